Source: an optimization exercise on an open RTL-to-GDS flow (aim: small area). Production flows keep margins and buffers that such runs may drop.
At most, simulation tests tie the RTL to the original design; equivalence was not proved.
The runs stand in the order in which they began. Some may have run side by side, so a run need not build on the results above it, and the first need not be the original design.
Some runs may be left out. An edit can pass the tests and still lose a function that they never use.
The RTL of run 13 was laid out without a check of its function. The clock port is modelled as an ideal driver; clocking choices that lean on that would not hold on a real chip.

**flow/config.mk**
```make
export PLATFORM = sky130hd
export DESIGN_NAME = audiotrans
export DESIGN_NICKNAME = audiotrans
export VERILOG_FILES = /design/flow/design.v
export SDC_FILE = /design/flow/constraint.sdc
export NUM_CORES = 4
export LEC_CHECK = 0
export CAP_MARGIN = 20
export CORE_MARGIN = 2
export CORE_UTILIZATION = 40
export SLEW_MARGIN = 20
```
**flow/constraint.sdc**
```tcl
create_clock -name core_clock -period 30.0 [get_ports {CLOCK_50}]
set_input_delay 6.0000 -clock core_clock [delete_from_list [all_inputs] [get_ports {CLOCK_50}]]
set_output_delay 6.0000 -clock core_clock [all_outputs]
set_load 0.01 [all_outputs]
```
**flow/run.sh**
```bash
#!/bin/bash
# synth_recipe.tcl (not shown) runs the flow's synth.tcl, then flattens the netlist and writes it again
# the make line also repeats each setting of config.mk as NAME=value (left out here)
make -C /OpenROAD-flow-scripts/flow DESIGN_CONFIG=/design/flow/config.mk WORK_HOME=/design/flow/orfs CLKGATE_MAP_FILE= SYNTH_SCRIPT=/design/flow/synth_recipe.tcl finish
```
**flow/design.v**
```verilog
module displayLogic(input logic [3:0] dispNum, output logic [6:0] dispOut); 
always_comb
	begin
		case (dispNum)
			4'd0: dispOut=7'b1000000; 
			4'd1: dispOut=7'b1111001; 
			4'd2: dispOut=7'b0100100; 
			4'd3: dispOut=7'b0110000; 
			4'd4: dispOut=7'b0011001; 
			4'd5: dispOut=7'b0010010; 
			4'd6: dispOut=7'b0000010; 
			4'd7: dispOut=7'b1111000; 
			4'd8: dispOut=7'b0000000; 
			4'd9: dispOut=7'b0011000; 
			4'd15: dispOut=7'b0111111; 
			default: dispOut=7'b0111111; 
		endcase
	end
endmodule
module dualDisp(input logic [3:0] inputValue, output logic [6:0] disp1, disp2);
logic [3:0] inDisp1, inDisp2;
logic [3:0] inValue;
always_comb
begin
			inValue = inputValue; 
end
always_comb 
begin
		if(inValue>=4'd10) begin 
			inDisp2 = inValue % 4'd10;
			inDisp1 = inValue/(4'd10);
		end else begin 
			inDisp1=0;
			inDisp2=inValue;
		end
end
displayLogic display1(.dispNum(inDisp1),.dispOut(disp1));
displayLogic display2(.dispNum(inDisp2),.dispOut(disp2));
endmodule
module bitcrush(input logic [32:1] inleft, inright,  
                    input logic reset, clock, slow_tick,
                    output logic [32:1] outleft, outright);		  
always_ff @(posedge clock or negedge reset) begin
	if(~reset) begin
		outleft<=32'd0;
		outright<=32'd0;
	end else if(slow_tick) begin
		outleft<=inleft;
		outright<=inright;
	end
end
endmodule
module compressor(input logic [31:0] inleft, inright, 				 
                        input logic clock, reset,     				 
                        output logic [31:0] outleft, outright); 	 
		localparam logic [31:0] threshold = 32'd4294967295/32'd2;  
		logic [31:0] rcomp0, rcomp1, rcomp2, rcomp3, rcomp4, rcomp5, rcomp6, rcomp7, rcomp8, rcomp9,rcomp10, rcomp11, rcomp12, rcomp13, rcomp14, rcomp15, rcomp16, rcomp17, rcomp18, rcomp19, rcomp;
		logic [31:0] lcomp0, lcomp1, lcomp2, lcomp3, lcomp4, lcomp5, lcomp6, lcomp7, lcomp8, lcomp9, lcomp10, lcomp11, lcomp12, lcomp13, lcomp14, lcomp15, lcomp16, lcomp17, lcomp18, lcomp19, lcomp;
		always_comb begin
			if (inleft<threshold) begin 
				outleft = (inleft);
			end else begin
				outleft = threshold+(lcomp-threshold);
			end
			if (inright<threshold) begin  
				outright = (inright);
			end else begin
				outright = threshold+(rcomp-threshold); 
			end
		end
		always_ff @(posedge clock or negedge reset)begin
			if(~reset) begin
				rcomp19<=32'd0;
				rcomp18<=32'd0;
				rcomp17<=32'd0;
				rcomp16<=32'd0;
				rcomp15<=32'd0;
				rcomp14<=32'd0;
				rcomp13<=32'd0;
				rcomp12<=32'd0;
				rcomp11<=32'd0;
				rcomp10<=32'd0;
				rcomp9<=32'd0;
				rcomp8<=32'd0;
				rcomp7<=32'd0;
				rcomp6<=32'd0;
				rcomp5<=32'd0;
				rcomp4<=32'd0;
				rcomp3<=32'd0;
				rcomp2<=32'd0;
				rcomp1<=32'd0;
				rcomp0<=32'd0;
				rcomp<=32'd0;
			end else begin
				rcomp19<=rcomp18;
				rcomp18<=rcomp17;
				rcomp17<=rcomp16;
				rcomp16<=rcomp15;
				rcomp15<=rcomp14;
				rcomp14<=rcomp13;
				rcomp13<=rcomp12;
				rcomp12<=rcomp11;
				rcomp11<=rcomp10;
				rcomp10<=rcomp9;
				rcomp9<=rcomp8;
				rcomp8<=rcomp7;
				rcomp7<=rcomp6;
				rcomp6<=rcomp5;
				rcomp5<=rcomp4;
				rcomp4<=rcomp3;
				rcomp3<=rcomp2;
				rcomp2<=rcomp1;
				rcomp1<=rcomp0;
				rcomp0<=inright;  
				rcomp <= ({5'd0,rcomp0} +rcomp1+rcomp2+rcomp3+rcomp4+rcomp5+rcomp6+rcomp7+rcomp8+rcomp9+rcomp10+rcomp11+rcomp12+rcomp13+rcomp14+rcomp15+rcomp16+rcomp17+rcomp18+rcomp19) / 37'd20;
			end
		end
		always_ff @(posedge clock or negedge reset)begin
			if(~reset) begin
				lcomp19<=32'd0;
				lcomp18<=32'd0;
				lcomp17<=32'd0;
				lcomp16<=32'd0;
				lcomp15<=32'd0;
				lcomp14<=32'd0;
				lcomp13<=32'd0;
				lcomp12<=32'd0;
				lcomp11<=32'd0;
				lcomp10<=32'd0;
				lcomp9<=32'd0;
				lcomp8<=32'd0;
				lcomp7<=32'd0;
				lcomp6<=32'd0;
				lcomp5<=32'd0;
				lcomp4<=32'd0;
				lcomp3<=32'd0;
				lcomp2<=32'd0;
				lcomp1<=32'd0;
				lcomp0<=32'd0;
				lcomp<=32'd0;
			end else begin
				lcomp19<=lcomp18;
				lcomp18<=lcomp17;
				lcomp17<=lcomp16;
				lcomp16<=lcomp15;
				lcomp15<=lcomp14;
				lcomp14<=lcomp13;
				lcomp13<=lcomp12;
				lcomp12<=lcomp11;
				lcomp11<=lcomp10;
				lcomp10<=lcomp9;
				lcomp9<=lcomp8;
				lcomp8<=lcomp7;
				lcomp7<=lcomp6;
				lcomp6<=lcomp5;
				lcomp5<=lcomp4;
				lcomp4<=lcomp3;
				lcomp3<=lcomp2;
				lcomp2<=lcomp1;
				lcomp1<=lcomp0;
				lcomp0<=inleft;  
				lcomp <= ({5'd0,lcomp0} +lcomp1+lcomp2+lcomp3+lcomp4+lcomp5+lcomp6+lcomp7+lcomp8+lcomp9+lcomp10+lcomp11+lcomp12+lcomp13+lcomp14+lcomp15+lcomp16+lcomp17+lcomp18+lcomp19) / 37'd20;
			end
		end
endmodule
module visualizer(input logic clock, com_tick, reset,			 
						input logic [31:0] right, left,
						output logic [25:0] lights);
		int i;
		logic [31:0] rms0, rms1, rms2, rms3, rms4, rms5, rms6, rms7, rms8, rms9, rms;
		logic [25:0] temp;
		always_comb begin
		rms0 = ({1'b0,left} + {1'b0,right}) / 33'd2;
		 for(i = 25; i >= 0; i = i - 1)
			  begin
				temp[i] = ( rms > (600000/2*i) ) ? 1'b1 : 1'b0;  
			  end
		end
		always_ff @(posedge clock or negedge reset)begin
			if(~reset) begin
				rms9<=32'd0;
				rms8<=32'd0;
				rms7<=32'd0;
				rms6<=32'd0;
				rms5<=32'd0;
				rms4<=32'd0;
				rms3<=32'd0;
				rms2<=32'd0;
				rms1<=32'd0;
				rms<=32'd0;
				lights<=26'd0;
			end else if(com_tick) begin
				rms9<=rms8;
				rms8<=rms7;
				rms7<=rms6;
				rms6<=rms5;
				rms5<=rms4;
				rms4<=rms3;
				rms3<=rms2;
				rms2<=rms1;
				rms1<=rms0;
				lights<=temp;  
				rms <= ({4'd0,rms0} +rms1+rms2+rms3+rms4+rms5+rms6+rms7+rms8+rms9) / 36'd10;
			end
		end
endmodule
module fxfsm(input logic clock, slow_tick, reset,  
					input logic [3:0] sel,
					input logic [31:0] leftin,rightin,
					output logic [31:0] leftout,rightout);
	logic [31:0] bcright, bcleft, compright, compleft; 
	typedef enum logic [3:0] {IDLE, BCRUSH, MONO, BIT8, COMP} statetype;  
	statetype presentState, nextState;
	always_ff@(posedge clock or negedge reset)
		begin
		if(~reset) begin
			presentState<=IDLE;
		end else begin
			presentState<=nextState;
		end
		end
	always_comb
		begin
			case(presentState)
			IDLE: if(sel==4'b0001)  
							nextState=BCRUSH;
					else if(sel==4'b0010)  
							nextState=MONO;
							else if(sel==4'b0100)  
								nextState=BIT8;
								else if(sel==4'b1000)  
									nextState=COMP;
									else
										nextState=IDLE;  
			BCRUSH: if(sel==4'b0000)
							nextState=IDLE;
					else
							nextState=BCRUSH;  
			MONO: if(sel==4'b0000)
							nextState=IDLE;
					else
							nextState=MONO;  
			BIT8: if(sel==4'b0000)
							nextState=IDLE;
					else
							nextState=BIT8;  
			COMP: if(sel==4'b0000)
							nextState=IDLE;
					else
							nextState=COMP;  
			default: nextState=IDLE;
			endcase
		end
	always_ff@(posedge clock or negedge reset)
		begin
		if(~reset) begin
		leftout<=32'd0;
		rightout<=32'd0;
		end else begin
			case(presentState)
				IDLE: begin  
				leftout<=leftin;
				rightout<=rightin;
				end
				BCRUSH: begin  
				leftout<=bcleft;
				rightout<=bcright;
				end
				MONO: begin  
				leftout<=leftin;
				rightout<=leftin;
				end
				BIT8: begin  
				leftout<=leftin/(32'd256);
				rightout<=rightin/(32'd256);
				end
				COMP: begin
				leftout<=compleft;
				rightout<=compright;
				end
			endcase
			end
		end
		compressor comp(.inleft(leftin), .inright(rightin),  
								.clock(clock), .reset(reset),
								.outleft(compleft), .outright(compright));
		bitcrush bc(.inright(rightin), .inleft(leftin), .clock(clock), .slow_tick(slow_tick),  
						.reset(reset),
						.outright(bcright),.outleft(bcleft));	
endmodule
module reset(input logic clk, rst,
					output logic rstSync);
	logic intRst;
	always_ff@(posedge clk or negedge rst) begin
		if(~rst) begin
			intRst<=1'b0;
			rstSync<=1'b0;
		end else begin
			intRst<=1'b1;
			rstSync<=intRst;
		end
	end
endmodule
module audiotrans(		input logic CLOCK_50, reset_in,
						input logic slow_tick, com_tick,
						input logic [0:3] volume,
						input logic [3:0] sel,
						input logic [31:0] left_in, right_in,
						output logic [31:0] left_out, right_out,
						output logic [25:0] lights,
						output logic [6:0] vol0, vol1);
	logic reset;
	logic [31:0] right_internal, left_internal;
	always_comb begin
		right_out = right_internal*volume;
		left_out = left_internal*volume;
	end
	reset rst(.clk(CLOCK_50), .rst(reset_in),.rstSync(reset));
	fxfsm fx(.clock(CLOCK_50), .slow_tick(slow_tick), .reset(reset),
						 .sel(sel),
						.leftin(left_in),.rightin(right_in),
						.leftout(left_internal),.rightout(right_internal));
	visualizer viz(.clock(CLOCK_50), .com_tick(com_tick), .reset(reset), .right(right_internal), .left(left_internal), .lights(lights));
	dualDisp dispVolume(.inputValue(volume), .disp1(vol0), .disp2(vol1));
endmodule
```
==> results of run 1 <==
==> worst max-delay path: cells and delay by family, from the launching register on <==
family | cells | cell delay, ns
xor gates and xnor gates | 2 | 0.42
DFF | 1 | 0.43
and+or+nand+nor | 15 | 5.24
AOI/OAI and AO/OA | 56 | 14.55
adders and majority gates | 7 | 3.15
buffers and inverters | 4 | 0.28
muxes | 3 | 1.20
==> cells by family after synthesis <==
kind of cell / count (synthesis) / share of synthesized area, %
AO/OA/AOI/OAI: 2024 / 12.2
XOR/XNOR: 324 / 2.42
adder cells (fa/ha/maj): 1773 / 28.3
buffers and inverters: 1745 / 5.71
flip-flops: 1823 / 38.8
multiplexers: 468 / 4.65
other: 2 / 0.00638
AND/OR/NAND/NOR: 1953 / 7.98
==> cell type report <==
class | count | area, sq um | area share, %
timing repair buffer | 314 | 2900 | 2.20
sequential | 1823 | 45600 | 34.7
antenna | 8 | 20.0 | 0.0152
clock buffer | 282 | 5910 | 4.50
clock inverter | 99 | 1450 | 1.10
multi-input combinational | 6546 | 65500 | 49.8
inverter | 1358 | 5100 | 3.88
tap | 3919 | 4900 | 3.73
==> metrics by stage <==
step	hold WS, ns	instance area, sq um
6_report	0.348	131000
5_1_grt	0.358	131000
4_1_cts	0.352	131000
3_5_place_dp	0.343	124000
3_3_place_gp	0.339	124000
2_1_floorplan	0.331	118000
==> Yosys cell counts (all sizes together), types with 27 or more instances <==
| cell | n |
|---|---|
| mux2 | 361 |
| dfrtp | 1823 |
| nor4 | 72 |
| nor3 | 165 |
| and2 | 90 |
| a31oi | 71 |
| nand2b | 38 |
| nand3 | 229 |
| o221ai | 32 |
| o21ai | 395 |
| fa | 1479 |
| a211oi | 100 |
| nand2 | 653 |
| o211ai | 94 |
| a21oi | 465 |
| xor2 | 96 |
| mux2i | 83 |
| a21o | 87 |
| nor2 | 380 |
| o31ai | 46 |
| buf | 87 |
| a221oi | 28 |
| and3 | 54 |
| or2 | 32 |
| a22oi | 27 |
| o22ai | 34 |
| or3 | 46 |
| inv | 1356 |
| a211o | 27 |
| o311ai | 28 |
| o21bai | 83 |
| a32oi | 27 |
| clkbuf | 300 |
| ha | 280 |
| xnor2 | 228 |
| a221o | 74 |
| a2111oi | 46 |
| o21a | 60 |
| nand4 | 94 |
==> how the worst min path moves through the flow <==
| stage | end | slack [ns] | cells after the start |
|---|---|---|---|
| after floorplan | rst.rstSync$_DFF_PN0_ | 0.33 | 0 |
| after global placement | rst.rstSync$_DFF_PN0_ | 0.34 | 0 |
| after detailed placement | rst.rstSync$_DFF_PN0_ | 0.34 | 0 |
| after CTS | fx.comp.lcomp15[21]$_DFF_PN0_ | 0.35 | 0 |
| after global routing | fx.comp.lcomp6[11]$_DFF_PN0_ | 0.36 | 0 |
| final | fx.comp.lcomp6[11]$_DFF_PN0_ | 0.35 | 0 |
==> per-layer routing <==
layer	global-route usage [%]	up-vias
li1	-	34600
met1	27.1	40200
met2	32.5	2162
met3	2.99	491
met4	7.89	8
met5	0	-
==> run_results.csv, run 1 <==
group,metric,value,unit
finish,final_layout_size_suffix_gt1_share,10.2,%
run,timing.max_cap.violations,0,
synthesis,async_flop_share,100,%
timing,max_freq,0.0394,GHz
route,met2WireLength,140000,um
die,placeableCoreArea,0.293,sq mm
synthesis,avgSynthCellArea,11.6,sq um
setup_path,crit_fanout,21,
grt,grt-ovfl-total,0,
route,first_pass_iters,8,
finish,nNetsFinal,12100,
grt,grt_max_degree,202,
clock_network,h-tree-depth,4,
setup_path,reg2reg_depth,87,
setup_path,criticalPathCategory,"reg -> reg",
route,vias,77400,
timing,worst_pin_slew,1.15,ns
setup_path,worst_r2r_endpoint,"viz.rms[0]$_DFFE_PN0P_",
placement,dp_worst_setup_slack,4.37,ns
clock_network,cts-resized-gates,0,
timing,setup_viol,0,
synthesis,synth-edff-count,0,
setup_path,worstPathRequired,30.77,ns
synthesis,synthTopCellsByArea,"dfrtp_1 39%, fa_1 25%, inv_1 4.3%",
synthesis,synthCells,10100,
setup_path,cp-start-kind,"flop",
grt,grt_pass1_vias,83200,
grt,antenna_found_initial,22,
clock_network,clock_path_buffers,4,
placement,place_congestion,0.899,
setup_path,crit_path_top_delay_cell,"or4_1",
route,avgRoutedWirePerCell,20.5,um
die,die_y,546,um
finish,syn2layout_area_growth,11.7,%
route,topRoutingLayerUsed,"met5",
finish,layout_commonest_cell,"dfrtp_1",
finish,final_cell_mix,"1820 x dfrtp_1, 1479 x fa_1, 1345 x inv_1, 652 x nand2_1, 455 x a21oi_1",
finish,final_core_util,44.8,%
synthesis,synth.cell_area,0.118,sq mm
timing,setup_slack,4.59,ns
die,design.die.area,0.298,sq mm
die,row_count,199,
timing,rsz0062_at_grt,"false",
setup_path,critical-path-max-stage-delay,0.73,ns
timing,relSlewSlack,23.1,%
die,initial_core_util,40.1,%
placement,place_hpwl,225000,um
setup_path,end_kind,"flop",
route,drt-total-wl,294000,um
setup_path,cp.arrival,26.18,ns
clock_network,cts_root_buf,"clkbuf_16",
outcome,status,"complete, no violations",
clock_network,post_cts_buffers,0,
route,dr_wl_met3,15700,um
timing,slew_viol_final,0,
grt,grt_use_total,20.0,%
setup_path,worstSetupEndpoint,"viz.rms[0]$_DFFE_PN0P_",
setup_path,regToRegSetupSlack,4.59,ns
setup_path,r2r_start,"fx.rightout[1]$_DFFE_PN0P_",
timing,post-route-period-util,84.7,%
placement,portBuffers,176,
synthesis,yosys.area.top_type_share,38.8,%
timing,period_needed,25.41,ns
finish,final_cells,14300,
synthesis,ys_seq_area_share,38.8,%
route,drc,0,
synthesis,synth_area_leader_cell,"dfrtp_1",
die,die_w,546,um
timing,finalHoldViolCount,0,
clock_network,holdBufCountCts,0,
clock_network,cts_sinks,1823,
synthesis,synth_cell_types,142,
hold_path,min_path_type,"reg -> reg",
clock_network,cts_tree,"built",
placement,post-place-cells,14000,
route,met1_length,126000,um
synthesis,synth_top_flop_cell,"dfrtp_1",
timing,skew,0.0726,ns
clock_network,clk_latency,0.92,ns
synthesis,ys_seq_elements,1823,
clock_network,clk_pin_slew,0.07,ns
route,final_antenna_net_count,0,
clock_network,cts_made_buffers,208,
hold_path,min_from,"fx.comp.lcomp5[11]$_DFF_PN0_",
synthesis,yosysWarnings,8,
finish,n_fill_cell,26800,
route,vias_per_cell,5.40,
timing,tns,0,ns
setup_path,cp-startpoint,"fx.rightout[1]$_DFFE_PN0P_",
route,drt_first_iter_violations,6047,
die,ios,180,
grt,grt_pass1_wl,476000,um
Power of run 1 is left out: the tool's default activity adds up to more than one toggle a clock period on the data nets, which glitch-free logic cannot reach.
==> inputs of run 2 (changes only) <==
==> flow/design.v (replaced) <==
module displayLogic(input logic [3:0] dispNum, output logic [6:0] dispOut);	 
always_comb
	begin
		case (dispNum)
			4'd0: dispOut=7'b1000000;
			4'd1: dispOut=7'b1111001;
			4'd2: dispOut=7'b0100100;
			4'd3: dispOut=7'b0110000;
			4'd4: dispOut=7'b0011001;
			4'd5: dispOut=7'b0010010;
			4'd6: dispOut=7'b0000010;
			4'd7: dispOut=7'b1111000;
			4'd8: dispOut=7'b0000000;
			4'd9: dispOut=7'b0011000;
			default: dispOut=7'bxxxxxxx;	 
		endcase
	end
endmodule
module dualDisp(input logic [3:0] inputValue, output logic [6:0] disp1, disp2);
logic ten;
logic [3:0] units;
always_comb begin
	ten = inputValue >= 4'd10;
	units = ten ? inputValue - 4'd10 : inputValue;
end
assign disp1 = ten ? 7'b1111001 : 7'b1000000;
displayLogic display2(.dispNum(units), .dispOut(disp2));
endmodule
module bitcrush(input logic [31:0] inleft, inright,	 
				input logic reset, clock, slow_tick,
				output logic [31:0] outleft, outright,
				output logic valid);	 
always_ff @(posedge clock) begin
	if(slow_tick) begin
		outleft<=inleft;
		outright<=inright;
	end
end
always_ff @(posedge clock or negedge reset) begin
	if(~reset) valid<=1'b0;
	else if(slow_tick) valid<=1'b1;
end
endmodule
module compressor(input logic [31:0] inleft, inright,	 
				  input logic clock, reset,
				  output logic [31:0] avgleft, avgright);
	logic [4:0] cnt;
	logic full;
	assign full = (cnt == 5'd20);
	always_ff @(posedge clock or negedge reset) begin
		if (~reset) cnt <= 5'd0;
		else if (!full) cnt <= cnt + 5'd1;
	end
	avg20 l(.clock(clock), .reset(reset), .full(full), .in(inleft), .avg(avgleft));
	avg20 r(.clock(clock), .reset(reset), .full(full), .in(inright), .avg(avgright));
endmodule
module avg20(input logic clock, reset, full,
			 input logic [31:0] in,
			 output logic [31:0] avg);
	logic [31:0] h [0:19];	 
	logic [36:0] s, sn;		 
	logic [36:0] cs, cc;	 
	logic [31:0] nh;
	logic unused;
	assign nh = ~(h[19] & {32{full}});
	always_comb begin
		for (int i = 0; i < 32; i++) begin
			cs[i] = s[i] ^ in[i] ^ nh[i];
			cc[i+1] = (s[i] & in[i]) | (s[i] & nh[i]) | (in[i] & nh[i]);
		end
		for (int i = 32; i < 37; i++) cs[i] = ~s[i];
		for (int i = 32; i < 36; i++) cc[i+1] = s[i];
		cc[0] = 1'b1;
	end
	rca #(37) add(.a(cs), .b(cc), .ci(1'b0), .s(sn), .co(unused));
	always_ff @(posedge clock) begin
		h[0] <= in;
		for (int k = 1; k < 20; k++) h[k] <= h[k-1];
		avg <= div20(s);
	end
	always_ff @(posedge clock or negedge reset) begin
		if (~reset) s <= 37'd0;
		else s <= sn;
	end
	function automatic logic [2:0] mod5(input logic [34:0] x);
		logic [6:0] ds;
		logic [4:0] f;
		ds = 7'(x[3:0]) + 7'(x[7:4]) + 7'(x[11:8]) + 7'(x[15:12]) + 7'(x[19:16])
		   + 7'(x[23:20]) + 7'(x[27:24]) + 7'(x[31:28]) + 7'(x[34:32]);
		f = 5'(ds[3:0]) + 5'(ds[6:4]);
		mod5 = 3'(f % 5'd5);
	endfunction
	function automatic logic [31:0] div20(input logic [36:0] v);
		logic [34:0] x;
		logic [2:0] r;
		logic [31:0] q;
		logic c, a, rc;
		x = v[36:2];
		r = mod5(x);
		q[0] = x[0] ^ r[0];
		c = q[0] & r[0];
		q[1] = x[1] ^ r[1] ^ c;
		c = (q[1] & r[1]) | (q[1] & c) | (r[1] & c);
		rc = r[2] | c;		 
		q[2] = x[2] ^ q[0] ^ rc;
		c = (q[2] & q[0]) | (q[2] & rc) | (q[0] & rc);
		for (int i = 3; i < 32; i++) begin
			a = q[i-2];
			q[i] = x[i] ^ a ^ c;
			c = (~x[i] & a) | (~x[i] & c) | (a & c);
		end
		div20 = q;
	endfunction
endmodule
module visualizer(input logic clock, com_tick, reset,	 
				  input logic [31:0] right, left,
				  output logic [25:0] lights);
	logic [32:0] both;
	logic [26:0] m;
	logic [26:0] g [1:9];	 
	logic [3:0] vcnt;
	logic vfull;
	logic [30:0] t, tn;		 
	logic [31:0] sum10;
	logic [4:0] lvl;		 
	logic [4:0] rmsLvl, litLvl;
	logic [25:0] ge;
	logic unused1, unused2;
	rca #(32) addlr(.a(left), .b(right), .ci(1'b0), .s(both[31:0]), .co(both[32]));
	assign m = (|both[32:28]) ? {27{1'b1}} : both[27:1];
	assign vfull = (vcnt == 4'd9);
	rca #(31) add10(.a({4'd0, m}), .b(t), .ci(1'b0), .s(sum10[30:0]), .co(sum10[31]));
	rca #(31) sub9(.a(sum10[30:0]), .b(~{4'd0, g[9] & {27{vfull}}}), .ci(1'b1), .s(tn), .co(unused1));
	function automatic logic ge_k(input logic [31:0] x, input logic [31:0] k);
		logic r;
		r = 1'b1;
		for (int i = 0; i < 32; i++) r = k[i] ? (x[i] & r) : (x[i] | r);
		ge_k = r;
	endfunction
	always_comb begin
		for (int i = 0; i < 26; i++) ge[i] = ge_k(sum10, 32'(3000000*i + 10));
		lvl = 5'd0;
		for (int i = 0; i < 26; i++) if (ge[i]) lvl = 5'(i + 1);
	end
	always_ff @(posedge clock) begin
		if (com_tick) begin
			g[1] <= m;
			for (int k = 2; k <= 9; k++) g[k] <= g[k-1];
		end
	end
	always_ff @(posedge clock or negedge reset) begin
		if (~reset) begin
			vcnt <= 4'd0;
			t <= 31'd0;
			rmsLvl <= 5'd0;
			litLvl <= 5'd0;
		end else if (com_tick) begin
			if (!vfull) vcnt <= vcnt + 4'd1;
			t <= tn;
			rmsLvl <= lvl;
			litLvl <= rmsLvl;
		end
	end
	always_comb
		for (int i = 0; i < 26; i++) lights[i] = (litLvl > 5'(i));
endmodule
module fxfsm(input logic clock, slow_tick, reset,	 
			 input logic [3:0] sel,
			 input logic [31:0] leftin, rightin,
			 output logic [31:0] leftout, rightout);
	logic [31:0] bcright, bcleft, avgleft, avgright;
	logic bcvalid;
	logic sBC, sMONO, sB8, sCOMP, idle, selz;
	assign idle = ~(sBC | sMONO | sB8 | sCOMP);
	assign selz = (sel == 4'b0000);
	always_ff @(posedge clock or negedge reset) begin
		if (~reset) begin
			sBC <= 1'b0; sMONO <= 1'b0; sB8 <= 1'b0; sCOMP <= 1'b0;
		end else begin
			sBC   <= idle ? (sel == 4'b0001) : (sBC   & ~selz);
			sMONO <= idle ? (sel == 4'b0010) : (sMONO & ~selz);
			sB8   <= idle ? (sel == 4'b0100) : (sB8   & ~selz);
			sCOMP <= idle ? (sel == 4'b1000) : (sCOMP & ~selz);
		end
	end
	logic lbig, rbig;	 
	assign lbig = leftin[31] | (&leftin[30:0]);
	assign rbig = rightin[31] | (&rightin[30:0]);
	logic lIn, lBc, lB8, lAvg, rIn, rBc, rL, rB8, rAvg;
	assign lIn  = idle | sMONO | (sCOMP & ~lbig);
	assign lBc  = sBC & bcvalid;
	assign lB8  = sB8;
	assign lAvg = sCOMP & lbig;
	assign rIn  = idle | (sCOMP & ~rbig);
	assign rBc  = sBC & bcvalid;
	assign rL   = sMONO;
	assign rB8  = sB8;
	assign rAvg = sCOMP & rbig;
	logic [31:0] nl, nr;
	assign nl = (leftin & {32{lIn}}) | (bcleft & {32{lBc}}) | ({8'd0, leftin[31:8]} & {32{lB8}})
			  | (avgleft & {32{lAvg}});
	assign nr = (rightin & {32{rIn}}) | (bcright & {32{rBc}}) | (leftin & {32{rL}})
			  | ({8'd0, rightin[31:8]} & {32{rB8}}) | (avgright & {32{rAvg}});
	always_ff @(posedge clock or negedge reset) begin
		if (~reset) begin
			leftout <= 32'd0;
			rightout <= 32'd0;
		end else begin
			leftout <= nl;
			rightout <= nr;
		end
	end
	compressor comp(.inleft(leftin), .inright(rightin), .clock(clock), .reset(reset),
					.avgleft(avgleft), .avgright(avgright));
	bitcrush bc(.inright(rightin), .inleft(leftin), .clock(clock), .slow_tick(slow_tick),
				.reset(reset), .outright(bcright), .outleft(bcleft), .valid(bcvalid));
endmodule
module reset(input logic clk, rst,
					output logic rstSync);
	logic intRst;
	always_ff@(posedge clk or negedge rst) begin
		if(~rst) begin
			intRst<=1'b0;
			rstSync<=1'b0;
		end else begin
			intRst<=1'b1;
			rstSync<=intRst;
		end
	end
endmodule
module audiotrans(		input logic CLOCK_50, reset_in,
						input logic slow_tick, com_tick,
						input logic [0:3] volume,
						input logic [3:0] sel,
						input logic [31:0] left_in, right_in,
						output logic [31:0] left_out, right_out,
						output logic [25:0] lights,
						output logic [6:0] vol0, vol1);
	logic reset;
	logic [31:0] right_internal, left_internal;
	logic [3:0] vol;
	assign vol = {volume[0], volume[1], volume[2], volume[3]};
	volmul lmul(.a(left_internal), .v(vol), .y(left_out));
	volmul rmul(.a(right_internal), .v(vol), .y(right_out));
	reset rst(.clk(CLOCK_50), .rst(reset_in), .rstSync(reset));
	fxfsm fx(.clock(CLOCK_50), .slow_tick(slow_tick), .reset(reset), .sel(sel),
			 .leftin(left_in), .rightin(right_in),
			 .leftout(left_internal), .rightout(right_internal));
	visualizer viz(.clock(CLOCK_50), .com_tick(com_tick), .reset(reset),
				   .right(right_internal), .left(left_internal), .lights(lights));
	dualDisp dispVolume(.inputValue(vol), .disp1(vol0), .disp2(vol1));
endmodule
module rca #(parameter int W = 32) (input logic [W-1:0] a, b, input logic ci,
									output logic [W-1:0] s, output logic co);
	logic [W:0] c;
	assign c[0] = ci;
	for (genvar i = 0; i < W; i++) begin : bit_
		assign s[i] = a[i] ^ b[i] ^ c[i];
		assign c[i+1] = (a[i] & b[i]) | (a[i] & c[i]) | (b[i] & c[i]);
	end
	assign co = c[W];
endmodule
module volmul(input logic [31:0] a, input logic [3:0] v, output logic [31:0] y);
	logic [31:0] p0, p1, p2, p3, s1, s2;
	logic unused1, unused2, unused3;
	assign p0 = a & {32{v[0]}};
	assign p1 = {a[30:0], 1'b0} & {32{v[1]}};
	assign p2 = {a[29:0], 2'b0} & {32{v[2]}};
	assign p3 = {a[28:0], 3'b0} & {32{v[3]}};
	rca #(32) r1(.a(p0), .b(p1), .ci(1'b0), .s(s1), .co(unused1));
	rca #(32) r2(.a(s1), .b(p2), .ci(1'b0), .s(s2), .co(unused2));
	rca #(32) r3(.a(s2), .b(p3), .ci(1'b0), .s(y), .co(unused3));
endmodule
==> run 2 against run 1 <==
Compared with the run above: still clean on timing, DRC and antenna; utilization rose by 2.4 points; critical path depth is 4 lower; first-iteration DRC count is 61% lower; clock-buffer cell count is 45 lower; global-route usage decreased by 4.0 points; die area fell by 48%; register-to-register slack lost 3.4 ns; area after synthesis shrank 48%; critical path type unchanged; largest cell class is now sequential cells.
==> run_results.csv, run 2 <==
group,metric,value,unit
grt,grt-ovfl-total,0,
die,die_y,395,um
timing,rsz0062_at_grt,"false",
route,final_antenna_net_count,0,
setup_path,crit_fanout,5,
setup_path,worst_r2r_endpoint,"viz.rmsLvl[0]$_DFFE_PN0P_",
synthesis,async_flop_share,10.6,%
timing,relSlewSlack,21.4,%
timing,slew_viol_final,0,
setup_path,r2r_start,"fx.rightout[0]$_DFF_PN0_",
placement,portBuffers,176,
die,design.die.area,0.156,sq mm
synthesis,synth_area_leader_cell,"dfxtp_1",
route,drt-total-wl,123000,um
synthesis,synth_top_flop_cell,"dfxtp_1",
setup_path,crit_path_top_delay_cell,"fa_1",
timing,worst_pin_slew,1.18,ns
synthesis,synth_cell_types,79,
clock_network,cts_sinks,1846,
timing,period_needed,28.76,ns
synthesis,yosysWarnings,10,
synthesis,ys_seq_elements,1846,
synthesis,ys_seq_area_share,67.1,%
synthesis,yosys.area.top_type_share,44.0,%
grt,grt_pass1_wl,188000,um
route,vias_per_cell,4.53,
clock_network,clk_pin_slew,0.06,ns
route,drt_first_iter_violations,2335,
setup_path,criticalPathCategory,"reg -> reg",
clock_network,clock_path_buffers,3,
timing,tns,0,ns
route,avgRoutedWirePerCell,18.1,um
timing,skew,0.0461,ns
synthesis,synthTopCellsByArea,"dfxtp_1 44%, fa_1 16%, edfxtp_1 15%",
finish,syn2layout_area_growth,17.4,%
die,placeableCoreArea,0.152,sq mm
grt,grt_use_total,16.0,%
timing,max_freq,0.0348,GHz
setup_path,crit_path_frequent_cell,"fa_1",
clock_network,cts_made_buffers,175,
synthesis,synthCells,4289,
hold_path,min_from,"fx.comp.r.h[0][30]$_DFF_P_",
timing,post-route-period-util,95.9,%
hold_path,min_to,"fx.comp.r.h[1][30]$_DFF_P_",
clock_network,clk_latency,0.81,ns
finish,layout_commonest_cell,"dfxtp_1",
synthesis,synth-edff-count,307,
setup_path,cp-start-kind,"flop",
clock_network,h-tree-depth,4,
timing,fin_hold_ws,0.300,ns
setup_path,regToRegSetupSlack,1.24,ns
die,ios,180,
route,vias,30700,
finish,final_layout_size_suffix_gt1_share,9.57,%
die,die_w,395,um
setup_path,cp.arrival,29.48,ns
outcome,status,"complete, no violations",
clock_network,cts_root_buf,"clkbuf_16",
setup_path,end_kind,"flop",
setup_path,worstPathRequired,30.72,ns
finish,largestRegisters,"fx.comp.l.h: 640 flops, fx.comp.r.h: 640 flops, viz.g: 243 flops",
timing,finalHoldViolCount,0,
setup_path,reg2reg_depth,83,
placement,place_congestion,0.846,
route,drc,0,
setup_path,critical-path-max-stage-delay,0.49,ns
route,first_pass_iters,13,
synthesis,avgSynthCellArea,14.3,sq um
clock_network,cts_tree,"built",
grt,grt_pass1_vias,31200,
synthesis,yosysMostFrequentCell,"dfxtp_1",
synthesis,synth_commonest_cells,"1344 x dfxtp_1, 627 x inv_1, 489 x fa_1",
synthesis,synth.cell_area,0.0611,sq mm
hold_path,hold_depth,0,
die,initial_core_util,40.2,%
grt,antenna_found_initial,16,
finish,nNetsFinal,5224,
timing,setup_viol,0,
hold_path,min_path_type,"reg -> reg",
clock_network,holdBufCountCts,0,
die,row_count,143,
finish,final_cell_mix,"1344 x dfxtp_1, 627 x inv_1, 489 x fa_1, 373 x nand2_1, 307 x edfxtp_1",
placement,place_hpwl,89000,um
grt,grt_max_degree,181,
run,timing.max_cap.violations,0,
run 2: cell count changes in the layout (fill, tap and decap cells not counted), sizes merged, moves of 332 or more:
cell / previous run / this run
dfrtp: 1823 / 195
fa: 1479 / 489
a21oi: 465 / 60
inv: 1368 / 643
o21ai: 395 / 40
dfxtp: 0 / 1344
mux2: 361 / 29
run 2: critical path, delay by kind of cell, from the launching register on:
family          cells  cell delay [ns]
fa+ha+maj          62            25.15
simple gates        7             1.43
compound gates      6             1.04
buf+inv             8             0.66
flops               1             0.41
run 2: worst max-delay path by stage:
stage                                   from                   endpoint  slack [ns]  cells after the start
floorplan           fx.rightout[0]$_DFF_PN0_  viz.rmsLvl[0]$_DFFE_PN0P_        2.31                     81
finish              fx.rightout[0]$_DFF_PN0_  viz.rmsLvl[0]$_DFFE_PN0P_        1.24                     83
CTS                 fx.rightout[0]$_DFF_PN0_  viz.rmsLvl[0]$_DFFE_PN0P_        0.74                     82
detailed placement  fx.rightout[0]$_DFF_PN0_  viz.rmsLvl[0]$_DFFE_PN0P_        0.82                     82
global route        fx.rightout[0]$_DFF_PN0_  viz.rmsLvl[0]$_DFFE_PN0P_        0.02                     83
global placement    fx.rightout[0]$_DFF_PN0_  viz.rmsLvl[0]$_DFFE_PN0P_        0.97                     82
run 2: final cells by class:
cell class | instances | area (sq um)
fill | 13200 | 80100
clock inverter | 94 | 1290
timing repair buffer | 234 | 2210
antenna | 7 | 17.5
clock buffer | 237 | 5020
tap | 2030 | 2540
sequential | 1846 | 41000
multi-input combinational | 1702 | 17300
inverter | 629 | 2360
run 2: routing by layer:
metal / global-route usage, % / vias up / routed length, um
met1: 22.1 / 15500 / 55700
met3: 3.60 / 215 / 7290
met2: 25.2 / 862 / 56600
met4: 4.72 / 6 / 3050
met5: 0 / - / 34
li1: - / 14100 / -
run 2: stage by stage:
stage / std cells / cell area (sq um) / worst slack, ns / util [%]
after floorplan: 4291 / 61100 / 2.31 / -
after global placement: 6438 / 65400 / 0.970 / 43.1
after detailed placement: 6438 / 65400 / 0.820 / 43.1
after CTS: 6769 / 71700 / 0.741 / 47.2
after global routing: 6773 / 71800 / 0.0206 / 47.2
final: 6779 / 71800 / 1.24 / 47.3
run 2: repair_timing:
action / 4_1_cts / 5_1_grt
endpoints found under the setup margin: 0 / 2
setup buffers: 0 / 3
resized for setup: 0 / 4
run 2: logic make-up (layout without fill, tap and decap cells):
group,Yosys count,in the layout,synth area share [%]
AOI/OAI and AO/OA,295,295,3.60
xor gates and xnor gates,51,51,0.743
adders and majority gates,562,562,17.5
buffers and inverters,743,1194,4.62
DFF,1846,1846,67.1
muxes,34,34,0.616
other,2,11,0.0123
and+or+nand+nor,756,756,5.82
Power of run 2 is left out for the same reason.
==> inputs of run 3 (changes only) <==
--- a/flow/config.mk
+++ b/flow/config.mk
@@ -7,5 +7,7 @@
 export LEC_CHECK = 0
 export CAP_MARGIN = 20
 export CORE_MARGIN = 2
-export CORE_UTILIZATION = 40
+export CORE_UTILIZATION = 65
+export CTS_BUF_LIST = sky130_fd_sc_hd__clkbuf_8
+export CTS_CLUSTER_SIZE = 40
 export SLEW_MARGIN = 20
==> run 3 against run 2 <==
Compared with the run above: critical path depth fell by 1; first-iteration DRC count rose by 17%; die area fell by 38%; clock skew rose by 0.029 ns; area after synthesis did not move; worst hold slack got worse by 0.013 ns; worst setup slack got worse by 0.18 ns; critical endpoint unchanged.
==> run_results.csv, run 3 <==
group,metric,value,unit
synthesis,synth-edff-count,307,
die,ios,180,
route,final_antenna_net_count,0,
route,drc,0,
finish,final_layout_size_suffix_gt1_share,11.0,%
clock_network,clk_pin_slew,0.07,ns
route,vias,31500,
timing,tns,0,ns
finish,multi_input_area,0.0173,sq mm
timing,period_needed,28.94,ns
setup_path,crit_path_top_delay_cell,"fa_1",
clock_network,cts_made_buffers,286,
placement,placed_area,0.0644,sq mm
grt,grt_pass1_vias,33500,
synthesis,synth_area_leader_cell,"dfxtp_1",
clock_network,clock_path_buffers,4,
setup_path,worstPathRequired,30.80,ns
setup_path,criticalPathCategory,"reg -> reg",
finish,regArea,0.0410,sq mm
route,vias_per_cell,5.12,
hold_path,min_to,"fx.comp.l.h[6][26]$_DFF_P_",
timing,max_freq,0.0346,GHz
synthesis,avgSynthCellArea,14.3,sq um
route,avgRoutedWirePerCell,20.3,um
outcome,status,"complete, no violations",
timing,setup_viol,0,
finish,final_cell_mix,"1344 x dfxtp_1, 712 x inv_1, 489 x fa_1, 373 x nand2_1, 350 x clkbuf_8",
synthesis,synth_compound_area_share,3.60,%
setup_path,reg2reg_depth,82,
die,design.die.area,0.0965,sq mm
clock_network,cts_tree,"built",
clock_network,post_cts_buffers,0,
placement,portBuffers,176,
synthesis,synthTopCellsByArea,"dfxtp_1 44%, fa_1 16%, edfxtp_1 15%",
synthesis,synthAdderAreaFrac,17.5,%
setup_path,crit_fanout,5,
die,initial_core_util,65.5,%
clock_network,holdBufCountCts,0,
setup_path,worst_r2r_endpoint,"viz.rmsLvl[0]$_DFFE_PN0P_",
synthesis,synth_commonest_cells,"1344 x dfxtp_1, 627 x inv_1, 489 x fa_1",
grt,grt_pass1_wl,193000,um
synthesis,muxShareOfSynthArea,0.616,%
grt,antenna_found_initial,21,
setup_path,critical-path-max-stage-delay,0.50,ns
die,row_count,112,
synthesis,yosysMostFrequentCell,"dfxtp_1",
timing,finalHoldViolCount,0,
setup_path,regToRegSetupSlack,1.06,ns
route,first_pass_iters,10,
die,placeableCoreArea,0.0933,sq mm
synthesis,synth_cell_types,79,
synthesis,async_flop_share,10.6,%
finish,largestRegisters,"fx.comp.l.h: 640 flops, fx.comp.r.h: 640 flops, viz.g: 243 flops",
die,die_w,311,um
setup_path,cp-start-kind,"flop",
synthesis,synth-simple-area-share,5.82,%
clock_network,h-tree-depth,5,
die,die_y,311,um
finish,final_core_util,75.0,%
placement,post-place-cells,5660,
timing,slew_viol_final,0,
timing,skew,0.0747,ns
synthesis,synth_top_flop_cell,"dfxtp_1",
placement,place_hpwl,83800,um
setup_path,crit_path_frequent_cell,"fa_1",
grt,grt-ovfl-total,0,
clock_network,clk_latency,0.92,ns
timing,worst_pin_slew,1.03,ns
synthesis,yosysWarnings,10,
setup_path,cp.arrival,29.74,ns
hold_path,min_path_type,"reg -> reg",
finish,n_fill_cell,5790,
timing,rsz0062_at_grt,"false",
synthesis,ys_seq_elements,1846,
finish,final_area,0.0700,sq mm
synthesis,yosys.area.top_type_share,44.0,%
run,timing.max_cap.violations,0,
synthesis,synthXorXnorAreaFrac,0.743,%
clock_network,cts_root_buf,"clkbuf_8",
finish,final_cells,6156,
route,drt-total-wl,125000,um
synthesis,synthCells,4289,
timing,relSlewSlack,31.4,%
synthesis,synth.cell_area,0.0611,sq mm
clock_network,cts-resized-gates,0,
synthesis,ys_seq_area_share,67.1,%
clock_network,cts_sinks,1846,
route,drt_first_iter_violations,2722,
setup_path,r2r_start,"fx.rightout[0]$_DFF_PN0_",
timing,post-route-period-util,96.5,%
grt,grt_use_total,26.6,%
setup_path,end_kind,"flop",
placement,place_congestion,0.883,
finish,layout_commonest_cell,"dfxtp_1",
setup_path,cp-startpoint,"fx.rightout[0]$_DFF_PN0_",
finish,syn2layout_area_growth,14.6,%
hold_path,min_from,"fx.comp.l.h[5][26]$_DFF_P_",
hold_path,hold_depth,0,
finish,nNetsFinal,5330,
grt,grt_max_degree,143,
synthesis,synth_top_family_by_area,"adder cells",
-- run 3: cell counts after synthesis --
Identical to the previous run, type by type.
-- run 3: per-layer routing --
metal	wire [um]	track usage, %	vias up
met4	4320	10.6	10
met1	55200	37.9	15700
met2	56500	40.1	1162
li1	-	-	14400
met5	70	0	-
met3	8960	6.34	278
-- run 3: worst max path at each step --
stage | endpoint | slack, ns | depth (start not counted)
CTS | viz.rmsLvl[0]$_DFFE_PN0P_ | 0.78 | 80
detailed placement | viz.rmsLvl[0]$_DFFE_PN0P_ | 0.88 | 80
global placement | viz.rmsLvl[0]$_DFFE_PN0P_ | 1.03 | 80
global route | viz.rmsLvl[1]$_DFFE_PN0P_ | 0.02 | 81
finish | viz.rmsLvl[0]$_DFFE_PN0P_ | 1.06 | 82
floorplan | viz.rmsLvl[0]$_DFFE_PN0P_ | 2.31 | 81
-- run 3: area by class of cell --
class                           instances  share of cell area, %
Clock buffer                          350                   6.88
Sequential cell                      1846                   58.6
Clock inverter                        144                   1.13
Tap cell                             1254                   2.24
Antenna cell                            2                0.00715
Inverter                              629                   3.37
Multi-Input combinational cell       1702                   24.7
Timing Repair Buffer                  229                   3.08
-- run 3: metrics by stage --
step	setup WS, ns	hold WS, ns
after floorplan	2.31	0.310
after global placement	1.03	0.310
after detailed placement	0.876	0.312
after CTS	0.777	0.278
after global routing	0.0225	0.293
final	1.06	0.286
-- run 3: cell families after synthesis --
| kind of cell | after synthesis |
|---|---|
| buf+inv | 743 |
| other cells | 2 |
| mux | 34 |
| simple gates | 756 |
| compound gates | 295 |
| fa+ha+maj | 562 |
| xor+xnor | 51 |
| flops | 1846 |
-- run 3: critical path: cells and delay by family, from the launching register on --
| family | cells | cell delay (ns) |
|---|---|---|
| buf+inv | 7 | 0.51 |
| simple gates | 7 | 1.62 |
| compound gates | 6 | 1.09 |
| fa+ha+maj | 62 | 25.23 |
| flops | 1 | 0.41 |
Power of run 3 is left out for the same reason.
==> inputs of run 4 (changes only) <==
--- a/flow/config.mk
+++ b/flow/config.mk
@@ -7,7 +7,7 @@
 export LEC_CHECK = 0
 export CAP_MARGIN = 20
 export CORE_MARGIN = 2
-export CORE_UTILIZATION = 65
-export CTS_BUF_LIST = sky130_fd_sc_hd__clkbuf_8
-export CTS_CLUSTER_SIZE = 40
+export CORE_UTILIZATION = 40
+export CTS_BUF_LIST = sky130_fd_sc_hd__clkbuf_4
+export CTS_CLUSTER_SIZE = 30
 export SLEW_MARGIN = 20
==> run 4 against run 3 <==
Compared with the run above: still clean; worst setup slack better by 0.11 ns; sequential share of layout area is 0.79 points lower; worst hold slack worse by 0.051 ns; via count is 2.2% higher; area after synthesis stayed put; sequential cell count stayed put; critical path depth is 1 higher; utilization is 28 points lower; synthesized cell count stayed put; clock-buffer cell count is 299 higher.
==> run_results.csv, run 4 <==
group,metric,value,unit
hold_path,min_path_type,"reg -> reg",
route,drt_first_iter_violations,2471,
setup_path,r2r_start,"fx.rightout[0]$_DFF_PN0_",
route,final_antenna_net_count,0,
placement,place_hpwl,89000,um
synthesis,synth.cell_area,0.0611,sq mm
synthesis,synth_top_flop_cell,"dfxtp_1",
timing,relSlewSlack,21.9,%
synthesis,ys_seq_area_share,67.1,%
route,drt-total-wl,124000,um
synthesis,yosysWarnings,10,
grt,grt_use_total,16.3,%
setup_path,cp-startpoint,"fx.rightout[0]$_DFF_PN0_",
timing,max_freq,0.0347,GHz
synthesis,ys_seq_elements,1846,
die,placeableCoreArea,0.152,sq mm
hold_path,min_to,"fx.comp.l.h[3][14]$_DFF_P_",
timing,finalHoldViolCount,0,
timing,fin_hold_ws,0.235,ns
route,avgRoutedWirePerCell,17.2,um
finish,syn2layout_area_growth,16.1,%
setup_path,worst_r2r_endpoint,"viz.rmsLvl[0]$_DFFE_PN0P_",
setup_path,critical-path-max-stage-delay,0.49,ns
die,die_y,395,um
die,die_w,395,um
timing,setup_viol,0,
clock_network,cts_root_buf,"clkbuf_4",
hold_path,hold_depth,0,
hold_path,min_from,"fx.comp.l.h[2][14]$_DFF_P_",
finish,final_cell_mix,"1344 x dfxtp_1, 649 x clkbuf_4, 627 x inv_1, 489 x fa_1, 373 x nand2_1",
clock_network,h-tree-depth,5,
setup_path,cp-start-kind,"flop",
synthesis,synth-edff-count,307,
clock_network,clock_path_buffers,4,
timing,post-route-period-util,96.1,%
setup_path,end_kind,"flop",
die,ios,180,
clock_network,clk_latency,1.28,ns
grt,antenna_found_initial,20,
grt,grt_max_degree,181,
finish,nNetsFinal,5495,
finish,layout_commonest_cell,"dfxtp_1",
clock_network,clk_pin_slew,0.07,ns
outcome,status,"complete, no violations",
synthesis,synth_area_leader_cell,"dfxtp_1",
setup_path,crit_fanout,5,
finish,final_core_util,46.7,%
synthesis,avgSynthCellArea,14.3,sq um
synthesis,yosysMostFrequentCell,"dfxtp_1",
clock_network,cts_tree,"built",
synthesis,synth_cell_types,79,
clock_network,cts_made_buffers,446,
timing,skew,0.118,ns
placement,portBuffers,176,
setup_path,crit_path_top_delay_cell,"fa_1",
clock_network,cts_sinks,1846,
setup_path,worstPathRequired,31.18,ns
timing,worst_pin_slew,1.17,ns
route,first_pass_iters,10,
placement,place_congestion,0.846,
synthesis,synthTopCellsByArea,"dfxtp_1 44%, fa_1 16%, edfxtp_1 15%",
route,drc,0,
synthesis,yosys.area.top_type_share,44.0,%
clock_network,holdBufCountCts,0,
setup_path,reg2reg_depth,83,
synthesis,synthCells,4289,
synthesis,synth_commonest_cells,"1344 x dfxtp_1, 627 x inv_1, 489 x fa_1",
grt,grt_pass1_vias,33600,
die,design.die.area,0.156,sq mm
run,timing.max_cap.violations,0,
setup_path,crit_path_frequent_cell,"fa_1",
finish,final_layout_size_suffix_gt1_share,16.2,%
setup_path,cp.arrival,30.00,ns
die,initial_core_util,40.2,%
die,row_count,143,
timing,period_needed,28.82,ns
finish,largestRegisters,"fx.comp.l.h: 640 flops, fx.comp.r.h: 640 flops, viz.g: 243 flops",
route,vias,32200,
grt,grt_pass1_wl,192000,um
grt,grt-ovfl-total,0,
synthesis,async_flop_share,10.6,%
timing,slew_viol_final,0,
route,vias_per_cell,4.46,
setup_path,criticalPathCategory,"reg -> reg",
setup_path,regToRegSetupSlack,1.18,ns
==> run 4: cell counts after synthesis <==
No cell type changed its count.
==> run 4: final cells by class <==
type	count	area [sq um]
diodes	19	47.5
clock buffers	649	4870
clock inverters	119	628
fillers	13600	80900
inverters	629	2360
multi-input cells	1702	17300
flip-flops and latches	1846	41000
well taps	2030	2540
repair buffers	234	2210
==> run 4: worst max path at each step <==
| stage | slack (ns) | to | depth (start not counted) |
|---|---|---|---|
| floorplan | 2.31 | viz.rmsLvl[0]$_DFFE_PN0P_ | 81 |
| global placement | 0.97 | viz.rmsLvl[0]$_DFFE_PN0P_ | 82 |
| detailed placement | 0.82 | viz.rmsLvl[0]$_DFFE_PN0P_ | 82 |
| CTS | 0.76 | viz.rmsLvl[0]$_DFFE_PN0P_ | 82 |
| global route | -0.01 | viz.rmsLvl[0]$_DFFE_PN0P_ | 83 |
| finish | 1.18 | viz.rmsLvl[0]$_DFFE_PN0P_ | 83 |
==> run 4: worst max-delay path: cells and delay by family, from the launching register on <==
| kind | cells | cell delay [ns] |
|---|---|---|
| adders and majority gates | 62 | 25.15 |
| AOI/OAI and AO/OA | 6 | 1.05 |
| buffers and inverters | 8 | 0.67 |
| DFF | 1 | 0.41 |
| and+or+nand+nor | 7 | 1.48 |
==> run 4: per-layer routing <==
layer	track usage [%]	wire (um)
met1	21.7	55800
met2	25.5	57800
met5	0	25
met4	6.00	3120
met3	4.40	7580
==> run 4: kinds of logic after synthesis <==
family,after synthesis,synth area share [%]
flops,1846,67.1
simple gates,756,5.82
buf+inv,743,4.62
mux,34,0.616
fa+ha+maj,562,17.5
xor+xnor,51,0.743
other cells,2,0.0123
compound gates,295,3.60
==> run 4: timing repair <==
action / CTS / global route
resized for setup: 0 / 3
endpoints found under the setup margin: 0 / 2
buffers inserted: 0 / 3
==> run 4: per-stage QoR <==
step                      setup TNS [ns]  worst slack, ns  instance area (sq um)  instances
after floorplan                        0             2.31                  61100       4291
after global placement                 0            0.970                  65400       6438
after detailed placement               0            0.820                  65400       6438
after CTS                              0            0.764                  70900       7206
after global routing             -0.0161          -0.0145                  71000       7219
final                                  0             1.18                  71000       7228
Power of run 4 is left out for the same reason.
==> inputs of run 5 (changes only) <==
==> flow/flow/run.sh (new file) <==
#!/bin/bash
bash standard.sh CTS_ARGS="-sink_clustering_enable -repair_clock_nets -dont_use_dummy_load -buf_list sky130_fd_sc_hd__clkbuf_16 -sink_clustering_size 26 -sink_clustering_max_diameter 100" > standard_run.log 2>&1
==> flow/standard.sh (new file) <==
#!/bin/bash
# synth_recipe.tcl (not shown) runs the flow's synth.tcl, then flattens the netlist and writes it again
# the make line also repeats each setting of config.mk as NAME=value (left out here)
make -C /OpenROAD-flow-scripts/flow DESIGN_CONFIG=/design/flow/config.mk WORK_HOME=/design/flow/orfs CLKGATE_MAP_FILE= SYNTH_SCRIPT=/design/flow/synth_recipe.tcl "${@:-finish}"
--- a/flow/config.mk
+++ b/flow/config.mk
@@ -8,6 +8,4 @@
 export CAP_MARGIN = 20
 export CORE_MARGIN = 2
 export CORE_UTILIZATION = 40
-export CTS_BUF_LIST = sky130_fd_sc_hd__clkbuf_4
-export CTS_CLUSTER_SIZE = 30
 export SLEW_MARGIN = 20
removed: flow/run.sh
==> run 5 against run 4 <==
Compared with the run above: largest cell class unchanged; routed wire length decreased by 3.8%; worst hold slack improved by 0.032 ns; sequential share of layout area increased by 2.9 points; critical path depth unchanged; clock skew decreased by 0.0085 ns; synthesized cell count unchanged.
==> run_results.csv, run 5 <==
group,metric,value,unit
setup_path,cp-start-kind,"flop",
synthesis,avgSynthCellArea,14.3,sq um
timing,skew,0.109,ns
clock_network,cts_sinks,1846,
synthesis,yosysWarnings,10,
clock_network,clk_pin_slew,0.10,ns
timing,setup_viol,0,
finish,n_fill_cell,13600,
timing,slew_viol_final,0,
clock_network,cts_made_buffers,84,
synthesis,synthCells,4289,
timing,worst_pin_slew,1.17,ns
synthesis,synth.cell_area,0.0611,sq mm
synthesis,synth_top_flop_cell,"dfxtp_1",
placement,dp_worst_setup_slack,0.820,ns
clock_network,clk_latency,0.71,ns
clock_network,cts_tree,"built",
clock_network,clock_path_buffers,3,
timing,period_needed,28.76,ns
synthesis,synth_cell_types,79,
timing,finalHoldViolCount,0,
setup_path,end_kind,"flop",
grt,antenna_found_initial,17,
finish,layout_commonest_cell,"dfxtp_1",
grt,grt_max_degree,181,
grt,grt_pass1_vias,29800,
die,die_w,395,um
clock_network,h-tree-depth,3,
synthesis,ys_seq_elements,1846,
timing,relSlewSlack,21.9,%
synthesis,synth_commonest_cells,"1344 x dfxtp_1, 627 x inv_1, 489 x fa_1",
synthesis,yosysMostFrequentCell,"dfxtp_1",
grt,grt_use_total,15.5,%
finish,multi_input_area,0.0173,sq mm
finish,largestRegisters,"fx.comp.l.h: 640 flops, fx.comp.r.h: 640 flops, viz.g: 243 flops",
finish,final_cell_mix,"1344 x dfxtp_1, 627 x inv_1, 489 x fa_1, 373 x nand2_1, 307 x edfxtp_1",
run,timing.max_cap.violations,0,
setup_path,crit_path_frequent_cell,"fa_1",
timing,tns,0,ns
placement,place_hpwl,89000,um
die,row_count,143,
outcome,status,"complete, no violations",
die,ios,180,
grt,grt_pass1_wl,182000,um
die,initial_core_util,40.2,%
synthesis,async_flop_share,10.6,%
clock_network,holdBufCountCts,0,
hold_path,min_path_type,"reg -> async",
timing,fin_hold_ws,0.267,ns
timing,post-route-period-util,95.9,%
route,first_pass_iters,10,
synthesis,ys_seq_area_share,67.1,%
route,vias,29800,
setup_path,criticalPathCategory,"reg -> reg",
setup_path,cp.arrival,29.36,ns
setup_path,worst-path-buf-inv,8,
synthesis,synthTopCellsByArea,"dfxtp_1 44%, fa_1 16%, edfxtp_1 15%",
finish,regArea,0.0410,sq mm
route,drt_first_iter_violations,2360,
die,placeableCoreArea,0.152,sq mm
setup_path,worstPathRequired,30.60,ns
route,final_antenna_net_count,0,
finish,final_layout_size_suffix_gt1_share,5.36,%
placement,place_congestion,0.846,
setup_path,path_delay_family,"adder cells",
setup_path,critical-path-max-stage-delay,0.49,ns
route,drt-total-wl,120000,um
clock_network,cts_root_buf,"clkbuf_16",
finish,syn2layout_area_growth,10.6,%
grt,grt-ovfl-total,0,
finish,final_area,0.0676,sq mm
timing,max_freq,0.0348,GHz
route,avgRoutedWirePerCell,18.3,um
setup_path,crit_path_top_delay_cell,"fa_1",
route,vias_per_cell,4.56,
synthesis,synth-edff-count,307,
die,die_y,395,um
timing,setup_slack,1.24,ns
placement,portBuffers,176,
route,drc,0,
synthesis,yosys.area.top_type_share,44.0,%
placement,placed_area,0.0654,sq mm
synthesis,synth_area_leader_cell,"dfxtp_1",
finish,nNetsFinal,5133,
die,design.die.area,0.156,sq mm
setup_path,crit_fanout,5,
-- run 5: worst paths after layout --
check	from	to	slack (ns)	cells after the start
min in group core_clock	fx.comp.r.h[14][29]$_DFF_P_	fx.comp.r.h[15][29]$_DFF_P_	0.29	0
hold / removal	rst.rstSync$_DFF_PN0_	viz.vcnt[0]$_DFFE_PN0P_	0.27	0
setup / recovery	fx.rightout[0]$_DFF_PN0_	viz.rmsLvl[0]$_DFFE_PN0P_	1.24	83
setup reg to reg	fx.rightout[0]$_DFF_PN0_	viz.rmsLvl[0]$_DFFE_PN0P_	1.24	83
hold reg to reg	rst.rstSync$_DFF_PN0_	viz.vcnt[0]$_DFFE_PN0P_	0.27	0
max in group asynchronous	reset_in	rst.rstSync$_DFF_PN0_	24.30	1
-- run 5: kinds of logic (layout without fill, tap and decap cells) --
family	count (synthesis)	after routing	share of synthesized area, %
DFF	1846	1846	67.1
and+or+nand+nor	756	756	5.82
buffers and inverters	743	947	4.62
adders and majority gates	562	562	17.5
AOI/OAI and AO/OA	295	295	3.60
xor gates and xnor gates	51	51	0.743
muxes	34	34	0.616
other	2	12	0.0123
-- run 5: area by class of cell --
| class | instances | share of cell area, % |
|---|---|---|
| clock buffer | 84 | 3.11 |
| multi-input combinational | 1702 | 25.7 |
| tap | 2030 | 3.76 |
| timing repair buffer | 234 | 3.26 |
| inverter | 629 | 3.49 |
| sequential | 1846 | 60.7 |
| antenna | 8 | 0.0296 |
-- run 5: per-layer routing --
layer	part of all wire [%]	track usage, %
met1	46	22.0
met2	46	24.6
met3	5.7	2.54
met4	2.3	4.42
met5	0.028	0
-- run 5: what timing repair did --
action,in CTS,in global routing
setup buffers,0,3
endpoints found under the setup margin,0,2
resized for setup,0,5
-- run 5: stage by stage --
| stage | utilization (%) | cells |
|---|---|---|
| after floorplan | - | 4291 |
| after global placement | 43.1 | 6438 |
| after detailed placement | 43.1 | 6438 |
| after CTS | 44.4 | 6522 |
| after global routing | 44.5 | 6526 |
| final | 44.5 | 6533 |
Power of run 5 is left out for the same reason.
==> inputs of run 6 (changes only) <==
==> flow/flow/run.sh (replaced) <==
#!/bin/bash
bash standard.sh CTS_ARGS="-sink_clustering_enable -repair_clock_nets -dont_use_dummy_load -buf_list sky130_fd_sc_hd__clkbuf_8 -sink_clustering_size 16 -sink_clustering_max_diameter 80" > standard_run.log 2>&1
==> run 6 against run 5 <==
Compared with the run above: still clean on timing, DRC and antenna; worst setup slack worse by 0.047 ns; sequential share of layout area is 0.15 points higher; synthesized cell count stayed put; area after synthesis stayed put; critical path depth stayed put; sequential cell count stayed put; final area is 0.24% lower; clock-buffer cell count is 56 higher; register-to-register slack worse by 0.05 ns; via count is 0.96% higher.
==> run_results.csv, run 6 <==
group,metric,value,unit
die,initial_core_util,40.2,%
finish,syn2layout_area_growth,10.3,%
synthesis,avgSynthCellArea,14.3,sq um
synthesis,yosysMostFrequentCell,"dfxtp_1",
finish,layout_commonest_cell,"dfxtp_1",
timing,setup_viol,0,
grt,grt_pass1_vias,30300,
route,drt_first_iter_violations,2355,
hold_path,min_path_type,"reg -> reg",
synthesis,synthAdderAreaFrac,17.5,%
synthesis,synth_compound_area_share,3.60,%
synthesis,ys_seq_elements,1846,
die,die_w,395,um
synthesis,synth_commonest_cells,"1344 x dfxtp_1, 627 x inv_1, 489 x fa_1",
grt,grt_use_total,15.7,%
setup_path,crit_path_top_delay_cell,"fa_1",
route,vias_per_cell,4.56,
timing,period_needed,28.80,ns
route,avgRoutedWirePerCell,18.3,um
finish,final_layout_size_suffix_gt1_share,6.50,%
route,drc,0,
setup_path,regToRegSetupSlack,1.20,ns
route,drt-total-wl,121000,um
die,ios,180,
clock_network,cts_made_buffers,140,
finish,largestRegisters,"fx.comp.l.h: 640 flops, fx.comp.r.h: 640 flops, viz.g: 243 flops",
die,placeableCoreArea,0.152,sq mm
route,met2WireLength,55200,um
timing,worst_pin_slew,1.11,ns
timing,skew,0.118,ns
synthesis,synth-edff-count,307,
clock_network,clk_latency,0.89,ns
setup_path,criticalPathCategory,"reg -> reg",
grt,grt_max_degree,181,
placement,placed_area,0.0654,sq mm
clock_network,cts_sinks,1846,
timing,post-route-period-util,96.0,%
clock_network,holdBufCountCts,0,
route,final_antenna_net_count,0,
timing,finalHoldViolCount,0,
synthesis,synth_top_family_by_area,"adder cells",
setup_path,cp-start-kind,"flop",
synthesis,synth_top_flop_cell,"dfxtp_1",
timing,max_freq,0.0347,GHz
die,die_y,395,um
grt,grt-ovfl-total,0,
synthesis,synth-simple-area-share,5.82,%
clock_network,cts_tree,"built",
route,vias,30100,
synthesis,synthTopCellsByArea,"dfxtp_1 44%, fa_1 16%, edfxtp_1 15%",
synthesis,synth_cell_types,79,
grt,antenna_found_initial,19,
clock_network,clk_pin_slew,0.10,ns
finish,final_cell_mix,"1344 x dfxtp_1, 627 x inv_1, 489 x fa_1, 373 x nand2_1, 307 x edfxtp_1",
finish,n_fill_cell,13700,
clock_network,clock_path_buffers,3,
finish,nNetsFinal,5189,
setup_path,cp.arrival,29.57,ns
route,topRoutingLayerUsed,"met5",
synthesis,synth_area_leader_cell,"dfxtp_1",
grt,grt_pass1_wl,184000,um
outcome,status,"complete, no violations",
timing,slew_viol_final,0,
placement,portBuffers,176,
placement,place_hpwl,89000,um
route,dr_wl_met3,7230,um
synthesis,synthXorXnorAreaFrac,0.743,%
synthesis,yosysWarnings,10,
synthesis,muxShareOfSynthArea,0.616,%
die,row_count,143,
timing,relSlewSlack,25.9,%
synthesis,async_flop_share,10.6,%
synthesis,ys_seq_area_share,67.1,%
setup_path,crit_fanout,5,
setup_path,critical-path-max-stage-delay,0.49,ns
synthesis,synth.cell_area,0.0611,sq mm
clock_network,h-tree-depth,4,
clock_network,cts_root_buf,"clkbuf_8",
die,design.die.area,0.156,sq mm
finish,final_area,0.0674,sq mm
route,first_pass_iters,10,
route,met1_length,55200,um
synthesis,synthCells,4289,
setup_path,crit_path_frequent_cell,"fa_1",
setup_path,end_kind,"flop",
finish,final_core_util,44.4,%
setup_path,worstPathRequired,30.76,ns
synthesis,yosys.area.top_type_share,44.0,%
run,timing.max_cap.violations,0,
placement,place_congestion,0.846,
run 6: metrics by stage:
| step | hold slack, ns | instances | setup TNS [ns] | worst slack [ns] |
|---|---|---|---|---|
| 2_1_floorplan | 0.310 | 4291 | 0 | 2.31 |
| 3_3_place_gp | 0.310 | 6438 | 0 | 0.970 |
| 3_5_place_dp | 0.312 | 6438 | 0 | 0.820 |
| 4_1_cts | 0.281 | 6578 | 0 | 0.717 |
| 5_1_grt | 0.290 | 6586 | -0.0101 | -0.00923 |
| 6_report | 0.281 | 6596 | 0 | 1.20 |
run 6: worst paths after layout:
kind / start / endpoint / depth (start not counted)
min in group asynchronous: rst.rstSync$_DFF_PN0_ / viz.t[4]$_DFFE_PN0P_ / 0
setup reg to reg: fx.rightout[0]$_DFF_PN0_ / viz.rmsLvl[0]$_DFFE_PN0P_ / 83
hold / removal: fx.comp.r.h[16][16]$_DFF_P_ / fx.comp.r.h[17][16]$_DFF_P_ / 0
max in group asynchronous: reset_in / rst.rstSync$_DFF_PN0_ / 1
setup / recovery: fx.rightout[0]$_DFF_PN0_ / viz.rmsLvl[0]$_DFFE_PN0P_ / 83
hold reg to reg: fx.comp.r.h[16][16]$_DFF_P_ / fx.comp.r.h[17][16]$_DFF_P_ / 0
run 6: cell families (layout without fill, tap and decap cells):
logic type | Yosys count | in the layout
XOR/XNOR | 51 | 51
multiplexers | 34 | 34
other | 2 | 19
AO/OA/AOI/OAI | 295 | 295
buffers and inverters | 743 | 1003
adder cells (fa/ha/maj) | 562 | 562
AND/OR/NAND/NOR | 756 | 756
flip-flops | 1846 | 1846
run 6: worst max-delay path: cells and delay by family, from the launching register on:
kind	cells	cell delay, ns
flops	1	0.42
compound gates	6	1.05
fa+ha+maj	62	25.15
buf+inv	8	0.67
simple gates	7	1.43
run 6: per-layer routing:
layer	vias up	GRT usage, %
li1	13900	-
met5	-	0
met4	6	4.75
met3	215	3.17
met1	15100	22.0
met2	831	24.7
run 6: timing repair:
action	4_1_cts	5_1_grt
buffers inserted	0	3
endpoints found under the setup margin	0	2
gates resized for setup	0	4
run 6: layout make-up:
class	count	area, sq um	share of cell area, %
flip-flops and latches	1846	41000	60.8
multi-input cells	1702	17300	25.7
well taps	2030	2540	3.77
inverters	629	2360	3.50
repair buffers	234	2210	3.27
clock buffers	140	1930	2.86
diodes	15	37.5	0.0557
Power of run 6 is left out for the same reason.
==> inputs of run 7 (changes only) <==
==> flow/flow/run.sh (replaced) <==
#!/bin/bash
# Standard layout with two changes:
#  - after synthesis, invopt.py re-chooses the polarity of each full adder so
#    fewer inverters are needed (the logic is unchanged, registers untouched);
#  - clock tree from smaller buffers in larger sink clusters, no dummy loads.
set -euo pipefail
RES=$PWD/orfs/results/sky130hd/audiotrans/base
bash standard.sh $RES/1_2_yosys.v > synth_run.log 2>&1
cp $RES/1_2_yosys.v $RES/1_2_yosys_std.v
python3 flow/invopt.py $RES/1_2_yosys_std.v $RES/1_2_yosys.v > invopt.log 2>&1
bash standard.sh CTS_ARGS="-sink_clustering_enable -repair_clock_nets -dont_use_dummy_load -buf_list sky130_fd_sc_hd__clkbuf_16 -sink_clustering_size 32 -sink_clustering_max_diameter 100" finish > standard_run.log 2>&1
==> flow/flow/invopt.py (new file) <==
#!/usr/bin/env python3
"""Inverter minimisation on a Yosys gate netlist (sky130hd).

A full adder computes the same function with every input and both outputs
inverted: fa(~a,~b,~c) = (~cout, ~sum).  This script removes every plain
inverter, chooses for each full adder whether it works on true or inverted
signals so that as few signals as possible need an inverter, and then puts
back one inverter for each signal that some pin needs inverted.

usage: invopt.py IN.v OUT.v
"""
import re
import sys
import random

INV = re.compile(r'^sky130_fd_sc_hd__(inv|clkinv)_\d+$')
FA = re.compile(r'^sky130_fd_sc_hd__fa_\d+$')
OUTPINS = {'X', 'Y', 'Q', 'Q_N', 'SUM', 'COUT', 'HI', 'LO'}


def parse(text):
    m = re.search(r'^module\s+(\S+)\s*\((.*?)\);', text, re.S | re.M)
    body_start = m.end()
    end = text.rindex('endmodule')
    body = text[body_start:end]
    decls = []
    cells = []
    pos = 0
    cell_re = re.compile(r'\s*(\S+)\s+(\S+)\s*\((.*?)\);', re.S)
    for stmt in re.finditer(r'(.*?);', body, re.S):
        s = stmt.group(1).strip()
        if not s:
            continue
        first = s.split()[0]
        if first in ('wire', 'input', 'output', 'inout', 'reg'):
            decls.append(s + ' ;')
        elif first == 'assign':
            raise SystemExit('assign statements not supported')
        else:
            mm = re.match(r'(\S+)\s+(\S+)\s*\((.*)\)$', s, re.S)
            if not mm:
                raise SystemExit('cannot parse: ' + s[:200])
            typ, name, pins = mm.groups()
            pd = {}
            for pm in re.finditer(r'\.(\w+)\s*\(\s*(.*?)\s*\)\s*(,|$)', pins, re.S):
                pd[pm.group(1)] = pm.group(2)
            cells.append([typ, name, pd])
    return text[:body_start], decls, cells, text[end:]


def main():
    src, dst = sys.argv[1], sys.argv[2]
    text = open(src).read()
    head, decls, cells, tail = parse(text)

    outputs = set()
    for d in decls:
        if d.startswith('output'):
            mm = re.match(r'output\s+(\[(\d+):(\d+)\]\s+)?(\S+) ;', d)
            name = mm.group(4)
            if mm.group(1):
                a, b = int(mm.group(2)), int(mm.group(3))
                for i in range(min(a, b), max(a, b) + 1):
                    outputs.add('%s[%d]' % (name, i))
            else:
                outputs.add(name)

    driver = {}
    for ci, (typ, name, pd) in enumerate(cells):
        for p, n in pd.items():
            if p in OUTPINS:
                driver[n] = (ci, p)

    inv_in = {}
    for ci, (typ, name, pd) in enumerate(cells):
        if INV.match(typ):
            inv_in[pd['Y']] = pd['A']

    def resolve(n):
        pol = 0
        while n in inv_in:
            n = inv_in[n]
            pol ^= 1
        return n, pol

    # inverter outputs that are ports must stay as they are
    keep_inv = set()
    for ci, (typ, name, pd) in enumerate(cells):
        if INV.match(typ) and pd['Y'] in outputs:
            keep_inv.add(ci)

    fa_ids = [ci for ci, c in enumerate(cells) if FA.match(c[0])
              and c[2]['SUM'] not in outputs and c[2]['COUT'] not in outputs]
    flip = {ci: 0 for ci in fa_ids}

    def root_flip(root):
        d = driver.get(root)
        if d is None:
            return 0
        return flip.get(d[0], 0)

    # consumers: (cell index or None for port, pin, root, logical pol)
    consumers = []
    for ci, (typ, name, pd) in enumerate(cells):
        if INV.match(typ) and ci not in keep_inv:
            continue
        for p, n in pd.items():
            if p in OUTPINS:
                continue
            root, pol = resolve(n)
            consumers.append((ci, p, root, pol))
    # port outputs driven through removed inverters keep their inverter (keep_inv)

    by_root = {}
    for k, (ci, p, root, pol) in enumerate(consumers):
        by_root.setdefault(root, []).append(k)
    fa_roots = {}
    for ci in fa_ids:
        pd = cells[ci][2]
        rs = set()
        for p in ('A', 'B', 'CIN'):
            rs.add(resolve(pd[p])[0])
        rs.add(pd['SUM'])
        rs.add(pd['COUT'])
        fa_roots[ci] = rs

    def need(k):
        ci, p, root, pol = consumers[k]
        f = flip.get(ci, 0) if ci is not None else 0
        return pol ^ root_flip(root) ^ f

    def root_cost(root):
        for k in by_root.get(root, ()):
            if need(k):
                return 1
        return 0

    def total():
        return sum(root_cost(r) for r in by_root)

    before = total()
    improved = True
    passes = 0
    order = list(fa_ids)
    while improved and passes < 50:
        improved = False
        passes += 1
        random.Random(passes).shuffle(order)
        for ci in order:
            rs = fa_roots[ci]
            c0 = sum(root_cost(r) for r in rs)
            flip[ci] ^= 1
            c1 = sum(root_cost(r) for r in rs)
            if c1 < c0:
                improved = True
            else:
                flip[ci] ^= 1
    after = total()

    # rebuild
    new_cells = []
    new_decls = list(decls)
    inv_of = {}
    cnt = [0]


    # nets of flipped full adders carry the complement of their old value:
    # give them new names so no name keeps a different meaning
    phys = {}
    for ci in fa_ids:
        if flip[ci]:
            for p in ('SUM', 'COUT'):
                cnt[0] += 1
                n2 = '_invoptn_%d_' % cnt[0]
                new_decls.append('wire %s ;' % n2)
                phys[cells[ci][2][p]] = n2

    def inverted(root):
        if root not in inv_of:
            cnt[0] += 1
            net = '_invopt_%d_' % cnt[0]
            new_decls.append('wire %s ;' % net)
            inv_of[root] = net
            new_cells.append(['sky130_fd_sc_hd__inv_1', '_invopt_c%d_' % cnt[0],
                              {'A': phys.get(root, root), 'Y': net}])
        return inv_of[root]

    pins_new = {}
    for k, (ci, p, root, pol) in enumerate(consumers):
        pins_new[(ci, p)] = inverted(root) if need(k) else phys.get(root, root)
    for ci in fa_ids:
        if flip[ci]:
            for p in ('SUM', 'COUT'):
                pins_new[(ci, p)] = phys[cells[ci][2][p]]
    for ci, (typ, name, pd) in enumerate(cells):
        if INV.match(typ) and ci not in keep_inv:
            continue
        pd2 = dict(pd)
        for p in pd:
            if (ci, p) in pins_new:
                pd2[p] = pins_new[(ci, p)]
        new_cells.append([typ, name, pd2])

    # drop declarations of nets no longer used
    used = set()
    for typ, name, pd in new_cells:
        used.update(pd.values())
    out_decls = []
    for d in new_decls:
        mm = re.match(r'wire\s+(\S+) ;$', d)
        if mm and mm.group(1) not in used and not mm.group(1).startswith('['):
            continue
        out_decls.append(d)

    with open(dst, 'w') as f:
        f.write(head + '\n')
        for d in out_decls:
            f.write('  ' + d + '\n')
        for typ, name, pd in new_cells:
            f.write('  %s %s (\n' % (typ, name))
            f.write(',\n'.join('    .%s(%s )' % (p, n) for p, n in pd.items()))
            f.write('\n  );\n')
        f.write(tail)
    ninv_before = sum(1 for c in cells if INV.match(c[0]))
    ninv_after = sum(1 for c in new_cells if INV.match(c[0]))
    sys.stderr.write('invopt: inverters %d -> %d (model %d -> %d), %d FAs flipped, %d passes\n'
                     % (ninv_before, ninv_after, before, after, sum(flip.values()), passes))


if __name__ == '__main__':
    main()
--- a/flow/config.mk
+++ b/flow/config.mk
@@ -7,5 +7,5 @@
 export LEC_CHECK = 0
 export CAP_MARGIN = 20
 export CORE_MARGIN = 2
-export CORE_UTILIZATION = 40
+export CORE_UTILIZATION = 55
 export SLEW_MARGIN = 20
==> run 7 against run 6 <==
Compared with the run above: critical path type unchanged; critical endpoint unchanged; synthesized cell count is 5.8% lower; sequential cell count unchanged; final area fell by 2.6%; still clean on timing, DRC and antenna; routed wire length is 2.3% lower.
==> run_results.csv, run 7 <==
group,metric,value,unit
route,first_pass_iters,9,
route,vias,28900,
die,initial_core_util,55.4,%
die,placeableCoreArea,0.109,sq mm
grt,grt_pass1_wl,179000,um
finish,nNetsFinal,4880,
setup_path,critical-path-max-stage-delay,0.48,ns
finish,final_core_util,60.4,%
outcome,status,"complete, no violations",
timing,relSlewSlack,27.8,%
grt,grtUsageMet3,3.44,%
setup_path,worst-path-buf-inv,2,
clock_network,cts_root_buf,"clkbuf_16",
timing,tns,0,ns
clock_network,cts_tree,"built",
timing,period_needed,29.00,ns
clock_network,clock_path_buffers,3,
die,design.die.area,0.112,sq mm
hold_path,min_path_type,"reg -> async",
setup_path,worstPathRequired,30.49,ns
synthesis,yosysWarnings,10,
clock_network,clk_latency,0.68,ns
placement,post-place-cells,5582,
finish,syn2layout_area_growth,9.05,%
route,drt-total-wl,118000,um
clock_network,cts_sinks,1846,
timing,skew,0.116,ns
route,drt_first_iter_violations,2332,
finish,final_cell_mix,"1344 x dfxtp_1, 475 x fa_1, 379 x inv_1, 373 x nand2_1, 307 x edfxtp_1",
setup_path,cp-start-kind,"flop",
setup_path,path_delay_family,"adder cells",
timing,post-route-period-util,96.7,%
grt,grt_use_met2,32.5,%
route,vias_per_cell,5.10,
timing,rsz0062_at_grt,"false",
die,row_count,121,
finish,final_layout_size_suffix_gt1_share,5.94,%
finish,final_cells,5659,
die,die_y,335,um
route,avgRoutedWirePerCell,20.8,um
setup_path,crit_path_frequent_cell,"fa_1",
run,timing.max_cap.violations,0,
grt,grt-ovfl-total,0,
placement,place_congestion,0.871,
setup_path,end_kind,"flop",
synthesis,synthCells,4039,
placement,portBuffers,176,
route,final_antenna_net_count,0,
timing,worst_pin_slew,1.08,ns
die,die_w,335,um
synthesis,synth.cell_area,0.0602,sq mm
clock_network,cts_made_buffers,71,
grt,met1_usage,32.6,%
grt,grt_pass1_vias,29000,
setup_path,cp.arrival,29.49,ns
timing,slew_viol_final,0,
timing,setup_viol,0,
setup_path,crit_path_top_delay_cell,"fa_1",
setup_path,crit_fanout,4,
timing,finalHoldViolCount,0,
clock_network,holdBufCountCts,0,
setup_path,criticalPathCategory,"reg -> reg",
grt,antenna_found_initial,12,
synthesis,avgSynthCellArea,14.9,sq um
grt,grt_use_total,21.6,%
grt,grt_max_degree,78,
finish,layout_commonest_cell,"dfxtp_1",
finish,largestRegisters,"fx.comp.l.h: 640 flops, fx.comp.r.h: 640 flops, viz.g: 243 flops",
grt,top_usage_layer,"met1",
placement,place_hpwl,87300,um
timing,max_freq,0.0345,GHz
route,drc,0,
clock_network,clk_pin_slew,0.11,ns
die,ios,180,
clock_network,h-tree-depth,3,
-- run 7: cell types whose count changed in the layout (fill, tap and decap cells not counted), moves of 2 or more --
cell       change
buf_12         -2
buf_4         +12
clkbuf_16     +71
clkbuf_8     -140
diode_2       -12
fa_1          -14
fa_2          +14
inv_1        -248
inv_2          -2
-- run 7: metal layers --
metal / up-vias / routed length (um)
met2: 743 / 52500
li1: 13300 / -
met4: 10 / 3260
met5: - / 113
met1: 14700 / 55800
met3: 148 / 6310
-- run 7: worst register-to-register path, delay by kind of cell (launching register included) --
| kind | cells | cell delay [ns] |
|---|---|---|
| AO/OA/AOI/OAI | 6 | 1.04 |
| adder cells (fa/ha/maj) | 61 | 25.68 |
| flip-flops | 1 | 0.38 |
| AND/OR/NAND/NOR | 7 | 1.48 |
| buffers and inverters | 2 | 0.27 |
-- run 7: path summary, 6_finish.rpt --
kind                       slack (ns)                        start                     endpoint  cells past startpoint
min                              0.20        rst.rstSync$_DFF_PN0_        viz.t[22]$_DFFE_PN0P_                      0
max reg2reg                      1.00     fx.rightout[0]$_DFF_PN0_    viz.rmsLvl[0]$_DFFE_PN0P_                     76
max in group asynchronous       24.34                     reset_in        rst.rstSync$_DFF_PN0_                      1
max                              1.00     fx.rightout[0]$_DFF_PN0_    viz.rmsLvl[0]$_DFFE_PN0P_                     76
min in group core_clock          0.30  fx.comp.r.h[18][27]$_DFF_P_  fx.comp.r.h[19][27]$_DFF_P_                      0
min reg2reg                      0.20        rst.rstSync$_DFF_PN0_        viz.t[22]$_DFFE_PN0P_                      0
-- run 7: area by class of cell --
cell class                      instances  area (sq um)
Fill cell                            8553         43100
Timing Repair Buffer                  244          2270
Sequential cell                      1846         41000
Antenna cell                            3          7.51
Inverter                              379          1420
Multi-Input combinational cell       1702         17400
Tap cell                             1414          1770
Clock buffer                           71          1780
-- run 7: what timing repair did --
action | in CTS | in global routing
endpoints found under the hold margin | 0 | 0
setup buffers | 0 | 2
setup endpoints to repair | 2 | 5
pin swaps | 1 | 2
resized for setup | 3 | 17
-- run 7: metrics by stage --
| stage | setup slack [ns] | area, sq um | hold slack [ns] |
|---|---|---|---|
| 4_1_cts | 0.00184 | 65500 | 0.219 |
| 2_1_floorplan | 0.943 | 60200 | 0.310 |
| 6_report | 1.00 | 65600 | 0.203 |
| 3_3_place_gp | 0.0623 | 63800 | 0.230 |
| 5_1_grt | 0.0298 | 65600 | 0.236 |
| 3_5_place_dp | -0.0178 | 63800 | 0.234 |
Power of run 7 is left out for the same reason.
==> inputs of run 8 (changes only) <==
--- a/flow/design.v
+++ b/flow/design.v
@@ -59,20 +59,12 @@
 			 output logic [31:0] avg);
 	logic [31:0] h [0:19];	 
 	logic [36:0] s, sn;		 
-	logic [36:0] cs, cc;	 
+	logic [32:0] d;			 
 	logic [31:0] nh;
 	logic unused;
 	assign nh = ~(h[19] & {32{full}});
-	always_comb begin
-		for (int i = 0; i < 32; i++) begin
-			cs[i] = s[i] ^ in[i] ^ nh[i];
-			cc[i+1] = (s[i] & in[i]) | (s[i] & nh[i]) | (in[i] & nh[i]);
-		end
-		for (int i = 32; i < 37; i++) cs[i] = ~s[i];
-		for (int i = 32; i < 36; i++) cc[i+1] = s[i];
-		cc[0] = 1'b1;
-	end
-	rca #(37) add(.a(cs), .b(cc), .ci(1'b0), .s(sn), .co(unused));
+	rca #(32) sub(.a(in), .b(nh), .ci(1'b1), .s(d[31:0]), .co(d[32]));
+	rca #(37) add(.a(s), .b({{5{~d[32]}}, d[31:0]}), .ci(1'b0), .s(sn), .co(unused));
 	always_ff @(posedge clock) begin
 		h[0] <= in;
 		for (int k = 1; k < 20; k++) h[k] <= h[k-1];
@@ -261,13 +253,23 @@
 	assign co = c[W];
 endmodule
 module volmul(input logic [31:0] a, input logic [3:0] v, output logic [31:0] y);
-	logic [31:0] p0, p1, p2, p3, s1, s2;
-	logic unused1, unused2, unused3;
+	logic [31:0] p0, p1, p2, p3, s1, c1, s2, c2;
+	logic unused;
 	assign p0 = a & {32{v[0]}};
 	assign p1 = {a[30:0], 1'b0} & {32{v[1]}};
 	assign p2 = {a[29:0], 2'b0} & {32{v[2]}};
 	assign p3 = {a[28:0], 3'b0} & {32{v[3]}};
-	rca #(32) r1(.a(p0), .b(p1), .ci(1'b0), .s(s1), .co(unused1));
-	rca #(32) r2(.a(s1), .b(p2), .ci(1'b0), .s(s2), .co(unused2));
-	rca #(32) r3(.a(s2), .b(p3), .ci(1'b0), .s(y), .co(unused3));
-endmodule
+	always_comb begin
+		c1[0] = 1'b0;
+		c2[0] = 1'b0;
+		for (int i = 0; i < 32; i++) begin
+			s1[i] = p0[i] ^ p1[i] ^ p2[i];
+			if (i < 31) c1[i+1] = (p0[i] & p1[i]) | (p0[i] & p2[i]) | (p1[i] & p2[i]);
+		end
+		for (int i = 0; i < 32; i++) begin
+			s2[i] = s1[i] ^ c1[i] ^ p3[i];
+			if (i < 31) c2[i+1] = (s1[i] & c1[i]) | (s1[i] & p3[i]) | (c1[i] & p3[i]);
+		end
+	end
+	rca #(32) r(.a(s2), .b(c2), .ci(1'b0), .s(y), .co(unused));
+endmodule
==> flow/flow/run.sh (replaced) <==
#!/bin/bash
# Standard layout (standard.sh, ORFS) with three changes:
#  - after the standard synthesis, invopt2.py re-chooses the polarity of full
#    adders and of gates that have an inverting twin (and2/nand2, ...) so that
#    fewer inverters are needed; the logic and the registers are unchanged;
#  - the clock tree is built from clkbuf_16 in clusters of up to 32 sinks,
#    without dummy loads;
#  - the port buffers are buf_1 cells.
# Each step writes its full output to its own log in this folder.
set -euo pipefail
RES=$PWD/orfs/results/sky130hd/audiotrans/base
LIB=$FLOW_HOME/platforms/sky130hd/lib/sky130_fd_sc_hd__tt_025C_1v80.lib
CTS="-sink_clustering_enable -repair_clock_nets -dont_use_dummy_load -buf_list sky130_fd_sc_hd__clkbuf_16 -sink_clustering_size 32 -sink_clustering_max_diameter 100"
bash standard.sh $RES/1_2_yosys.v > synth_run.log 2>&1
cp $RES/1_2_yosys.v $RES/1_2_yosys_std.v
python3 flow/invopt2.py $LIB $RES/1_2_yosys_std.v $RES/1_2_yosys.v > invopt.log 2>&1
bash standard.sh CTS_ARGS="$CTS" BUFFER_PORTS_ARGS="-buffer_cell sky130_fd_sc_hd__buf_1" finish > layout_run.log 2>&1
==> flow/flow/invopt2.py (new file) <==
#!/usr/bin/env python3
"""Inverter minimisation on a Yosys gate netlist (sky130hd).

Two ways to move an inversion without changing the logic:
  - a full adder computes the same with every input and both outputs
    inverted: fa(~a,~b,~c) = (~cout, ~sum);
  - a gate with an inverting twin (and2/nand2, or2/nor2, a21o/a21oi, ...)
    can be swapped for its twin, which inverts its output.
This script removes every plain inverter, chooses for each full adder and
each such gate whether to invert, so that the cell area plus the inverters
still needed is smallest, and then puts back one inverter for each signal
that some pin needs inverted.  Registers and ports are left as they are.

usage: invopt2.py LIBERTY IN.v OUT.v
"""
import math
import random
import re
import sys

P = 'sky130_fd_sc_hd__'
INV = re.compile(r'^sky130_fd_sc_hd__(inv|clkinv)_\d+$')
FA = re.compile(r'^sky130_fd_sc_hd__fa_\d+$')
OUTPINS = {'X', 'Y', 'Q', 'Q_N', 'SUM', 'COUT', 'HI', 'LO'}
TWINS = [('and2', 'nand2'), ('and3', 'nand3'), ('and4', 'nand4'),
         ('or2', 'nor2'), ('or3', 'nor3'), ('or4', 'nor4'),
         ('xor2', 'xnor2'), ('xor3', 'xnor3'),
         ('a21o', 'a21oi'), ('a22o', 'a22oi'), ('a31o', 'a31oi'), ('a32o', 'a32oi'),
         ('a41o', 'a41oi'), ('a211o', 'a211oi'), ('a221o', 'a221oi'), ('a311o', 'a311oi'),
         ('a2111o', 'a2111oi'), ('a2bb2o', 'a2bb2oi'), ('a21bo', 'a21boi'),
         ('o21a', 'o21ai'), ('o22a', 'o22ai'), ('o31a', 'o31ai'), ('o32a', 'o32ai'),
         ('o41a', 'o41ai'), ('o211a', 'o211ai'), ('o221a', 'o221ai'), ('o311a', 'o311ai'),
         ('o2111a', 'o2111ai'), ('o2bb2a', 'o2bb2ai'), ('o21ba', 'o21bai'),
         ('and2b', 'nand2b'), ('or2b', 'nor2b'), ('and3b', 'nand3b'), ('or3b', 'nor3b'),
         ('and4b', 'nand4b'), ('or4b', 'nor4b'), ('and4bb', 'nand4bb'), ('or4bb', 'nor4bb')]


def lib_cells(path):
    txt = open(path).read()
    cells = {}
    for m in re.finditer(r'\n\s*cell\s*\(\s*"?(\w+)"?\s*\)\s*\{', txt):
        name = m.group(1)
        start = m.end()
        am = re.search(r'\barea\s*:\s*([\d.]+)', txt[start:start + 3000])
        pins = []
        nxt = txt.find('\n    cell (', start)
        body = txt[start:nxt if nxt > 0 else len(txt)]
        for pm in re.finditer(r'\n\s*pin\s*\(\s*"?(\w+)"?\s*\)\s*\{(.*?)direction\s*:\s*"?(\w+)"?', body, re.S):
            pins.append((pm.group(1), pm.group(3)))
        cells[name] = (float(am.group(1)) if am else 0.0, pins)
    return cells


def parse(text):
    m = re.search(r'^module\s+(\S+)\s*\((.*?)\);', text, re.S | re.M)
    body_start = m.end()
    end = text.rindex('endmodule')
    body = text[body_start:end]
    decls = []
    cells = []
    for stmt in re.finditer(r'(.*?);', body, re.S):
        s = stmt.group(1).strip()
        if not s:
            continue
        first = s.split()[0]
        if first in ('wire', 'input', 'output', 'inout', 'reg'):
            decls.append(s + ' ;')
        elif first == 'assign':
            raise SystemExit('assign statements not supported')
        else:
            mm = re.match(r'(\S+)\s+(\S+)\s*\((.*)\)$', s, re.S)
            if not mm:
                raise SystemExit('cannot parse: ' + s[:200])
            typ, name, pins = mm.groups()
            pd = {}
            for pm in re.finditer(r'\.(\w+)\s*\(\s*(.*?)\s*\)\s*(,|$)', pins, re.S):
                pd[pm.group(1)] = pm.group(2)
            cells.append([typ, name, pd])
    return text[:body_start], decls, cells, text[end:]


def main():
    lib, src, dst = sys.argv[1], sys.argv[2], sys.argv[3]
    lc = lib_cells(lib)
    area = {k: v[0] for k, v in lc.items()}
    inv_area = area[P + 'inv_1']

    # twin cell for each cell of a twin pair, when both exist with the same inputs
    twin = {}
    for a, b in TWINS:
        for sfx in ('_0', '_1', '_2', '_4'):
            ca, cb = P + a + sfx, P + b + sfx
            if ca in lc and cb in lc:
                ia = sorted(p for p, d in lc[ca][1] if d == 'input')
                ib = sorted(p for p, d in lc[cb][1] if d == 'input')
                oa = [p for p, d in lc[ca][1] if d == 'output']
                ob = [p for p, d in lc[cb][1] if d == 'output']
                if ia == ib and len(oa) == 1 and len(ob) == 1:
                    twin[ca] = (cb, oa[0], ob[0])
                    twin[cb] = (ca, ob[0], oa[0])

    text = open(src).read()
    head, decls, cells, tail = parse(text)

    outputs = set()
    inputs = set()
    for d in decls:
        for kind, sset in (('output', outputs), ('input', inputs)):
            if d.startswith(kind):
                mm = re.match(kind + r'\s+(\[(\d+):(\d+)\]\s+)?(\S+) ;', d)
                name = mm.group(4)
                if mm.group(1):
                    a, b = int(mm.group(2)), int(mm.group(3))
                    for i in range(min(a, b), max(a, b) + 1):
                        sset.add('%s[%d]' % (name, i))
                else:
                    sset.add(name)

    driver = {}
    for ci, (typ, name, pd) in enumerate(cells):
        for p, n in pd.items():
            if p in OUTPINS:
                driver[n] = ci

    inv_in = {}
    for ci, (typ, name, pd) in enumerate(cells):
        if INV.match(typ):
            inv_in[pd['Y']] = pd['A']

    def resolve(n):
        pol = 0
        while n in inv_in:
            n = inv_in[n]
            pol ^= 1
        return n, pol

    # flippable nodes: full adders and gates with a twin; not if an output is a port
    kind = {}
    for ci, (typ, name, pd) in enumerate(cells):
        outs = [n for p, n in pd.items() if p in OUTPINS]
        if any(n in outputs for n in outs):
            continue
        if FA.match(typ):
            kind[ci] = 'fa'
        elif typ in twin:
            kind[ci] = 'gate'
    flip = {ci: 0 for ci in kind}
    nodes = list(kind)

    def area_delta(ci):
        # area change of the flipped cell relative to its current cell
        if kind[ci] != 'gate':
            return 0.0
        typ = cells[ci][0]
        return area[twin[typ][0]] - area[typ]

    def root_flip(root):
        ci = driver.get(root)
        if ci is None:
            return 0
        return flip.get(ci, 0)

    # consumers: every input pin of every cell but removed inverters, and each
    # output port driven through inverters (port consumers: cell index -1)
    consumers = []
    for ci, (typ, name, pd) in enumerate(cells):
        if INV.match(typ):
            continue
        for p, n in pd.items():
            if p in OUTPINS:
                continue
            root, pol = resolve(n)
            consumers.append((ci, p, root, pol))
    port_inv = {}
    for ci, (typ, name, pd) in enumerate(cells):
        if INV.match(typ) and pd['Y'] in outputs:
            root, pol = resolve(pd['A'])
            consumers.append((-1, pd['Y'], root, pol ^ 1))
            port_inv[pd['Y']] = ci
    # a port can take its driver's net directly only if that net has no other
    # port and is the output of a cell we may rename
    port_roots = {}
    for k, (ci, p, root, pol) in enumerate(consumers):
        if ci == -1:
            port_roots.setdefault(root, []).append(k)
    direct_ok = set()
    for root, ks in port_roots.items():
        d = driver.get(root)
        if len(ks) == 1 and d is not None and root not in outputs and root not in inputs \
                and (FA.match(cells[d][0]) or cells[d][0] in twin or
                     any(cells[d][0].startswith(P + x) for x in ('a2', 'a3', 'o2', 'o3', 'nand', 'nor', 'and', 'or', 'xor', 'xnor', 'mux2', 'maj3', 'ha_'))):
            direct_ok.add(ks[0])

    by_root = {}
    for k, (ci, p, root, pol) in enumerate(consumers):
        by_root.setdefault(root, []).append(k)

    node_roots = {}
    for ci in nodes:
        typ, name, pd = cells[ci]
        rs = set()
        for p, n in pd.items():
            if p in OUTPINS:
                rs.add(n)
            elif kind[ci] == 'fa':
                rs.add(resolve(n)[0])
        node_roots[ci] = rs

    def need(k):
        ci, p, root, pol = consumers[k]
        f = flip.get(ci, 0) if (ci >= 0 and kind.get(ci) == 'fa') else 0
        return pol ^ root_flip(root) ^ f

    def root_cost(root):
        # inverters needed for this root (a port needing the inverse has its own)
        c = 0
        shared = False
        for k in by_root.get(root, ()):
            ci = consumers[k][0]
            if ci == -1:
                if need(k) or k not in direct_ok:
                    c += 1
            elif need(k):
                shared = True
        return (c + (1 if shared else 0)) * inv_area

    def node_cost(ci):
        return sum(root_cost(r) for r in node_roots[ci]) + (area_delta(ci) if flip[ci] else 0.0)

    def total():
        return sum(root_cost(r) for r in by_root) + sum(area_delta(ci) for ci in nodes if flip[ci])

    before = total()
    order = list(nodes)
    passes = 0
    improved = True
    while improved and passes < 50:
        improved = False
        passes += 1
        random.Random(passes).shuffle(order)
        for ci in order:
            c0 = node_cost(ci)
            flip[ci] ^= 1
            c1 = node_cost(ci)
            if c1 < c0 - 1e-9:
                improved = True
            else:
                flip[ci] ^= 1
    rng = random.Random(1)
    cur = total()
    best = cur
    best_flip = dict(flip)
    if nodes:
        steps = 300000
        for it in range(steps):
            temp = 2.0 * (1.0 - it / steps) + 0.05
            ci = nodes[rng.randrange(len(nodes))]
            c0 = node_cost(ci)
            flip[ci] ^= 1
            c1 = node_cost(ci)
            d = c1 - c0
            if d <= 0 or rng.random() < math.exp(-d / temp):
                cur += d
                if cur < best - 1e-9:
                    best = cur
                    best_flip = dict(flip)
            else:
                flip[ci] ^= 1
        flip.update(best_flip)
    after = total()

    # rebuild
    new_decls = list(decls)
    cnt = [0]

    def fresh():
        cnt[0] += 1
        n = '_invopt_%d_' % cnt[0]
        new_decls.append('wire %s ;' % n)
        return n

    # physical name of each root: flipped drivers get new names (their nets
    # now carry the inverse), and a port fed directly takes over the name
    phys = {}
    for ci in nodes:
        if flip[ci]:
            for p, n in cells[ci][2].items():
                if p in OUTPINS:
                    phys[n] = fresh()
    direct = {}
    for k, (ci, p, root, pol) in enumerate(consumers):
        if ci == -1 and k in direct_ok and not need(k):
            direct[root] = p
            phys[root] = p

    new_cells = []
    inv_of = {}

    def inverted(root):
        if root not in inv_of:
            net = fresh()
            inv_of[root] = net
            cnt[0] += 1
            new_cells.append([P + 'inv_1', '_invopt_c%d_' % cnt[0],
                              {'A': phys.get(root, root), 'Y': net}])
        return inv_of[root]

    pins_new = {}
    for k, (ci, p, root, pol) in enumerate(consumers):
        if ci == -1:
            if need(k):
                cnt[0] += 1
                new_cells.append([P + 'inv_1', '_invopt_c%d_' % cnt[0],
                                  {'A': phys.get(root, root), 'Y': p}])
            elif k not in direct_ok:
                # keep an inverter pair as before: should not happen often
                mid = inverted(root)
                cnt[0] += 1
                new_cells.append([P + 'inv_1', '_invopt_c%d_' % cnt[0], {'A': mid, 'Y': p}])
            continue
        pins_new[(ci, p)] = inverted(root) if need(k) else phys.get(root, root)
    for ci, (typ, name, pd) in enumerate(cells):
        if INV.match(typ):
            continue
        pd2 = {}
        for p, n in pd.items():
            if p in OUTPINS:
                n2 = phys.get(n, n)
                if ci in flip and flip[ci] and kind[ci] == 'gate':
                    p = twin[typ][2]
                pd2[p] = n2
            else:
                pd2[p] = pins_new.get((ci, p), n)
        if ci in flip and flip[ci] and kind[ci] == 'gate':
            typ = twin[typ][0]
        new_cells.append([typ, name, pd2])

    used = set()
    for typ, name, pd in new_cells:
        used.update(pd.values())
    out_decls = []
    for d in new_decls:
        mm = re.match(r'wire\s+(\S+) ;$', d)
        if mm and mm.group(1) not in used:
            continue
        out_decls.append(d)

    with open(dst, 'w') as f:
        f.write(head + '\n')
        for d in out_decls:
            f.write('  ' + d + '\n')
        for typ, name, pd in new_cells:
            f.write('  %s %s (\n' % (typ, name))
            f.write(',\n'.join('    .%s(%s )' % (p, n) for p, n in pd.items()))
            f.write('\n  );\n')
        f.write(tail)

    def tot_area(cs):
        return sum(area.get(c[0], 0.0) for c in cs)
    ninv0 = sum(1 for c in cells if INV.match(c[0]))
    ninv1 = sum(1 for c in new_cells if INV.match(c[0]))
    sys.stderr.write('invopt2: inverters %d -> %d, area %.1f -> %.1f (model %.1f -> %.1f), '
                     '%d FAs and %d gates flipped, %d greedy passes\n'
                     % (ninv0, ninv1, tot_area(cells), tot_area(new_cells), before, after,
                        sum(1 for c in nodes if flip[c] and kind[c] == 'fa'),
                        sum(1 for c in nodes if flip[c] and kind[c] == 'gate'), passes))


if __name__ == '__main__':
    main()
removed: flow/flow/invopt.py
==> run 8 against run 7 <==
Compared with the run above: final area shrank 2.3%; critical path depth rose by 1; via count decreased by 1.3%; worst hold slack better by 0.12 ns; final cell count decreased by 1.8%; sequential cell count stayed put; die area decreased by 0.78%; area after synthesis is 0.78% lower; highest routed layer is now met4; clock-buffer cell count increased by 1; worst setup slack improved by 0.025 ns; global-route usage decreased by 0.31 points; first-iteration DRC count fell by 11%.
==> run_results.csv, run 8 <==
group,metric,value,unit
route,vias_per_cell,5.13,
route,drt-total-wl,116000,um
timing,relSlewSlack,24.1,%
die,placeableCoreArea,0.107,sq mm
clock_network,h-tree-depth,3,
die,die_w,334,um
route,first_pass_iters,9,
finish,final_core_util,59.7,%
setup_path,worst_r2r_endpoint,"viz.rmsLvl[1]$_DFFE_PN0P_",
clock_network,clk_pin_slew,0.11,ns
finish,final_layout_size_suffix_gt1_share,6.25,%
setup_path,cp.arrival,29.44,ns
setup_path,regToRegSetupSlack,1.03,ns
finish,nNetsFinal,4783,
setup_path,worstPathRequired,30.47,ns
route,final_antenna_net_count,0,
hold_path,min_from,"fx.comp.r.h[12][9]$_DFF_P_",
timing,fin_hold_ws,0.319,ns
die,ios,180,
finish,layout_commonest_cell,"dfxtp_1",
timing,max_freq,0.0345,GHz
placement,portBuffers,176,
outcome,status,"complete, no violations",
hold_path,hold_depth,0,
setup_path,path_delay_family,"adder cells",
grt,antenna_found_initial,16,
timing,slew_viol_final,0,
clock_network,cts_tree,"built",
setup_path,worst-path-buf-inv,5,
clock_network,clk_latency,0.68,ns
setup_path,end_kind,"flop",
clock_network,cts_root_buf,"clkbuf_16",
setup_path,cp-start-kind,"flop",
die,die_y,334,um
clock_network,cts-resized-gates,2,
run,timing.max_cap.violations,0,
setup_path,crit_path_top_delay_cell,"or4_1",
setup_path,r2r_start,"fx.leftout[0]$_DFF_PN0_",
clock_network,cts_made_buffers,72,
clock_network,clock_path_buffers,3,
finish,regArea,0.0410,sq mm
timing,skew,0.106,ns
synthesis,synthCells,3947,
finish,syn2layout_area_growth,7.40,%
placement,place_congestion,0.855,
clock_network,post_cts_buffers,0,
clock_network,holdBufCountCts,0,
setup_path,crit_fanout,27,
timing,worst_pin_slew,1.13,ns
timing,finalHoldViolCount,0,
grt,grt-ovfl-total,0,
setup_path,criticalPathCategory,"reg -> reg",
route,drc,0,
grt,grt_use_total,21.3,%
hold_path,min_path_type,"reg -> reg",
setup_path,reg2reg_depth,77,
setup_path,critical-path-max-stage-delay,0.57,ns
placement,place_hpwl,85500,um
route,drt_first_iter_violations,2065,
grt,grt_max_degree,182,
timing,setup_viol,0,
finish,final_cell_mix,"1344 x dfxtp_1, 473 x fa_1, 470 x nand2_1, 307 x edfxtp_1, 251 x inv_1",
finish,multi_input_area,0.0173,sq mm
die,design.die.area,0.111,sq mm
finish,largestRegisters,"fx.comp.l.h: 640 flops, fx.comp.r.h: 640 flops, viz.g: 243 flops",
synthesis,avgSynthCellArea,15.1,sq um
route,avgRoutedWirePerCell,20.8,um
synthesis,yosysWarnings,11,
synthesis,synth.cell_area,0.0597,sq mm
grt,grt_pass1_wl,177000,um
die,initial_core_util,55.6,%
hold_path,min_to,"fx.comp.r.h[13][9]$_DFF_P_",
route,vias,28500,
timing,post-route-period-util,96.6,%
clock_network,cts_sinks,1846,
die,row_count,120,
setup_path,crit_path_frequent_cell,"fa_1",
finish,n_fill_cell,8354,
timing,period_needed,28.97,ns
grt,grt_pass1_vias,28900,
## run 8: stage by stage
step                      worst slack (ns)  area, sq um  std cells  setup TNS, ns
after global placement               0.169        62300       5478              0
after CTS                           0.0403        64100       5550              0
after global routing               -0.0369        64100       5551        -0.0369
final                                 1.03        64100       5557              0
after floorplan                       1.10        59700       3949              0
after detailed placement            0.0800        62300       5478              0
## run 8: final cells by class
type                            count  share of cell area (%)
Sequential cell                  1846                    63.9
Multi-Input combinational cell   1726                    27.0
Clock buffer                       72                    2.81
Tap cell                         1403                    2.74
Timing Repair Buffer              252                    1.99
Inverter                          251                    1.47
Antenna cell                        7                  0.0273
## run 8: per-layer routing
layer / GRT usage, % / vias up / wire length (um)
li1: - / 13200 / -
met1: 29.8 / 14500 / 51700
met2: 35.6 / 649 / 56200
met3: 2.58 / 156 / 4700
met4: 5.75 / 0 / 3130
met5: 0 / - / 0
## run 8: worst max-delay path by stage
stage | depth (start not counted) | slack (ns) | from | endpoint
finish | 77 | 1.03 | fx.leftout[0]$_DFF_PN0_ | viz.rmsLvl[1]$_DFFE_PN0P_
global route | 77 | -0.04 | fx.rightout[0]$_DFF_PN0_ | viz.rmsLvl[1]$_DFFE_PN0P_
CTS | 77 | 0.04 | fx.leftout[0]$_DFF_PN0_ | viz.rmsLvl[1]$_DFFE_PN0P_
detailed placement | 77 | 0.08 | fx.leftout[0]$_DFF_PN0_ | viz.rmsLvl[1]$_DFFE_PN0P_
global placement | 77 | 0.17 | fx.leftout[0]$_DFF_PN0_ | viz.rmsLvl[1]$_DFFE_PN0P_
floorplan | 76 | 1.10 | fx.leftout[0]$_DFF_PN0_ | viz.rmsLvl[0]$_DFFE_PN0P_
## run 8: worst register-to-register path: cells and delay by family, from the launching register on
| kind | cells | cell delay, ns |
|---|---|---|
| adder cells (fa/ha/maj) | 62 | 25.44 |
| AO/OA/AOI/OAI | 2 | 0.53 |
| flip-flops | 1 | 0.39 |
| buffers and inverters | 5 | 0.55 |
| AND/OR/NAND/NOR | 8 | 1.86 |
Power of run 8 is left out for the same reason.
==> inputs of run 9 (changes only) <==
--- a/flow/flow/run.sh
+++ b/flow/flow/run.sh
@@ -10,7 +10,7 @@
 set -euo pipefail
 RES=$PWD/orfs/results/sky130hd/audiotrans/base
 LIB=$FLOW_HOME/platforms/sky130hd/lib/sky130_fd_sc_hd__tt_025C_1v80.lib
-CTS="-sink_clustering_enable -repair_clock_nets -dont_use_dummy_load -buf_list sky130_fd_sc_hd__clkbuf_16 -sink_clustering_size 32 -sink_clustering_max_diameter 100"
+CTS="-sink_clustering_enable -repair_clock_nets -dont_use_dummy_load -buf_list sky130_fd_sc_hd__clkbuf_16 -sink_clustering_size 36 -sink_clustering_max_diameter 60"
 bash standard.sh $RES/1_2_yosys.v > synth_run.log 2>&1
 cp $RES/1_2_yosys.v $RES/1_2_yosys_std.v
 python3 flow/invopt2.py $LIB $RES/1_2_yosys_std.v $RES/1_2_yosys.v > invopt.log 2>&1
==> run 9 against run 8 <==
Compared with the run above: routed wire length grew 0.28%; via count grew 0.10%; worst setup slack gained 0.059 ns; sequential share of layout area shrank 0.83 points; final area grew 1.3%; clock skew grew 0.0025 ns; non-clock buffer count is the same; clock-buffer cell count grew 34; sequential cell count is the same; utilization grew 0.79 points; maximum frequency grew 0.20%; largest cell class unchanged.
==> run_results.csv, run 9 <==
group,metric,value,unit
clock_network,cts_tree,"built",
placement,place_congestion,0.855,
route,drt-total-wl,116000,um
finish,layout_commonest_cell,"dfxtp_1",
placement,portBuffers,176,
clock_network,cts-resized-gates,0,
setup_path,critical-path-max-stage-delay,0.57,ns
die,die_y,334,um
run,timing.max_cap.violations,0,
grt,grt_pass1_vias,29300,
setup_path,reg2reg_depth,77,
finish,final_layout_size_suffix_gt1_share,6.98,%
setup_path,worstPathRequired,30.49,ns
route,avgRoutedWirePerCell,20.8,um
clock_network,holdBufCountCts,0,
finish,largestRegisters,"fx.comp.l.h: 640 flops, fx.comp.r.h: 640 flops, viz.g: 243 flops",
clock_network,h-tree-depth,3,
finish,syn2layout_area_growth,8.81,%
clock_network,cts_root_buf,"clkbuf_16",
timing,post-route-period-util,96.4,%
route,drt_first_iter_violations,1789,
die,placeableCoreArea,0.107,sq mm
synthesis,synth.cell_area,0.0597,sq mm
hold_path,min_path_type,"reg -> reg",
grt,grt_pass1_wl,177000,um
clock_network,clock_path_buffers,3,
synthesis,yosysWarnings,11,
finish,final_cell_mix,"1344 x dfxtp_1, 474 x fa_1, 470 x nand2_1, 307 x edfxtp_1, 251 x inv_1",
setup_path,cp.arrival,29.41,ns
clock_network,post_cts_buffers,0,
timing,finalHoldViolCount,0,
route,first_pass_iters,8,
clock_network,cts_made_buffers,106,
timing,setup_viol,0,
setup_path,crit_path_top_delay_cell,"or4_1",
route,final_antenna_net_count,0,
grt,grt-ovfl-total,0,
timing,slew_viol_final,0,
grt,grt_max_degree,182,
synthesis,avgSynthCellArea,15.1,sq um
outcome,status,"complete, no violations",
clock_network,clk_latency,0.73,ns
setup_path,crit_path_frequent_cell,"fa_1",
die,initial_core_util,55.6,%
route,vias_per_cell,5.11,
route,drc,0,
setup_path,criticalPathCategory,"reg -> reg",
timing,rsz0062_at_grt,"false",
grt,antenna_found_initial,15,
timing,relSlewSlack,25.5,%
setup_path,crit_fanout,27,
timing,max_freq,0.0346,GHz
setup_path,cp-start-kind,"flop",
timing,worst_pin_slew,1.11,ns
clock_network,cts_sinks,1846,
timing,skew,0.109,ns
timing,period_needed,28.91,ns
setup_path,regToRegSetupSlack,1.09,ns
setup_path,end_kind,"flop",
hold_path,hold_depth,0,
die,row_count,120,
grt,grt_use_total,21.4,%
die,die_w,334,um
finish,n_fill_cell,8265,
die,ios,180,
placement,place_hpwl,85500,um
die,design.die.area,0.111,sq mm
route,vias,28500,
synthesis,synthCells,3947,
finish,nNetsFinal,4817,
clock_network,clk_pin_slew,0.11,ns
timing,tns,0,ns
==> run 9: per-stage QoR <==
stage / util [%] / instances / setup WS (ns) / hold WS (ns) / instance area (sq um)
floorplan: - / 3949 / 1.10 / 0.310 / 59700
global placement: 58.0 / 5478 / 0.169 / 0.310 / 62300
detailed placement: 58.0 / 5478 / 0.0800 / 0.312 / 62300
CTS: 60.5 / 5584 / 0.000334 / 0.242 / 64900
global route: 60.5 / 5585 / 0.0104 / 0.223 / 65000
finish: 60.5 / 5589 / 1.09 / 0.236 / 65000
==> run 9: path summary, 6_finish.rpt <==
check                                       startpoint                     endpoint
max                            fx.leftout[0]$_DFF_PN0_    viz.rmsLvl[1]$_DFFE_PN0P_
max reg2reg                    fx.leftout[0]$_DFF_PN0_    viz.rmsLvl[1]$_DFFE_PN0P_
min in group asynchronous        rst.rstSync$_DFF_PN0_      viz.vcnt[1]$_DFFE_PN0P_
min reg2reg                fx.comp.l.h[17][26]$_DFF_P_  fx.comp.l.h[18][26]$_DFF_P_
max in group asynchronous                     reset_in        rst.rstSync$_DFF_PN0_
min                        fx.comp.l.h[17][26]$_DFF_P_  fx.comp.l.h[18][26]$_DFF_P_
==> run 9: cell type report <==
cell class              count  area [sq um]  area share [%]
flip-flops and latches   1846         41000            63.1
multi-input cells        1726         17300            26.7
clock buffers             106          2650            4.08
well taps                1403          1760            2.70
repair buffers            252          1280            1.97
inverters                 251           942            1.45
diodes                      5          12.5          0.0193
==> run 9: layer usage <==
layer	global-route usage [%]	up-vias	part of all wire, %
met4	6.30	0	3.0
li1	-	13300	-
met5	0	-	0
met1	29.7	14400	45
met2	35.6	634	48
met3	2.66	173	4.1
==> run 9: worst max-delay path: cells and delay by family, from the launching register on <==
family,cells,cell delay [ns]
adders and majority gates,62,25.43
and+or+nand+nor,8,1.84
DFF,1,0.36
AOI/OAI and AO/OA,2,0.53
buffers and inverters,5,0.55
Power of run 9 is left out for the same reason.
==> inputs of run 10 (changes only) <==
--- a/flow/flow/run.sh
+++ b/flow/flow/run.sh
@@ -10,7 +10,7 @@
 set -euo pipefail
 RES=$PWD/orfs/results/sky130hd/audiotrans/base
 LIB=$FLOW_HOME/platforms/sky130hd/lib/sky130_fd_sc_hd__tt_025C_1v80.lib
-CTS="-sink_clustering_enable -repair_clock_nets -dont_use_dummy_load -buf_list sky130_fd_sc_hd__clkbuf_16 -sink_clustering_size 36 -sink_clustering_max_diameter 60"
+CTS="-sink_clustering_enable -repair_clock_nets -dont_use_dummy_load -buf_list sky130_fd_sc_hd__clkbuf_16 -sink_clustering_size 30 -sink_clustering_max_diameter 80"
 bash standard.sh $RES/1_2_yosys.v > synth_run.log 2>&1
 cp $RES/1_2_yosys.v $RES/1_2_yosys_std.v
 python3 flow/invopt2.py $LIB $RES/1_2_yosys_std.v $RES/1_2_yosys.v > invopt.log 2>&1
--- a/flow/config.mk
+++ b/flow/config.mk
@@ -5,7 +5,7 @@
 export SDC_FILE = /design/flow/constraint.sdc
 export NUM_CORES = 4
 export LEC_CHECK = 0
-export CAP_MARGIN = 20
+export CAP_MARGIN = 5
 export CORE_MARGIN = 2
 export CORE_UTILIZATION = 55
-export SLEW_MARGIN = 20
+export SLEW_MARGIN = 5
==> run 10 against run 9 <==
Compared with the run above: sequential share of layout area grew 0.68 points; critical path depth stayed put; synthesized cell count did not move; register-to-register slack gained 0.04 ns; non-clock buffer count unchanged; critical path type unchanged; largest cell class unchanged; highest routed layer is now met5.
==> run_results.csv, run 10 <==
group,metric,value,unit
clock_network,clk_latency,0.69,ns
timing,skew,0.125,ns
synthesis,synthCells,3947,
die,row_count,120,
grt,grt-ovfl-total,0,
clock_network,cts_tree,"built",
clock_network,cts_made_buffers,78,
setup_path,worst-path-buf-inv,5,
clock_network,cts_sinks,1846,
finish,layout_commonest_cell,"dfxtp_1",
route,first_pass_iters,6,
grt,grt_pass1_wl,177000,um
route,drc,0,
setup_path,crit_fanout,27,
placement,place_congestion,0.855,
die,initial_core_util,55.6,%
synthesis,avgSynthCellArea,15.1,sq um
finish,final_cell_mix,"1344 x dfxtp_1, 472 x fa_1, 470 x nand2_1, 307 x edfxtp_1, 251 x inv_1",
grt,grt_max_degree,182,
clock_network,holdBufCountCts,0,
grt,grt_pass1_vias,29000,
clock_network,cts-resized-gates,2,
setup_path,crit_path_top_delay_cell,"or4_1",
timing,relSlewSlack,24.5,%
grt,antenna_found_initial,14,
timing,tns,0,ns
route,vias_per_cell,5.11,
clock_network,post_cts_buffers,0,
setup_path,crit_path_frequent_cell,"fa_1",
placement,place_hpwl,85500,um
outcome,status,"complete, no violations",
timing,period_needed,28.88,ns
hold_path,min_path_type,"reg -> reg",
placement,placed_area,0.0623,sq mm
route,vias,28400,
finish,syn2layout_area_growth,7.65,%
setup_path,end_kind,"flop",
synthesis,synth.cell_area,0.0597,sq mm
timing,post-route-period-util,96.3,%
finish,final_area,0.0643,sq mm
grt,grt_use_total,21.3,%
timing,worst_pin_slew,1.13,ns
route,avgRoutedWirePerCell,20.8,um
die,design.die.area,0.111,sq mm
setup_path,worstPathRequired,30.49,ns
clock_network,cts_root_buf,"clkbuf_16",
setup_path,cp.arrival,29.37,ns
route,drt_first_iter_violations,1914,
timing,setup_viol,0,
finish,nNetsFinal,4789,
clock_network,h-tree-depth,3,
setup_path,criticalPathCategory,"reg -> reg",
die,die_w,334,um
finish,final_layout_size_suffix_gt1_share,6.41,%
setup_path,cp-start-kind,"flop",
timing,finalHoldViolCount,0,
die,die_y,334,um
finish,largestRegisters,"fx.comp.l.h: 640 flops, fx.comp.r.h: 640 flops, viz.g: 243 flops",
setup_path,path_delay_family,"adder cells",
timing,rsz0062_at_grt,"false",
synthesis,yosysWarnings,11,
die,placeableCoreArea,0.107,sq mm
finish,final_cells,5562,
route,final_antenna_net_count,0,
timing,fin_hold_ws,0.247,ns
clock_network,clock_path_buffers,3,
setup_path,critical-path-max-stage-delay,0.57,ns
clock_network,clk_pin_slew,0.11,ns
route,drt-total-wl,116000,um
timing,max_freq,0.0346,GHz
placement,portBuffers,176,
placement,post-place-cells,5478,
run,timing.max_cap.violations,0,
timing,slew_viol_final,0,
die,ios,180,
-- run 10: path summary, 6_finish.rpt --
| kind | startpoint | to | slack, ns | cells past startpoint |
|---|---|---|---|---|
| max | fx.leftout[0]$_DFF_PN0_ | viz.rmsLvl[1]$_DFFE_PN0P_ | 1.12 | 77 |
| min | fx.comp.l.h[17][26]$_DFF_P_ | fx.comp.l.h[18][26]$_DFF_P_ | 0.25 | 0 |
| max reg2reg | fx.leftout[0]$_DFF_PN0_ | viz.rmsLvl[1]$_DFFE_PN0P_ | 1.12 | 77 |
| min reg2reg | fx.comp.l.h[17][26]$_DFF_P_ | fx.comp.l.h[18][26]$_DFF_P_ | 0.25 | 0 |
| max in group asynchronous | reset_in | rst.rstSync$_DFF_PN0_ | 24.73 | 1 |
| min in group asynchronous | rst.rstSync$_DFF_PN0_ | viz.t[29]$_DFFE_PN0P_ | 0.40 | 0 |
-- run 10: final cells by class --
class                      count  area (sq um)
fill                        8339         43100
timing repair buffer         252          1280
antenna                        6          15.0
sequential                  1846         41000
inverter                     251           942
multi-input combinational   1726         17300
tap                         1403          1760
clock buffer                  78          1950
-- run 10: stage by stage --
step	setup slack [ns]	utilization, %
floorplan	1.10	-
global placement	0.169	58.0
detailed placement	0.0800	58.0
CTS	0.0404	59.8
global route	0.0366	59.9
finish	1.12	59.9
-- run 10: worst reg2reg max path: cells and delay by family, from the launching register on --
family	cells	cell delay, ns
fa+ha+maj	62	25.35
simple gates	8	1.86
buf+inv	5	0.55
compound gates	2	0.53
flops	1	0.39
-- run 10: layer usage --
layer | GRT usage (%) | vias to the layer above | share of wire [%]
li1 | - | 13200 | -
met1 | 29.7 | 14400 | 44
met2 | 35.6 | 630 | 49
met3 | 2.42 | 165 | 4.0
met4 | 6.31 | 2 | 2.9
met5 | 0 | - | 0.0086
Power of run 10 is left out for the same reason.
==> inputs of run 11 (changes only) <==
--- a/flow/design.v
+++ b/flow/design.v
@@ -59,12 +59,20 @@
 			 output logic [31:0] avg);
 	logic [31:0] h [0:19];	 
 	logic [36:0] s, sn;		 
-	logic [32:0] d;			 
+	logic [36:0] cs, cc;	 
 	logic [31:0] nh;
 	logic unused;
 	assign nh = ~(h[19] & {32{full}});
-	rca #(32) sub(.a(in), .b(nh), .ci(1'b1), .s(d[31:0]), .co(d[32]));
-	rca #(37) add(.a(s), .b({{5{~d[32]}}, d[31:0]}), .ci(1'b0), .s(sn), .co(unused));
+	always_comb begin
+		for (int i = 0; i < 32; i++) begin
+			cs[i] = s[i] ^ in[i] ^ nh[i];
+			cc[i+1] = (s[i] & in[i]) | (s[i] & nh[i]) | (in[i] & nh[i]);
+		end
+		for (int i = 32; i < 37; i++) cs[i] = ~s[i];
+		for (int i = 32; i < 36; i++) cc[i+1] = s[i];
+		cc[0] = 1'b1;
+	end
+	rca #(37) add(.a(cs), .b(cc), .ci(1'b0), .s(sn), .co(unused));
 	always_ff @(posedge clock) begin
 		h[0] <= in;
 		for (int k = 1; k < 20; k++) h[k] <= h[k-1];
@@ -253,23 +261,13 @@
 	assign co = c[W];
 endmodule
 module volmul(input logic [31:0] a, input logic [3:0] v, output logic [31:0] y);
-	logic [31:0] p0, p1, p2, p3, s1, c1, s2, c2;
-	logic unused;
+	logic [31:0] p0, p1, p2, p3, s1, s2;
+	logic unused1, unused2, unused3;
 	assign p0 = a & {32{v[0]}};
 	assign p1 = {a[30:0], 1'b0} & {32{v[1]}};
 	assign p2 = {a[29:0], 2'b0} & {32{v[2]}};
 	assign p3 = {a[28:0], 3'b0} & {32{v[3]}};
-	always_comb begin
-		c1[0] = 1'b0;
-		c2[0] = 1'b0;
-		for (int i = 0; i < 32; i++) begin
-			s1[i] = p0[i] ^ p1[i] ^ p2[i];
-			if (i < 31) c1[i+1] = (p0[i] & p1[i]) | (p0[i] & p2[i]) | (p1[i] & p2[i]);
-		end
-		for (int i = 0; i < 32; i++) begin
-			s2[i] = s1[i] ^ c1[i] ^ p3[i];
-			if (i < 31) c2[i+1] = (s1[i] & c1[i]) | (s1[i] & p3[i]) | (c1[i] & p3[i]);
-		end
-	end
-	rca #(32) r(.a(s2), .b(c2), .ci(1'b0), .s(y), .co(unused));
-endmodule
+	rca #(32) r1(.a(p0), .b(p1), .ci(1'b0), .s(s1), .co(unused1));
+	rca #(32) r2(.a(s1), .b(p2), .ci(1'b0), .s(s2), .co(unused2));
+	rca #(32) r3(.a(s2), .b(p3), .ci(1'b0), .s(y), .co(unused3));
+endmodule
--- a/flow/flow/run.sh
+++ b/flow/flow/run.sh
@@ -10,7 +10,7 @@
 set -euo pipefail
 RES=$PWD/orfs/results/sky130hd/audiotrans/base
 LIB=$FLOW_HOME/platforms/sky130hd/lib/sky130_fd_sc_hd__tt_025C_1v80.lib
-CTS="-sink_clustering_enable -repair_clock_nets -dont_use_dummy_load -buf_list sky130_fd_sc_hd__clkbuf_16 -sink_clustering_size 30 -sink_clustering_max_diameter 80"
+CTS="-sink_clustering_enable -repair_clock_nets -dont_use_dummy_load -buf_list sky130_fd_sc_hd__clkbuf_16 -sink_clustering_size 32 -sink_clustering_max_diameter 100"
 bash standard.sh $RES/1_2_yosys.v > synth_run.log 2>&1
 cp $RES/1_2_yosys.v $RES/1_2_yosys_std.v
 python3 flow/invopt2.py $LIB $RES/1_2_yosys_std.v $RES/1_2_yosys.v > invopt.log 2>&1
--- a/flow/config.mk
+++ b/flow/config.mk
@@ -5,7 +5,7 @@
 export SDC_FILE = /design/flow/constraint.sdc
 export NUM_CORES = 4
 export LEC_CHECK = 0
-export CAP_MARGIN = 5
+export CAP_MARGIN = 20
 export CORE_MARGIN = 2
 export CORE_UTILIZATION = 55
-export SLEW_MARGIN = 5
+export SLEW_MARGIN = 20
==> run 11 against run 10 <==
Compared with the run above: still clean; non-clock buffer count rose by 8; sequential cell count is the same; final area fell by 0.94%; clock skew is 0.059 ns lower; die area fell by 0.77%; worst setup slack worse by 0.14 ns; routed wire length decreased by 2.0%; register-to-register slack worse by 0.14 ns; synthesized cell count decreased by 2.1%; critical path type unchanged.
==> run_results.csv, run 11 <==
group,metric,value,unit
outcome,status,"complete, no violations",
grt,antenna_found_initial,8,
setup_path,worstPathRequired,30.54,ns
setup_path,reg2reg_depth,77,
timing,post-route-period-util,96.7,%
route,final_antenna_net_count,0,
setup_path,crit_path_frequent_cell,"fa_1",
route,vias_per_cell,5.12,
route,drt-total-wl,113000,um
finish,layout_commonest_cell,"dfxtp_1",
timing,skew,0.0662,ns
run,timing.max_cap.violations,0,
grt,grt_pass1_vias,28100,
route,drc,0,
finish,final_cell_mix,"1344 x dfxtp_1, 488 x nand2_1, 469 x fa_1, 307 x edfxtp_1, 206 x inv_1",
setup_path,cp-start-kind,"flop",
grt,grt-ovfl-total,0,
route,avgRoutedWirePerCell,20.6,um
placement,portBuffers,176,
finish,nNetsFinal,4721,
finish,final_layout_size_suffix_gt1_share,6.66,%
timing,relSlewSlack,30.2,%
setup_path,end_kind,"flop",
clock_network,cts_sinks,1846,
clock_network,clk_pin_slew,0.11,ns
synthesis,synthCells,3866,
timing,max_freq,0.0345,GHz
clock_network,clock_path_buffers,3,
timing,tns,0,ns
timing,setup_viol,0,
die,row_count,120,
synthesis,avgSynthCellArea,15.3,sq um
die,die_y,332,um
die,ios,180,
setup_path,criticalPathCategory,"reg -> reg",
finish,largestRegisters,"fx.comp.l.h: 640 flops, fx.comp.r.h: 640 flops, viz.g: 243 flops",
hold_path,hold_depth,0,
timing,worst_pin_slew,1.05,ns
finish,final_cells,5488,
setup_path,critical-path-max-stage-delay,0.54,ns
die,die_w,332,um
finish,final_core_util,59.6,%
timing,slew_viol_final,0,
synthesis,yosysWarnings,10,
route,vias,28100,
grt,grt_pass1_wl,174000,um
finish,syn2layout_area_growth,7.47,%
placement,place_hpwl,82800,um
grt,grt_use_total,21.1,%
die,design.die.area,0.110,sq mm
timing,period_needed,29.01,ns
placement,place_congestion,0.874,
timing,fin_hold_ws,0.306,ns
clock_network,h-tree-depth,3,
clock_network,clk_latency,0.67,ns
clock_network,cts_root_buf,"clkbuf_16",
grt,grt_max_degree,84,
die,placeableCoreArea,0.107,sq mm
placement,post-place-cells,5417,
setup_path,cp.arrival,29.56,ns
route,drt_first_iter_violations,2220,
timing,finalHoldViolCount,0,
die,initial_core_util,55.4,%
clock_network,cts_tree,"built",
synthesis,synth.cell_area,0.0593,sq mm
clock_network,cts_made_buffers,69,
hold_path,min_path_type,"reg -> reg",
clock_network,post_cts_buffers,0,
route,first_pass_iters,9,
setup_path,crit_fanout,10,
setup_path,crit_path_top_delay_cell,"or4_4",
## run 11: what timing repair did
action                                  CTS  global route
hold buffers                              0             0
pin swaps                                 0             3
gates resized for setup                   9            16
endpoints found under the setup margin    5             5
## run 11: metrics by stage
step / area (sq um) / setup slack (ns)
after global routing: 63700 / -0.0109
after detailed placement: 61900 / -0.182
after global placement: 61900 / -0.0592
after floorplan: 59300 / 0.943
final: 63700 / 0.987
after CTS: 63600 / 0.0420
## run 11: worst paths after layout
check / slack, ns / endpoint / from
max: 0.99 / viz.rmsLvl[0]$_DFFE_PN0P_ / fx.rightout[0]$_DFF_PN0_
min: 0.31 / fx.comp.l.h[18][28]$_DFF_P_ / fx.comp.l.h[17][28]$_DFF_P_
max reg2reg: 0.99 / viz.rmsLvl[0]$_DFFE_PN0P_ / fx.rightout[0]$_DFF_PN0_
min reg2reg: 0.31 / fx.comp.l.h[18][28]$_DFF_P_ / fx.comp.l.h[17][28]$_DFF_P_
max in group asynchronous: 24.75 / rst.rstSync$_DFF_PN0_ / reset_in
min in group asynchronous: 0.45 / viz.vcnt[0]$_DFFE_PN0P_ / rst.rstSync$_DFF_PN0_
## run 11: metal layers
metal	track usage, %	vias up	wire [um]
met1	32.2	14300	53800
met2	31.5	744	49800
met3	3.78	120	7410
met4	5.06	2	2210
met5	0	-	9
li1	-	13000	-
## run 11: final cells by class
type / count / area (sq um)
multi-input cells: 1702 / 17100
clock buffers: 69 / 1730
well taps: 1403 / 1760
repair buffers: 260 / 1300
flip-flops and latches: 1846 / 41000
diodes: 2 / 5.00
inverters: 206 / 773
fillers: 8440 / 43200
## run 11: worst max-delay path: cells and delay by family (launching register included)
kind / cells / cell delay, ns
flops: 1 / 0.39
fa+ha+maj: 62 / 25.70
compound gates: 6 / 1.06
buf+inv: 2 / 0.25
simple gates: 7 / 1.51
Power of run 11 is left out for the same reason.
==> inputs of run 12 (changes only) <==
--- a/flow/flow/run.sh
+++ b/flow/flow/run.sh
@@ -10,7 +10,7 @@
 set -euo pipefail
 RES=$PWD/orfs/results/sky130hd/audiotrans/base
 LIB=$FLOW_HOME/platforms/sky130hd/lib/sky130_fd_sc_hd__tt_025C_1v80.lib
-CTS="-sink_clustering_enable -repair_clock_nets -dont_use_dummy_load -buf_list sky130_fd_sc_hd__clkbuf_16 -sink_clustering_size 32 -sink_clustering_max_diameter 100"
+CTS="-sink_clustering_enable -repair_clock_nets -dont_use_dummy_load -buf_list sky130_fd_sc_hd__clkbuf_16 -sink_clustering_size 32 -sink_clustering_max_diameter 100 -root_buf sky130_fd_sc_hd__clkbuf_8 -tree_buf sky130_fd_sc_hd__clkbuf_8"
 bash standard.sh $RES/1_2_yosys.v > synth_run.log 2>&1
 cp $RES/1_2_yosys.v $RES/1_2_yosys_std.v
 python3 flow/invopt2.py $LIB $RES/1_2_yosys_std.v $RES/1_2_yosys.v > invopt.log 2>&1
==> run 12 against run 11 <==
Compared with the run above: clock skew up 0.0084 ns; final area down 0.14%; register-to-register slack better by 0.04 ns; utilization down 0.086 points; critical path type unchanged.
==> run_results.csv, run 12 <==
group,metric,value,unit
hold_path,min_path_type,"reg -> reg",
timing,worst_pin_slew,1.03,ns
die,die_w,332,um
finish,syn2layout_area_growth,7.32,%
clock_network,holdBufCountCts,0,
clock_network,cts_root_buf,"clkbuf_8",
finish,largestRegisters,"fx.comp.l.h: 640 flops, fx.comp.r.h: 640 flops, viz.g: 243 flops",
clock_network,clock_path_buffers,3,
die,placeableCoreArea,0.107,sq mm
finish,final_core_util,59.5,%
setup_path,cp-start-kind,"flop",
setup_path,worstPathRequired,30.64,ns
route,avgRoutedWirePerCell,20.7,um
route,vias,28200,
grt,grt_use_total,21.1,%
setup_path,criticalPathCategory,"reg -> reg",
finish,n_fill_cell,8453,
placement,place_hpwl,82800,um
finish,final_cells,5491,
timing,relSlewSlack,31.1,%
setup_path,crit_path_top_delay_cell,"or4_4",
clock_network,cts_made_buffers,69,
grt,grt_max_degree,84,
die,initial_core_util,55.4,%
timing,rsz0062_at_grt,"false",
timing,post-route-period-util,96.6,%
route,drt_first_iter_violations,2060,
synthesis,avgSynthCellArea,15.3,sq um
finish,nNetsFinal,4721,
finish,layout_commonest_cell,"dfxtp_1",
clock_network,cts_tree,"built",
die,ios,180,
route,drt-total-wl,113000,um
timing,skew,0.0746,ns
placement,portBuffers,176,
setup_path,end_kind,"flop",
outcome,status,"complete, no violations",
route,drc,0,
timing,tns,0,ns
timing,fin_hold_ws,0.290,ns
clock_network,clk_latency,0.78,ns
setup_path,critical-path-max-stage-delay,0.54,ns
timing,max_freq,0.0345,GHz
clock_network,clk_pin_slew,0.11,ns
grt,grt_pass1_wl,174000,um
clock_network,h-tree-depth,3,
die,row_count,120,
placement,post-place-cells,5417,
synthesis,synth.cell_area,0.0593,sq mm
timing,finalHoldViolCount,0,
route,final_antenna_net_count,0,
placement,place_congestion,0.874,
setup_path,crit_fanout,10,
die,die_y,332,um
timing,period_needed,28.97,ns
synthesis,yosysWarnings,10,
clock_network,post_cts_buffers,0,
setup_path,cp.arrival,29.61,ns
route,vias_per_cell,5.13,
synthesis,synthCells,3866,
route,first_pass_iters,9,
clock_network,cts_sinks,1846,
grt,grt-ovfl-total,0,
grt,antenna_found_initial,9,
finish,final_cell_mix,"1344 x dfxtp_1, 488 x nand2_1, 468 x fa_1, 307 x edfxtp_1, 206 x inv_1",
finish,final_layout_size_suffix_gt1_share,6.69,%
timing,slew_viol_final,0,
timing,setup_viol,0,
setup_path,crit_path_frequent_cell,"fa_1",
run,timing.max_cap.violations,0,
die,design.die.area,0.110,sq mm
grt,grt_pass1_vias,28100,
run 12: critical path: cells and delay by family, from the launching register on:
| kind | cells | cell delay, ns |
|---|---|---|
| buf+inv | 2 | 0.25 |
| flops | 1 | 0.39 |
| compound gates | 6 | 1.06 |
| simple gates | 7 | 1.51 |
| fa+ha+maj | 62 | 25.64 |
run 12: timing repair:
action / in CTS / in global routing
resized for setup: 9 / 17
pin swaps: 0 / 3
endpoints found under the setup margin: 5 / 5
gates cloned: 0 / 0
run 12: through the flow:
stage,cell area [sq um],worst slack (ns)
floorplan,59300,0.943
global placement,61900,-0.0592
detailed placement,61900,-0.182
CTS,63500,0.0207
finish,63600,1.03
global route,63600,0.0289
run 12: final timing paths:
path / from / end / slack [ns] / cells past startpoint
min reg2reg: fx.comp.l.h[0][27]$_DFF_P_ / fx.comp.l.h[1][27]$_DFF_P_ / 0.29 / 0
max: fx.rightout[0]$_DFF_PN0_ / viz.rmsLvl[0]$_DFFE_PN0P_ / 1.03 / 77
max reg2reg: fx.rightout[0]$_DFF_PN0_ / viz.rmsLvl[0]$_DFFE_PN0P_ / 1.03 / 77
min: fx.comp.l.h[0][27]$_DFF_P_ / fx.comp.l.h[1][27]$_DFF_P_ / 0.29 / 0
min in group asynchronous: rst.rstSync$_DFF_PN0_ / fx.comp.r.s[28]$_DFF_PN0_ / 0.44 / 0
max in group asynchronous: reset_in / rst.rstSync$_DFF_PN0_ / 24.85 / 1
run 12: area by class of cell:
type                       instances  area [sq um]  area share (%)
sequential                      1846         41000            64.5
antenna                            5          12.5          0.0197
clock buffer                      69          1630            2.56
timing repair buffer             260          1300            2.05
multi-input combinational       1702         17100            26.9
inverter                         206           773            1.22
tap                             1403          1760            2.76
run 12: per-layer routing:
metal	wire (um)	global-route usage [%]	vias up
met5	12	0	-
met4	2230	5.08	2
met3	7350	3.75	116
met2	49800	31.5	747
met1	54000	32.2	14300
li1	-	-	13000
Power of run 12 is left out for the same reason.
==> inputs of run 13 (changes only) <==
--- a/flow/design.v
+++ b/flow/design.v
@@ -116,29 +116,29 @@
 				  input logic [31:0] right, left,
 				  output logic [25:0] lights);
 	logic [32:0] both;
-	logic [26:0] m;
-	logic [26:0] g [1:9];	 
+	logic [27:0] m;
+	logic [27:0] g [1:9];	 
 	logic [3:0] vcnt;
 	logic vfull;
-	logic [30:0] t, tn;		 
-	logic [31:0] sum10;
+	logic [31:0] t, tn;		 
+	logic [32:0] sum10;
 	logic [4:0] lvl;		 
 	logic [4:0] rmsLvl, litLvl;
 	logic [25:0] ge;
 	logic unused1, unused2;
 	rca #(32) addlr(.a(left), .b(right), .ci(1'b0), .s(both[31:0]), .co(both[32]));
-	assign m = (|both[32:28]) ? {27{1'b1}} : both[27:1];
+	assign m = (|left[31:28] | (|right[31:28])) ? {28{1'b1}} : both[28:1];
 	assign vfull = (vcnt == 4'd9);
-	rca #(31) add10(.a({4'd0, m}), .b(t), .ci(1'b0), .s(sum10[30:0]), .co(sum10[31]));
-	rca #(31) sub9(.a(sum10[30:0]), .b(~{4'd0, g[9] & {27{vfull}}}), .ci(1'b1), .s(tn), .co(unused1));
-	function automatic logic ge_k(input logic [31:0] x, input logic [31:0] k);
+	rca #(32) add10(.a({4'd0, m}), .b(t), .ci(1'b0), .s(sum10[31:0]), .co(sum10[32]));
+	rca #(32) sub9(.a(sum10[31:0]), .b(~{4'd0, g[9] & {28{vfull}}}), .ci(1'b1), .s(tn), .co(unused1));
+	function automatic logic ge_k(input logic [32:0] x, input logic [32:0] k);
 		logic r;
 		r = 1'b1;
-		for (int i = 0; i < 32; i++) r = k[i] ? (x[i] & r) : (x[i] | r);
+		for (int i = 0; i < 33; i++) r = k[i] ? (x[i] & r) : (x[i] | r);
 		ge_k = r;
 	endfunction
 	always_comb begin
-		for (int i = 0; i < 26; i++) ge[i] = ge_k(sum10, 32'(3000000*i + 10));
+		for (int i = 0; i < 26; i++) ge[i] = ge_k(sum10, 33'(3000000*i + 10));
 		lvl = 5'd0;
 		for (int i = 0; i < 26; i++) if (ge[i]) lvl = 5'(i + 1);
 	end
@@ -151,7 +151,7 @@
 	always_ff @(posedge clock or negedge reset) begin
 		if (~reset) begin
 			vcnt <= 4'd0;
-			t <= 31'd0;
+			t <= 32'd0;
 			rmsLvl <= 5'd0;
 			litLvl <= 5'd0;
 		end else if (com_tick) begin
--- a/flow/flow/run.sh
+++ b/flow/flow/run.sh
@@ -3,7 +3,8 @@
 #  - after the standard synthesis, invopt2.py re-chooses the polarity of full
 #    adders and of gates that have an inverting twin (and2/nand2, ...) so that
 #    fewer inverters are needed; the logic and the registers are unchanged;
-#  - the clock tree is built from clkbuf_16 in clusters of up to 32 sinks,
+#  - the clock tree is built from clkbuf_16 in clusters of up to 32 sinks
+#    (clkbuf_8 for the root and the upper levels),
 #    without dummy loads;
 #  - the port buffers are buf_1 cells.
 # Each step writes its full output to its own log in this folder.
==> run 13 against run 12 <==
Compared with the run above: first-iteration DRC count rose by 22%; worst hold slack got worse by 0.034 ns; non-clock buffer count fell by 7; sequential share of layout area rose by 0.17 points; synthesized cell count rose by 0.52%; via count rose by 0.41%; final area rose by 0.46%; routed wire length rose by 0.50%.
==> run_results.csv, run 13 <==
group,metric,value,unit
outcome,status,"complete, no violations",
setup_path,worstPathRequired,24.00,ns
setup_path,reg2reg_depth,62,
clock_network,holdBufCountCts,0,
finish,regArea,0.0413,sq mm
grt,grt_pass1_vias,28100,
timing,tns,0,ns
timing,post-route-period-util,87.4,%
grt,grt-ovfl-total,0,
route,drt_first_iter_violations,2522,
die,placeableCoreArea,0.107,sq mm
timing,period_needed,26.23,ns
run,timing.max_cap.violations,0,
grt,grt_max_degree,181,
grt,antenna_found_initial,22,
setup_path,critical-path-max-stage-delay,0.52,ns
clock_network,cts_tree,"built",
die,die_w,333,um
finish,multi_input_area,0.0171,sq mm
setup_path,end_kind,"primary output",
finish,n_fill_cell,8423,
die,initial_core_util,55.6,%
placement,place_congestion,0.848,
setup_path,worst-path-buf-inv,4,
timing,setup_viol,0,
clock_network,clk_pin_slew,0.10,ns
timing,skew,0.150,ns
finish,largestRegisters,"fx.comp.l.h: 640 flops, fx.comp.r.h: 640 flops, viz.g: 252 flops",
setup_path,path_delay_family,"adder cells",
clock_network,post_cts_buffers,0,
timing,finalHoldViolCount,0,
synthesis,synth.cell_area,0.0596,sq mm
setup_path,cp-start-kind,"input pin",
clock_network,clk_latency,0.81,ns
die,row_count,120,
route,final_antenna_net_count,0,
route,first_pass_iters,10,
setup_path,crit_path_top_delay_cell,"buf_4",
die,ios,180,
setup_path,crit_fanout,65,
timing,rsz0062_at_grt,"false",
timing,worst_pin_slew,1.01,ns
setup_path,crit_path_frequent_cell,"fa_1",
die,design.die.area,0.111,sq mm
synthesis,yosysWarnings,10,
finish,layout_commonest_cell,"dfxtp_1",
setup_path,cp.arrival,20.23,ns
timing,slew_viol_final,0,
hold_path,min_path_type,"reg -> reg",
clock_network,clock_path_buffers,3,
finish,final_layout_size_suffix_gt1_share,5.89,%
clock_network,cts_root_buf,"clkbuf_8",
clock_network,h-tree-depth,3,
die,die_y,333,um
finish,final_cell_mix,"1344 x dfxtp_1, 492 x nand2_1, 487 x fa_1, 316 x edfxtp_1, 204 x inv_1",
timing,max_freq,0.0381,GHz
placement,place_hpwl,82900,um
route,avgRoutedWirePerCell,20.7,um
route,vias,28300,
clock_network,cts_made_buffers,72,
setup_path,criticalPathCategory,"in -> out",
clock_network,cts_sinks,1856,
placement,portBuffers,176,
synthesis,avgSynthCellArea,15.3,sq um
grt,grt_use_total,21.0,%
timing,relSlewSlack,32.9,%
synthesis,synthCells,3886,
setup_path,worst-path-stages,40,
route,drc,0,
clock_network,cts-resized-gates,0,
finish,nNetsFinal,4725,
hold_path,hold_depth,0,
grt,grt_pass1_wl,173000,um
route,drt-total-wl,114000,um
route,vias_per_cell,5.15,
finish,syn2layout_area_growth,7.21,%
run 13: path summary, 6_finish.rpt:
path | end | startpoint | slack, ns
hold reg to reg | fx.comp.l.h[7][23]$_DFF_P_ | fx.comp.l.h[6][23]$_DFF_P_ | 0.26
setup reg to reg | fx.comp.r.avg[31]$_DFF_P_ | fx.comp.r.s[2]$_DFF_PN0_ | 9.35
max in group asynchronous | rst.rstSync$_DFF_PN0_ | reset_in | 24.86
min in group asynchronous | viz.t[26]$_DFFE_PN0P_ | rst.rstSync$_DFF_PN0_ | 0.35
setup / recovery | right_out[31] | volume[2] | 3.77
hold / removal | fx.comp.l.h[7][23]$_DFF_P_ | fx.comp.l.h[6][23]$_DFF_P_ | 0.26
run 13: layout make-up:
class	instances	share of cell area, %
flip-flops and latches	1856	64.7
clock buffers	72	2.66
repair buffers	253	1.99
diodes	3	0.0118
well taps	1403	2.75
inverters	204	1.20
multi-input cells	1708	26.7
run 13: layer usage:
metal	track usage (%)	share of wire (%)	wire length, um
met1	29.9	45	50800
met2	33.3	47	53100
met3	3.83	5.7	6510
met4	6.11	3.1	3520
met5	0	0.041	47
run 13: through the flow:
| step | utilization [%] | worst slack [ns] | area [sq um] | instances | hold slack, ns |
|---|---|---|---|---|---|
| finish | 59.6 | 3.77 | 63900 | 5499 | 0.256 |
| global route | 59.6 | 3.28 | 63900 | 5498 | 0.282 |
| CTS | 59.6 | 3.60 | 63900 | 5496 | 0.277 |
| detailed placement | 58.0 | 3.62 | 62200 | 5424 | 0.312 |
| global placement | 58.0 | 3.85 | 62200 | 5424 | 0.310 |
| floorplan | - | 4.61 | 59600 | 3888 | 0.310 |
Power of run 13 is left out for the same reason.
==> inputs of run 14 (changes only) <==
--- a/flow/design.v
+++ b/flow/design.v
@@ -116,29 +116,29 @@
 				  input logic [31:0] right, left,
 				  output logic [25:0] lights);
 	logic [32:0] both;
-	logic [27:0] m;
-	logic [27:0] g [1:9];	 
+	logic [26:0] m;
+	logic [26:0] g [1:9];	 
 	logic [3:0] vcnt;
 	logic vfull;
-	logic [31:0] t, tn;		 
-	logic [32:0] sum10;
+	logic [30:0] t, tn;		 
+	logic [31:0] sum10;
 	logic [4:0] lvl;		 
 	logic [4:0] rmsLvl, litLvl;
 	logic [25:0] ge;
 	logic unused1, unused2;
 	rca #(32) addlr(.a(left), .b(right), .ci(1'b0), .s(both[31:0]), .co(both[32]));
-	assign m = (|left[31:28] | (|right[31:28])) ? {28{1'b1}} : both[28:1];
+	assign m = (|both[32:28]) ? {27{1'b1}} : both[27:1];
 	assign vfull = (vcnt == 4'd9);
-	rca #(32) add10(.a({4'd0, m}), .b(t), .ci(1'b0), .s(sum10[31:0]), .co(sum10[32]));
-	rca #(32) sub9(.a(sum10[31:0]), .b(~{4'd0, g[9] & {28{vfull}}}), .ci(1'b1), .s(tn), .co(unused1));
-	function automatic logic ge_k(input logic [32:0] x, input logic [32:0] k);
+	rca #(31) add10(.a({4'd0, m}), .b(t), .ci(1'b0), .s(sum10[30:0]), .co(sum10[31]));
+	rca #(31) sub9(.a(sum10[30:0]), .b(~{4'd0, g[9] & {27{vfull}}}), .ci(1'b1), .s(tn), .co(unused1));
+	function automatic logic ge_k(input logic [31:0] x, input logic [31:0] k);
 		logic r;
 		r = 1'b1;
-		for (int i = 0; i < 33; i++) r = k[i] ? (x[i] & r) : (x[i] | r);
+		for (int i = 0; i < 32; i++) r = k[i] ? (x[i] & r) : (x[i] | r);
 		ge_k = r;
 	endfunction
 	always_comb begin
-		for (int i = 0; i < 26; i++) ge[i] = ge_k(sum10, 33'(3000000*i + 10));
+		for (int i = 0; i < 26; i++) ge[i] = ge_k(sum10, 32'(3000000*i + 10));
 		lvl = 5'd0;
 		for (int i = 0; i < 26; i++) if (ge[i]) lvl = 5'(i + 1);
 	end
@@ -151,7 +151,7 @@
 	always_ff @(posedge clock or negedge reset) begin
 		if (~reset) begin
 			vcnt <= 4'd0;
-			t <= 32'd0;
+			t <= 31'd0;
 			rmsLvl <= 5'd0;
 			litLvl <= 5'd0;
 		end else if (com_tick) begin
==> flow/flow/run.sh (replaced) <==
#!/bin/bash
# Standard layout (standard.sh, ORFS) with three changes:
#  - after the standard synthesis, invopt2.py re-chooses the polarity of full
#    adders and of gates that have an inverting twin (and2/nand2, ...) so that
#    fewer inverters are needed; the logic and the registers are unchanged;
#  - the clock tree is built from clkbuf_16 in clusters of up to 28 sinks
#    (clkbuf_8 for the root and the upper levels),
#    without dummy loads;
#  - the port buffers are buf_1 cells.
# Each step writes its full output to its own log in this folder.
set -euo pipefail
RES=$PWD/orfs/results/sky130hd/audiotrans/base
LIB=$FLOW_HOME/platforms/sky130hd/lib/sky130_fd_sc_hd__tt_025C_1v80.lib
CTS="-sink_clustering_enable -repair_clock_nets -dont_use_dummy_load -buf_list sky130_fd_sc_hd__clkbuf_16 -sink_clustering_size 28 -sink_clustering_max_diameter 100 -root_buf sky130_fd_sc_hd__clkbuf_8 -tree_buf sky130_fd_sc_hd__clkbuf_8"
bash standard.sh $RES/1_2_yosys.v > synth_run.log 2>&1
cp $RES/1_2_yosys.v $RES/1_2_yosys_std.v
python3 flow/invopt2.py $LIB $RES/1_2_yosys_std.v $RES/1_2_yosys.v > invopt.log 2>&1
bash standard.sh CTS_ARGS="$CTS" BUFFER_PORTS_ARGS="-buffer_cell sky130_fd_sc_hd__buf_1" finish > layout_run.log 2>&1
--- a/flow/flow/invopt2.py
+++ b/flow/flow/invopt2.py
@@ -31,7 +31,7 @@
          ('o21a', 'o21ai'), ('o22a', 'o22ai'), ('o31a', 'o31ai'), ('o32a', 'o32ai'),
          ('o41a', 'o41ai'), ('o211a', 'o211ai'), ('o221a', 'o221ai'), ('o311a', 'o311ai'),
          ('o2111a', 'o2111ai'), ('o2bb2a', 'o2bb2ai'), ('o21ba', 'o21bai'),
-         ('and2b', 'nand2b'), ('or2b', 'nor2b'), ('and3b', 'nand3b'), ('or3b', 'nor3b'),
+         ('mux2', 'mux2i'), ('and2b', 'nand2b'), ('or2b', 'nor2b'), ('and3b', 'nand3b'), ('or3b', 'nor3b'),
          ('and4b', 'nand4b'), ('or4b', 'nor4b'), ('and4bb', 'nand4bb'), ('or4bb', 'nor4bb')]
 
 
==> run 14 against run 13 <==
Compared with the run above: final area down 0.14%; non-clock buffer count up 5; register-to-register slack worse by 8.3 ns; maximum frequency down 9.4%; sequential cell count down 10; first-iteration DRC count down 9.5%; routed wire length up 0.63%; area after synthesis down 0.57%; sequential share of layout area down 0.37 points; clock skew down 0.043 ns; critical path type is now reg -> reg; critical endpoint is now viz.rmsLvl[0]$_DFFE_PN0P_.
==> run_results.csv, run 14 <==
group,metric,value,unit
setup_path,crit_path_top_delay_cell,"fa_1",
clock_network,cts_tree,"built",
setup_path,path_delay_family,"adder cells",
grt,antenna_found_initial,19,
synthesis,synth.cell_area,0.0592,sq mm
timing,finalHoldViolCount,0,
placement,portBuffers,176,
setup_path,crit_path_frequent_cell,"fa_1",
die,row_count,120,
finish,regArea,0.0410,sq mm
timing,setup_slack,1.05,ns
finish,multi_input_area,0.0171,sq mm
route,final_antenna_net_count,0,
finish,layout_commonest_cell,"dfxtp_1",
route,avgRoutedWirePerCell,20.9,um
timing,max_freq,0.0345,GHz
clock_network,clock_path_buffers,3,
synthesis,synthCells,3868,
grt,grt_max_degree,77,
timing,worst_pin_slew,1.17,ns
die,initial_core_util,55.4,%
timing,rsz0062_at_grt,"false",
setup_path,end_kind,"flop",
route,vias,28300,
clock_network,h-tree-depth,3,
clock_network,cts_made_buffers,78,
setup_path,cp.arrival,29.64,ns
die,die_w,332,um
route,drc,0,
synthesis,yosysWarnings,10,
timing,skew,0.106,ns
clock_network,cts_sinks,1846,
setup_path,worstPathRequired,30.68,ns
run,timing.max_cap.violations,0,
die,ios,180,
route,first_pass_iters,8,
clock_network,cts_root_buf,"clkbuf_8",
setup_path,criticalPathCategory,"reg -> reg",
grt,grt_pass1_wl,174000,um
clock_network,clk_latency,0.83,ns
timing,period_needed,28.95,ns
route,vias_per_cell,5.15,
grt,grt_pass1_vias,28300,
finish,n_fill_cell,8358,
finish,largestRegisters,"fx.comp.l.h: 640 flops, fx.comp.r.h: 640 flops, viz.g: 243 flops",
grt,grt_use_total,21.3,%
clock_network,clk_pin_slew,0.11,ns
setup_path,cp-start-kind,"flop",
route,drt_first_iter_violations,2283,
die,design.die.area,0.110,sq mm
placement,place_congestion,0.848,
finish,syn2layout_area_growth,7.66,%
synthesis,avgSynthCellArea,15.3,sq um
timing,setup_viol,0,
setup_path,crit_fanout,3,
timing,post-route-period-util,96.5,%
finish,final_cell_mix,"1344 x dfxtp_1, 493 x nand2_1, 472 x fa_1, 307 x edfxtp_1, 208 x inv_1",
route,drt-total-wl,115000,um
timing,fin_hold_ws,0.266,ns
grt,grt-ovfl-total,0,
outcome,status,"complete, no violations",
timing,relSlewSlack,21.0,%
finish,final_layout_size_suffix_gt1_share,6.79,%
setup_path,worst-path-buf-inv,1,
hold_path,min_path_type,"reg -> reg",
timing,slew_viol_final,0,
placement,dp_worst_setup_slack,-0.141,ns
die,placeableCoreArea,0.107,sq mm
finish,nNetsFinal,4730,
placement,place_hpwl,83100,um
die,die_y,332,um
setup_path,critical-path-max-stage-delay,0.48,ns
-- run 14: repair_timing --
action,CTS,global route
cloned,0,0
resized for setup,7,17
hold buffers,0,0
endpoints found under the setup margin,2,5
setup buffers,0,0
pin swaps,1,1
-- run 14: routing by layer --
layer	track usage [%]	routed length (um)
met4	5.88	3140
met1	31.3	53300
met2	31.1	49300
met5	0	11
met3	5.96	8940
-- run 14: through the flow --
step	instances	util (%)	setup TNS, ns	instance area, sq um
after detailed placement	5417	57.9	-0.201	61900
after CTS	5495	59.6	0	63700
final	5499	59.7	0	63800
after global routing	5497	59.7	0	63800
after floorplan	3870	-	0	59300
after global placement	5417	57.9	-0.145	61900
-- run 14: path summary, 6_finish.rpt --
kind	start	endpoint	slack, ns	cells after the start
worst max-delay path	fx.rightout[0]$_DFF_PN0_	viz.rmsLvl[0]$_DFFE_PN0P_	1.05	76
worst min-delay path	fx.comp.r.h[15][0]$_DFF_P_	fx.comp.r.h[16][0]$_DFF_P_	0.27	0
worst max register to register	fx.rightout[0]$_DFF_PN0_	viz.rmsLvl[0]$_DFFE_PN0P_	1.05	76
worst min register to register	fx.comp.r.h[15][0]$_DFF_P_	fx.comp.r.h[16][0]$_DFF_P_	0.27	0
max in group asynchronous	reset_in	rst.rstSync$_DFF_PN0_	24.91	1
min in group asynchronous	rst.rstSync$_DFF_PN0_	viz.t[19]$_DFFE_PN0P_	0.36	0
-- run 14: cell type report --
type	count	share of cell area, %
sequential	1846	64.3
multi-input combinational	1702	26.8
clock buffer	78	2.90
tap	1403	2.75
timing repair buffer	258	2.02
inverter	208	1.22
antenna	4	0.0157
Power of run 14 is left out for the same reason.
==> inputs of run 15 (changes only) <==
==> flow/flow/run.sh (replaced) <==
#!/bin/bash
# Standard layout (standard.sh, ORFS) with three changes:
#  - after the standard synthesis, invopt2.py re-chooses the polarity of full
#    adders and of gates that have an inverting twin (and2/nand2, ...) so that
#    fewer inverters are needed; the logic and the registers are unchanged;
#  - the clock tree is built from clkbuf_16 in clusters of up to 30 sinks
#    (clkbuf_8 for the root and the upper levels),
#    without dummy loads;
#  - the port buffers are buf_1 cells.
# Each step writes its full output to its own log in this folder.
set -euo pipefail
RES=$PWD/orfs/results/sky130hd/audiotrans/base
LIB=$FLOW_HOME/platforms/sky130hd/lib/sky130_fd_sc_hd__tt_025C_1v80.lib
CTS="-sink_clustering_enable -repair_clock_nets -dont_use_dummy_load -buf_list sky130_fd_sc_hd__clkbuf_16 -sink_clustering_size 30 -sink_clustering_max_diameter 100 -root_buf sky130_fd_sc_hd__clkbuf_8 -tree_buf sky130_fd_sc_hd__clkbuf_8"
bash standard.sh $RES/1_2_yosys.v > synth_run.log 2>&1
cp $RES/1_2_yosys.v $RES/1_2_yosys_std.v
python3 flow/invopt2.py $LIB $RES/1_2_yosys_std.v $RES/1_2_yosys.v > invopt.log 2>&1
bash standard.sh CTS_ARGS="$CTS" BUFFER_PORTS_ARGS="-buffer_cell sky130_fd_sc_hd__buf_1" finish > layout_run.log 2>&1
==> run 15 against run 14 <==
Compared with the run above: routed wire length about the same; utilization down 0.12 points; via count decreased by 0.15%; synthesized cell count unchanged; critical endpoint unchanged; critical path type unchanged; area after synthesis stayed put.
==> run_results.csv, run 15 <==
group,metric,value,unit
die,initial_core_util,55.4,%
grt,antenna_found_initial,18,
synthesis,synth.cell_area,0.0592,sq mm
timing,slew_viol_final,0,
clock_network,h-tree-depth,3,
grt,grt_use_total,21.2,%
finish,syn2layout_area_growth,7.45,%
run,timing.max_cap.violations,0,
clock_network,cts_root_buf,"clkbuf_8",
synthesis,yosysWarnings,10,
route,avgRoutedWirePerCell,20.9,um
setup_path,r2r_start,"fx.rightout[0]$_DFF_PN0_",
timing,worst_pin_slew,1.17,ns
grt,grt_max_degree,77,
outcome,status,"complete, no violations",
finish,layout_commonest_cell,"dfxtp_1",
setup_path,critical-path-max-stage-delay,0.47,ns
synthesis,synthCells,3868,
placement,place_hpwl,83100,um
setup_path,reg2reg_depth,76,
timing,post-route-period-util,96.5,%
route,drt-total-wl,115000,um
clock_network,post_cts_buffers,0,
route,vias_per_cell,5.14,
finish,nNetsFinal,4725,
timing,finalHoldViolCount,0,
setup_path,end_kind,"flop",
clock_network,clock_path_buffers,3,
placement,portBuffers,176,
finish,largestRegisters,"fx.comp.l.h: 640 flops, fx.comp.r.h: 640 flops, viz.g: 243 flops",
timing,max_freq,0.0345,GHz
clock_network,clk_latency,0.83,ns
setup_path,crit_path_top_delay_cell,"fa_1",
setup_path,regToRegSetupSlack,1.04,ns
finish,final_layout_size_suffix_gt1_share,6.68,%
clock_network,cts_made_buffers,73,
finish,final_cells,5493,
clock_network,clk_pin_slew,0.11,ns
timing,skew,0.0991,ns
route,first_pass_iters,8,
setup_path,cp.arrival,29.64,ns
setup_path,worstPathRequired,30.68,ns
synthesis,avgSynthCellArea,15.3,sq um
setup_path,criticalPathCategory,"reg -> reg",
clock_network,cts_tree,"built",
die,die_w,332,um
route,final_antenna_net_count,0,
setup_path,cp-start-kind,"flop",
die,design.die.area,0.110,sq mm
route,drt_first_iter_violations,2249,
setup_path,crit_path_frequent_cell,"fa_1",
timing,rsz0062_at_grt,"false",
timing,setup_viol,0,
finish,final_cell_mix,"1344 x dfxtp_1, 493 x nand2_1, 472 x fa_1, 307 x edfxtp_1, 208 x inv_1",
die,die_y,332,um
clock_network,cts_sinks,1846,
hold_path,min_path_type,"reg -> async",
placement,place_congestion,0.848,
die,ios,180,
timing,relSlewSlack,21.3,%
grt,grt-ovfl-total,0,
clock_network,holdBufCountCts,0,
die,placeableCoreArea,0.107,sq mm
route,drc,0,
grt,grt_pass1_vias,28200,
placement,post-place-cells,5417,
setup_path,crit_fanout,3,
route,vias,28300,
grt,grt_pass1_wl,174000,um
setup_path,worst_r2r_endpoint,"viz.rmsLvl[0]$_DFFE_PN0P_",
die,row_count,120,
timing,period_needed,28.96,ns
==> run 15: worst max path at each step <==
stage,start,endpoint,slack (ns),depth (start not counted)
global placement,fx.rightout[0]$_DFF_PN0_,viz.rmsLvl[1]$_DFFE_PN0P_,-0.13,75
detailed placement,fx.rightout[0]$_DFF_PN0_,viz.rmsLvl[1]$_DFFE_PN0P_,-0.14,75
finish,fx.rightout[0]$_DFF_PN0_,viz.rmsLvl[0]$_DFFE_PN0P_,1.04,76
global route,fx.rightout[0]$_DFF_PN0_,viz.rmsLvl[0]$_DFFE_PN0P_,0.02,76
CTS,fx.rightout[0]$_DFF_PN0_,viz.rmsLvl[0]$_DFFE_PN0P_,0.02,76
floorplan,fx.rightout[0]$_DFF_PN0_,viz.rmsLvl[0]$_DFFE_PN0P_,0.94,75
==> run 15: metal layers <==
layer	part of all wire, %	global-route usage (%)	vias to the layer above
li1	-	-	13000
met1	46	31.3	14300
met2	43	31.1	798
met3	8.2	5.96	153
met4	2.4	5.84	8
met5	0.049	0	-
==> run 15: per-stage QoR <==
stage | hold WS, ns | cell area (sq um) | setup WS, ns | TNS [ns] | util [%]
after CTS | 0.250 | 63600 | 0.0238 | 0 | 59.5
final | 0.265 | 63700 | 1.04 | 0 | 59.6
after detailed placement | 0.273 | 61900 | -0.141 | -0.201 | 57.9
after floorplan | 0.310 | 59300 | 0.943 | 0 | -
after global routing | 0.263 | 63700 | 0.0180 | 0 | 59.5
after global placement | 0.271 | 61900 | -0.127 | -0.145 | 57.9
==> run 15: worst max-delay path, delay by kind of cell, from the launching register on <==
kind                     cells  cell delay (ns)
buffers and inverters        1             0.06
AND/OR/NAND/NOR              7             1.48
AO/OA/AOI/OAI                6             1.04
flip-flops                   1             0.38
adder cells (fa/ha/maj)     62            25.93
==> run 15: final cells by class <==
| cell class | count | area, sq um |
|---|---|---|
| Fill cell | 8383 | 43200 |
| Sequential cell | 1846 | 41000 |
| Multi-Input combinational cell | 1702 | 17100 |
| Tap cell | 1403 | 1760 |
| Clock buffer | 73 | 1730 |
| Timing Repair Buffer | 258 | 1290 |
| Inverter | 208 | 781 |
| Antenna cell | 3 | 7.51 |
==> run 15: repair_timing <==
action	CTS	global route
endpoints found under the setup margin	3	5
resized for setup	7	17
pin swaps	1	1
Power of run 15 is left out for the same reason.
==> inputs of run 16 (changes only) <==
--- a/flow/design.v
+++ b/flow/design.v
@@ -130,7 +130,9 @@
 	assign m = (|both[32:28]) ? {27{1'b1}} : both[27:1];
 	assign vfull = (vcnt == 4'd9);
 	rca #(31) add10(.a({4'd0, m}), .b(t), .ci(1'b0), .s(sum10[30:0]), .co(sum10[31]));
-	rca #(31) sub9(.a(sum10[30:0]), .b(~{4'd0, g[9] & {27{vfull}}}), .ci(1'b1), .s(tn), .co(unused1));
+	logic [26:0] leave;
+	assign leave = com_tick ? (g[9] & {27{vfull}}) : m;
+	rca #(31) sub9(.a(sum10[30:0]), .b(~{4'd0, leave}), .ci(1'b1), .s(tn), .co(unused1));
 	function automatic logic ge_k(input logic [31:0] x, input logic [31:0] k);
 		logic r;
 		r = 1'b1;
@@ -154,11 +156,13 @@
 			t <= 31'd0;
 			rmsLvl <= 5'd0;
 			litLvl <= 5'd0;
-		end else if (com_tick) begin
-			if (!vfull) vcnt <= vcnt + 4'd1;
+		end else begin
 			t <= tn;
-			rmsLvl <= lvl;
-			litLvl <= rmsLvl;
+			if (com_tick) begin
+				if (!vfull) vcnt <= vcnt + 4'd1;
+				rmsLvl <= lvl;
+				litLvl <= rmsLvl;
+			end
 		end
 	end
 	always_comb
--- a/flow/flow/invopt2.py
+++ b/flow/flow/invopt2.py
@@ -41,10 +41,10 @@
     for m in re.finditer(r'\n\s*cell\s*\(\s*"?(\w+)"?\s*\)\s*\{', txt):
         name = m.group(1)
         start = m.end()
-        am = re.search(r'\barea\s*:\s*([\d.]+)', txt[start:start + 3000])
         pins = []
         nxt = txt.find('\n    cell (', start)
         body = txt[start:nxt if nxt > 0 else len(txt)]
+        am = re.search(r'\n\s*area\s*:\s*([\d.]+)', body)
         for pm in re.finditer(r'\n\s*pin\s*\(\s*"?(\w+)"?\s*\)\s*\{(.*?)direction\s*:\s*"?(\w+)"?', body, re.S):
             pins.append((pm.group(1), pm.group(3)))
         cells[name] = (float(am.group(1)) if am else 0.0, pins)
==> run 16 against run 15 <==
Compared with the run above: still clean on timing, DRC and antenna; final area about the same; sequential cell count stayed put; routed wire length increased by 2.3%; via count increased by 0.33%; clock-buffer cell count is the same; worst setup slack better by 0.10 ns; worst hold slack improved by 0.013 ns; utilization fell by 0.12 points; sequential share of layout area about the same; clock skew decreased by 0.0065 ns; critical endpoint unchanged; highest routed layer unchanged.
==> run_results.csv, run 16 <==
group,metric,value,unit
route,first_pass_iters,9,
finish,layout_commonest_cell,"dfxtp_1",
timing,period_needed,28.86,ns
clock_network,cts_made_buffers,73,
die,die_w,332,um
clock_network,cts_sinks,1846,
die,die_y,332,um
timing,relSlewSlack,32.8,%
die,row_count,120,
clock_network,clk_latency,0.82,ns
finish,regArea,0.0410,sq mm
grt,grt_pass1_vias,28200,
finish,n_fill_cell,8413,
setup_path,crit_path_frequent_cell,"fa_1",
die,ios,180,
route,topRoutingLayerUsed,"met5",
finish,nNetsFinal,4704,
timing,setup_slack,1.14,ns
setup_path,reg2reg_depth,73,
clock_network,holdBufCountCts,0,
grt,grt_max_degree,130,
run,timing.max_cap.violations,0,
setup_path,criticalPathCategory,"reg -> reg",
grt,grt_pass1_wl,177000,um
finish,largestRegisters,"fx.comp.l.h: 640 flops, fx.comp.r.h: 640 flops, viz.g: 243 flops",
route,met1_length,55600,um
setup_path,cp.arrival,29.52,ns
grt,antenna_found_initial,17,
die,initial_core_util,55.4,%
finish,final_layout_size_suffix_gt1_share,5.88,%
route,avgRoutedWirePerCell,21.4,um
die,placeableCoreArea,0.107,sq mm
setup_path,critical-path-max-stage-delay,0.47,ns
grt,grt-ovfl-total,0,
route,drt_first_iter_violations,2664,
hold_path,hold_depth,0,
finish,final_cell_mix,"1344 x dfxtp_1, 478 x fa_1, 468 x nand2_1, 307 x edfxtp_1, 211 x inv_1",
timing,max_freq,0.0346,GHz
timing,worst_pin_slew,1.01,ns
timing,finalHoldViolCount,0,
setup_path,crit_path_top_delay_cell,"fa_1",
route,vias_per_cell,5.18,
synthesis,synthCells,3860,
synthesis,yosysWarnings,10,
synthesis,synth.cell_area,0.0593,sq mm
timing,rsz0062_at_grt,"false",
clock_network,clk_pin_slew,0.11,ns
clock_network,cts_root_buf,"clkbuf_8",
clock_network,h-tree-depth,3,
finish,final_cells,5474,
grt,grt_use_total,21.6,%
route,drc,0,
timing,post-route-period-util,96.2,%
placement,place_hpwl,86400,um
die,design.die.area,0.110,sq mm
route,vias,28300,
placement,portBuffers,176,
timing,tns,0,ns
route,drt-total-wl,117000,um
timing,setup_viol,0,
route,final_antenna_net_count,0,
placement,place_congestion,0.908,
placement,dp_worst_setup_slack,-0.00338,ns
setup_path,cp-start-kind,"flop",
finish,multi_input_area,0.0171,sq mm
clock_network,clock_path_buffers,3,
clock_network,cts_tree,"built",
placement,post-place-cells,5395,
finish,syn2layout_area_growth,7.33,%
setup_path,end_kind,"flop",
synthesis,avgSynthCellArea,15.4,sq um
setup_path,crit_fanout,5,
timing,skew,0.0926,ns
route,met2WireLength,51200,um
timing,slew_viol_final,0,
setup_path,worstPathRequired,30.65,ns
route,dr_wl_met3,7620,um
outcome,status,"complete, no violations",
hold_path,min_path_type,"reg -> reg",
run 16: final cells by class:
cell class / count / area share (%)
flip-flops and latches: 1846 / 64.5
multi-input cells: 1687 / 26.9
repair buffers: 249 / 1.94
clock buffers: 73 / 2.71
diodes: 5 / 0.0197
well taps: 1403 / 2.76
inverters: 211 / 1.24
run 16: stage by stage:
| stage | hold slack (ns) | instance area [sq um] | utilization, % |
|---|---|---|---|
| 2_1_floorplan | 0.310 | 59300 | - |
| 3_3_place_gp | 0.310 | 61800 | 57.7 |
| 3_5_place_dp | 0.312 | 61800 | 57.7 |
| 4_1_cts | 0.282 | 63600 | 59.4 |
| 5_1_grt | 0.287 | 63600 | 59.4 |
| 6_report | 0.278 | 63600 | 59.4 |
run 16: worst max-delay path: cells and delay by family, from the launching register on:
| kind | cells | cell delay [ns] |
|---|---|---|
| simple gates | 5 | 0.88 |
| buf+inv | 2 | 0.28 |
| compound gates | 4 | 1.06 |
| fa+ha+maj | 62 | 26.13 |
| flops | 1 | 0.42 |
run 16: metal layers:
layer	vias to the layer above	GRT usage [%]
met5	-	0
met4	4	5.78
met3	142	3.73
met2	804	32.3
met1	14400	33.0
li1	13000	-
run 16: final timing paths:
path                                                  from                    endpoint  slack (ns)
worst min register to register  fx.comp.l.h[4][23]$_DFF_P_  fx.comp.l.h[5][23]$_DFF_P_        0.28
min in group asynchronous            rst.rstSync$_DFF_PN0_   fx.comp.r.s[11]$_DFF_PN0_        0.49
worst min-delay path            fx.comp.l.h[4][23]$_DFF_P_  fx.comp.l.h[5][23]$_DFF_P_        0.28
max in group asynchronous                         reset_in       rst.rstSync$_DFF_PN0_       24.85
worst max register to register     fx.leftout[0]$_DFF_PN0_   viz.rmsLvl[0]$_DFFE_PN0P_        1.14
worst max-delay path               fx.leftout[0]$_DFF_PN0_   viz.rmsLvl[0]$_DFFE_PN0P_        1.14
run 16: what timing repair did:
action,CTS,global route
buffers inserted,0,1
setup endpoints to repair,2,5
gates resized for setup,4,16
pin swaps,0,1
Power of run 16 is left out for the same reason.
==> inputs of run 17 (changes only) <==
--- a/flow/config.mk
+++ b/flow/config.mk
@@ -7,5 +7,5 @@
 export LEC_CHECK = 0
 export CAP_MARGIN = 20
 export CORE_MARGIN = 2
-export CORE_UTILIZATION = 55
+export CORE_UTILIZATION = 60
 export SLEW_MARGIN = 20
==> run 17 against run 16 <==
Compared with the run above: clock-buffer cell count is 2 higher; final cell count is 1.9% lower; sequential share of layout area hardly changed; critical path depth is 2 higher; largest cell class unchanged; highest routed layer unchanged.
==> run_results.csv, run 17 <==
group,metric,value,unit
outcome,status,"complete, no violations",
clock_network,h-tree-depth,3,
timing,worst_pin_slew,0.960,ns
route,drt_first_iter_violations,3332,
finish,syn2layout_area_growth,7.34,%
placement,portBuffers,176,
finish,layout_commonest_cell,"dfxtp_1",
timing,post-route-period-util,96.8,%
grt,top_usage_layer,"met2",
hold_path,min_path_type,"reg -> reg",
route,drt-total-wl,126000,um
route,drc,0,
setup_path,cp.arrival,29.60,ns
clock_network,clk_pin_slew,0.11,ns
hold_path,min_to,"fx.comp.l.h[11][13]$_DFF_P_",
grt,grt_max_degree,149,
die,die_y,318,um
setup_path,r2r_start,"fx.rightout[0]$_DFF_PN0_",
setup_path,worst_r2r_endpoint,"viz.rmsLvl[0]$_DFFE_PN0P_",
clock_network,cts_made_buffers,75,
grt,antenna_found_initial,14,
die,row_count,115,
setup_path,crit_path_top_delay_cell,"fa_1",
die,die_w,318,um
setup_path,regToRegSetupSlack,0.97,ns
timing,relSlewSlack,36.0,%
setup_path,criticalPathCategory,"reg -> reg",
timing,finalHoldViolCount,0,
route,avgRoutedWirePerCell,23.4,um
clock_network,cts_root_buf,"clkbuf_8",
synthesis,synthCells,3860,
timing,skew,0.164,ns
synthesis,avgSynthCellArea,15.4,sq um
grt,grt-ovfl-total,0,
timing,slew_viol_final,0,
grt,grt_pass1_vias,30900,
clock_network,cts_sinks,1846,
timing,max_freq,0.0344,GHz
finish,largestRegisters,"fx.comp.l.h: 640 flops, fx.comp.r.h: 640 flops, viz.g: 243 flops",
die,design.die.area,0.101,sq mm
route,first_pass_iters,10,
finish,final_layout_size_suffix_gt1_share,6.30,%
clock_network,holdBufCountCts,0,
setup_path,worstPathRequired,30.57,ns
placement,place_congestion,0.932,
grt,met1_usage,37.0,%
clock_network,cts_tree,"built",
die,placeableCoreArea,0.0981,sq mm
finish,final_area,0.0636,sq mm
placement,placed_area,0.0617,sq mm
finish,nNetsFinal,4716,
placement,place_hpwl,91200,um
timing,period_needed,29.03,ns
route,vias,29400,
route,final_antenna_net_count,0,
finish,final_cell_mix,"1344 x dfxtp_1, 475 x fa_1, 468 x nand2_1, 307 x edfxtp_1, 211 x inv_1",
die,ios,180,
route,vias_per_cell,5.47,
grt,grtUsageMet3,4.86,%
setup_path,cp-start-kind,"flop",
clock_network,clk_latency,0.82,ns
setup_path,critical-path-max-stage-delay,0.49,ns
finish,n_fill_cell,6888,
synthesis,synth.cell_area,0.0593,sq mm
clock_network,clock_path_buffers,3,
grt,grt_use_met2,39.8,%
run,timing.max_cap.violations,0,
die,initial_core_util,60.4,%
setup_path,end_kind,"flop",
synthesis,yosysWarnings,10,
grt,grt_use_total,25.3,%
grt,grt_pass1_wl,191000,um
timing,setup_viol,0,
setup_path,crit_path_frequent_cell,"fa_1",
hold_path,hold_depth,0,
hold_path,min_from,"fx.comp.l.h[10][13]$_DFF_P_",
setup_path,crit_fanout,5,
setup_path,reg2reg_depth,75,
## run 17: timing repair
| action | CTS | global route |
|---|---|---|
| pin swaps | 1 | 4 |
| setup buffers | 1 | 3 |
| resized for setup | 4 | 21 |
| setup endpoints to repair | 3 | 5 |
## run 17: critical path: cells and delay by family, from the launching register on
kind	cells	cell delay [ns]
adder cells (fa/ha/maj)	62	26.12
flip-flops	1	0.42
AND/OR/NAND/NOR	5	0.84
buffers and inverters	4	0.49
AO/OA/AOI/OAI	4	1.00
## run 17: cell type report
cell class / instances / area, sq um / area share, %
antenna: 7 / 17.5 / 0.0275
clock buffer: 75 / 1780 / 2.79
inverter: 211 / 792 / 1.24
multi-input combinational: 1687 / 17100 / 26.9
sequential: 1846 / 41000 / 64.4
tap: 1287 / 1610 / 2.53
timing repair buffer: 259 / 1310 / 2.06
## run 17: worst max path at each step
stage / from / to / slack, ns / depth (start not counted)
floorplan: fx.leftout[0]$_DFF_PN0_ / viz.rmsLvl[0]$_DFFE_PN0P_ / 1.31 / 75
global placement: fx.rightout[0]$_DFF_PN0_ / viz.rmsLvl[0]$_DFFE_PN0P_ / -0.03 / 75
detailed placement: fx.rightout[0]$_DFF_PN0_ / viz.rmsLvl[0]$_DFFE_PN0P_ / -0.17 / 75
CTS: fx.rightout[0]$_DFF_PN0_ / viz.rmsLvl[0]$_DFFE_PN0P_ / 0.0004 / 75
global route: fx.rightout[0]$_DFF_PN0_ / viz.rmsLvl[0]$_DFFE_PN0P_ / -0.01 / 75
finish: fx.rightout[0]$_DFF_PN0_ / viz.rmsLvl[0]$_DFFE_PN0P_ / 0.97 / 75
## run 17: stage by stage
stage          hold WS [ns]  TNS (ns)  setup WS (ns)  instances  util (%)
2_1_floorplan         0.310         0           1.31       3862         -
3_3_place_gp          0.310   -0.0324        -0.0324       5285      62.9
3_5_place_dp          0.312    -0.254         -0.166       5286      62.9
4_1_cts               0.288         0       0.000377       5362      64.7
5_1_grt               0.295   -0.0104        -0.0104       5369      64.8
6_report              0.288         0          0.972       5372      64.8
## run 17: per-layer routing
metal	wire (um)	part of all wire, %
met1	54600	43
met2	58700	47
met3	9430	7.5
met4	2880	2.3
met5	29	0.023
Power of run 17 is left out for the same reason.
==> inputs of run 18 (changes only) <==
--- a/flow/flow/run.sh
+++ b/flow/flow/run.sh
@@ -15,4 +15,4 @@
 bash standard.sh $RES/1_2_yosys.v > synth_run.log 2>&1
 cp $RES/1_2_yosys.v $RES/1_2_yosys_std.v
 python3 flow/invopt2.py $LIB $RES/1_2_yosys_std.v $RES/1_2_yosys.v > invopt.log 2>&1
-bash standard.sh CTS_ARGS="$CTS" BUFFER_PORTS_ARGS="-buffer_cell sky130_fd_sc_hd__buf_1" finish > layout_run.log 2>&1
+bash standard.sh CTS_ARGS="$CTS" BUFFER_PORTS_ARGS="-buffer_cell sky130_fd_sc_hd__buf_1" REMOVE_ABC_BUFFERS=1 finish > layout_run.log 2>&1
--- a/flow/config.mk
+++ b/flow/config.mk
@@ -7,5 +7,6 @@
 export LEC_CHECK = 0
 export CAP_MARGIN = 20
 export CORE_MARGIN = 2
-export CORE_UTILIZATION = 60
+export CORE_UTILIZATION = 55
+export GPL_TIMING_DRIVEN = 0
 export SLEW_MARGIN = 20
==> run 18 against run 17 <==
Compared with the run above: non-clock buffer count down 47; maximum frequency about the same; die area up 9.0%; highest routed layer unchanged; critical path depth rose by 2; worst setup slack better by 0.028 ns; synthesized cell count unchanged; largest cell class unchanged; final area rose by 0.34%; utilization shrank 5.2 points; first-iteration DRC count decreased by 42%; sequential cell count is the same.
==> run_results.csv, run 18 <==
group,metric,value,unit
outcome,status,"complete, no violations",
route,final_antenna_net_count,0,
route,first_pass_iters,7,
timing,setup_viol,0,
setup_path,worst_r2r_endpoint,"viz.rmsLvl[0]$_DFFE_PN0P_",
die,design.die.area,0.110,sq mm
setup_path,regToRegSetupSlack,1.0,ns
finish,layout_commonest_cell,"dfxtp_1",
grt,grt_use_total,20.4,%
setup_path,cp-start-kind,"flop",
clock_network,clock_path_buffers,3,
timing,relSlewSlack,30.3,%
run,timing.max_cap.violations,0,
setup_path,criticalPathCategory,"reg -> reg",
timing,skew,0.108,ns
grt,antenna_found_initial,19,
clock_network,clk_latency,0.79,ns
placement,place_hpwl,80900,um
clock_network,cts_tree,"built",
hold_path,min_path_type,"reg -> async",
timing,slew_viol_final,0,
grt,grt-ovfl-total,0,
setup_path,crit_fanout,14,
placement,place_congestion,0.843,
route,vias,28200,
placement,portBuffers,176,
finish,final_layout_size_suffix_gt1_share,5.43,%
finish,final_cell_mix,"1344 x dfxtp_1, 470 x fa_1, 468 x nand2_1, 307 x edfxtp_1, 208 x inv_1",
finish,final_area,0.0639,sq mm
grt,grt_pass1_vias,28200,
die,die_y,332,um
clock_network,cts_made_buffers,74,
timing,rsz0062_at_grt,"false",
setup_path,cp.arrival,29.66,ns
route,met2WireLength,52500,um
grt,grt_pass1_wl,169000,um
setup_path,critical-path-max-stage-delay,0.49,ns
die,die_w,332,um
route,drt-total-wl,110000,um
timing,max_freq,0.0345,GHz
synthesis,avgSynthCellArea,15.4,sq um
route,met1_length,48900,um
finish,nNetsFinal,4669,
setup_path,r2r_start,"fx.leftout[0]$_DFF_PN0_",
clock_network,holdBufCountCts,0,
route,dr_wl_met3,4770,um
route,topRoutingLayerUsed,"met5",
clock_network,cts_sinks,1846,
setup_path,worstPathRequired,30.66,ns
synthesis,synthCells,3860,
route,vias_per_cell,5.18,
setup_path,end_kind,"flop",
setup_path,crit_path_frequent_cell,"fa_1",
setup_path,reg2reg_depth,77,
setup_path,cp-startpoint,"fx.leftout[0]$_DFF_PN0_",
route,avgRoutedWirePerCell,20.2,um
finish,largestRegisters,"fx.comp.l.h: 640 flops, fx.comp.r.h: 640 flops, viz.g: 243 flops",
clock_network,cts_root_buf,"clkbuf_8",
die,initial_core_util,55.4,%
setup_path,crit_path_top_delay_cell,"fa_1",
die,ios,180,
clock_network,h-tree-depth,3,
timing,worst_pin_slew,1.05,ns
clock_network,clk_pin_slew,0.11,ns
synthesis,synth.cell_area,0.0593,sq mm
placement,placed_area,0.0619,sq mm
finish,n_fill_cell,8334,
synthesis,yosysWarnings,10,
timing,finalHoldViolCount,0,
route,drc,0,
grt,grt_max_degree,51,
die,row_count,120,
timing,post-route-period-util,96.7,%
die,placeableCoreArea,0.107,sq mm
setup_path,worstSetupEndpoint,"viz.rmsLvl[0]$_DFFE_PN0P_",
finish,syn2layout_area_growth,7.71,%
route,drt_first_iter_violations,1949,
timing,period_needed,29.00,ns
## run 18: how the worst min path moves through the flow
stage / from / end / depth (start not counted)
final: rst.rstSync$_DFF_PN0_ / fx.rightout[26]$_DFF_PN0_ / 0
after global routing: rst.rstSync$_DFF_PN0_ / fx.rightout[26]$_DFF_PN0_ / 0
after CTS: rst.rstSync$_DFF_PN0_ / fx.rightout[26]$_DFF_PN0_ / 0
after detailed placement: rst.rstSync$_DFF_PN0_ / fx.rightout[26]$_DFF_PN0_ / 0
after global placement: fx.comp.l.h[3][12]$_DFF_P_ / fx.comp.l.h[4][12]$_DFF_P_ / 0
after floorplan: fx.comp.l.h[9][0]$_DFF_P_ / fx.comp.l.h[10][0]$_DFF_P_ / 0
## run 18: final cells by class
type                       count  area [sq um]  area share (%)
inverter                     211           792            1.24
multi-input combinational   1688         17200            26.9
tap                         1403          1760            2.75
sequential                  1846         41000            64.2
timing repair buffer         212          1360            2.13
clock buffer                  74          1750            2.74
antenna                        4          10.0          0.0157
## run 18: critical path, delay by kind of cell (launching register included)
kind                     cells  cell delay (ns)
adder cells (fa/ha/maj)     62            25.74
flip-flops                   1             0.43
AND/OR/NAND/NOR              5             0.95
buffers and inverters        3             0.49
AO/OA/AOI/OAI                7             1.24
## run 18: routing by layer
metal  global-route usage [%]  vias to the layer above
li1                         -                    12900
met1                     28.7                    14400
met2                     33.3                      633
met3                     2.62                      161
met4                     6.30                        2
met5                        0                        -
## run 18: what timing repair did
| item | in CTS | in global routing |
|---|---|---|
| gates resized for setup | 17 | 17 |
| buffers inserted | 5 | 1 |
| setup endpoints to repair | 7 | 5 |
| pin swaps | 2 | 1 |
| gates cloned | 1 | 0 |
## run 18: stage by stage
step                cells  utilization, %  setup slack (ns)  hold slack [ns]  TNS (ns)
floorplan            3744               -              1.01            0.310         0
global placement     5323            57.2             -5.74            0.309    -66.46
detailed placement   5353            57.9             -1.87            0.173     -6.75
CTS                  5433            59.6            0.0455            0.175         0
global route         5436            59.6            0.0285            0.179         0
finish               5438            59.6             0.999            0.165         0
Power of run 18 is left out for the same reason.
==> inputs of run 19 (changes only) <==
--- a/flow/flow/run.sh
+++ b/flow/flow/run.sh
@@ -6,7 +6,7 @@
 #  - the clock tree is built from clkbuf_16 in clusters of up to 30 sinks
 #    (clkbuf_8 for the root and the upper levels),
 #    without dummy loads;
-#  - the port buffers are buf_1 cells.
+#  - the port buffers are buf_2 cells.
 # Each step writes its full output to its own log in this folder.
 set -euo pipefail
 RES=$PWD/orfs/results/sky130hd/audiotrans/base
@@ -15,4 +15,4 @@
 bash standard.sh $RES/1_2_yosys.v > synth_run.log 2>&1
 cp $RES/1_2_yosys.v $RES/1_2_yosys_std.v
 python3 flow/invopt2.py $LIB $RES/1_2_yosys_std.v $RES/1_2_yosys.v > invopt.log 2>&1
-bash standard.sh CTS_ARGS="$CTS" BUFFER_PORTS_ARGS="-buffer_cell sky130_fd_sc_hd__buf_1" REMOVE_ABC_BUFFERS=1 finish > layout_run.log 2>&1
+bash standard.sh CTS_ARGS="$CTS" BUFFER_PORTS_ARGS="-buffer_cell sky130_fd_sc_hd__buf_2" finish > layout_run.log 2>&1
--- a/flow/config.mk
+++ b/flow/config.mk
@@ -8,5 +8,4 @@
 export CAP_MARGIN = 20
 export CORE_MARGIN = 2
 export CORE_UTILIZATION = 55
-export GPL_TIMING_DRIVEN = 0
 export SLEW_MARGIN = 20
==> run 19 against run 18 <==
Compared with the run above: clock skew grew 0.031 ns; via count grew 0.33%; synthesized cell count is the same; critical path depth shrank 3; worst setup slack gained 0.036 ns; area after synthesis is the same; first-iteration DRC count grew 34%; clock-buffer cell count is the same.
==> run_results.csv, run 19 <==
group,metric,value,unit
finish,layout_commonest_cell,"dfxtp_1",
grt,antenna_found_initial,14,
setup_path,r2r_start,"fx.leftout[0]$_DFF_PN0_",
synthesis,synth.cell_area,0.0593,sq mm
setup_path,worst_r2r_endpoint,"viz.rmsLvl[0]$_DFFE_PN0P_",
setup_path,end_kind,"flop",
synthesis,avgSynthCellArea,15.4,sq um
setup_path,crit_path_frequent_cell,"fa_1",
placement,place_hpwl,84600,um
route,drc,0,
timing,worst_pin_slew,1.03,ns
timing,skew,0.139,ns
grt,grt_pass1_wl,176000,um
finish,multi_input_area,0.0171,sq mm
timing,tns,0,ns
setup_path,regToRegSetupSlack,1.04,ns
route,first_pass_iters,9,
finish,n_fill_cell,8387,
grt,grt_max_degree,128,
die,die_y,332,um
setup_path,critical-path-max-stage-delay,0.49,ns
route,vias_per_cell,5.20,
setup_path,worstPathRequired,30.64,ns
placement,portBuffers,176,
clock_network,h-tree-depth,3,
clock_network,clk_pin_slew,0.11,ns
finish,final_layout_size_suffix_gt1_share,9.10,%
finish,largestRegisters,"fx.comp.l.h: 640 flops, fx.comp.r.h: 640 flops, viz.g: 243 flops",
grt,grt_pass1_vias,28000,
hold_path,min_path_type,"reg -> async",
setup_path,cp.arrival,29.61,ns
finish,final_cell_mix,"1344 x dfxtp_1, 479 x fa_1, 468 x nand2_1, 307 x edfxtp_1, 211 x inv_1",
setup_path,crit_path_top_delay_cell,"fa_1",
setup_path,cp-start-kind,"flop",
timing,finalHoldViolCount,0,
die,die_w,332,um
placement,place_congestion,0.895,
timing,period_needed,28.96,ns
die,placeableCoreArea,0.107,sq mm
synthesis,synthCells,3860,
outcome,status,"complete, no violations",
clock_network,cts_made_buffers,74,
route,avgRoutedWirePerCell,21.3,um
timing,rsz0062_at_grt,"false",
clock_network,cts_sinks,1846,
route,drt_first_iter_violations,2620,
grt,grt-ovfl-total,0,
clock_network,cts_root_buf,"clkbuf_8",
timing,setup_viol,0,
die,ios,180,
setup_path,reg2reg_depth,74,
clock_network,clk_latency,0.81,ns
finish,nNetsFinal,4661,
setup_path,crit_fanout,5,
route,drt-total-wl,116000,um
timing,relSlewSlack,31.5,%
grt,grt_use_total,21.4,%
die,design.die.area,0.110,sq mm
finish,final_area,0.0636,sq mm
die,initial_core_util,55.4,%
finish,syn2layout_area_growth,7.21,%
timing,post-route-period-util,96.5,%
finish,regArea,0.0410,sq mm
setup_path,criticalPathCategory,"reg -> reg",
clock_network,cts_tree,"built",
timing,max_freq,0.0345,GHz
die,row_count,120,
run,timing.max_cap.violations,0,
timing,fin_hold_ws,0.183,ns
finish,final_cells,5429,
placement,post-place-cells,5349,
timing,slew_viol_final,0,
synthesis,yosysWarnings,10,
clock_network,clock_path_buffers,3,
placement,placed_area,0.0617,sq mm
route,final_antenna_net_count,0,
route,vias,28200,
[run 19: changes by cell type in the layout (fill, tap and decap cells not counted), sizes merged]
cell	previous run	this run
nand4	19	18
diode	4	3
buf	212	205
[run 19: cell type report]
type	count	share of cell area [%]
timing repair buffer	205	1.80
tap	1403	2.76
sequential	1846	64.5
clock buffer	74	2.75
inverter	211	1.25
antenna	3	0.0118
multi-input combinational	1687	26.9
[run 19: worst max path at each step]
stage | slack (ns) | end | from
detailed placement | -0.07 | viz.rmsLvl[0]$_DFFE_PN0P_ | fx.leftout[0]$_DFF_PN0_
floorplan | 1.31 | viz.rmsLvl[0]$_DFFE_PN0P_ | fx.leftout[0]$_DFF_PN0_
finish | 1.04 | viz.rmsLvl[0]$_DFFE_PN0P_ | fx.leftout[0]$_DFF_PN0_
global route | 0.003 | viz.rmsLvl[2]$_DFFE_PN0P_ | fx.leftout[0]$_DFF_PN0_
CTS | 0.02 | viz.rmsLvl[2]$_DFFE_PN0P_ | fx.leftout[0]$_DFF_PN0_
global placement | 0.08 | viz.rmsLvl[0]$_DFFE_PN0P_ | fx.leftout[0]$_DFF_PN0_
[run 19: what timing repair did]
item                                    in CTS  in global routing
pin swaps                                    1                  2
endpoints found under the setup margin       2                  5
buffers inserted                             1                  1
hold buffers                                 0                  0
resized for setup                            5                 16
[run 19: per-layer routing]
metal / GRT usage (%) / wire [um] / part of all wire (%) / vias to the layer above
met4: 6.14 / 3560 / 3.1 / 6
met5: 0 / 30 / 0.026 / -
met3: 4.11 / 7950 / 6.9 / 173
met1: 32.8 / 54500 / 47 / 14300
met2: 31.4 / 49700 / 43 / 877
li1: - / - / - / 12900
[run 19: stage by stage]
stage | utilization [%] | worst slack [ns]
floorplan | - | 1.31
global placement | 57.6 | 0.0766
detailed placement | 57.6 | -0.0656
CTS | 59.3 | 0.0173
global route | 59.4 | 0.00349
finish | 59.4 | 1.04
[run 19: critical path, delay by kind of cell (launching register included)]
family	cells	cell delay, ns
fa+ha+maj	62	26.19
buf+inv	3	0.39
flops	1	0.42
compound gates	4	1.04
simple gates	5	0.82
Power of run 19 is left out for the same reason.
==> inputs of run 20 (changes only) <==
--- a/flow/config.mk
+++ b/flow/config.mk
@@ -7,5 +7,5 @@
 export LEC_CHECK = 0
 export CAP_MARGIN = 20
 export CORE_MARGIN = 2
-export CORE_UTILIZATION = 55
+export CORE_UTILIZATION = 58
 export SLEW_MARGIN = 20
==> run 20 against run 19 <==
Compared with the run above: routed wire length grew 6.5%; critical endpoint unchanged; still clean on timing, DRC and antenna; non-clock buffer count grew 6; sequential share of layout area is essentially flat; clock-buffer cell count increased by 1; worst hold slack lost 0.0070 ns; die area shrank 5.1%; via count up 2.4%; utilization is 3.2 points higher; critical path depth rose by 1.
==> run_results.csv, run 20 <==
group,metric,value,unit
outcome,status,"complete, no violations",
setup_path,crit_fanout,3,
grt,grt-ovfl-total,0,
route,vias,28900,
clock_network,cts_root_buf,"clkbuf_8",
route,vias_per_cell,5.36,
route,final_antenna_net_count,0,
grt,antenna_found_initial,20,
clock_network,holdBufCountCts,0,
clock_network,cts_sinks,1846,
setup_path,cp-start-kind,"flop",
timing,worst_pin_slew,0.995,ns
grt,grt_pass1_vias,30200,
setup_path,criticalPathCategory,"reg -> reg",
timing,setup_viol,0,
clock_network,cts_made_buffers,75,
finish,syn2layout_area_growth,7.28,%
placement,portBuffers,176,
timing,skew,0.131,ns
synthesis,yosysWarnings,10,
finish,final_cells,5401,
setup_path,worstPathRequired,30.63,ns
die,design.die.area,0.105,sq mm
route,avgRoutedWirePerCell,22.8,um
run,timing.max_cap.violations,0,
setup_path,crit_path_top_delay_cell,"fa_1",
clock_network,clock_path_buffers,3,
timing,relSlewSlack,33.7,%
setup_path,worst-path-stages,75,
grt,grt_use_total,24.1,%
route,drt-total-wl,123000,um
placement,post-place-cells,5319,
timing,slew_viol_final,0,
finish,n_fill_cell,7433,
route,drc,0,
route,drt_first_iter_violations,2649,
clock_network,cts_tree,"built",
die,placeableCoreArea,0.102,sq mm
die,ios,180,
timing,finalHoldViolCount,0,
setup_path,end_kind,"flop",
die,die_y,324,um
setup_path,critical-path-max-stage-delay,0.48,ns
setup_path,crit_path_frequent_cell,"fa_1",
timing,max_freq,0.0346,GHz
setup_path,reg2reg_depth,75,
synthesis,synthCells,3860,
setup_path,worst-path-buf-inv,4,
placement,place_congestion,0.931,
setup_path,path_delay_family,"adder cells",
finish,nNetsFinal,4668,
grt,grt_pass1_wl,185000,um
route,first_pass_iters,13,
timing,post-route-period-util,96.5,%
finish,final_cell_mix,"1344 x dfxtp_1, 472 x fa_1, 468 x nand2_1, 307 x edfxtp_1, 211 x inv_1",
timing,period_needed,28.94,ns
finish,largestRegisters,"fx.comp.l.h: 640 flops, fx.comp.r.h: 640 flops, viz.g: 243 flops",
die,initial_core_util,58.4,%
timing,rsz0062_at_grt,"false",
grt,grt_max_degree,188,
synthesis,synth.cell_area,0.0593,sq mm
timing,fin_hold_ws,0.176,ns
clock_network,h-tree-depth,3,
hold_path,min_path_type,"reg -> async",
die,row_count,117,
setup_path,cp.arrival,29.56,ns
finish,final_layout_size_suffix_gt1_share,9.43,%
placement,place_hpwl,89300,um
die,die_w,324,um
finish,layout_commonest_cell,"dfxtp_1",
clock_network,clk_pin_slew,0.10,ns
clock_network,clk_latency,0.84,ns
synthesis,avgSynthCellArea,15.4,sq um
-- run 20: layout make-up --
class	instances	area (sq um)	share of cell area (%)
Tap cell	1368	1710	2.69
Antenna cell	3	7.51	0.0118
Inverter	211	792	1.25
Clock buffer	75	1780	2.79
Timing Repair Buffer	211	1180	1.85
Multi-Input combinational cell	1687	17100	26.9
Sequential cell	1846	41000	64.5
-- run 20: final timing paths --
check	start	to	slack (ns)
worst max register to register	fx.rightout[0]$_DFF_PN0_	viz.rmsLvl[0]$_DFFE_PN0P_	1.06
worst min register to register	rst.rstSync$_DFF_PN0_	viz.vcnt[0]$_DFFE_PN0P_	0.18
min in group core_clock	fx.comp.r.h[14][2]$_DFF_P_	fx.comp.r.h[15][2]$_DFF_P_	0.29
max in group asynchronous	reset_in	rst.rstSync$_DFF_PN0_	24.83
worst max-delay path	fx.rightout[0]$_DFF_PN0_	viz.rmsLvl[0]$_DFFE_PN0P_	1.06
worst min-delay path	rst.rstSync$_DFF_PN0_	viz.vcnt[0]$_DFFE_PN0P_	0.18
-- run 20: repair_timing --
item / in CTS / in global routing
pin swaps: 1 / 3
gates resized for setup: 6 / 18
setup buffers: 3 / 1
setup endpoints to repair: 3 / 5
-- run 20: per-stage QoR --
step                setup WS (ns)  util (%)  instance area, sq um  TNS (ns)
finish                       1.06      62.6                 63600         0
global route               0.0111      62.6                 63600         0
CTS                        0.0149      62.5                 63500         0
detailed placement         -0.235      60.7                 61700    -0.254
global placement           0.0968      60.7                 61700         0
floorplan                    1.31         -                 59300         0
-- run 20: metal layers --
layer	routed length (um)	up-vias	track usage, %
li1	-	12900	-
met1	54700	14800	34.8
met2	55500	977	36.7
met3	9000	211	5.51
met4	3970	12	7.53
met5	70	-	0
Power of run 20 is left out for the same reason.
==> inputs of run 21 (changes only) <==
--- a/flow/config.mk
+++ b/flow/config.mk
@@ -7,5 +7,5 @@
 export LEC_CHECK = 0
 export CAP_MARGIN = 20
 export CORE_MARGIN = 2
-export CORE_UTILIZATION = 58
+export CORE_UTILIZATION = 50
 export SLEW_MARGIN = 20
==> run 21 against run 20 <==
Compared with the run above: maximum frequency decreased by 0.28%; non-clock buffer count increased by 9; clock-buffer cell count decreased by 1; final cell count increased by 3.3%; worst setup slack got worse by 0.082 ns; critical path depth increased by 1; final area increased by 0.35%; utilization decreased by 8.4 points; largest cell class unchanged.
==> run_results.csv, run 21 <==
group,metric,value,unit
outcome,status,"complete, no violations",
die,die_y,348,um
route,drt-total-wl,120000,um
die,placeableCoreArea,0.118,sq mm
setup_path,reg2reg_depth,76,
finish,final_area,0.0638,sq mm
finish,syn2layout_area_growth,7.65,%
setup_path,crit_path_frequent_cell,"fa_1",
setup_path,critical-path-max-stage-delay,0.48,ns
finish,layout_commonest_cell,"dfxtp_1",
synthesis,synthCells,3860,
die,ios,180,
placement,placed_area,0.0620,sq mm
clock_network,clk_pin_slew,0.11,ns
route,vias,28400,
synthesis,yosysWarnings,10,
route,first_pass_iters,7,
timing,max_freq,0.0345,GHz
grt,antenna_found_initial,22,
route,drt_first_iter_violations,2335,
timing,finalHoldViolCount,0,
clock_network,clk_latency,0.84,ns
clock_network,cts_root_buf,"clkbuf_8",
die,design.die.area,0.121,sq mm
grt,grt_use_total,20.2,%
grt,grt_pass1_vias,28600,
finish,nNetsFinal,4676,
route,final_antenna_net_count,0,
timing,setup_viol,0,
clock_network,h-tree-depth,3,
clock_network,cts_sinks,1846,
die,initial_core_util,50.3,%
route,vias_per_cell,5.09,
grt,grt-ovfl-total,0,
setup_path,criticalPathCategory,"reg -> reg",
setup_path,worstSetupEndpoint,"viz.rmsLvl[0]$_DFFE_PN0P_",
clock_network,clock_path_buffers,3,
setup_path,regToRegSetupSlack,0.98,ns
setup_path,cp.arrival,29.61,ns
clock_network,cts_made_buffers,74,
route,avgRoutedWirePerCell,21.5,um
setup_path,crit_path_top_delay_cell,"fa_1",
placement,place_hpwl,87500,um
timing,slew_viol_final,0,
finish,final_layout_size_suffix_gt1_share,9.53,%
timing,skew,0.164,ns
setup_path,worstPathRequired,30.59,ns
setup_path,end_kind,"flop",
clock_network,cts_tree,"built",
timing,period_needed,29.02,ns
die,row_count,126,
setup_path,worst_r2r_endpoint,"viz.rmsLvl[0]$_DFFE_PN0P_",
placement,place_congestion,0.869,
timing,tns,0,ns
setup_path,cp-startpoint,"fx.leftout[0]$_DFF_PN0_",
run,timing.max_cap.violations,0,
timing,worst_pin_slew,0.993,ns
hold_path,min_path_type,"reg -> reg",
timing,post-route-period-util,96.7,%
placement,portBuffers,176,
grt,grt_max_degree,152,
finish,final_cell_mix,"1344 x dfxtp_1, 474 x fa_1, 468 x nand2_1, 307 x edfxtp_1, 211 x inv_1",
setup_path,path_delay_family,"adder cells",
grt,grt_pass1_wl,180000,um
setup_path,r2r_start,"fx.leftout[0]$_DFF_PN0_",
finish,largestRegisters,"fx.comp.l.h: 640 flops, fx.comp.r.h: 640 flops, viz.g: 243 flops",
timing,fin_hold_ws,0.264,ns
timing,relSlewSlack,32.1,%
setup_path,worst-path-stages,76,
die,die_w,348,um
setup_path,worst-path-buf-inv,2,
route,drc,0,
synthesis,avgSynthCellArea,15.4,sq um
setup_path,cp-start-kind,"flop",
synthesis,synth.cell_area,0.0593,sq mm
setup_path,crit_fanout,3,
finish,n_fill_cell,9648,
-- run 21: worst reg2reg max path, delay by kind of cell (launching register included) --
kind / cells / cell delay (ns)
AOI/OAI and AO/OA: 7 / 1.25
DFF: 1 / 0.39
and+or+nand+nor: 5 / 0.99
buffers and inverters: 2 / 0.24
adders and majority gates: 62 / 25.99
-- run 21: layer usage --
metal | routed length, um | track usage (%) | vias to the layer above | share of wire (%)
met5 | 80 | 0 | - | 0.067
met4 | 4260 | 6.86 | 14 | 3.6
met3 | 7660 | 4.33 | 193 | 6.4
met2 | 53200 | 30.6 | 771 | 44
met1 | 54600 | 29.0 | 14500 | 46
li1 | - | - | 12900 | -
-- run 21: worst min path at each step --
stage	depth (start not counted)	from	slack (ns)	end
finish	0	fx.comp.r.h[16][1]$_DFF_P_	0.26	fx.comp.r.h[17][1]$_DFF_P_
global route	0	fx.comp.l.h[8][26]$_DFF_P_	0.27	fx.comp.l.h[9][26]$_DFF_P_
CTS	0	fx.comp.r.h[16][1]$_DFF_P_	0.26	fx.comp.r.h[17][1]$_DFF_P_
detailed placement	0	fx.comp.l.h[10][2]$_DFF_P_	0.31	fx.comp.l.h[11][2]$_DFF_P_
global placement	0	fx.comp.l.h[13][13]$_DFF_P_	0.31	fx.comp.l.h[14][13]$_DFF_P_
floorplan	0	fx.comp.l.h[9][0]$_DFF_P_	0.31	fx.comp.l.h[10][0]$_DFF_P_
-- run 21: area by class of cell --
cell class / instances / area (sq um) / area share [%]
Clock buffer: 74 / 1750 / 2.74
Inverter: 211 / 792 / 1.24
Timing Repair Buffer: 220 / 1230 / 1.93
Tap cell: 1536 / 1920 / 3.01
Multi-Input combinational cell: 1687 / 17100 / 26.8
Sequential cell: 1846 / 41000 / 64.3
Antenna cell: 6 / 15.0 / 0.0235
-- run 21: timing repair --
action | in CTS | in global routing
setup buffers | 2 | 0
gates cloned | 0 | 0
resized for setup | 5 | 15
hold endpoints to repair | 0 | 0
setup endpoints to repair | 3 | 5
hold buffers | 0 | 0
-- run 21: through the flow --
stage	util, %	setup slack, ns	instances
after detailed placement	52.6	-0.0528	5498
final	54.2	0.982	5580
after CTS	54.1	0.0238	5574
after global placement	52.6	0.0752	5498
after global routing	54.2	-0.00598	5576
after floorplan	-	1.31	3862
Power of run 21 is left out for the same reason.

## static timing again, ports no longer ideal
How much do the figures lean on ideal ports? The routed layouts below were timed once more, with nothing changed but the port constraints.
Step 1: set_driving_cell puts a clkbuf_16 on CLOCK_50 and a buf_2 on each other input, an assumption about the parent block.
Step 2 also shifts input and output timing later by t, the mid clock arrival at the registers, as if the neighbouring blocks saw the same clock.
Slacks: ideal / step 1 / step 2; pairs: ideal / step 1.
run	t, ns	slack for setup (ns)	worst slew at a driven data input, ns
run 1	0.987	4.589 / 4.589 / 4.589	0.18
run 2	0.863	1.239 / 1.239 / 1.239	0.14
run 3	0.968	1.062 / 1.062 / 1.062	0.12
run 4	1.299	1.177 / 1.177 / 1.177	0.14
run 5	0.738	1.244 / 1.244 / 1.244	0.13
run 6	0.902	1.197 / 1.197 / 1.197	0.13
run 7	0.700	1.003 / 1.003 / 1.003	0.11
run 8	0.708	1.028 / 1.028 / 1.028	0.16
run 9	0.748	1.087 / 1.087 / 1.087	0.15
run 10	0.710	1.124 / 1.124 / 1.124	0.15
run 11	0.714	0.987 / 0.987 / 0.987	0.08
run 12	0.827	1.026 / 1.026 / 1.026	0.09
run 13	0.812	3.769 / 3.741 / 3.741	0.13
run 14	0.853	1.048 / 1.048 / 1.048	0.08
run 15	0.841	1.036 / 1.036 / 1.036	0.08
run 16	0.834	1.135 / 1.135 / 1.135	0.15
run 17	0.817	0.972 / 0.972 / 0.972	0.13
run 18	0.820	0.999 / 0.999 / 0.999	0.13
run 19	0.821	1.035 / 1.035 / 1.035	0.12
run 20	0.824	1.064 / 1.064 / 1.064	0.12
run 21	0.833	0.982 / 0.982 / 0.982	0.11
After both steps setup and hold are still met in every run listed. For run 13, which loses most, drivers alone change the setup slack by -0.028 ns; drivers and shift together by -0.028 ns.
